Context: an optimization exercise on an open-source flow, tuned for small area. The choices shown serve that exercise and are no tape-out recipe.
At most, simulation tests tie the RTL to the original design; equivalence was not proved.
Order is by start time. A run may have started before the one above it ended, and the first run may already hold edits.
Not every run is shown, and edits may drop behaviour that the tests do not exercise.
The RTL of runs 3, 4 and 14 was laid out without a check of its function.
In runs 13, 14, 17 and 18 the design's own scripts or RTL, not TritonCTS, make the clock network.
The clock port is modelled as an ideal driver, which makes a skipped or thinned clock tree look cheaper than it is; a real chip needs a root buffer or a tree.
Power and IR drop assume default switching activity.

===== run.sh =====
#!/bin/bash
# synth_recipe.tcl (not shown) runs the flow's synth.tcl, then flattens the netlist and writes it again
# the make line also repeats each setting of config.mk as NAME=value (left out here)
make -C /OpenROAD-flow-scripts/flow DESIGN_CONFIG=/design/flow/config.mk WORK_HOME=/design/flow/orfs CLKGATE_MAP_FILE= SYNTH_SCRIPT=/design/flow/synth_recipe.tcl finish

===== config.mk =====
export PLATFORM = sky130hd
export DESIGN_NAME = timer_top
export DESIGN_NICKNAME = timer_top
export VERILOG_FILES = /design/flow/design.v
export SDC_FILE = /design/flow/constraint.sdc
export NUM_CORES = 4
export LEC_CHECK = 0
export CAP_MARGIN = 20
export CORE_MARGIN = 2
export CORE_UTILIZATION = 40
export SLEW_MARGIN = 20

===== constraint.sdc =====
create_clock -name core_clock -period 36.0 [get_ports {CLOCK_50}]
set_input_delay 7.2000 -clock core_clock [delete_from_list [all_inputs] [get_ports {CLOCK_50}]]
set_output_delay 7.2000 -clock core_clock [all_outputs]
set_load 0.01 [all_outputs]

===== design.v =====
module decoder(
	input clk,
	input rst,
	input isCounting,
	input [3:0] digit,
	output reg [6:0] outsegment
);
always @(posedge clk)
begin
	if(rst)
		outsegment <= 7'b1111111;
	else
	if(isCounting)
	begin
		case(digit)
			0: outsegment <= 7'b1000000;
			1: outsegment <= 7'b1111001;	
			2: outsegment <= 7'b0100100;	
			3: outsegment <= 7'b0110000;
			4: outsegment <= 7'b0011001;
			5: outsegment <= 7'b0010010;	
			6: outsegment <= 7'b0000010;	
			7: outsegment <= 7'b1111000;	
			8: outsegment <= 7'b0000000;
			9: outsegment <= 7'b0010000;	
		endcase
	end
	else outsegment <= 7'b1000000;
end
endmodule
module digitPositionDecoder(
	input clk,
	input rst,
	input [13:0] in,
	output reg [3:0] digitAtPosition, 
	output reg [3:0] position	
);
localparam CLK_HZ = 4000; 
integer clk_counter;
integer count;
always @(posedge clk)
begin
	if(rst)
	begin
		clk_counter <= 0;
		count <= 0;
		digitAtPosition <= 0;
		position <= 0;
	end
	else
	if(clk_counter == CLK_HZ / 1000) 
	begin
		case(count)
			0: 
			begin
				digitAtPosition <= in % 10; 
				position <= 4'b0001;
			end
			1: 
			begin
				digitAtPosition <= ((in % 100) - (in % 10)) / 10;
				position <= 4'b0010;
			end
			2: 
			begin
				digitAtPosition <= ((in % 1000) - (in % 100)) / 100;
				position <= 4'b0100;
			end
			3: 
			begin
				digitAtPosition <= ((in % 10000) - (in % 1000)) / 1000;
				position <= 4'b1000;
			end
		endcase	
		count <= count == 4 ? 0 : count + 1;
		clk_counter <= 0;
	end
	else clk_counter <= clk_counter + 1;
end
endmodule
module timer_top(
	input CLOCK_50,
	input rst,
	input [1:0] KEY, 
	output [6:0] SEG,
	output [3:0] POS
);
reg [1:0] prevKey;
localparam CLK_HZ = 200; 
integer clock_counter;
reg isTimerCounting;
integer counter;
wire [3:0] digitAtPosition;
wire [6:0] outsegment;
wire [3:0] position;
digitPositionDecoder d2(CLOCK_50, rst, counter, digitAtPosition, position);
decoder d1(CLOCK_50, rst, isTimerCounting, digitAtPosition, outsegment);
assign SEG[6:0] = outsegment[6:0];
assign POS = position;
always @(posedge CLOCK_50)
begin
	if(rst)
	begin
		prevKey <= 2'b11;
		clock_counter <= 0;
		isTimerCounting <= 0;
		counter <= 0;
	end
	else
	begin
	if((clock_counter == CLK_HZ) && isTimerCounting)
	begin
		counter <= counter + 1;
		clock_counter <= 0;
	end
	else if(isTimerCounting) clock_counter <= clock_counter + 1;
	if(KEY[0] && prevKey[0] == 0) 
	begin
		isTimerCounting <= 0;
		counter <= 0;		
	end
	if(KEY[1] && ~prevKey[1]) isTimerCounting <= ~isTimerCounting;
	prevKey <= KEY;
	end
end
endmodule

==> flow_metrics.env, run 1 <==
export IMPL_status="finished clean"
export IMPL_tritoncts="built"
export IMPL_syn_area_per_cell_um2=6.69
export IMPL_finalCriticalPeriod_ns=32.65
export IMPL_pin_count=15
export IMPL_wirelength_um=93900
export IMPL_netlist_area_before_placement_mm2=0.0327
export IMPL_hpwlAfterDp_um=71500
export IMPL_syn_inst=4891
export IMPL_area_delta_synth_final_pct=4.68
export IMPL_cp_top_family="compound AO/OA/AOI/OAI gates"
export IMPL_post_synth_top_area_cell="sky130_fd_sc_hd__dfxtp_1"
export IMPL_synth_ff_latch_count=128
export IMPL_crit_reg2reg_launch="counter[10]"
export IMPL_whs_ns=0.458
export IMPL_period_utilization_post_route_pct=90.7
export IMPL_synth_enable_flop_cells=0
export IMPL_crit_start="counter[10]"
export IMPL_max_stage_delay_ns=0.98
export IMPL_finClkSkew_ns=0.0192
export IMPL_floorplan_core_area_mm2=0.0808
export IMPL_drc=0
export IMPL_grt_pass1_wl_um=157000
export IMPL_post_cts_resized_instances=0
export IMPL_total_iterations_of_the_first_detailed_routing_run=8
export IMPL_buffer_ports_inserted=14
export IMPL_arrival_ns=32.92
export IMPL_drt_vias_per_instance=6.26
export IMPL_groute_usage_overall_pct=21.0
export IMPL_setup_worst_path_class="flop to flop"
export IMPL_cts_hold_fix_buffers=0
export IMPL_num_rows=104
export IMPL_grt_remaining_overflow=0
export IMPL_synth_seq_area_share_pct=7.83
export IMPL_cts_htree_levels=4
export IMPL_crit_fanout=20
export IMPL_slowest_stage="sky130_fd_sc_hd__nor3_2"
export IMPL_setup_viol=0
export IMPL_grt_pass1_vias=32100
export IMPL_report_final_hold_viol_count=0
export IMPL_final_antenna_net_count=0
export IMPL_gp_congestion=0.906
export IMPL_numCtsBuffers=17
export IMPL_timing_critical_path_mode_cell="sky130_fd_sc_hd__nor2_1"
export IMPL_antenna_diode_count=0
export IMPL_synth_top_cells_by_area="sky130_fd_sc_hd__dfxtp_1 7.8%, sky130_fd_sc_hd__nor2_1 6.4%, sky130_fd_sc_hd__xnor2_1 6.3%"
export IMPL_synth_main_ff_cell="sky130_fd_sc_hd__dfxtp_1"
export IMPL_drv_cap=0
export IMPL_max_clock_path_buffers=2
export IMPL_hold_path_class="flop to flop"
export IMPL_crit_required_ns=36.26
export IMPL_drive_gt1_share_pct=6.85
export IMPL_die_height_um=290
export IMPL_postCtsSetupRepairBufs=0
export IMPL_path_clk_slew_ns=0.07
export IMPL_worstHoldStart="d2.position[3]"
export IMPL_post_synth_top_count_cell="sky130_fd_sc_hd__nor2_1"
export IMPL_clock_insertion_delay_worst_skew_ns=0.44
export IMPL_yosysWarningCount=4
export IMPL_clkSinkCount=128
export IMPL_critPathBufInv=6
export IMPL_starting_density_of_the_core_pct=40.5
export IMPL_maxSlewViolCount=0
export IMPL_fmax_mhz=30.6
export IMPL_synth_largest_type_area_fraction_pct=7.83
export IMPL_number_of_antenna_violations_at_the_first_check_in_global_routing=0
export IMPL_crit_path_end_kind="flop"
export IMPL_nets=4871
export IMPL_vias=36500
export IMPL_detail_route_wl_per_cell_um=16.1
export IMPL_synth_distinct_cells=142
export IMPL_largest_net_degree_at_the_start_of_global_routing=54
export IMPL_maxSlewHeadroom_pct=25.1
export IMPL_netlist_top_cells_count="561 x sky130_fd_sc_hd__nor2_1, 413 x sky130_fd_sc_hd__nand2_1, 319 x sky130_fd_sc_hd__a21oi_1"
export IMPL_die_width_um=290
export IMPL_detail_route_iter0_violations=2997
export IMPL_worst_slew_pin_transition_ns=1.12
export IMPL_timing_critical_path_from_type="flop"
export IMPL_die_area_mm2=0.0841
export IMPL_asyncSetResetFlopFracSynth_pct=0
export IMPL_finalSetupTns_ns=0
export IMPL_cts_root_buffer_cell="sky130_fd_sc_hd__clkbuf_16"
export IMPL_grt_setup_unrepaired="no"
## worst paths after layout
path / slack, ns / to / cells after the start
hold reg to reg: 0.46 / d2.position[3] / 2
setup / recovery: 3.35 / d2.digitAtPosition[1] / 119
hold / removal: 0.46 / d2.position[3] / 2
setup reg to reg: 3.35 / d2.digitAtPosition[1] / 119
## worst min-delay path, stage by stage (launching register included)
cell and delay (ns):
sky130_fd_sc_hd__dfxtp_1 0.31, sky130_fd_sc_hd__nand2_1 0.05, sky130_fd_sc_hd__a21oi_1 0.05
## registers in the layout (all words and copies together), names as in the netlist
signal	cells
isTimerCounting	1
d2.position	4
d2.clk_counter	32
d2.digitAtPosition	4
d1.outsegment	7
prevKey	2
d2.count	32
clock_counter	32
counter	14
## logic make-up (layout without fill, tap and decap cells)
kind of cell,count (synthesis),in the layout,synth area share (%)
other,2,28,0.0229
muxes,104,104,3.33
xor gates and xnor gates,395,395,10.7
buffers and inverters,387,244,4.72
and+or+nand+nor,2024,2024,30.9
AOI/OAI and AO/OA,1731,1731,38.1
DFF,128,128,7.83
adders and majority gates,120,120,4.48
## final cells by class
| type | instances | area, um^2 |
|---|---|---|
| Tap cell | 1060 | 1330 |
| Clock buffer | 18 | 439 |
| Sequential cell | 128 | 2560 |
| Fill cell | 8421 | 46500 |
| Multi-Input combinational cell | 4402 | 28800 |
| Clock inverter | 14 | 166 |
| Timing Repair Buffer | 46 | 380 |
| Inverter | 166 | 623 |
## per-layer routing
layer	GRT usage (%)	up-vias	wire length [um]
met5	0	-	0
met4	3.48	0	1170
met3	1.55	82	3910
met2	35.3	951	43200
met1	29.6	17100	45700
li1	-	18400	-
## through the flow
| step | instance area, um^2 | cells | worst slack, ns | util, % |
|---|---|---|---|---|
| 2_1_floorplan | 32800 | 4917 | 8.56 | - |
| 3_3_place_gp | 33600 | 5800 | 4.79 | 41.6 |
| 3_5_place_dp | 33600 | 5800 | 3.98 | 41.6 |
| 4_1_cts | 34200 | 5832 | 3.90 | 42.4 |
| 5_1_grt | 34300 | 5834 | 0.206 | 42.4 |
| 6_report | 34300 | 5834 | 3.35 | 42.4 |
## cell usage in the layout, fill, tap and decap left out, drive strengths merged, types with 32 or more instances in the layout
cell type	n
nor2	566
nand2	414
o21ai	345
a21oi	332
xnor2	237
nand3	231
nor3	214
inv	171
xor2	157
dfxtp	128
ha	106
a211oi	101
a21o	95
o211ai	94
or2	78
mux2i	74
and2	66
nor4	65
a31oi	64
and3	63
o21a	61
or3	60
nand4	60
nand2b	59
o22ai	47
o31ai	44
a22oi	39
a211o	35
a311oi	33
a21boi	33
nor2b	32
a221oi	32
a2111oi	32
Power of run 1 is left out: the tool's default activity adds up to more than one toggle a clock period on the data nets, which glitch-free logic cannot reach.
==> run 2, diff against run 1 <==
==> design.v (replaced) <==
module timer_top(
	input CLOCK_50,
	input rst,
	input [1:0] KEY,
	output [6:0] SEG,
	output [3:0] POS
);
reg [1:0] prevKey;
reg run;
reg [7:0] tc;
reg [3:0] d0, d1, d2, d3;    
reg hi;                       
reg [2:0] sc;
reg [2:0] slot;               
reg [3:0] dig;
reg [3:0] segCode;            
wire clr = KEY[0] & ~prevKey[0];
wire tog = KEY[1] & ~prevKey[1];
wire tick = run & (tc == 8'd200);
wire c1 = tick & (d0 == 4'd9);
wire c2 = c1 & (d1 == 4'd9);
wire c3 = c2 & (d2 == 4'd9);
wire c4 = c3 & (d3 == 4'd9);
wire wrap = tick & hi & (d3 == 4'd6) & (d2 == 4'd3) & (d1 == 4'd8) & (d0 == 4'd3);
wire zero = clr | wrap;
always @(posedge CLOCK_50)
begin
	if(rst)
	begin
		prevKey <= 2'b11;
		run <= 0;
		tc <= 0;
		d0 <= 0; d1 <= 0; d2 <= 0; d3 <= 0;
		hi <= 0;
		sc <= 0;
		slot <= 0;
		dig <= 0;
		segCode <= 4'd15;
	end
	else
	begin
		prevKey <= KEY;
		if(tog) run <= ~run;
		else if(clr) run <= 0;
		if(tick) tc <= 0;
		else if(run) tc <= tc + 1'b1;
		if(zero)
		begin
			d0 <= 0; d1 <= 0; d2 <= 0; d3 <= 0;
			hi <= 0;
		end
		else
		begin
			if(tick) d0 <= (d0 == 4'd9) ? 4'd0 : d0 + 1'b1;
			if(c1) d1 <= (d1 == 4'd9) ? 4'd0 : d1 + 1'b1;
			if(c2) d2 <= (d2 == 4'd9) ? 4'd0 : d2 + 1'b1;
			if(c3) d3 <= (d3 == 4'd9) ? 4'd0 : d3 + 1'b1;
			if(c4) hi <= 1'b1;
		end
		if(sc == 3'd4)
		begin
			sc <= 0;
			case(slot)
				3'd1: dig <= d1;
				3'd2: dig <= d2;
				3'd3: dig <= d3;
				3'd4: ;
				default: dig <= d0;
			endcase
			slot <= (slot == 3'd4) ? 3'd5 : (slot == 3'd5) ? 3'd1 : slot + 1'b1;
		end
		else sc <= sc + 1'b1;
		segCode <= run ? dig : 4'd0;
	end
end
wire [6:0] seg = (segCode == 4'd0) ? 7'b1000000 :
                 (segCode == 4'd1) ? 7'b1111001 :
                 (segCode == 4'd2) ? 7'b0100100 :
                 (segCode == 4'd3) ? 7'b0110000 :
                 (segCode == 4'd4) ? 7'b0011001 :
                 (segCode == 4'd5) ? 7'b0010010 :
                 (segCode == 4'd6) ? 7'b0000010 :
                 (segCode == 4'd7) ? 7'b1111000 :
                 (segCode == 4'd8) ? 7'b0000000 :
                 (segCode == 4'd9) ? 7'b0010000 : 7'b1111111;
assign SEG = seg;
assign POS = (slot == 3'd1) ? 4'b0001 :
             (slot == 3'd2) ? 4'b0010 :
             (slot == 3'd3) ? 4'b0100 :
             (slot == 3'd0) ? 4'b0000 : 4'b1000;
endmodule
--- a/config.mk
+++ b/config.mk
@@ -5,6 +5,7 @@
 export SDC_FILE = /design/flow/constraint.sdc
 export NUM_CORES = 4
 export LEC_CHECK = 0
+export ABC_AREA = 1
 export CAP_MARGIN = 20
 export CORE_MARGIN = 2
 export CORE_UTILIZATION = 40
==> flow_metrics.env, run 2 <==
export IMPL_max_clock_path_buffers=2
export IMPL_worst_slew_pin_transition_ns=0.565
export IMPL_power_frac_comb_pct=9.4
export IMPL_r2r_slack_ns=34.23
export IMPL_post_synth_fa_ha_maj_area_fraction_pct=2.77
export IMPL_grt_pass1_wl_um=7890
export IMPL_setup_viol=0
export IMPL_drv_cap=0
export IMPL_maxSlewHeadroom_pct=62.3
export IMPL_tritoncts="built"
export IMPL_synth_distinct_cells=28
export IMPL_timing_critical_path_from_type="flop"
export IMPL_report_final_hold_viol_count=0
export IMPL_finClkSkew_ns=0.00726
export IMPL_final_core_utilization_pct=46.3
export IMPL_starting_density_of_the_core_pct=41.3
export IMPL_layout_cells_non_filler=423
export IMPL_critical_path_cell_chain="inv_1 > nand2_1 > nor2_1 > nor3_1 > o21ai_0 > nor2_1 > clkdlybuf4s50_1"
export IMPL_post_cts_resized_instances=0
export IMPL_num_rows=27
export IMPL_groute_usage_overall_pct=15.7
export IMPL_synth_mux_area_fraction_pct=0
export IMPL_die_area_mm2=0.00627
export IMPL_critPathBufInv=2
export IMPL_drive_gt1_share_pct=7.69
export IMPL_post_dp_cell_area_mm2=0.00244
export IMPL_total_iterations_of_the_first_detailed_routing_run=4
export IMPL_status="finished clean"
export IMPL_die_height_um=79.2
export IMPL_drc=0
export IMPL_p_clk_share_pct=36.0
export IMPL_stages_on_worst_setup_path=7
export IMPL_die_width_um=79.2
export IMPL_grt_setup_unrepaired="no"
export IMPL_crit_fanout=4
export IMPL_timing_critical_path_mode_cell="sky130_fd_sc_hd__nor2_1"
export IMPL_cts_root_buffer_cell="sky130_fd_sc_hd__clkbuf_8"
export IMPL_dominant_combinational_cell_family_by_area_after_synthesis="simple AND/OR/NAND/NOR gates"
export IMPL_netlist_area_before_placement_mm2=0.00226
export IMPL_path_clk_slew_ns=0.09
export IMPL_mostFrequentLayoutCells="85 x sky130_fd_sc_hd__nand2_1, 52 x sky130_fd_sc_hd__nor2_1, 45 x sky130_fd_sc_hd__inv_1"
export IMPL_hpwlAfterDp_um=3440
export IMPL_postCtsSetupRepairBufs=0
export IMPL_crit_end="SEG[6]"
export IMPL_p_int_mw=0.0655
export IMPL_area_delta_synth_final_pct=12.2
export IMPL_max_stage_delay_ns=0.54
export IMPL_wirelength_um=4550
export IMPL_top_register_by_number_of_flip_flops="tc"
export IMPL_crit_path_end_kind="primary output"
export IMPL_power_density_cell_area_mw_per_mm2=35.2
export IMPL_asyncSetResetFlopFracSynth_pct=0
export IMPL_syn_area_per_cell_um2=6.77
export IMPL_synth_top_cells_by_area="sky130_fd_sc_hd__dfxtp_1 37%, sky130_fd_sc_hd__nand2_1 14%, sky130_fd_sc_hd__nor2_1 8.6%"
export IMPL_rr_endpoint="d3[3]"
export IMPL_setup_worst_path_class="flop to primary output"
export IMPL_antenna_diode_count=0
export IMPL_yosysWarningCount=1
export IMPL_vdd_ir_drop_max_mv=0.0149
export IMPL_largest_net_degree_at_the_start_of_global_routing=16
export IMPL_synth_largest_type_area_fraction_pct=37.2
export IMPL_finalInstanceArea_mm2=0.00254
export IMPL_cts_hold_fix_buffers=0
export IMPL_detail_route_wl_per_cell_um=10.8
export IMPL_synth_enable_flop_cells=0
export IMPL_p_sw_mw=0.0238
export IMPL_netSwitchingFraction_pct=26.7
export IMPL_detail_route_iter0_violations=106
export IMPL_final_antenna_net_count=0
export IMPL_hold_path_class="flop to flop"
export IMPL_grt_pass1_vias=1875
export IMPL_cts_htree_levels=2
export IMPL_nets=359
export IMPL_synth_xor_area_share_pct=1.94
export IMPL_buffer_ports_inserted=14
export IMPL_cp_top_family="buffers and inverters"
export IMPL_post_place_cells=415
export IMPL_synth_ff_latch_count=42
export IMPL_crit_required_ns=28.80
export IMPL_finalSetupTns_ns=0
export IMPL_clock_insertion_delay_worst_skew_ns=0.30
export IMPL_fmax_mhz=108
export IMPL_synth_compound_gate_area_share_pct=10.6
export IMPL_largest_reg_flops=8
export IMPL_grt_remaining_overflow=0
export IMPL_vias=2033
export IMPL_ff2ff_path_depth=9
export IMPL_clkSinkCount=42
export IMPL_netlist_top_cells_count="85 x sky130_fd_sc_hd__nand2_1, 52 x sky130_fd_sc_hd__nor2_1, 45 x sky130_fd_sc_hd__inv_1"
export IMPL_arrival_ns=2.05
export IMPL_synth_main_ff_cell="sky130_fd_sc_hd__dfxtp_1"
export IMPL_post_synth_top_count_cell="sky130_fd_sc_hd__nand2_1"
export IMPL_drt_vias_per_instance=4.81
export IMPL_numCtsBuffers=5
export IMPL_period_utilization_post_route_pct=25.7
export IMPL_filler_cell_count=583
export IMPL_maxSlewViolCount=0
export IMPL_slowest_stage="sky130_fd_sc_hd__clkdlybuf4s50_1"
export IMPL_layout_cells_most_common="sky130_fd_sc_hd__nand2_1"
export IMPL_finalCriticalPeriod_ns=9.25
export IMPL_post_synth_top_area_cell="sky130_fd_sc_hd__dfxtp_1"
export IMPL_cellLeakagePower_nw=0.972
export IMPL_power_share_sequential_pct=54.6
export IMPL_number_of_antenna_violations_at_the_first_check_in_global_routing=0
export IMPL_yosys_area_share_simple_pct=37.7
export IMPL_crit_reg2reg_launch="tc[0]"
export IMPL_synth_seq_area_share_pct=37.2
export IMPL_floorplan_core_area_mm2=0.00547
export IMPL_syn_inst=334
export IMPL_pin_count=15
export IMPL_crit_start="segCode[3]"
export IMPL_gp_congestion=0.808
-- run 2: worst min path at each step --
stage / startpoint / to / slack, ns / cells past startpoint
3_3_place_gp: dig[1] / segCode[1] / 0.43 / 2
6_report: dig[0] / segCode[0] / 0.45 / 2
2_1_floorplan: dig[0] / segCode[0] / 0.41 / 2
3_5_place_dp: dig[1] / segCode[1] / 0.42 / 2
5_1_grt: sc[0] / sc[0] / 0.47 / 1
4_1_cts: dig[1] / segCode[1] / 0.44 / 2
-- run 2: power by group through the flow --
| stage | registers (mW) | clock network [mW] | logic, mW |
|---|---|---|---|
| 6_report | 0.0487 | 0.0322 | 0.00841 |
| 5_1_grt | 0.0490 | 0.0350 | 0.00966 |
| 4_1_cts | 0.0487 | 0.0335 | 0.00857 |
| 3_5_place_dp | 0.0498 | 0 | 0.00852 |
| 3_3_place_gp | 0.0498 | 0 | 0.00833 |
| 2_1_floorplan | 0.0495 | 0 | 0.00561 |
-- run 2: cell families (layout without fill, tap and decap cells) --
logic type                 after synthesis  in the layout
DFF                                     42             42
AOI/OAI and AO/OA                       44             44
adders and majority gates                5              5
buffers and inverters                   51             68
xor gates and xnor gates                 5              5
and+or+nand+nor                        187            187
-- run 2: cell type report --
class,count,area [um^2],area share (%)
Clock buffer,5,68.8,2.71
Clock inverter,3,25.0,0.987
Inverter,46,173,6.81
Multi-Input combinational cell,241,1200,47.3
Sequential cell,42,841,33.2
Tap cell,72,90.1,3.55
Timing Repair Buffer,14,140,5.53
-- run 2: metrics by stage --
step / power, mW / hold WS [ns] / setup slack (ns)
after floorplan: 0.0551 / 0.410 / 27.67
after global placement: 0.0581 / 0.426 / 27.13
after detailed placement: 0.0584 / 0.425 / 27.12
after CTS: 0.0908 / 0.445 / 26.78
after global routing: 0.0936 / 0.468 / 26.60
final: 0.0893 / 0.447 / 26.75
-- run 2: worst min-delay path, delay by kind of cell (launching register included) --
kind | cells | cell delay, ns
simple gates | 2 | 0.09
flops | 1 | 0.32
-- run 2: per-layer routing --
layer	track usage, %	vias up	part of all wire [%]
met2	26.7	25	47
met1	19.5	918	49
li1	-	1085	-
met3	3.75	5	3.1
met4	5.17	0	1.1
met5	0	-	0
==> run 3, diff against run 2 <==
--- a/design.v
+++ b/design.v
@@ -16,12 +16,12 @@
 reg [3:0] segCode;            
 wire clr = KEY[0] & ~prevKey[0];
 wire tog = KEY[1] & ~prevKey[1];
-wire tick = run & (tc == 8'd200);
-wire c1 = tick & (d0 == 4'd9);
-wire c2 = c1 & (d1 == 4'd9);
-wire c3 = c2 & (d2 == 4'd9);
-wire c4 = c3 & (d3 == 4'd9);
-wire wrap = tick & hi & (d3 == 4'd6) & (d2 == 4'd3) & (d1 == 4'd8) & (d0 == 4'd3);
+wire tick = run & tc[7] & tc[6] & tc[3];
+wire c1 = tick & (d0[3] & d0[0]);
+wire c2 = c1 & (d1[3] & d1[0]);
+wire c3 = c2 & (d2[3] & d2[0]);
+wire c4 = c3 & (d3[3] & d3[0]);
+wire wrap = tick & hi & d3[2] & d3[1] & d2[1] & d2[0] & d1[3] & d0[1] & d0[0];
 wire zero = clr | wrap;
 always @(posedge CLOCK_50)
 begin
@@ -43,7 +43,8 @@
 		if(tog) run <= ~run;
 		else if(clr) run <= 0;
 		if(tick) tc <= 0;
-		else if(run) tc <= tc + 1'b1;
+		else tc <= tc ^ {&tc[6:0] & run, &tc[5:0] & run, &tc[4:0] & run, &tc[3:0] & run,
+		                 &tc[2:0] & run, &tc[1:0] & run, tc[0] & run, run};
 		if(zero)
 		begin
 			d0 <= 0; d1 <= 0; d2 <= 0; d3 <= 0;
@@ -51,10 +52,10 @@
 		end
 		else
 		begin
-			if(tick) d0 <= (d0 == 4'd9) ? 4'd0 : d0 + 1'b1;
-			if(c1) d1 <= (d1 == 4'd9) ? 4'd0 : d1 + 1'b1;
-			if(c2) d2 <= (d2 == 4'd9) ? 4'd0 : d2 + 1'b1;
-			if(c3) d3 <= (d3 == 4'd9) ? 4'd0 : d3 + 1'b1;
+			if(tick) d0 <= (d0[3] & d0[0]) ? 4'd0 : d0 ^ {&d0[2:0], &d0[1:0], d0[0], 1'b1};
+			if(c1) d1 <= (d1[3] & d1[0]) ? 4'd0 : d1 ^ {&d1[2:0], &d1[1:0], d1[0], 1'b1};
+			if(c2) d2 <= (d2[3] & d2[0]) ? 4'd0 : d2 ^ {&d2[2:0], &d2[1:0], d2[0], 1'b1};
+			if(c3) d3 <= (d3[3] & d3[0]) ? 4'd0 : d3 ^ {&d3[2:0], &d3[1:0], d3[0], 1'b1};
 			if(c4) hi <= 1'b1;
 		end
 		if(sc == 3'd4)
@@ -69,7 +70,7 @@
 			endcase
 			slot <= (slot == 3'd4) ? 3'd5 : (slot == 3'd5) ? 3'd1 : slot + 1'b1;
 		end
-		else sc <= sc + 1'b1;
+		else sc <= {sc[1] & sc[0], sc[1] ^ sc[0], ~sc[0]};
 		segCode <= run ? dig : 4'd0;
 	end
 end
==> flow/run.sh (new file) <==
#!/bin/bash
# Standard ORFS layout, with two changes:
#  - synthesis maps the logic with an area-oriented ABC script (flow/area.abc);
#    everything else in synthesis (and so every register) is as standard.sh synth makes it
#  - ports are buffered with the smallest buffer
set -euo pipefail
W=$PWD
rm -rf "$W/myscripts"
cp -r "$FLOW_HOME/scripts" "$W/myscripts"
cp "$W/flow/area.abc" "$W/myscripts/abc_area.script"
bash "$W/standard.sh" "SCRIPTS_DIR=$W/myscripts" synth > "$W/synth.log" 2>&1
bash "$W/standard.sh" "BUFFER_PORTS_ARGS=-buffer_cell sky130_fd_sc_hd__buf_1" finish > "$W/layout.log" 2>&1
==> flow/area.abc (new file) <==
strash
dc2
dch -f
amap
==> standard.sh (new file) <==
#!/bin/bash
# synth_recipe.tcl (not shown) runs the flow's synth.tcl, then flattens the netlist and writes it again
# the make line also repeats each setting of config.mk as NAME=value (left out here)
make -C /OpenROAD-flow-scripts/flow DESIGN_CONFIG=/design/flow/config.mk WORK_HOME=/design/flow/orfs CLKGATE_MAP_FILE= SYNTH_SCRIPT=/design/flow/synth_recipe.tcl "${@:-finish}"
removed: run.sh
==> flow_metrics.env, run 3 <==
export IMPL_top_register_by_number_of_flip_flops="tc"
export IMPL_syn_inst=224
export IMPL_final_antenna_net_count=0
export IMPL_period_utilization_post_route_pct=24.7
export IMPL_yosysWarningCount=1
export IMPL_synth_xor_area_share_pct=0
export IMPL_nets=261
export IMPL_path_clk_slew_ns=0.07
export IMPL_synth_main_ff_cell="sky130_fd_sc_hd__dfxtp_1"
export IMPL_largest_net_degree_at_the_start_of_global_routing=18
export IMPL_power_density_cell_area_mw_per_mm2=39.8
export IMPL_wirelength_um=3540
export IMPL_timing_critical_path_from_type="flop"
export IMPL_worst_slew_pin_transition_ns=0.728
export IMPL_netlist_top_cells_count="43 x sky130_fd_sc_hd__nor2_1, 42 x sky130_fd_sc_hd__dfxtp_1, 27 x sky130_fd_sc_hd__clkinv_1"
export IMPL_timing_critical_path_mode_cell="sky130_fd_sc_hd__clkinv_1"
export IMPL_maxSlewViolCount=0
export IMPL_synth_seq_area_share_pct=45.3
export IMPL_num_rows=24
export IMPL_yosys_area_share_simple_pct=23.3
export IMPL_cts_root_buffer_cell="sky130_fd_sc_hd__clkbuf_8"
export IMPL_crit_fanout=6
export IMPL_crit_path_end_kind="primary output"
export IMPL_crit_reg2reg_launch="run"
export IMPL_number_of_antenna_violations_at_the_first_check_in_global_routing=0
export IMPL_cp_top_family="buffers and inverters"
export IMPL_grt_pass1_wl_um=6250
export IMPL_numCtsBuffers=5
export IMPL_synth_top_cells_by_area="sky130_fd_sc_hd__dfxtp_1 45%, sky130_fd_sc_hd__nor2_1 8.7%, sky130_fd_sc_hd__ha_1 8.1%"
export IMPL_finClkSkew_ns=0.00625
export IMPL_hpwlAfterDp_um=2690
export IMPL_dp_worst_setup_slack_ns=27.34
export IMPL_postCtsSetupRepairBufs=0
export IMPL_critical_path_cell_chain="clkinv_1 > nor2_1 > ha_1 > clkinv_1 > nor3_1 > buf_1"
export IMPL_die_height_um=72.1
export IMPL_rr_endpoint="d3[3]"
export IMPL_synth_largest_type_area_fraction_pct=45.3
export IMPL_drv_cap=0
export IMPL_cellLeakagePower_nw=0.786
export IMPL_asyncSetResetFlopFracSynth_pct=0
export IMPL_post_cts_resized_instances=0
export IMPL_max_clock_path_buffers=2
export IMPL_critPathBufInv=3
export IMPL_gp_congestion=0.782
export IMPL_finalCriticalPeriod_ns=8.89
export IMPL_syn_area_per_cell_um2=8.28
export IMPL_maxSlewHeadroom_pct=51.4
export IMPL_clock_insertion_delay_worst_skew_ns=0.29
export IMPL_post_synth_top_count_cell="sky130_fd_sc_hd__nor2_1"
export IMPL_die_area_mm2=0.00520
export IMPL_tritoncts="built"
export IMPL_pin_count=15
export IMPL_report_final_hold_viol_count=0
export IMPL_hold_path_endpoint="segCode[1]"
export IMPL_worstHoldStart="dig[1]"
export IMPL_drc=0
export IMPL_cts_htree_levels=2
export IMPL_stages_on_worst_setup_path=6
export IMPL_post_synth_top_area_cell="sky130_fd_sc_hd__dfxtp_1"
export IMPL_clkSinkCount=42
export IMPL_vias=1533
export IMPL_setup_worst_path_class="flop to primary output"
export IMPL_ff2ff_path_depth=10
export IMPL_layout_cells_most_common="sky130_fd_sc_hd__nor2_1"
export IMPL_timing_hold_worst_path_depth=2
export IMPL_netlist_area_before_placement_mm2=0.00186
export IMPL_crit_required_ns=28.80
export IMPL_synth_enable_flop_cells=0
export IMPL_starting_density_of_the_core_pct=42.0
export IMPL_slowest_stage="sky130_fd_sc_hd__dfxtp_1"
export IMPL_synth_ff_latch_count=42
export IMPL_cts_hold_fix_buffers=0
export IMPL_grt_remaining_overflow=0
export IMPL_finalSetupTns_ns=0
export IMPL_hold_path_class="flop to flop"
export IMPL_r2r_slack_ns=33.18
export IMPL_grt_setup_unrepaired="no"
export IMPL_buffer_ports_inserted=14
export IMPL_detail_route_wl_per_cell_um=12.0
export IMPL_setup_viol=0
export IMPL_max_stage_delay_ns=0.35
export IMPL_post_synth_fa_ha_maj_area_fraction_pct=8.09
export IMPL_detail_route_iter0_violations=58
export IMPL_grt_pass1_vias=1418
export IMPL_synth_compound_gate_area_share_pct=17.8
export IMPL_largest_reg_flops=8
export IMPL_vdd_ir_drop_max_mv=0.0211
export IMPL_die_width_um=72.1
export IMPL_fmax_mhz=112
export IMPL_area_delta_synth_final_pct=11.7
export IMPL_antenna_diode_count=0
export IMPL_status="finished clean"
export IMPL_floorplan_core_area_mm2=0.00441
export IMPL_arrival_ns=1.69
export IMPL_groute_usage_overall_pct=15.3
export IMPL_finalWorstSetupSlack_ns=27.11
export IMPL_dominant_combinational_cell_family_by_area_after_synthesis="simple AND/OR/NAND/NOR gates"
export IMPL_drive_gt1_share_pct=2.87
export IMPL_synth_distinct_cells=26
export IMPL_synth_mux_area_fraction_pct=0
export IMPL_mostFrequentLayoutCells="43 x sky130_fd_sc_hd__nor2_1, 42 x sky130_fd_sc_hd__dfxtp_1, 27 x sky130_fd_sc_hd__clkinv_1"
export IMPL_total_iterations_of_the_first_detailed_routing_run=4
export IMPL_drt_vias_per_instance=5.18
run 3: changes by cell type after synthesis, moves of 9 or more:
cell / change
sky130_fd_sc_hd__nor2_1: -9
sky130_fd_sc_hd__inv_1: -45
sky130_fd_sc_hd__o21ai_0: -9
sky130_fd_sc_hd__a21oi_1: -14
sky130_fd_sc_hd__nand2_1: -64
sky130_fd_sc_hd__nand3_1: -13
sky130_fd_sc_hd__clkinv_1: +27
run 3: power breakdown:
group,internal [mW],switching (mW)
Sequential,0.0474,0.000769
Combinational,0.00175,0.00307
Clock,0.0148,0.0147
run 3: worst max path at each step:
stage	startpoint	to	slack, ns
after floorplan	rst	d1[3]	27.46
after global placement	rst	d3[3]	27.42
after detailed placement	rst	d3[3]	27.34
after CTS	slot[0]	POS[2]	27.10
after global routing	slot[0]	POS[2]	26.99
final	slot[0]	POS[2]	27.11
run 3: kinds of logic (layout without fill, tap and decap cells):
logic type | count (synthesis) | in the layout
buf+inv | 27 | 47
flops | 42 | 42
fa+ha+maj | 12 | 12
compound gates | 45 | 45
simple gates | 98 | 98
run 3: layer usage:
metal / vias to the layer above / share of wire [%] / track usage [%]
li1: 844 / - / -
met1: 657 / 52 / 20.6
met2: 27 / 43 / 23.4
met3: 5 / 3.9 / 3.75
met4: 0 / 1.6 / 6.29
met5: - / 0 / 0
run 3: stage by stage:
step	instance area [um^2]	hold slack (ns)	power (mW)	instances	utilization [%]
after global placement	1980	0.440	0.0539	290	44.9
after CTS	2060	0.450	0.0833	296	46.7
final	2070	0.448	0.0825	296	47.0
after global routing	2070	0.472	0.0858	296	47.0
after floorplan	1860	0.423	0.0523	224	-
after detailed placement	1980	0.439	0.0540	290	44.9
run 3: layout make-up:
| cell class | instances | area, um^2 |
|---|---|---|
| Sequential cell | 42 | 841 |
| Inverter | 27 | 101 |
| Tap cell | 52 | 65.1 |
| Timing Repair Buffer | 14 | 52.6 |
| Clock buffer | 6 | 82.6 |
| Fill cell | 435 | 2340 |
| Multi-Input combinational cell | 155 | 931 |
run 3: worst register-to-register path, stage by stage (launching register included):
cell and delay [ns]:
sky130_fd_sc_hd__dfxtp_1 0.50, sky130_fd_sc_hd__nand4_1 0.33, sky130_fd_sc_hd__clkinv_1 0.21, sky130_fd_sc_hd__nand3_1 0.19, sky130_fd_sc_hd__nor2_1 0.33, sky130_fd_sc_hd__clkinv_1 0.20
sky130_fd_sc_hd__nor2_1 0.17, sky130_fd_sc_hd__nand2_1 0.14, sky130_fd_sc_hd__clkinv_1 0.16, sky130_fd_sc_hd__nand2_1 0.09, sky130_fd_sc_hd__a2111oi_0 0.39
==> run 4, diff against run 3 <==
--- a/config.mk
+++ b/config.mk
@@ -9,4 +9,7 @@
 export CAP_MARGIN = 20
 export CORE_MARGIN = 2
 export CORE_UTILIZATION = 40
+export CTS_BUF_LIST = sky130_fd_sc_hd__clkbuf_4
+export CTS_CLUSTER_DIAMETER = 100
+export CTS_CLUSTER_SIZE = 30
 export SLEW_MARGIN = 20
==> flow_metrics.env, run 4 <==
export IMPL_largest_net_degree_at_the_start_of_global_routing=18
export IMPL_antenna_diode_count=0
export IMPL_post_cts_resized_instances=0
export IMPL_timing_hold_worst_path_depth=2
export IMPL_total_power_mw=0.0732
export IMPL_finalCriticalPeriod_ns=8.96
export IMPL_synth_enable_flop_cells=0
export IMPL_cts_root_buffer_cell="sky130_fd_sc_hd__clkbuf_4"
export IMPL_crit_reg2reg_launch="run"
export IMPL_p_sw_mw=0.0173
export IMPL_ff2ff_path_depth=10
export IMPL_finalInstanceArea_mm2=0.00203
export IMPL_cts_hold_fix_buffers=0
export IMPL_power_density_cell_area_mw_per_mm2=36.0
export IMPL_grt_pass1_vias=1418
export IMPL_final_antenna_net_count=0
export IMPL_die_width_um=72.1
export IMPL_setup_viol=0
export IMPL_clock_insertion_delay_worst_skew_ns=0.34
export IMPL_path_clk_slew_ns=0.10
export IMPL_fmax_mhz=112
export IMPL_layout_cells_most_common="sky130_fd_sc_hd__nor2_1"
export IMPL_setup_worst_path_class="flop to primary output"
export IMPL_area_delta_synth_final_pct=9.51
export IMPL_grt_remaining_overflow=0
export IMPL_report_final_hold_viol_count=0
export IMPL_final_core_utilization_pct=46.0
export IMPL_buffer_ports_inserted=14
export IMPL_rr_endpoint="d3[3]"
export IMPL_mostFrequentLayoutCells="43 x sky130_fd_sc_hd__nor2_1, 42 x sky130_fd_sc_hd__dfxtp_1, 28 x sky130_fd_sc_hd__clkinv_1"
export IMPL_grt_setup_unrepaired="no"
export IMPL_worstHoldStart="dig[1]"
export IMPL_largest_reg_flops=8
export IMPL_top_register_by_number_of_flip_flops="tc"
export IMPL_synth_top_cells_by_area="sky130_fd_sc_hd__dfxtp_1 45%, sky130_fd_sc_hd__nor2_1 8.7%, sky130_fd_sc_hd__ha_1 8.1%"
export IMPL_yosysWarningCount=1
export IMPL_nets=261
export IMPL_postCtsSetupRepairBufs=0
export IMPL_number_of_antenna_violations_at_the_first_check_in_global_routing=0
export IMPL_maxSlewViolCount=0
export IMPL_grt_pass1_wl_um=6220
export IMPL_drt_vias_per_instance=5.22
export IMPL_period_utilization_post_route_pct=24.9
export IMPL_vias=1546
export IMPL_post_synth_top_count_cell="sky130_fd_sc_hd__nor2_1"
export IMPL_power_frac_comb_pct=6.6
export IMPL_worst_slew_pin_transition_ns=0.715
export IMPL_crit_required_ns=28.80
export IMPL_asyncSetResetFlopFracSynth_pct=0
export IMPL_cellLeakagePower_nw=0.767
export IMPL_cts_htree_levels=2
export IMPL_syn_area_per_cell_um2=8.28
export IMPL_wirelength_um=3530
export IMPL_hold_path_endpoint="segCode[1]"
export IMPL_hpwlAfterDp_um=2690
export IMPL_post_dp_cell_area_mm2=0.00198
export IMPL_finalSetupTns_ns=0
export IMPL_starting_density_of_the_core_pct=42.0
export IMPL_post_synth_top_area_cell="sky130_fd_sc_hd__dfxtp_1"
export IMPL_detail_route_iter0_violations=47
export IMPL_die_height_um=72.1
export IMPL_gp_congestion=0.782
export IMPL_drv_cap=0
export IMPL_synth_largest_type_area_fraction_pct=45.3
export IMPL_synth_main_ff_cell="sky130_fd_sc_hd__dfxtp_1"
export IMPL_netlist_area_before_placement_mm2=0.00186
export IMPL_finClkSkew_ns=0.00757
export IMPL_max_clock_path_buffers=2
export IMPL_whs_ns=0.455
export IMPL_die_area_mm2=0.00520
export IMPL_total_iterations_of_the_first_detailed_routing_run=4
export IMPL_synth_seq_area_share_pct=45.3
export IMPL_crit_path_end_kind="primary output"
export IMPL_maxSlewHeadroom_pct=52.2
export IMPL_netlist_top_cells_count="43 x sky130_fd_sc_hd__nor2_1, 42 x sky130_fd_sc_hd__dfxtp_1, 27 x sky130_fd_sc_hd__clkinv_1"
export IMPL_timing_critical_path_from_type="flop"
export IMPL_p_int_mw=0.0558
export IMPL_clkSinkCount=42
export IMPL_drive_gt1_share_pct=2.46
export IMPL_power_share_sequential_pct=65.8
export IMPL_status="finished clean"
export IMPL_tritoncts="built"
export IMPL_detail_route_wl_per_cell_um=11.9
export IMPL_floorplan_core_area_mm2=0.00441
export IMPL_syn_inst=224
export IMPL_pin_count=15
export IMPL_vdd_ir_drop_max_mv=0.0197
export IMPL_synth_ff_latch_count=42
export IMPL_p_clk_share_pct=27.6
export IMPL_arrival_ns=1.76
export IMPL_num_rows=24
export IMPL_hold_path_class="flop to flop"
export IMPL_drc=0
export IMPL_r2r_slack_ns=33.17
export IMPL_groute_usage_overall_pct=15.1
export IMPL_netSwitchingFraction_pct=23.7
export IMPL_crit_fanout=6
export IMPL_synth_distinct_cells=26
export IMPL_numCtsBuffers=5
run 4: changes by cell type in the layout (fill, tap and decap cells not counted), sizes merged:
cell | previous run | this run
clkinv | 27 | 28
clkbuf | 6 | 5
run 4: kinds of logic after synthesis:
family	after synthesis	share of synthesized area, %
adder cells (fa/ha/maj)	12	8.09
flip-flops	42	45.3
AO/OA/AOI/OAI	45	17.8
buffers and inverters	27	5.46
AND/OR/NAND/NOR	98	23.3
run 4: area by class of cell:
cell class	count	area (um^2)
Timing Repair Buffer	14	52.6
Tap cell	52	65.1
Multi-Input combinational cell	155	931
Clock inverter	1	3.75
Inverter	27	101
Sequential cell	42	841
Fill cell	440	2380
Clock buffer	5	37.5
run 4: critical path: stages, from the launching register on:
cell and delay (ns):
sky130_fd_sc_hd__dfxtp_1 0.36, sky130_fd_sc_hd__clkinv_1 0.15, sky130_fd_sc_hd__nor2_1 0.18, sky130_fd_sc_hd__ha_1 0.23
sky130_fd_sc_hd__clkinv_1 0.13, sky130_fd_sc_hd__nor3_1 0.21, sky130_fd_sc_hd__buf_1 0.17
run 4: power by group through the flow:
| stage | Clock [mW] | Sequential, mW | Combinational (mW) |
|---|---|---|---|
| 2_1_floorplan | 0 | 0.0490 | 0.00328 |
| 3_3_place_gp | 0 | 0.0492 | 0.00469 |
| 3_5_place_dp | 0 | 0.0493 | 0.00478 |
| 4_1_cts | 0.0213 | 0.0482 | 0.00479 |
| 5_1_grt | 0.0229 | 0.0484 | 0.00553 |
| 6_report | 0.0202 | 0.0482 | 0.00482 |
run 4: layer usage:
layer	vias to the layer above	routed length, um	track usage, %
met2	20	1510	23.8
met5	-	0	0
met3	7	120	3.75
met1	665	1850	20.3
met4	0	56	5.03
li1	854	-	-
run 4: worst max path at each step:
stage / cells past startpoint / from / end
2_1_floorplan: 3 / rst / d1[3]
3_3_place_gp: 4 / rst / d3[3]
3_5_place_dp: 4 / rst / d3[3]
4_1_cts: 6 / slot[0] / POS[2]
5_1_grt: 6 / slot[0] / POS[2]
6_report: 6 / slot[0] / POS[2]
run 4: per-stage QoR:
stage | cells | worst slack [ns]
2_1_floorplan | 224 | 27.46
3_3_place_gp | 290 | 27.42
3_5_place_dp | 290 | 27.34
4_1_cts | 296 | 27.03
5_1_grt | 296 | 26.91
6_report | 296 | 27.04
==> run 5, diff against run 4 <==
==> design.v (replaced) <==
module timer_top(
	input CLOCK_50,
	input rst,
	input [1:0] KEY,
	output [6:0] SEG,
	output [3:0] POS
);
reg [1:0] prevKey;
reg run;
reg [7:0] tc;                 
reg [3:0] d0, d1, d2, d3;     
reg hi;                       
reg pc;                       
reg pt;                       
reg [2:0] sc;                 
reg [2:0] slot;               
reg [3:0] segCode;            
wire clr = KEY[0] & ~prevKey[0];
wire tog = KEY[1] & ~prevKey[1];
wire tick = run & tc[7] & tc[6] & tc[3];
wire [7:0] tcT = {&tc[6:0], &tc[5:0], &tc[4:0], &tc[3:0], &tc[2:0], &tc[1:0], tc[0], 1'b1} & {8{run}};
wire tcZ = rst | tick;
wire term = sc[2] & ~sc[1];
wire load = term & (slot[2] | slot[1] | ~slot[0]);
wire [3:0] pos = {~slot[2] & slot[0], ~slot[2] & ~slot[0], slot[2] & ~slot[1], slot[1] & ~slot[0]};
wire [3:0] dig = ({4{pos[0]}} & d0) | ({4{pos[1]}} & d1) | ({4{pos[2]}} & d2) | ({4{pos[3]}} & d3);
wire lc = load & pc;
wire e0 = load & pt & ~pc;
wire e1 = e0 & d0[3] & d0[0];
wire e2 = e1 & d1[3] & d1[0];
wire e3 = e2 & d2[3] & d2[0];
wire e4 = e3 & d3[3] & d3[0];
wire wrap = e0 & hi & d3[2] & d3[1] & d2[1] & d2[0] & d1[3] & d0[1] & d0[0];
wire z = rst | lc | wrap;
function [3:0] bcdNext(input [3:0] d, input en);
	bcdNext = {(en & d[0]) ? (d[1] & d[2]) : d[3],
	           d[2] ^ (en & d[0] & d[1]),
	           d[1] ^ (en & d[0] & ~d[3]),
	           d[0] ^ en};
endfunction
always @(posedge CLOCK_50)
begin
	prevKey <= rst ? 2'b11 : KEY;
	run <= ~rst & (tog ? ~run : (run & ~clr));
	tc <= tcZ ? 8'd0 : tc ^ tcT;
	d0 <= z ? {3'd0, ~rst & lc & pt} : bcdNext(d0, e0);
	d1 <= z ? 4'd0 : bcdNext(d1, e1);
	d2 <= z ? 4'd0 : bcdNext(d2, e2);
	d3 <= z ? 4'd0 : bcdNext(d3, e3);
	hi <= ~z & (hi | e4);
	pc <= ~rst & (clr | (pc & ~load));
	pt <= ~rst & ~clr & (tick | (pt & ~load));
	sc <= rst ? 3'b000 : {sc[1], sc[0], ~(sc[2] | sc[1])};
	slot <= rst ? 3'b111 : term ? {slot[1], slot[0], ~(slot[2] | slot[1])} : slot;
	segCode <= {4{rst}} | ({4{run}} & dig);
end
wire [3:0] c = segCode;
assign SEG[0] = (~c[3] & ~c[2] & ~c[1] & c[0]) | (c[3] & c[2]) | (c[2] & ~c[1] & ~c[0]);
assign SEG[1] = ~((~c[3] & c[1] & c[0]) | ~c[2] | (~c[1] & ~c[0]));
assign SEG[2] = (c[3] & c[2]) | (~c[2] & c[1] & ~c[0]);
assign SEG[3] = (~c[3] & ~c[2] & ~c[1] & c[0]) | (c[2] & ~c[1] & ~c[0]) | (c[2] & c[1] & c[0]);
assign SEG[4] = (c[2] & ~c[1]) | c[0];
assign SEG[5] = (~c[3] & ~c[2] & c[0]) | (~c[2] & c[1]) | (c[1] & c[0]);
assign SEG[6] = (~c[3] & ~c[2] & ~c[1]) | (c[2] & c[1] & c[0]);
assign POS = pos;
endmodule
==> flow/run.sh (replaced) <==
#!/bin/bash
# Standard ORFS layout, with these changes:
#  - synthesis maps the logic with an area-oriented ABC script (flow/area.abc) and
#    without the adder extraction step; everything else in synthesis (and so every
#    register) is as standard.sh synth makes it
#  - ports are buffered with the smallest buffer
set -euo pipefail
W=$PWD
rm -rf "$W/myscripts"
cp -r "$FLOW_HOME/scripts" "$W/myscripts"
cp "$W/flow/area.abc" "$W/myscripts/abc_area.script"
bash "$W/standard.sh" "SCRIPTS_DIR=$W/myscripts" "ADDER_MAP_FILE=" synth > "$W/synth.log" 2>&1
bash "$W/standard.sh" "BUFFER_PORTS_ARGS=-buffer_cell sky130_fd_sc_hd__buf_1" finish > "$W/layout.log" 2>&1
==> flow/area.abc (replaced) <==
strash
dc2
dch -f
amap
strash
dc2
dch -f
amap
==> flow_metrics.env, run 5 <==
export IMPL_floorplan_core_area_mm2=0.00369
export IMPL_cellLeakagePower_nw=0.593
export IMPL_grt_pass1_wl_um=5750
export IMPL_crit_required_ns=28.80
export IMPL_nets=212
export IMPL_post_synth_top_area_cell="sky130_fd_sc_hd__dfxtp_1"
export IMPL_num_rows=22
export IMPL_netlist_area_before_placement_mm2=0.00155
export IMPL_clkSinkCount=40
export IMPL_total_iterations_of_the_first_detailed_routing_run=4
export IMPL_detail_route_wl_per_cell_um=12.7
export IMPL_die_width_um=66.3
export IMPL_timing_critical_path_from_type="flop"
export IMPL_wirelength_um=3260
export IMPL_crit_path_end_kind="primary output"
export IMPL_die_area_mm2=0.00439
export IMPL_layout_cells_non_filler=256
export IMPL_filler_cell_count=385
export IMPL_synth_distinct_cells=30
export IMPL_worst_slew_pin_transition_ns=0.544
export IMPL_status="finished clean"
export IMPL_cts_root_buffer_cell="sky130_fd_sc_hd__clkbuf_4"
export IMPL_starting_density_of_the_core_pct=42.0
export IMPL_pin_count=15
export IMPL_synth_seq_area_share_pct=51.7
export IMPL_cts_htree_levels=2
export IMPL_drt_vias_per_instance=5.41
export IMPL_numCtsBuffers=5
export IMPL_grt_remaining_overflow=0
export IMPL_maxSlewHeadroom_pct=63.7
export IMPL_sequential_cell_area_um2=801
export IMPL_layout_cells_most_common="sky130_fd_sc_hd__dfxtp_1"
export IMPL_crit_reg2reg_launch="slot[1]"
export IMPL_hold_path_class="flop to flop"
export IMPL_drive_gt1_share_pct=3.37
export IMPL_die_height_um=66.3
export IMPL_report_final_hold_viol_count=0
export IMPL_largest_net_degree_at_the_start_of_global_routing=17
export IMPL_netlist_top_cells_count="40 x sky130_fd_sc_hd__dfxtp_1, 33 x sky130_fd_sc_hd__nor2_1, 20 x sky130_fd_sc_hd__clkinv_1"
export IMPL_post_place_cells=249
export IMPL_syn_area_per_cell_um2=8.29
export IMPL_clock_insertion_delay_worst_skew_ns=0.34
export IMPL_asyncSetResetFlopFracSynth_pct=0
export IMPL_groute_usage_overall_pct=17.3
export IMPL_buffer_ports_inserted=14
export IMPL_finalCriticalPeriod_ns=8.85
export IMPL_rr_endpoint="d3[3]"
export IMPL_drv_cap=0
export IMPL_detail_route_iter0_violations=90
export IMPL_ff2ff_path_depth=13
export IMPL_r2r_slack_ns=33.35
export IMPL_period_utilization_post_route_pct=24.6
export IMPL_finalWorstSetupSlack_ns=27.15
export IMPL_antenna_diode_count=0
export IMPL_crit_fanout=6
export IMPL_cts_hold_fix_buffers=0
export IMPL_number_of_antenna_violations_at_the_first_check_in_global_routing=0
export IMPL_arrival_ns=1.65
export IMPL_worstHoldStart="sc[2]"
export IMPL_finClkSkew_ns=0.0100
export IMPL_dp_worst_setup_slack_ns=27.36
export IMPL_setup_worst_path_class="flop to primary output"
export IMPL_drc=0
export IMPL_synth_ff_latch_count=40
export IMPL_mostFrequentLayoutCells="40 x sky130_fd_sc_hd__dfxtp_1, 33 x sky130_fd_sc_hd__nor2_1, 20 x sky130_fd_sc_hd__clkinv_1"
export IMPL_final_antenna_net_count=0
export IMPL_largest_reg_flops=8
export IMPL_synth_largest_type_area_fraction_pct=51.7
export IMPL_finalSetupTns_ns=0
export IMPL_hpwlAfterDp_um=2480
export IMPL_synth_main_ff_cell="sky130_fd_sc_hd__dfxtp_1"
export IMPL_grt_pass1_vias=1347
export IMPL_yosysWarningCount=1
export IMPL_fmax_mhz=113
export IMPL_tritoncts="built"
export IMPL_synth_top_cells_by_area="sky130_fd_sc_hd__dfxtp_1 52%, sky130_fd_sc_hd__nor2_1 8.0%, sky130_fd_sc_hd__a21oi_1 5.5%"
export IMPL_timing_hold_worst_path_depth=1
export IMPL_gp_congestion=0.843
export IMPL_area_delta_synth_final_pct=10.5
export IMPL_vias=1384
export IMPL_path_clk_slew_ns=0.11
export IMPL_synth_enable_flop_cells=0
export IMPL_vdd_ir_drop_max_mv=0.0209
export IMPL_top_register_by_number_of_flip_flops="tc"
export IMPL_multi_input_area_um2=674
export IMPL_postCtsSetupRepairBufs=0
export IMPL_post_cts_resized_instances=0
export IMPL_post_synth_top_count_cell="sky130_fd_sc_hd__dfxtp_1"
export IMPL_setup_viol=0
export IMPL_power_density_cell_area_mw_per_mm2=42.4
export IMPL_syn_inst=187
export IMPL_maxSlewViolCount=0
export IMPL_grt_setup_unrepaired="no"
export IMPL_hold_path_endpoint="sc[0]"
export IMPL_max_clock_path_buffers=2
## run 5: how the worst max path moves through the flow
stage,from,to,depth (start not counted)
final,segCode[2],SEG[0],5
after global routing,segCode[2],SEG[3],5
after CTS,segCode[2],SEG[0],5
after detailed placement,rst,d3[1],5
after global placement,rst,d2[1],5
after floorplan,segCode[2],SEG[0],4
## run 5: worst max-delay path: stages (launching register included)
cell	delay (ns)
sky130_fd_sc_hd__dfxtp_1	0.39
sky130_fd_sc_hd__clkinv_1	0.17
sky130_fd_sc_hd__o21ai_0	0.27
sky130_fd_sc_hd__o21ai_0	0.18
sky130_fd_sc_hd__o21ai_0	0.12
sky130_fd_sc_hd__buf_1	0.18
## run 5: metal layers
metal / global-route usage (%) / vias to the layer above / part of all wire, %
li1: - / 708 / -
met1: 19.3 / 640 / 45
met2: 30.0 / 31 / 50
met3: 5.28 / 5 / 3.6
met4: 7.40 / 0 / 1.4
met5: 0 / - / 0
## run 5: cell type report
type / count / share of cell area [%]
well taps: 48 / 3.51
clock buffers: 5 / 2.19
clock inverters: 2 / 0.730
flip-flops and latches: 40 / 46.7
inverters: 20 / 4.38
multi-input cells: 127 / 39.4
repair buffers: 14 / 3.07
## run 5: through the flow
step | power, mW | hold slack, ns | util, % | instance area, um^2
CTS | 0.0739 | 0.431 | 46.4 | 1710
detailed placement | 0.0527 | 0.410 | 45.1 | 1660
global route | 0.0767 | 0.449 | 46.4 | 1710
floorplan | 0.0508 | 0.391 | - | 1550
finish | 0.0727 | 0.429 | 46.4 | 1710
global placement | 0.0524 | 0.403 | 45.1 | 1660
## run 5: logic make-up (layout without fill, tap and decap cells)
kind of cell,count (synthesis),after routing,share of synthesized area (%)
AO/OA/AOI/OAI,46,46,19.2
buffers and inverters,20,41,4.84
flip-flops,40,40,51.7
AND/OR/NAND/NOR,81,81,24.3
## run 5: where the power goes
part	switching [mW]	leakage (nW)	total, mW	internal [mW]
Combinational	0.00356	0.241	0.00541	0.00185
Sequential	0.000917	0.325	0.0463	0.0454
Clock	0.0138	0.0271	0.0209	0.00713
Total	0.0183	0.593	0.0727	0.0544
==> run 6, diff against run 5 <==
--- a/config.mk
+++ b/config.mk
@@ -9,7 +9,7 @@
 export CAP_MARGIN = 20
 export CORE_MARGIN = 2
 export CORE_UTILIZATION = 40
-export CTS_BUF_LIST = sky130_fd_sc_hd__clkbuf_4
-export CTS_CLUSTER_DIAMETER = 100
-export CTS_CLUSTER_SIZE = 30
+export CTS_BUF_LIST = sky130_fd_sc_hd__clkbuf_8
+export CTS_CLUSTER_DIAMETER = 500
+export CTS_CLUSTER_SIZE = 50
 export SLEW_MARGIN = 20
==> flow_metrics.env, run 6 <==
export IMPL_detail_route_wl_per_cell_um=12.8
export IMPL_maxSlewViolCount=0
export IMPL_synth_top_cells_by_area="sky130_fd_sc_hd__dfxtp_1 52%, sky130_fd_sc_hd__nor2_1 8.0%, sky130_fd_sc_hd__a21oi_1 5.5%"
export IMPL_netSwitchingFraction_pct=24.2
export IMPL_post_dp_cell_area_mm2=0.00166
export IMPL_fmax_mhz=114
export IMPL_postCtsSetupRepairBufs=0
export IMPL_crit_path_end_kind="primary output"
export IMPL_power_density_cell_area_mw_per_mm2=45.7
export IMPL_grt_remaining_overflow=0
export IMPL_antenna_diode_count=0
export IMPL_synth_distinct_cells=30
export IMPL_finalInstanceArea_mm2=0.00174
export IMPL_cts_htree_levels=2
export IMPL_path_clk_slew_ns=0.08
export IMPL_status="finished clean"
export IMPL_timing_critical_path_from_type="flop"
export IMPL_syn_inst=187
export IMPL_arrival_ns=1.58
export IMPL_max_clock_path_buffers=2
export IMPL_post_place_cells=249
export IMPL_post_synth_top_area_cell="sky130_fd_sc_hd__dfxtp_1"
export IMPL_grt_setup_unrepaired="no"
export IMPL_grt_pass1_vias=1356
export IMPL_drt_vias_per_instance=5.38
export IMPL_post_synth_top_count_cell="sky130_fd_sc_hd__dfxtp_1"
export IMPL_worst_slew_pin_transition_ns=0.534
export IMPL_crit_required_ns=28.80
export IMPL_timing_hold_worst_path_depth=1
export IMPL_netlist_area_before_placement_mm2=0.00155
export IMPL_wirelength_um=3260
export IMPL_layout_cells_most_common="sky130_fd_sc_hd__dfxtp_1"
export IMPL_asyncSetResetFlopFracSynth_pct=0
export IMPL_mostFrequentLayoutCells="40 x sky130_fd_sc_hd__dfxtp_1, 33 x sky130_fd_sc_hd__nor2_1, 20 x sky130_fd_sc_hd__clkinv_1"
export IMPL_crit_fanout=6
export IMPL_finClkSkew_ns=0.00449
export IMPL_yosysWarningCount=1
export IMPL_synth_largest_type_area_fraction_pct=51.7
export IMPL_floorplan_core_area_mm2=0.00369
export IMPL_drc=0
export IMPL_total_iterations_of_the_first_detailed_routing_run=5
export IMPL_final_antenna_net_count=0
export IMPL_synth_ff_latch_count=40
export IMPL_number_of_antenna_violations_at_the_first_check_in_global_routing=0
export IMPL_die_area_mm2=0.00439
export IMPL_setup_viol=0
export IMPL_largest_net_degree_at_the_start_of_global_routing=17
export IMPL_report_final_hold_viol_count=0
export IMPL_maxSlewHeadroom_pct=64.4
export IMPL_drv_cap=0
export IMPL_clock_insertion_delay_worst_skew_ns=0.28
export IMPL_starting_density_of_the_core_pct=42.0
export IMPL_cts_root_buffer_cell="sky130_fd_sc_hd__clkbuf_8"
export IMPL_p_int_mw=0.0603
export IMPL_synth_enable_flop_cells=0
export IMPL_synth_main_ff_cell="sky130_fd_sc_hd__dfxtp_1"
export IMPL_hold_path_class="flop to flop"
export IMPL_area_delta_synth_final_pct=12.5
export IMPL_layout_cells_non_filler=256
export IMPL_power_share_sequential_pct=58.1
export IMPL_top_register_by_number_of_flip_flops="tc"
export IMPL_p_clk_share_pct=35.1
export IMPL_num_rows=22
export IMPL_period_utilization_post_route_pct=24.4
export IMPL_gp_congestion=0.843
export IMPL_power_frac_comb_pct=6.8
export IMPL_buffer_ports_inserted=14
export IMPL_nets=212
export IMPL_die_height_um=66.3
export IMPL_finalSetupTns_ns=0
export IMPL_groute_usage_overall_pct=17.7
export IMPL_drive_gt1_share_pct=3.37
export IMPL_vias=1377
export IMPL_detail_route_iter0_violations=74
export IMPL_hpwlAfterDp_um=2480
export IMPL_die_width_um=66.3
export IMPL_post_cts_resized_instances=0
export IMPL_p_sw_mw=0.0193
export IMPL_cellLeakagePower_nw=0.606
export IMPL_pin_count=15
export IMPL_numCtsBuffers=5
export IMPL_vdd_ir_drop_max_mv=0.0243
export IMPL_worstHoldStart="sc[2]"
export IMPL_largest_reg_flops=8
export IMPL_ff2ff_path_depth=13
export IMPL_netlist_top_cells_count="40 x sky130_fd_sc_hd__dfxtp_1, 33 x sky130_fd_sc_hd__nor2_1, 20 x sky130_fd_sc_hd__clkinv_1"
export IMPL_grt_pass1_wl_um=5800
export IMPL_cts_hold_fix_buffers=0
export IMPL_clkSinkCount=40
export IMPL_setup_worst_path_class="flop to primary output"
export IMPL_synth_seq_area_share_pct=51.7
export IMPL_crit_reg2reg_launch="slot[1]"
export IMPL_tritoncts="built"
export IMPL_finalCriticalPeriod_ns=8.78
export IMPL_crit_start="segCode[2]"
export IMPL_syn_area_per_cell_um2=8.29
[run 6: cell counts after synthesis]
Identical to the previous run, type by type.
[run 6: cells by family (layout without fill, tap and decap cells)]
kind of cell / Yosys count / in the layout / share of synthesized area (%)
buffers and inverters: 20 / 41 / 4.84
and+or+nand+nor: 81 / 81 / 24.3
AOI/OAI and AO/OA: 46 / 46 / 19.2
DFF: 40 / 40 / 51.7
[run 6: layout make-up]
type / instances / area (um^2)
fill: 381 / 1940
clock buffer: 5 / 68.8
multi-input combinational: 127 / 674
sequential: 40 / 801
tap: 48 / 60.1
timing repair buffer: 14 / 52.6
clock inverter: 2 / 12.5
inverter: 20 / 75.1
[run 6: power groups by stage]
stage	logic (mW)	clock network (mW)	registers, mW
floorplan	0.00368	0	0.0471
global placement	0.00515	0	0.0472
detailed placement	0.00542	0	0.0473
CTS	0.00544	0.0289	0.0463
global route	0.00626	0.0309	0.0465
finish	0.00540	0.0280	0.0463
[run 6: through the flow]
step | hold slack (ns) | power, mW | setup WS [ns] | util (%)
finish | 0.422 | 0.0797 | 27.22 | 47.3
global route | 0.443 | 0.0836 | 27.09 | 47.3
CTS | 0.425 | 0.0806 | 27.26 | 47.3
detailed placement | 0.410 | 0.0527 | 27.36 | 45.1
global placement | 0.403 | 0.0524 | 27.46 | 45.1
floorplan | 0.391 | 0.0508 | 27.67 | -
[run 6: metal layers]
layer | wire length (um) | vias to the layer above | GRT usage (%)
met5 | 0 | - | 0
met4 | 63 | 0 | 9.69
met3 | 117 | 5 | 5.28
met2 | 1600 | 28 | 30.5
met1 | 1490 | 635 | 19.1
li1 | - | 709 | -
[run 6: final timing paths]
check / endpoint / slack (ns)
setup / recovery: SEG[0] / 27.22
hold / removal: sc[0] / 0.42
setup reg to reg: d3[3] / 33.36
hold reg to reg: sc[0] / 0.42
[run 6: critical path, stage by stage, from the launching register on]
cell and delay, ns:
sky130_fd_sc_hd__dfxtp_1 0.38, sky130_fd_sc_hd__clkinv_1 0.16, sky130_fd_sc_hd__o21ai_0 0.27, sky130_fd_sc_hd__o21ai_0 0.17, sky130_fd_sc_hd__o21ai_0 0.12, sky130_fd_sc_hd__buf_1 0.18
==> run 7, diff against run 6 <==
--- a/flow/run.sh
+++ b/flow/run.sh
@@ -10,4 +10,4 @@
 cp -r "$FLOW_HOME/scripts" "$W/myscripts"
 cp "$W/flow/area.abc" "$W/myscripts/abc_area.script"
 bash "$W/standard.sh" "SCRIPTS_DIR=$W/myscripts" "ADDER_MAP_FILE=" synth > "$W/synth.log" 2>&1
-bash "$W/standard.sh" "BUFFER_PORTS_ARGS=-buffer_cell sky130_fd_sc_hd__buf_1" finish > "$W/layout.log" 2>&1
+bash "$W/standard.sh" "BUFFER_PORTS_ARGS=-buffer_cell sky130_fd_sc_hd__buf_1" "CTS_ARGS=-sink_clustering_enable -repair_clock_nets -root_buf sky130_fd_sc_hd__clkbuf_8 -buf_list sky130_fd_sc_hd__clkbuf_8 -sink_clustering_size 50 -sink_clustering_max_diameter 500 -dont_use_dummy_load" finish > "$W/layout.log" 2>&1
--- a/config.mk
+++ b/config.mk
@@ -9,7 +9,4 @@
 export CAP_MARGIN = 20
 export CORE_MARGIN = 2
 export CORE_UTILIZATION = 40
-export CTS_BUF_LIST = sky130_fd_sc_hd__clkbuf_8
-export CTS_CLUSTER_DIAMETER = 500
-export CTS_CLUSTER_SIZE = 50
 export SLEW_MARGIN = 20
==> flow_metrics.env, run 7 <==
export IMPL_status="finished clean"
export IMPL_final_antenna_net_count=0
export IMPL_mostFrequentLayoutCells="40 x sky130_fd_sc_hd__dfxtp_1, 33 x sky130_fd_sc_hd__nor2_1, 20 x sky130_fd_sc_hd__clkinv_1"
export IMPL_path_clk_slew_ns=0.08
export IMPL_maxSlewViolCount=0
export IMPL_report_final_hold_viol_count=0
export IMPL_tritoncts="built"
export IMPL_max_stage_delay_ns=0.38
export IMPL_asyncSetResetFlopFracSynth_pct=0
export IMPL_top_register_by_number_of_flip_flops="tc"
export IMPL_largest_net_degree_at_the_start_of_global_routing=17
export IMPL_floorplan_core_area_mm2=0.00369
export IMPL_power_share_sequential_pct=59.8
export IMPL_clkSinkCount=40
export IMPL_total_iterations_of_the_first_detailed_routing_run=4
export IMPL_timing_critical_path_from_type="flop"
export IMPL_synth_ff_latch_count=40
export IMPL_clock_insertion_delay_worst_skew_ns=0.28
export IMPL_syn_area_per_cell_um2=8.29
export IMPL_synth_enable_flop_cells=0
export IMPL_period_utilization_post_route_pct=24.4
export IMPL_drive_gt1_share_pct=2.43
export IMPL_detail_route_wl_per_cell_um=12.8
export IMPL_postCtsSetupRepairBufs=0
export IMPL_maxSlewHeadroom_pct=63.9
export IMPL_vdd_ir_drop_max_mv=0.0217
export IMPL_p_clk_share_pct=33.3
export IMPL_drc=0
export IMPL_finalSetupTns_ns=0
export IMPL_die_height_um=66.3
export IMPL_gp_congestion=0.843
export IMPL_power_density_cell_area_mw_per_mm2=44.8
export IMPL_number_of_antenna_violations_at_the_first_check_in_global_routing=0
export IMPL_finClkSkew_ns=0.0183
export IMPL_cts_hold_fix_buffers=0
export IMPL_synth_distinct_cells=30
export IMPL_slowest_stage="sky130_fd_sc_hd__dfxtp_1"
export IMPL_multi_input_area_um2=674
export IMPL_timing_critical_path_mode_cell="sky130_fd_sc_hd__o21ai_0"
export IMPL_nets=212
export IMPL_antenna_diode_count=0
export IMPL_layout_cells_most_common="sky130_fd_sc_hd__dfxtp_1"
export IMPL_setup_viol=0
export IMPL_die_area_mm2=0.00439
export IMPL_p_int_mw=0.0597
export IMPL_hpwlAfterDp_um=2480
export IMPL_yosysWarningCount=1
export IMPL_hold_path_class="flop to flop"
export IMPL_grt_pass1_wl_um=5790
export IMPL_finalCriticalPeriod_ns=8.77
export IMPL_pin_count=15
export IMPL_num_rows=22
export IMPL_buffer_ports_inserted=14
export IMPL_largest_reg_flops=8
export IMPL_detail_route_iter0_violations=77
export IMPL_syn_inst=187
export IMPL_arrival_ns=1.57
export IMPL_synth_main_ff_cell="sky130_fd_sc_hd__dfxtp_1"
export IMPL_cts_htree_levels=2
export IMPL_total_power_mw=0.0775
export IMPL_numCtsBuffers=5
export IMPL_p_sw_mw=0.0178
export IMPL_drv_cap=0
export IMPL_max_clock_path_buffers=2
export IMPL_vias=1383
export IMPL_fmax_mhz=114
export IMPL_crit_required_ns=28.80
export IMPL_synth_largest_type_area_fraction_pct=51.7
export IMPL_netlist_area_before_placement_mm2=0.00155
export IMPL_setup_worst_path_class="flop to primary output"
export IMPL_die_width_um=66.3
export IMPL_groute_usage_overall_pct=17.6
export IMPL_filler_cell_count=381
export IMPL_area_delta_synth_final_pct=11.7
export IMPL_worst_slew_pin_transition_ns=0.541
export IMPL_grt_remaining_overflow=0
export IMPL_post_cts_resized_instances=0
export IMPL_synth_seq_area_share_pct=51.7
export IMPL_sequential_cell_area_um2=801
export IMPL_cellLeakagePower_nw=0.602
export IMPL_crit_fanout=6
export IMPL_power_frac_comb_pct=7.0
export IMPL_critical_path_cell_chain="clkinv_1 > o21ai_0 > o21ai_0 > o21ai_0 > buf_1"
export IMPL_starting_density_of_the_core_pct=42.0
export IMPL_netlist_top_cells_count="40 x sky130_fd_sc_hd__dfxtp_1, 33 x sky130_fd_sc_hd__nor2_1, 20 x sky130_fd_sc_hd__clkinv_1"
export IMPL_netSwitchingFraction_pct=22.9
export IMPL_crit_path_end_kind="primary output"
export IMPL_grt_setup_unrepaired="no"
export IMPL_drt_vias_per_instance=5.44
export IMPL_post_synth_top_area_cell="sky130_fd_sc_hd__dfxtp_1"
export IMPL_grt_pass1_vias=1350
export IMPL_post_synth_top_count_cell="sky130_fd_sc_hd__dfxtp_1"
export IMPL_cts_root_buffer_cell="sky130_fd_sc_hd__clkbuf_8"
export IMPL_synth_top_cells_by_area="sky130_fd_sc_hd__dfxtp_1 52%, sky130_fd_sc_hd__nor2_1 8.0%, sky130_fd_sc_hd__a21oi_1 5.5%"
export IMPL_wirelength_um=3250
==> run 7: cell count changes in the layout (fill, tap and decap cells not counted) <==
cell	before	now
sky130_fd_sc_hd__clkinvlp_4	1	0
sky130_fd_sc_hd__clkinv_2	1	0
==> run 7: cell type report <==
cell class                 instances  share of cell area [%]
clock buffer                       5                    3.97
inverter                          20                    4.34
multi-input combinational        127                    38.9
sequential                        40                    46.2
tap                               48                    3.47
timing repair buffer              14                    3.03
==> run 7: cells by family (layout without fill, tap and decap cells) <==
kind of cell / count (synthesis) / count (layout) / share of synthesized area (%)
AND/OR/NAND/NOR: 81 / 81 / 24.3
flip-flops: 40 / 40 / 51.7
AO/OA/AOI/OAI: 46 / 46 / 19.2
buffers and inverters: 20 / 39 / 4.84
==> run 7: path summary, 6_finish.rpt <==
check	slack [ns]	depth (start not counted)	to	from
setup / recovery	27.23	5	SEG[0]	segCode[2]
hold / removal	0.42	1	sc[0]	sc[2]
setup reg to reg	33.37	13	d3[3]	slot[1]
hold reg to reg	0.42	1	sc[0]	sc[2]
==> run 7: worst max-delay path, delay by kind of cell (launching register included) <==
family	cells	cell delay [ns]
buf+inv	2	0.34
flops	1	0.38
compound gates	3	0.56
==> run 7: through the flow <==
| step | util (%) | hold WS, ns | std cells | area [um^2] | setup slack, ns |
|---|---|---|---|---|---|
| floorplan | - | 0.391 | 187 | 1550 | 27.67 |
| global placement | 45.1 | 0.403 | 249 | 1660 | 27.46 |
| detailed placement | 45.1 | 0.410 | 249 | 1660 | 27.36 |
| CTS | 46.9 | 0.425 | 254 | 1730 | 27.26 |
| global route | 46.9 | 0.443 | 254 | 1730 | 27.09 |
| finish | 46.9 | 0.422 | 254 | 1730 | 27.23 |
==> run 7: routing by layer <==
layer / part of all wire (%) / GRT usage (%)
met1: 45 / 19.1
met2: 49 / 30.4
met4: 1.9 / 9.69
met3: 4.2 / 5.28
met5: 0 / 0
==> run 7: power groups by stage <==
stage               logic [mW]  registers [mW]  clock network, mW
floorplan              0.00368          0.0471                  0
global placement       0.00515          0.0472                  0
detailed placement     0.00542          0.0473                  0
CTS                    0.00544          0.0463             0.0269
global route           0.00626          0.0465             0.0288
finish                 0.00541          0.0463             0.0258
==> run 8, diff against run 7 <==
==> flow/run.sh (replaced) <==
#!/bin/bash
# Standard ORFS layout, with these changes:
#  - synthesis maps the logic with an area-oriented ABC script (flow/area.abc) and
#    without the adder extraction step; everything else in synthesis (and so every
#    register) is as standard.sh synth makes it
#  - ports are buffered with the smallest buffer
set -euo pipefail
W=$PWD
rm -rf "$W/myscripts"
cp -r "$FLOW_HOME/scripts" "$W/myscripts"
cp "$W/flow/area.abc" "$W/myscripts/abc_area.script"
bash "$W/standard.sh" "SCRIPTS_DIR=$W/myscripts" "ADDER_MAP_FILE=" synth > "$W/synth.log" 2>&1
bash "$W/standard.sh" "BUFFER_PORTS_ARGS=-buffer_cell sky130_fd_sc_hd__buf_1" "CTS_ARGS=-repair_clock_nets -root_buf sky130_fd_sc_hd__clkbuf_4 -buf_list sky130_fd_sc_hd__clkbuf_8 -dont_use_dummy_load" finish > "$W/layout.log" 2>&1
==> flow_metrics.env, run 8 <==
export IMPL_setup_worst_path_class="flop to primary output"
export IMPL_finalWorstSetupSlack_ns=27.16
export IMPL_synth_distinct_cells=30
export IMPL_nets=212
export IMPL_post_synth_top_area_cell="sky130_fd_sc_hd__dfxtp_1"
export IMPL_arrival_ns=1.64
export IMPL_netSwitchingFraction_pct=24.0
export IMPL_synth_top_cells_by_area="sky130_fd_sc_hd__dfxtp_1 52%, sky130_fd_sc_hd__nor2_1 8.0%, sky130_fd_sc_hd__a21oi_1 5.5%"
export IMPL_clkSinkCount=40
export IMPL_wirelength_um=3260
export IMPL_drt_vias_per_instance=5.39
export IMPL_cts_root_buffer_cell="sky130_fd_sc_hd__clkbuf_4"
export IMPL_number_of_antenna_violations_at_the_first_check_in_global_routing=0
export IMPL_timing_critical_path_from_type="flop"
export IMPL_power_frac_comb_pct=7.6
export IMPL_fmax_mhz=113
export IMPL_hpwlAfterDp_um=2480
export IMPL_buffer_ports_inserted=14
export IMPL_post_cts_resized_instances=0
export IMPL_largest_net_degree_at_the_start_of_global_routing=17
export IMPL_report_final_hold_viol_count=0
export IMPL_cts_hold_fix_buffers=0
export IMPL_status="finished clean"
export IMPL_syn_inst=187
export IMPL_final_antenna_net_count=0
export IMPL_grt_pass1_wl_um=5750
export IMPL_synth_largest_type_area_fraction_pct=51.7
export IMPL_vdd_ir_drop_max_mv=0.0208
export IMPL_crit_start="segCode[2]"
export IMPL_total_iterations_of_the_first_detailed_routing_run=4
export IMPL_num_rows=22
export IMPL_yosysWarningCount=1
export IMPL_crit_path_end_kind="primary output"
export IMPL_drive_gt1_share_pct=2.43
export IMPL_maxSlewViolCount=0
export IMPL_drc=0
export IMPL_grt_remaining_overflow=0
export IMPL_gp_congestion=0.843
export IMPL_die_width_um=66.3
export IMPL_finalSetupTns_ns=0
export IMPL_antenna_diode_count=0
export IMPL_starting_density_of_the_core_pct=42.0
export IMPL_detail_route_wl_per_cell_um=12.8
export IMPL_synth_main_ff_cell="sky130_fd_sc_hd__dfxtp_1"
export IMPL_crit_reg2reg_launch="slot[1]"
export IMPL_path_clk_slew_ns=0.12
export IMPL_grt_pass1_vias=1347
export IMPL_crit_required_ns=28.80
export IMPL_power_density_cell_area_mw_per_mm2=41.6
export IMPL_maxSlewHeadroom_pct=63.6
export IMPL_pin_count=15
export IMPL_p_int_mw=0.0538
export IMPL_largest_reg_flops=8
export IMPL_synth_enable_flop_cells=0
export IMPL_worstHoldStart="sc[2]"
export IMPL_grt_setup_unrepaired="no"
export IMPL_dp_worst_setup_slack_ns=27.36
export IMPL_vias=1369
export IMPL_drv_cap=0
export IMPL_asyncSetResetFlopFracSynth_pct=0
export IMPL_floorplan_core_area_mm2=0.00369
export IMPL_tritoncts="built"
export IMPL_postCtsSetupRepairBufs=0
export IMPL_finalInstanceArea_mm2=0.00170
export IMPL_finalCriticalPeriod_ns=8.84
export IMPL_layout_cells_most_common="sky130_fd_sc_hd__dfxtp_1"
export IMPL_p_sw_mw=0.0170
export IMPL_netlist_area_before_placement_mm2=0.00155
export IMPL_netlist_top_cells_count="40 x sky130_fd_sc_hd__dfxtp_1, 33 x sky130_fd_sc_hd__nor2_1, 20 x sky130_fd_sc_hd__clkinv_1"
export IMPL_top_register_by_number_of_flip_flops="tc"
export IMPL_period_utilization_post_route_pct=24.6
export IMPL_numCtsBuffers=5
export IMPL_finClkSkew_ns=0.0291
export IMPL_cts_htree_levels=2
export IMPL_area_delta_synth_final_pct=9.69
export IMPL_clock_insertion_delay_worst_skew_ns=0.34
export IMPL_groute_usage_overall_pct=17.3
export IMPL_max_clock_path_buffers=2
export IMPL_mostFrequentLayoutCells="40 x sky130_fd_sc_hd__dfxtp_1, 33 x sky130_fd_sc_hd__nor2_1, 20 x sky130_fd_sc_hd__clkinv_1"
export IMPL_worst_slew_pin_transition_ns=0.546
export IMPL_power_share_sequential_pct=65.5
export IMPL_hold_path_class="flop to flop"
export IMPL_die_area_mm2=0.00439
export IMPL_setup_viol=0
export IMPL_p_clk_share_pct=26.9
export IMPL_post_synth_top_count_cell="sky130_fd_sc_hd__dfxtp_1"
export IMPL_crit_fanout=6
export IMPL_syn_area_per_cell_um2=8.29
export IMPL_cellLeakagePower_nw=0.589
export IMPL_synth_seq_area_share_pct=51.7
export IMPL_post_dp_cell_area_mm2=0.00166
export IMPL_detail_route_iter0_violations=95
export IMPL_synth_ff_latch_count=40
export IMPL_die_height_um=66.3
export IMPL_r2r_slack_ns=33.33
==> run 8: cell counts after synthesis <==
Identical to the previous run, type by type.
==> run 8: through the flow <==
step	hold slack (ns)	cells	utilization [%]	total power, mW
3_5_place_dp	0.410	249	45.1	0.0527
5_1_grt	0.449	254	46.1	0.0747
4_1_cts	0.431	254	46.1	0.0720
6_report	0.429	254	46.1	0.0707
2_1_floorplan	0.391	187	-	0.0508
3_3_place_gp	0.403	249	45.1	0.0524
==> run 8: logic make-up (layout without fill, tap and decap cells) <==
group / Yosys count / after routing / synth area share (%)
simple gates: 81 / 81 / 24.3
compound gates: 46 / 46 / 19.2
buf+inv: 20 / 39 / 4.84
flops: 40 / 40 / 51.7
==> run 8: cell type report <==
class,count,area (um^2)
fill,386,1990
sequential,40,801
clock buffer,5,37.5
inverter,20,75.1
timing repair buffer,14,52.6
multi-input combinational,127,674
tap,48,60.1
==> run 8: per-layer routing <==
layer	up-vias	GRT usage (%)	part of all wire, %
li1	706	-	-
met1	634	19.3	44
met2	27	30.0	51
met3	2	5.28	4.1
met4	0	7.40	0.52
met5	-	0	0
==> run 8: worst paths after layout <==
kind / cells past startpoint / to
worst max register to register: 13 / d3[3]
worst max-delay path: 5 / SEG[0]
worst min-delay path: 1 / sc[0]
worst min register to register: 1 / sc[0]
==> run 8: power groups by stage <==
stage               Sequential (mW)  Clock (mW)  Combinational (mW)
detailed placement           0.0473           0             0.00542
CTS                          0.0463      0.0202             0.00544
global route                 0.0466      0.0219             0.00626
floorplan                    0.0471           0             0.00368
finish                       0.0463      0.0190             0.00541
global placement             0.0472           0             0.00515
==> run 8: worst max-delay path, cell delays in order, from the launching register on <==
cell,delay [ns]
sky130_fd_sc_hd__dfxtp_1,0.39
sky130_fd_sc_hd__clkinv_1,0.17
sky130_fd_sc_hd__o21ai_0,0.27
sky130_fd_sc_hd__o21ai_0,0.17
sky130_fd_sc_hd__o21ai_0,0.12
sky130_fd_sc_hd__buf_1,0.18
==> run 9, diff against run 8 <==
--- a/flow/run.sh
+++ b/flow/run.sh
@@ -10,4 +10,4 @@
 cp -r "$FLOW_HOME/scripts" "$W/myscripts"
 cp "$W/flow/area.abc" "$W/myscripts/abc_area.script"
 bash "$W/standard.sh" "SCRIPTS_DIR=$W/myscripts" "ADDER_MAP_FILE=" synth > "$W/synth.log" 2>&1
-bash "$W/standard.sh" "BUFFER_PORTS_ARGS=-buffer_cell sky130_fd_sc_hd__buf_1" "CTS_ARGS=-repair_clock_nets -root_buf sky130_fd_sc_hd__clkbuf_4 -buf_list sky130_fd_sc_hd__clkbuf_8 -dont_use_dummy_load" finish > "$W/layout.log" 2>&1
+bash "$W/standard.sh" "BUFFER_PORTS_ARGS=-buffer_cell sky130_fd_sc_hd__buf_1" "CTS_ARGS=-repair_clock_nets -root_buf sky130_fd_sc_hd__clkbuf_8 -tree_buf sky130_fd_sc_hd__clkbuf_8 -buf_list sky130_fd_sc_hd__clkbuf_8 -distance_between_buffers 500 -dont_use_dummy_load" finish > "$W/layout.log" 2>&1
==> flow_metrics.env, run 9 <==
export IMPL_status="finished clean"
export IMPL_post_synth_top_area_cell="sky130_fd_sc_hd__dfxtp_1"
export IMPL_busiest_layer="met2"
export IMPL_power_frac_comb_pct=7.0
export IMPL_report_final_hold_viol_count=0
export IMPL_grt_pass1_wl_um=5790
export IMPL_groute_layer_met2_usage_pct=30.4
export IMPL_nets=212
export IMPL_syn_inst=187
export IMPL_detail_route_wl_per_cell_um=12.8
export IMPL_die_width_um=66.3
export IMPL_mostFrequentLayoutCells="40 x sky130_fd_sc_hd__dfxtp_1, 33 x sky130_fd_sc_hd__nor2_1, 20 x sky130_fd_sc_hd__clkinv_1"
export IMPL_setup_viol=0
export IMPL_slowest_stage="sky130_fd_sc_hd__dfxtp_1"
export IMPL_clock_insertion_delay_worst_skew_ns=0.28
export IMPL_multi_input_area_um2=674
export IMPL_filler_cell_count=381
export IMPL_period_utilization_post_route_pct=24.4
export IMPL_crit_required_ns=28.80
export IMPL_synth_ff_latch_count=40
export IMPL_total_iterations_of_the_first_detailed_routing_run=4
export IMPL_power_share_sequential_pct=59.8
export IMPL_crit_fanout=6
export IMPL_netlist_area_before_placement_mm2=0.00155
export IMPL_vdd_ir_drop_max_mv=0.0217
export IMPL_max_clock_path_buffers=2
export IMPL_buffer_ports_inserted=14
export IMPL_floorplan_core_area_mm2=0.00369
export IMPL_cts_hold_fix_buffers=0
export IMPL_finClkSkew_ns=0.0183
export IMPL_finalWorstSetupSlack_ns=27.23
export IMPL_synth_seq_area_share_pct=51.7
export IMPL_drive_gt1_share_pct=2.43
export IMPL_pin_count=15
export IMPL_dp_worst_setup_slack_ns=27.36
export IMPL_post_place_cells=249
export IMPL_layout_cells_non_filler=254
export IMPL_yosysWarningCount=1
export IMPL_top_register_by_number_of_flip_flops="tc"
export IMPL_die_height_um=66.3
export IMPL_synth_distinct_cells=30
export IMPL_finalCriticalPeriod_ns=8.77
export IMPL_drc=0
export IMPL_post_dp_cell_area_mm2=0.00166
export IMPL_synth_enable_flop_cells=0
export IMPL_fmax_mhz=114
export IMPL_whs_ns=0.422
export IMPL_area_delta_synth_final_pct=11.7
export IMPL_grt_setup_unrepaired="no"
export IMPL_cts_root_buffer_cell="sky130_fd_sc_hd__clkbuf_8"
export IMPL_detail_route_iter0_violations=77
export IMPL_arrival_ns=1.57
export IMPL_grt_pass1_vias=1350
export IMPL_wirelength_um=3250
export IMPL_post_cts_resized_instances=0
export IMPL_groute_layer_met1_usage_pct=19.1
export IMPL_maxSlewViolCount=0
export IMPL_numCtsBuffers=5
export IMPL_timing_critical_path_from_type="flop"
export IMPL_crit_path_end_kind="primary output"
export IMPL_asyncSetResetFlopFracSynth_pct=0
export IMPL_drv_cap=0
export IMPL_synth_top_cells_by_area="sky130_fd_sc_hd__dfxtp_1 52%, sky130_fd_sc_hd__nor2_1 8.0%, sky130_fd_sc_hd__a21oi_1 5.5%"
export IMPL_grtUsageMet3_pct=5.28
export IMPL_post_synth_top_count_cell="sky130_fd_sc_hd__dfxtp_1"
export IMPL_setup_worst_path_class="flop to primary output"
export IMPL_max_stage_delay_ns=0.38
export IMPL_p_sw_mw=0.0178
export IMPL_worst_slew_pin_transition_ns=0.541
export IMPL_starting_density_of_the_core_pct=42.0
export IMPL_netSwitchingFraction_pct=22.9
export IMPL_critical_path_cell_chain="clkinv_1 > o21ai_0 > o21ai_0 > o21ai_0 > buf_1"
export IMPL_cts_htree_levels=2
export IMPL_final_core_utilization_pct=46.9
export IMPL_num_rows=22
export IMPL_maxSlewHeadroom_pct=63.9
export IMPL_timing_critical_path_mode_cell="sky130_fd_sc_hd__o21ai_0"
export IMPL_largest_reg_flops=8
export IMPL_finalSetupTns_ns=0
export IMPL_clkSinkCount=40
export IMPL_total_power_mw=0.0775
export IMPL_hold_path_class="flop to flop"
export IMPL_syn_area_per_cell_um2=8.29
export IMPL_sequential_cell_area_um2=801
export IMPL_finalInstanceArea_mm2=0.00173
export IMPL_netlist_top_cells_count="40 x sky130_fd_sc_hd__dfxtp_1, 33 x sky130_fd_sc_hd__nor2_1, 20 x sky130_fd_sc_hd__clkinv_1"
export IMPL_number_of_antenna_violations_at_the_first_check_in_global_routing=0
export IMPL_drt_vias_per_instance=5.44
export IMPL_tritoncts="built"
export IMPL_power_density_cell_area_mw_per_mm2=44.8
export IMPL_p_clk_share_pct=33.3
export IMPL_synth_main_ff_cell="sky130_fd_sc_hd__dfxtp_1"
export IMPL_synth_largest_type_area_fraction_pct=51.7
export IMPL_p_int_mw=0.0597
export IMPL_antenna_diode_count=0
export IMPL_die_area_mm2=0.00439
export IMPL_grt_remaining_overflow=0
export IMPL_largest_net_degree_at_the_start_of_global_routing=17
export IMPL_postCtsSetupRepairBufs=0
export IMPL_cellLeakagePower_nw=0.602
export IMPL_path_clk_slew_ns=0.08
export IMPL_hpwlAfterDp_um=2480
export IMPL_vias=1383
export IMPL_final_antenna_net_count=0
export IMPL_groute_usage_overall_pct=17.6
export IMPL_layout_cells_most_common="sky130_fd_sc_hd__dfxtp_1"
export IMPL_gp_congestion=0.843
==> run 9: cells by family after synthesis <==
family	share of synthesized area, %
AND/OR/NAND/NOR	24.3
flip-flops	51.7
AO/OA/AOI/OAI	19.2
buffers and inverters	4.84
==> run 9: layout make-up <==
cell class                      instances  share of cell area [%]
Multi-Input combinational cell        127                    38.9
Tap cell                               48                    3.47
Timing Repair Buffer                   14                    3.03
Inverter                               20                    4.34
Sequential cell                        40                    46.2
Clock buffer                            5                    3.97
==> run 9: power by group through the flow <==
stage	clock [mW]	combinational, mW	sequential, mW
global placement	0	0.00515	0.0472
CTS	0.0269	0.00544	0.0463
detailed placement	0	0.00542	0.0473
finish	0.0258	0.00541	0.0463
floorplan	0	0.00368	0.0471
global route	0.0288	0.00626	0.0465
==> run 9: final timing paths <==
kind	from	cells past startpoint	endpoint	slack [ns]
setup / recovery	segCode[2]	5	SEG[0]	27.23
setup reg to reg	slot[1]	13	d3[3]	33.37
hold reg to reg	sc[2]	1	sc[0]	0.42
hold / removal	sc[2]	1	sc[0]	0.42
==> run 9: routing by layer <==
layer	routed length [um]	up-vias
li1	-	706
met1	1450	638
met2	1600	34
met3	137	5
met4	63	0
met5	0	-
==> run 9: critical path, delay by kind of cell, from the launching register on <==
kind            cells  cell delay (ns)
flops               1             0.38
compound gates      3             0.56
buf+inv             2             0.34
==> run 10, diff against run 9 <==
--- a/flow/run.sh
+++ b/flow/run.sh
@@ -10,4 +10,4 @@
 cp -r "$FLOW_HOME/scripts" "$W/myscripts"
 cp "$W/flow/area.abc" "$W/myscripts/abc_area.script"
 bash "$W/standard.sh" "SCRIPTS_DIR=$W/myscripts" "ADDER_MAP_FILE=" synth > "$W/synth.log" 2>&1
-bash "$W/standard.sh" "BUFFER_PORTS_ARGS=-buffer_cell sky130_fd_sc_hd__buf_1" "CTS_ARGS=-repair_clock_nets -root_buf sky130_fd_sc_hd__clkbuf_8 -tree_buf sky130_fd_sc_hd__clkbuf_8 -buf_list sky130_fd_sc_hd__clkbuf_8 -distance_between_buffers 500 -dont_use_dummy_load" finish > "$W/layout.log" 2>&1
+bash "$W/standard.sh" "BUFFER_PORTS_ARGS=-buffer_cell sky130_fd_sc_hd__buf_1" "CTS_ARGS=-repair_clock_nets -sink_clustering_enable -sink_clustering_size 40 -sink_clustering_max_diameter 1000 -sink_clustering_levels 1 -root_buf sky130_fd_sc_hd__clkbuf_8 -buf_list sky130_fd_sc_hd__clkbuf_8 -dont_use_dummy_load" finish > "$W/layout.log" 2>&1
==> flow_metrics.env, run 10 <==
export IMPL_fmax_mhz=114
export IMPL_post_synth_top_count_cell="sky130_fd_sc_hd__dfxtp_1"
export IMPL_maxSlewViolCount=0
export IMPL_grt_remaining_overflow=0
export IMPL_vdd_ir_drop_max_mv=0.0217
export IMPL_hpwlAfterDp_um=2480
export IMPL_cp_top_family="compound AO/OA/AOI/OAI gates"
export IMPL_largest_net_degree_at_the_start_of_global_routing=17
export IMPL_crit_fanout=6
export IMPL_grt_pass1_wl_um=5790
export IMPL_largest_reg_flops=8
export IMPL_finalCriticalPeriod_ns=8.77
export IMPL_die_height_um=66.3
export IMPL_synth_largest_type_area_fraction_pct=51.7
export IMPL_stages_on_worst_setup_path=5
export IMPL_setup_viol=0
export IMPL_pin_count=15
export IMPL_vias=1383
export IMPL_netlist_top_cells_count="40 x sky130_fd_sc_hd__dfxtp_1, 33 x sky130_fd_sc_hd__nor2_1, 20 x sky130_fd_sc_hd__clkinv_1"
export IMPL_die_width_um=66.3
export IMPL_grt_pass1_vias=1350
export IMPL_clock_insertion_delay_worst_skew_ns=0.28
export IMPL_starting_density_of_the_core_pct=42.0
export IMPL_synth_distinct_cells=30
export IMPL_max_stage_delay_ns=0.38
export IMPL_finalSetupTns_ns=0
export IMPL_top_register_by_number_of_flip_flops="tc"
export IMPL_critical_path_cell_chain="clkinv_1 > o21ai_0 > o21ai_0 > o21ai_0 > buf_1"
export IMPL_mostFrequentLayoutCells="40 x sky130_fd_sc_hd__dfxtp_1, 33 x sky130_fd_sc_hd__nor2_1, 20 x sky130_fd_sc_hd__clkinv_1"
export IMPL_syn_inst=187
export IMPL_drv_cap=0
export IMPL_filler_cell_count=381
export IMPL_grt_setup_unrepaired="no"
export IMPL_cts_root_buffer_cell="sky130_fd_sc_hd__clkbuf_8"
export IMPL_synth_enable_flop_cells=0
export IMPL_clkSinkCount=40
export IMPL_layout_cells_most_common="sky130_fd_sc_hd__dfxtp_1"
export IMPL_groute_usage_overall_pct=17.6
export IMPL_setup_worst_path_class="flop to primary output"
export IMPL_finClkSkew_ns=0.0183
export IMPL_hold_path_class="flop to flop"
export IMPL_netlist_area_before_placement_mm2=0.00155
export IMPL_floorplan_core_area_mm2=0.00369
export IMPL_arrival_ns=1.57
export IMPL_synth_seq_area_share_pct=51.7
export IMPL_cellLeakagePower_nw=0.602
export IMPL_detail_route_wl_per_cell_um=12.8
export IMPL_period_utilization_post_route_pct=24.4
export IMPL_timing_critical_path_from_type="flop"
export IMPL_detail_route_iter0_violations=77
export IMPL_numCtsBuffers=5
export IMPL_buffer_ports_inserted=14
export IMPL_crit_required_ns=28.80
export IMPL_asyncSetResetFlopFracSynth_pct=0
export IMPL_worst_slew_pin_transition_ns=0.541
export IMPL_syn_area_per_cell_um2=8.29
export IMPL_report_final_hold_viol_count=0
export IMPL_timing_critical_path_mode_cell="sky130_fd_sc_hd__o21ai_0"
export IMPL_wirelength_um=3250
export IMPL_slowest_stage="sky130_fd_sc_hd__dfxtp_1"
export IMPL_post_synth_top_area_cell="sky130_fd_sc_hd__dfxtp_1"
export IMPL_total_power_mw=0.0775
export IMPL_power_density_cell_area_mw_per_mm2=44.8
export IMPL_drive_gt1_share_pct=2.43
export IMPL_total_iterations_of_the_first_detailed_routing_run=4
export IMPL_final_antenna_net_count=0
export IMPL_synth_top_cells_by_area="sky130_fd_sc_hd__dfxtp_1 52%, sky130_fd_sc_hd__nor2_1 8.0%, sky130_fd_sc_hd__a21oi_1 5.5%"
export IMPL_nets=212
export IMPL_status="finished clean"
export IMPL_layout_cells_non_filler=254
export IMPL_path_clk_slew_ns=0.08
export IMPL_area_delta_synth_final_pct=11.7
export IMPL_cts_htree_levels=2
export IMPL_number_of_antenna_violations_at_the_first_check_in_global_routing=0
export IMPL_synth_ff_latch_count=40
export IMPL_num_rows=22
export IMPL_crit_path_end_kind="primary output"
export IMPL_critPathBufInv=2
export IMPL_synth_main_ff_cell="sky130_fd_sc_hd__dfxtp_1"
export IMPL_post_place_cells=249
export IMPL_gp_congestion=0.843
export IMPL_die_area_mm2=0.00439
export IMPL_drt_vias_per_instance=5.44
export IMPL_postCtsSetupRepairBufs=0
export IMPL_antenna_diode_count=0
export IMPL_max_clock_path_buffers=2
export IMPL_ff2ff_path_depth=13
export IMPL_maxSlewHeadroom_pct=63.9
export IMPL_cts_hold_fix_buffers=0
export IMPL_drc=0
export IMPL_yosysWarningCount=1
export IMPL_tritoncts="built"
export IMPL_timing_hold_worst_path_depth=1
export IMPL_post_cts_resized_instances=0
==> run 10: cell counts after synthesis <==
Identical to the previous run, type by type.
==> run 10: worst paths after layout <==
kind                                 start     end  slack (ns)
worst max-delay path            segCode[2]  SEG[0]       27.23
worst max register to register     slot[1]   d3[3]       33.37
worst min-delay path                 sc[2]   sc[0]        0.42
worst min register to register       sc[2]   sc[0]        0.42
==> run 10: logic make-up after synthesis <==
family	synth area share, %
AND/OR/NAND/NOR	24.3
AO/OA/AOI/OAI	19.2
flip-flops	51.7
buffers and inverters	4.84
==> run 10: metal layers <==
layer,up-vias,share of wire [%],GRT usage [%]
li1,706,-,-
met1,638,45,19.1
met2,34,49,30.4
met3,5,4.2,5.28
met4,0,1.9,9.69
met5,-,0,0
==> run 10: per-stage QoR <==
step | setup slack, ns | utilization [%] | hold WS, ns | instance area (um^2)
floorplan | 27.67 | - | 0.391 | 1550
global placement | 27.46 | 45.1 | 0.403 | 1660
detailed placement | 27.36 | 45.1 | 0.410 | 1660
CTS | 27.26 | 46.9 | 0.425 | 1730
global route | 27.09 | 46.9 | 0.443 | 1730
finish | 27.23 | 46.9 | 0.422 | 1730
==> run 10: where the power goes <==
group | internal, mW | total (mW) | switching (mW)
sequential | 0.0454 | 0.0463 | 0.000912
combinational | 0.00185 | 0.00541 | 0.00356
clock | 0.0125 | 0.0258 | 0.0133
total | 0.0597 | 0.0775 | 0.0178
==> run 10: cell type report <==
cell class | count | area, um^2 | area share (%)
sequential | 40 | 801 | 46.2
clock buffer | 5 | 68.8 | 3.97
inverter | 20 | 75.1 | 4.34
tap | 48 | 60.1 | 3.47
timing repair buffer | 14 | 52.6 | 3.03
multi-input combinational | 127 | 674 | 38.9
==> run 10: worst register-to-register path, stage by stage (launching register included) <==
cell,delay [ns]
sky130_fd_sc_hd__dfxtp_1,0.36
sky130_fd_sc_hd__clkinv_1,0.11
sky130_fd_sc_hd__a21oi_1,0.25
sky130_fd_sc_hd__nor2_1,0.11
sky130_fd_sc_hd__nor3_1,0.36
sky130_fd_sc_hd__and3_1,0.24
sky130_fd_sc_hd__nand2_1,0.08
sky130_fd_sc_hd__clkinv_1,0.12
sky130_fd_sc_hd__nand3_1,0.16
sky130_fd_sc_hd__clkinv_1,0.15
sky130_fd_sc_hd__nand3_1,0.17
sky130_fd_sc_hd__nor3_1,0.29
sky130_fd_sc_hd__a21oi_1,0.07
sky130_fd_sc_hd__nor2_1,0.08
==> run 11, diff against run 10 <==
==> flow/run.sh (replaced) <==
#!/bin/bash
# Standard ORFS layout, with these changes:
#  - synthesis maps the logic with an area-oriented ABC script (flow/area.abc) and
#    without the adder extraction step; everything else in synthesis (and so every
#    register) is as standard.sh synth makes it
#  - ports are buffered with the smallest buffer
#  - the clock tree is a single clock buffer that drives every register (flow/cts.tcl)
set -euo pipefail
W=$PWD
rm -rf "$W/myscripts"
cp -r "$FLOW_HOME/scripts" "$W/myscripts"
cp "$W/flow/area.abc" "$W/myscripts/abc_area.script"
cp "$W/flow/cts.tcl" "$W/myscripts/cts.tcl"
bash "$W/standard.sh" "SCRIPTS_DIR=$W/myscripts" "ADDER_MAP_FILE=" synth > "$W/synth.log" 2>&1
bash "$W/standard.sh" "SCRIPTS_DIR=$W/myscripts" "BUFFER_PORTS_ARGS=-buffer_cell sky130_fd_sc_hd__buf_1" \
  "CLOCK_BUFFER_CELL=sky130_fd_sc_hd__clkbuf_8" finish > "$W/layout.log" 2>&1
==> flow/cts.tcl (new file) <==
utl::set_metrics_stage "cts__{}"
source $::env(SCRIPTS_DIR)/load.tcl
source $::env(SCRIPTS_DIR)/lec_check.tcl
erase_non_stage_variables cts
load_design 3_place.odb 3_place.sdc
source_step_tcl PRE CTS

# Clone clock tree inverters next to register loads
# so cts does not try to buffer the inverted clocks.
repair_clock_inverters

proc save_progress { stage } {
  puts "Run 'make gui_$stage.odb' to load progress snapshot"
  orfs_write_db $::env(RESULTS_DIR)/$stage.odb
  orfs_write_sdc $::env(RESULTS_DIR)/$stage.sdc
}

# Run CTS
set cts_args [list \
  -sink_clustering_enable \
  -repair_clock_nets]

append_env_var cts_args CTS_BUF_DISTANCE -distance_between_buffers 1
append_env_var cts_args CTS_CLUSTER_SIZE -sink_clustering_size 1
append_env_var cts_args CTS_CLUSTER_DIAMETER -sink_clustering_max_diameter 1
append_env_var cts_args CTS_BUF_LIST -buf_list 1
append_env_var cts_args CTS_LIB_NAME -library 1


if { [env_var_exists_and_non_empty CTS_ARGS] } {
  set cts_args $::env(CTS_ARGS)
}

set_dont_use $::env(DONT_USE_CELLS)

# The clock tree: one clock buffer, placed at the centre of the registers,
# drives every register's clock pin (in place of clock_tree_synthesis).
set block [ord::get_db_block]
set dbu [$block getDbUnitsPerMicron]
set clk_port [lindex [get_ports -of_objects [get_clocks]] 0]
set clk_net_name [get_full_name [get_nets -of_objects $clk_port]]
set sx 0.0
set sy 0.0
set n 0
foreach inst [$block getInsts] {
  if {[[$inst getMaster] isSequential]} {
    set bb [$inst getBBox]
    set sx [expr {$sx + ([$bb xMin] + [$bb xMax]) / 2.0}]
    set sy [expr {$sy + ([$bb yMin] + [$bb yMax]) / 2.0}]
    incr n
  }
}
set cx [expr {$sx / $n / $dbu}]
set cy [expr {$sy / $n / $dbu}]
log_cmd insert_buffer -buffer_cell $::env(CLOCK_BUFFER_CELL) -net $clk_net_name \
  -location [list $cx $cy] -buffer_name clkbuf_root -net_name clknet_root
set_propagated_clock [all_clocks]

utl::push_metrics_stage "cts__{}__pre_repair_timing"
log_cmd estimate_parasitics -placement
if { $::env(DETAILED_METRICS) } {
  report_metrics 4 "cts pre-repair-timing"
}
utl::pop_metrics_stage

set_placement_padding -global \
  -left $::env(CELL_PAD_IN_SITES_DETAIL_PLACEMENT) \
  -right $::env(CELL_PAD_IN_SITES_DETAIL_PLACEMENT)

set result [catch { detailed_placement } msg]
if { $result != 0 } {
  save_progress 4_1_error
  error "Detailed placement failed in CTS: $msg"
}

log_cmd estimate_parasitics -placement

if { $::env(CTS_SNAPSHOTS) } {
  save_progress 4_1_pre_repair_hold_setup
}

if { !$::env(SKIP_CTS_REPAIR_TIMING) } {
  if { $::env(EQUIVALENCE_CHECK) } {
    write_eqy_verilog 4_before_rsz.v
  }
  if { $::env(LEC_CHECK) } {
    write_lec_verilog 4_before_rsz_lec.v
  }

  repair_timing_helper

  if { $::env(EQUIVALENCE_CHECK) } {
    run_equivalence_test
  }
  if { $::env(LEC_CHECK) } {
    write_lec_verilog 4_after_rsz_lec.v
    run_lec_test 4_rsz 4_before_rsz_lec.v 4_after_rsz_lec.v
  }

  set result [catch { detailed_placement } msg]
  if { $result != 0 } {
    save_progress 4_1_error
    error "Detailed placement failed in CTS: $msg"
  }

  check_placement -verbose
}

report_metrics 4 "cts final"

source_step_tcl POST CTS

orfs_write_db $::env(RESULTS_DIR)/4_1_cts.odb
orfs_write_sdc $::env(RESULTS_DIR)/4_cts.sdc
==> flow_metrics.env, run 11 <==
export IMPL_post_synth_top_count_cell="sky130_fd_sc_hd__dfxtp_1"
export IMPL_dp_worst_setup_slack_ns=27.36
export IMPL_starting_density_of_the_core_pct=42.0
export IMPL_status="did not finish"
export IMPL_netlist_area_before_placement_mm2=0.00155
export IMPL_synth_largest_type_area_fraction_pct=51.7
export IMPL_pin_count=15
export IMPL_tool_error="[ERROR STA-2204] get_property  is not an object."
export IMPL_buffer_ports_inserted=14
export IMPL_hpwlAfterDp_um=2480
export IMPL_syn_inst=187
export IMPL_synth_seq_area_share_pct=51.7
export IMPL_synth_main_ff_cell="sky130_fd_sc_hd__dfxtp_1"
export IMPL_asyncSetResetFlopFracSynth_pct=0
export IMPL_failed_stage="4_1_cts"
export IMPL_num_rows=22
export IMPL_synth_distinct_cells=30
export IMPL_post_synth_top_area_cell="sky130_fd_sc_hd__dfxtp_1"
export IMPL_synth_ff_latch_count=40
export IMPL_synth_top_cells_by_area="sky130_fd_sc_hd__dfxtp_1 52%, sky130_fd_sc_hd__nor2_1 8.0%, sky130_fd_sc_hd__a21oi_1 5.5%"
export IMPL_syn_area_per_cell_um2=8.29
export IMPL_post_place_cells=249
export IMPL_die_width_um=66.3
export IMPL_synth_enable_flop_cells=0
export IMPL_netlist_top_cells_count="40 x sky130_fd_sc_hd__dfxtp_1, 33 x sky130_fd_sc_hd__nor2_1, 20 x sky130_fd_sc_hd__clkinv_1"
export IMPL_yosysWarningCount=1
export IMPL_gp_congestion=0.843
export IMPL_die_height_um=66.3
==> run 11: cell counts after synthesis <==
Identical to the previous run, type by type.
==> run 11: cell families after synthesis <==
logic type	synth area share, %
simple gates	24.3
compound gates	19.2
flops	51.7
buf+inv	4.84
==> run 11: how the worst max path moves through the flow <==
| stage | from | end |
|---|---|---|
| 2_1_floorplan | segCode[2] | SEG[0] |
| 3_3_place_gp | rst | d2[1] |
| 3_5_place_dp | rst | d3[1] |
==> run 11: stage by stage <==
stage	instance area [um^2]	hold WS (ns)
after floorplan	1550	0.391
after global placement	1660	0.403
after detailed placement	1660	0.410
==> run 12, diff against run 11 <==
--- a/flow/run.sh
+++ b/flow/run.sh
@@ -13,4 +13,4 @@
 cp "$W/flow/cts.tcl" "$W/myscripts/cts.tcl"
 bash "$W/standard.sh" "SCRIPTS_DIR=$W/myscripts" "ADDER_MAP_FILE=" synth > "$W/synth.log" 2>&1
 bash "$W/standard.sh" "SCRIPTS_DIR=$W/myscripts" "BUFFER_PORTS_ARGS=-buffer_cell sky130_fd_sc_hd__buf_1" \
-  "CLOCK_BUFFER_CELL=sky130_fd_sc_hd__clkbuf_8" finish > "$W/layout.log" 2>&1
+  "CLOCK_BUFFER_CELL=sky130_fd_sc_hd__clkbuf_16" finish > "$W/layout.log" 2>&1
==> flow_metrics.env, run 12 <==
export IMPL_synth_main_ff_cell="sky130_fd_sc_hd__dfxtp_1"
export IMPL_yosysWarningCount=1
export IMPL_synth_ff_latch_count=40
export IMPL_die_height_um=66.3
export IMPL_tool_error="[ERROR STA-2204] get_property  is not an object."
export IMPL_post_synth_top_count_cell="sky130_fd_sc_hd__dfxtp_1"
export IMPL_netlist_top_cells_count="40 x sky130_fd_sc_hd__dfxtp_1, 33 x sky130_fd_sc_hd__nor2_1, 20 x sky130_fd_sc_hd__clkinv_1"
export IMPL_die_width_um=66.3
export IMPL_failed_stage="4_1_cts"
export IMPL_synth_distinct_cells=30
export IMPL_num_rows=22
export IMPL_post_synth_top_area_cell="sky130_fd_sc_hd__dfxtp_1"
export IMPL_syn_area_per_cell_um2=8.29
export IMPL_netlist_area_before_placement_mm2=0.00155
export IMPL_buffer_ports_inserted=14
export IMPL_pin_count=15
export IMPL_gp_congestion=0.843
export IMPL_synth_top_cells_by_area="sky130_fd_sc_hd__dfxtp_1 52%, sky130_fd_sc_hd__nor2_1 8.0%, sky130_fd_sc_hd__a21oi_1 5.5%"
export IMPL_synth_enable_flop_cells=0
export IMPL_syn_inst=187
export IMPL_asyncSetResetFlopFracSynth_pct=0
export IMPL_starting_density_of_the_core_pct=42.0
export IMPL_hpwlAfterDp_um=2480
export IMPL_synth_largest_type_area_fraction_pct=51.7
export IMPL_dp_worst_setup_slack_ns=27.36
export IMPL_synth_seq_area_share_pct=51.7
export IMPL_status="did not finish"
run 12: cell counts after synthesis:
Identical to the previous run, type by type.
run 12: through the flow:
stage               std cells  utilization [%]  cell area, um^2
detailed placement        249             45.1             1660
floorplan                 187                -             1550
global placement          249             45.1             1660
run 12: worst max path at each step:
stage,from,to
3_5_place_dp,rst,d3[1]
3_3_place_gp,rst,d2[1]
2_1_floorplan,segCode[2],SEG[0]
run 12: logic make-up after synthesis:
logic type,Yosys count,share of synthesized area (%)
buffers and inverters,20,4.84
flip-flops,40,51.7
AND/OR/NAND/NOR,81,24.3
AO/OA/AOI/OAI,46,19.2
==> run 13, diff against run 12 <==
--- a/flow/run.sh
+++ b/flow/run.sh
@@ -13,4 +13,4 @@
 cp "$W/flow/cts.tcl" "$W/myscripts/cts.tcl"
 bash "$W/standard.sh" "SCRIPTS_DIR=$W/myscripts" "ADDER_MAP_FILE=" synth > "$W/synth.log" 2>&1
 bash "$W/standard.sh" "SCRIPTS_DIR=$W/myscripts" "BUFFER_PORTS_ARGS=-buffer_cell sky130_fd_sc_hd__buf_1" \
-  "CLOCK_BUFFER_CELL=sky130_fd_sc_hd__clkbuf_16" finish > "$W/layout.log" 2>&1
+  "CLOCK_BUFFER_CELL=sky130_fd_sc_hd__clkbuf_8" "CLOCK_BUFFER_COUNT=2" finish > "$W/layout.log" 2>&1
--- a/flow/cts.tcl
+++ b/flow/cts.tcl
@@ -33,27 +33,41 @@
 
 set_dont_use $::env(DONT_USE_CELLS)
 
-# The clock tree: one clock buffer, placed at the centre of the registers,
-# drives every register's clock pin (in place of clock_tree_synthesis).
+# The clock tree: CLOCK_BUFFER_COUNT clock buffers, each placed at the centre
+# of its share of the registers (split by position), drive every register's
+# clock pin (in place of clock_tree_synthesis).
 set block [ord::get_db_block]
 set dbu [$block getDbUnitsPerMicron]
-set clk_port [lindex [get_ports -of_objects [get_clocks]] 0]
-set clk_net_name [get_full_name [get_nets -of_objects $clk_port]]
-set sx 0.0
-set sy 0.0
-set n 0
+set clk_src [get_full_name [lindex [get_property [lindex [all_clocks] 0] sources] 0]]
+set clk_net_name [[[$block findBTerm $clk_src] getNet] getName]
+set sinks {}
 foreach inst [$block getInsts] {
   if {[[$inst getMaster] isSequential]} {
     set bb [$inst getBBox]
-    set sx [expr {$sx + ([$bb xMin] + [$bb xMax]) / 2.0}]
-    set sy [expr {$sy + ([$bb yMin] + [$bb yMax]) / 2.0}]
-    incr n
+    lappend sinks [list [expr {([$bb xMin] + [$bb xMax]) / 2.0}] [expr {([$bb yMin] + [$bb yMax]) / 2.0}] [$inst getName]]
   }
 }
-set cx [expr {$sx / $n / $dbu}]
-set cy [expr {$sy / $n / $dbu}]
-log_cmd insert_buffer -buffer_cell $::env(CLOCK_BUFFER_CELL) -net $clk_net_name \
-  -location [list $cx $cy] -buffer_name clkbuf_root -net_name clknet_root
+set nbuf $::env(CLOCK_BUFFER_COUNT)
+set sinks [lsort -real -index 0 $sinks]
+set per [expr {int(ceil(double([llength $sinks]) / $nbuf))}]
+for {set g 0} {$g < $nbuf} {incr g} {
+  set group [lrange $sinks [expr {$g * $per}] [expr {($g + 1) * $per - 1}]]
+  if {[llength $group] == 0} continue
+  set sx 0.0
+  set sy 0.0
+  set pins {}
+  foreach s $group {
+    set sx [expr {$sx + [lindex $s 0]}]
+    set sy [expr {$sy + [lindex $s 1]}]
+    foreach p [get_pins -of_objects [get_cells [lindex $s 2]]] {
+      if {[get_property $p is_clock]} { lappend pins $p }
+    }
+  }
+  set cx [expr {$sx / [llength $group] / $dbu}]
+  set cy [expr {$sy / [llength $group] / $dbu}]
+  log_cmd insert_buffer -buffer_cell $::env(CLOCK_BUFFER_CELL) -net $clk_net_name \
+    -load_pins $pins -location [list $cx $cy] -buffer_name clkbuf_$g -net_name clknet_$g
+}
 set_propagated_clock [all_clocks]
 
 utl::push_metrics_stage "cts__{}__pre_repair_timing"
==> flow_metrics.env, run 13 <==
export IMPL_hpwlAfterDp_um=2480
export IMPL_netlist_top_cells_count="40 x sky130_fd_sc_hd__dfxtp_1, 33 x sky130_fd_sc_hd__nor2_1, 20 x sky130_fd_sc_hd__clkinv_1"
export IMPL_fmax_mhz=115
export IMPL_largest_reg_flops=8
export IMPL_crit_required_ns=28.80
export IMPL_synth_largest_type_area_fraction_pct=51.7
export IMPL_report_final_hold_viol_count=0
export IMPL_vias=1346
export IMPL_max_stage_delay_ns=0.39
export IMPL_buffer_ports_inserted=14
export IMPL_crit_path_end_kind="primary output"
export IMPL_period_utilization_post_route_pct=24.1
export IMPL_dominant_combinational_cell_family_by_area_after_synthesis="simple AND/OR/NAND/NOR gates"
export IMPL_post_synth_top_area_cell="sky130_fd_sc_hd__dfxtp_1"
export IMPL_synth_distinct_cells=30
export IMPL_cts_hold_fix_buffers=0
export IMPL_number_of_antenna_violations_at_the_first_check_in_global_routing=0
export IMPL_num_rows=22
export IMPL_area_delta_synth_final_pct=9.04
export IMPL_power_density_cell_area_mw_per_mm2=40.0
export IMPL_post_dp_cell_area_mm2=0.00166
export IMPL_synth_seq_area_share_pct=51.7
export IMPL_nets=209
export IMPL_synth_xor_area_share_pct=0
export IMPL_wirelength_um=3200
export IMPL_largest_net_degree_at_the_start_of_global_routing=21
export IMPL_finalSetupTns_ns=0
export IMPL_cp_top_family="compound AO/OA/AOI/OAI gates"
export IMPL_critical_path_cell_chain="clkinv_1 > o21ai_0 > o21ai_0 > o21ai_0 > buf_1"
export IMPL_worst_slew_pin_transition_ns=0.526
export IMPL_synth_ff_latch_count=40
export IMPL_finalInstanceArea_mm2=0.00169
export IMPL_maxSlewHeadroom_pct=64.9
export IMPL_maxSlewViolCount=0
export IMPL_critPathBufInv=2
export IMPL_synth_top_cells_by_area="sky130_fd_sc_hd__dfxtp_1 52%, sky130_fd_sc_hd__nor2_1 8.0%, sky130_fd_sc_hd__a21oi_1 5.5%"
export IMPL_vdd_ir_drop_max_mv=0.0219
export IMPL_post_synth_fa_ha_maj_area_fraction_pct=0
export IMPL_path_clk_slew_ns=0.12
export IMPL_final_antenna_net_count=0
export IMPL_grt_remaining_overflow=0
export IMPL_clock_insertion_delay_worst_skew_ns=0.17
export IMPL_yosysWarningCount=1
export IMPL_yosys_area_share_simple_pct=24.3
export IMPL_final_core_utilization_pct=45.8
export IMPL_met1Wirelength_um=1470
export IMPL_detailroute_wirelength_met3_um=102
export IMPL_synth_main_ff_cell="sky130_fd_sc_hd__dfxtp_1"
export IMPL_synth_enable_flop_cells=0
export IMPL_crit_reg2reg_launch="slot[1]"
export IMPL_layout_cells_most_common="sky130_fd_sc_hd__dfxtp_1"
export IMPL_whs_ns=0.430
export IMPL_starting_density_of_the_core_pct=42.0
export IMPL_post_synth_top_count_cell="sky130_fd_sc_hd__dfxtp_1"
export IMPL_synth_mux_area_fraction_pct=0
export IMPL_drt_vias_per_instance=5.36
export IMPL_status="finished clean"
export IMPL_synth_compound_gate_area_share_pct=19.2
export IMPL_setup_viol=0
export IMPL_die_area_mm2=0.00439
export IMPL_drc=0
export IMPL_sequential_cell_area_um2=801
export IMPL_r2r_slack_ns=33.35
export IMPL_hold_path_class="flop to flop"
export IMPL_post_cts_resized_instances=0
export IMPL_topRoutingLayerUsed="met4"
export IMPL_detail_route_wl_per_cell_um=12.7
export IMPL_postCtsSetupRepairBufs=0
export IMPL_die_height_um=66.3
export IMPL_netlist_area_before_placement_mm2=0.00155
export IMPL_total_power_mw=0.0676
export IMPL_grt_pass1_wl_um=5660
export IMPL_die_width_um=66.3
export IMPL_slowest_stage="sky130_fd_sc_hd__dfxtp_1"
export IMPL_crit_fanout=6
export IMPL_asyncSetResetFlopFracSynth_pct=0
export IMPL_total_iterations_of_the_first_detailed_routing_run=4
export IMPL_floorplan_core_area_mm2=0.00369
export IMPL_crit_start="segCode[2]"
export IMPL_timing_critical_path_mode_cell="sky130_fd_sc_hd__o21ai_0"
export IMPL_pin_count=15
export IMPL_syn_inst=187
export IMPL_groute_usage_overall_pct=15.8
export IMPL_antenna_diode_count=0
export IMPL_filler_cell_count=384
export IMPL_detail_route_iter0_violations=86
export IMPL_multi_input_area_um2=674
export IMPL_finClkSkew_ns=0.00656
export IMPL_drive_gt1_share_pct=0.985
export IMPL_top_register_by_number_of_flip_flops="tc"
export IMPL_grt_setup_unrepaired="no"
export IMPL_arrival_ns=1.47
export IMPL_setup_worst_path_class="flop to primary output"
export IMPL_grt_pass1_vias=1338
export IMPL_detailroute_wirelength_met2_um=1600
export IMPL_drv_cap=0
export IMPL_gp_congestion=0.843
export IMPL_worstHoldStart="sc[2]"
export IMPL_cellLeakagePower_nw=0.581
export IMPL_timing_critical_path_from_type="flop"
export IMPL_mostFrequentLayoutCells="40 x sky130_fd_sc_hd__dfxtp_1, 33 x sky130_fd_sc_hd__nor2_1, 20 x sky130_fd_sc_hd__clkinv_1"
export IMPL_syn_area_per_cell_um2=8.29
export IMPL_finalCriticalPeriod_ns=8.67
==> run 13: cell type report, clock buffers not listed <==
class / count / share of cell area (%)
well taps: 48 / 3.55
flip-flops and latches: 40 / 47.4
repair buffers: 14 / 3.11
multi-input cells: 127 / 39.9
inverters: 20 / 4.44
==> run 13: worst paths after layout <==
| check | to | depth (start not counted) |
|---|---|---|
| max reg2reg | d3[3] | 13 |
| min reg2reg | sc[0] | 1 |
| max | SEG[0] | 5 |
| min | sc[0] | 1 |
==> run 13: layer usage <==
metal,vias up,global-route usage (%)
met5,-,0
met4,0,2.30
met3,2,1.19
met2,23,30.8
met1,622,18.9
li1,699,-
==> run 13: logic make-up (layout without fill, tap and decap cells) <==
group | after synthesis | after routing
buf+inv | 20 | 36
simple gates | 81 | 81
compound gates | 46 | 46
flops | 40 | 40
==> run 13: report_power, final <==
| group | internal (mW) | switching (mW) |
|---|---|---|
| clock network | 0.00521 | 0.0107 |
| registers | 0.0454 | 0.000914 |
| logic | 0.00185 | 0.00356 |
| total | 0.0525 | 0.0152 |
==> run 13: per-stage QoR <==
| step | setup slack, ns | instances |
|---|---|---|
| after floorplan | 27.67 | 187 |
| after global placement | 27.46 | 249 |
| after detailed placement | 27.36 | 249 |
| after CTS | 27.37 | 251 |
| after global routing | 27.20 | 251 |
| final | 27.33 | 251 |
==> run 13: worst reg2reg max path, delay by kind of cell (launching register included) <==
family / cells / cell delay (ns)
DFF: 1 / 0.38
AOI/OAI and AO/OA: 2 / 0.32
buffers and inverters: 3 / 0.38
and+or+nand+nor: 8 / 1.51
==> run 14, diff against run 13 <==
--- a/design.v
+++ b/design.v
@@ -5,16 +5,33 @@
 	output [6:0] SEG,
 	output [3:0] POS
 );
-reg [1:0] prevKey;
-reg run;
-reg [7:0] tc;                 
-reg [3:0] d0, d1, d2, d3;     
-reg hi;                       
-reg pc;                       
-reg pt;                       
-reg [2:0] sc;                 
-reg [2:0] slot;               
-reg [3:0] segCode;            
+localparam [1:0] PK_INV = 2'd3;
+localparam       RUN_INV = 1'd1;
+localparam [7:0] TC_INV = 8'd10;
+localparam [3:0] D0_INV = 4'd0, D1_INV = 4'd0, D2_INV = 4'd0, D3_INV = 4'd0;
+localparam       HI_INV = 1'd0, PC_INV = 1'd0, PT_INV = 1'd0;
+localparam [2:0] SC_INV = 3'd0, SLOT_INV = 3'd0;
+localparam [3:0] SEG_INV = 4'd1;
+reg [1:0] prevKeyQ;
+reg runQ;
+reg [7:0] tcQ;
+reg [3:0] d0Q, d1Q, d2Q, d3Q;
+reg hiQ, pcQ, ptQ;
+reg [2:0] scQ, slotQ;
+reg [3:0] segCodeQ;
+wire [1:0] prevKey = prevKeyQ ^ PK_INV;
+wire run = runQ ^ RUN_INV;
+wire [7:0] tc = tcQ ^ TC_INV;         
+wire [3:0] d0 = d0Q ^ D0_INV;         
+wire [3:0] d1 = d1Q ^ D1_INV;
+wire [3:0] d2 = d2Q ^ D2_INV;
+wire [3:0] d3 = d3Q ^ D3_INV;
+wire hi = hiQ ^ HI_INV;               
+wire pc = pcQ ^ PC_INV;               
+wire pt = ptQ ^ PT_INV;               
+wire [2:0] sc = scQ ^ SC_INV;         
+wire [2:0] slot = slotQ ^ SLOT_INV;   
+wire [3:0] segCode = segCodeQ ^ SEG_INV;  
 wire clr = KEY[0] & ~prevKey[0];
 wire tog = KEY[1] & ~prevKey[1];
 wire tick = run & tc[7] & tc[6] & tc[3];
@@ -40,19 +57,19 @@
 endfunction
 always @(posedge CLOCK_50)
 begin
-	prevKey <= rst ? 2'b11 : KEY;
-	run <= ~rst & (tog ? ~run : (run & ~clr));
-	tc <= tcZ ? 8'd0 : tc ^ tcT;
-	d0 <= z ? {3'd0, ~rst & lc & pt} : bcdNext(d0, e0);
-	d1 <= z ? 4'd0 : bcdNext(d1, e1);
-	d2 <= z ? 4'd0 : bcdNext(d2, e2);
-	d3 <= z ? 4'd0 : bcdNext(d3, e3);
-	hi <= ~z & (hi | e4);
-	pc <= ~rst & (clr | (pc & ~load));
-	pt <= ~rst & ~clr & (tick | (pt & ~load));
-	sc <= rst ? 3'b000 : {sc[1], sc[0], ~(sc[2] | sc[1])};
-	slot <= rst ? 3'b111 : term ? {slot[1], slot[0], ~(slot[2] | slot[1])} : slot;
-	segCode <= {4{rst}} | ({4{run}} & dig);
+	prevKeyQ <= (rst ? 2'b11 : KEY) ^ PK_INV;
+	runQ <= (~rst & (tog ? ~run : (run & ~clr))) ^ RUN_INV;
+	tcQ <= (tcZ ? 8'd0 : tc ^ tcT) ^ TC_INV;
+	d0Q <= (z ? {3'd0, ~rst & lc & pt} : bcdNext(d0, e0)) ^ D0_INV;
+	d1Q <= (z ? 4'd0 : bcdNext(d1, e1)) ^ D1_INV;
+	d2Q <= (z ? 4'd0 : bcdNext(d2, e2)) ^ D2_INV;
+	d3Q <= (z ? 4'd0 : bcdNext(d3, e3)) ^ D3_INV;
+	hiQ <= (~z & (hi | e4)) ^ HI_INV;
+	pcQ <= (~rst & (clr | (pc & ~load))) ^ PC_INV;
+	ptQ <= (~rst & ~clr & (tick | (pt & ~load))) ^ PT_INV;
+	scQ <= (rst ? 3'b000 : {sc[1], sc[0], ~(sc[2] | sc[1])}) ^ SC_INV;
+	slotQ <= (rst ? 3'b111 : term ? {slot[1], slot[0], ~(slot[2] | slot[1])} : slot) ^ SLOT_INV;
+	segCodeQ <= ({4{rst}} | ({4{run}} & dig)) ^ SEG_INV;
 end
 wire [3:0] c = segCode;
 assign SEG[0] = (~c[3] & ~c[2] & ~c[1] & c[0]) | (c[3] & c[2]) | (c[2] & ~c[1] & ~c[0]);
==> flow_metrics.env, run 14 <==
export IMPL_yosysWarningCount=1
export IMPL_area_delta_synth_final_pct=9.39
export IMPL_largest_net_degree_at_the_start_of_global_routing=21
export IMPL_synth_ff_latch_count=40
export IMPL_slowest_stage="sky130_fd_sc_hd__dfxtp_1"
export IMPL_syn_area_per_cell_um2=8.02
export IMPL_cp_top_family="compound AO/OA/AOI/OAI gates"
export IMPL_syn_inst=196
export IMPL_rr_endpoint="d3Q[2]"
export IMPL_p_int_mw=0.0517
export IMPL_maxSlewHeadroom_pct=58.6
export IMPL_synth_enable_flop_cells=0
export IMPL_crit_required_ns=28.80
export IMPL_antenna_diode_count=0
export IMPL_worst_slew_pin_transition_ns=0.617
export IMPL_final_antenna_net_count=0
export IMPL_hold_path_endpoint="scQ[0]"
export IMPL_setup_viol=0
export IMPL_crit_reg2reg_launch="slotQ[1]"
export IMPL_detail_route_iter0_violations=79
export IMPL_post_cts_resized_instances=0
export IMPL_total_iterations_of_the_first_detailed_routing_run=4
export IMPL_ff2ff_path_depth=13
export IMPL_power_density_cell_area_mw_per_mm2=38.2
export IMPL_timing_hold_worst_path_depth=1
export IMPL_drive_gt1_share_pct=1.41
export IMPL_netSwitchingFraction_pct=21.3
export IMPL_buffer_ports_inserted=14
export IMPL_power_frac_comb_pct=6.3
export IMPL_detail_route_wl_per_cell_um=11.1
export IMPL_grt_setup_unrepaired="no"
export IMPL_path_clk_slew_ns=0.11
export IMPL_hpwlAfterDp_um=2270
export IMPL_gp_congestion=0.781
export IMPL_hold_path_class="flop to flop"
export IMPL_drc=0
export IMPL_die_height_um=66.7
export IMPL_vias=1334
export IMPL_postCtsSetupRepairBufs=0
export IMPL_status="finished clean"
export IMPL_timing_critical_path_mode_cell="sky130_fd_sc_hd__o21ai_0"
export IMPL_fmax_mhz=117
export IMPL_netlist_top_cells_count="40 x sky130_fd_sc_hd__dfxtp_1, 31 x sky130_fd_sc_hd__nor2_1, 29 x sky130_fd_sc_hd__clkinv_1"
export IMPL_starting_density_of_the_core_pct=42.3
export IMPL_groute_usage_overall_pct=13.7
export IMPL_post_synth_top_area_cell="sky130_fd_sc_hd__dfxtp_1"
export IMPL_finalCriticalPeriod_ns=8.55
export IMPL_mostFrequentLayoutCells="40 x sky130_fd_sc_hd__dfxtp_1, 31 x sky130_fd_sc_hd__nor2_1, 29 x sky130_fd_sc_hd__clkinv_1"
export IMPL_maxSlewViolCount=0
export IMPL_die_area_mm2=0.00445
export IMPL_r2r_slack_ns=32.67
export IMPL_pin_count=15
export IMPL_timing_critical_path_from_type="flop"
export IMPL_crit_start="segCodeQ[2]"
export IMPL_vdd_ir_drop_max_mv=0.0280
export IMPL_clock_insertion_delay_worst_skew_ns=0.17
export IMPL_die_width_um=66.7
export IMPL_largest_reg_flops=8
export IMPL_num_rows=22
export IMPL_synth_distinct_cells=27
export IMPL_synth_seq_area_share_pct=50.9
export IMPL_finalSetupTns_ns=0
export IMPL_number_of_antenna_violations_at_the_first_check_in_global_routing=0
export IMPL_grt_pass1_vias=1116
export IMPL_top_register_by_number_of_flip_flops="tcQ"
export IMPL_drv_cap=0
export IMPL_setup_worst_path_class="flop to primary output"
export IMPL_synth_largest_type_area_fraction_pct=50.9
export IMPL_finClkSkew_ns=0.00512
export IMPL_critical_path_cell_chain="clkinv_1 > o21ai_0 > o21ai_0 > o21ai_0 > buf_1"
export IMPL_power_share_sequential_pct=69.6
export IMPL_report_final_hold_viol_count=0
export IMPL_finalWorstSetupSlack_ns=27.45
export IMPL_netlist_area_before_placement_mm2=0.00157
export IMPL_floorplan_core_area_mm2=0.00372
export IMPL_asyncSetResetFlopFracSynth_pct=0
export IMPL_worstHoldStart="scQ[2]"
export IMPL_max_stage_delay_ns=0.41
export IMPL_synth_main_ff_cell="sky130_fd_sc_hd__dfxtp_1"
export IMPL_cellLeakagePower_nw=0.554
export IMPL_post_synth_top_count_cell="sky130_fd_sc_hd__dfxtp_1"
export IMPL_nets=219
export IMPL_dp_worst_setup_slack_ns=27.27
export IMPL_p_clk_share_pct=24.1
export IMPL_critPathBufInv=2
export IMPL_grt_pass1_wl_um=4990
export IMPL_crit_path_end_kind="primary output"
export IMPL_cts_hold_fix_buffers=0
export IMPL_grt_remaining_overflow=0
export IMPL_arrival_ns=1.35
export IMPL_p_sw_mw=0.0140
export IMPL_drt_vias_per_instance=5.11
export IMPL_layout_cells_most_common="sky130_fd_sc_hd__dfxtp_1"
export IMPL_synth_top_cells_by_area="sky130_fd_sc_hd__dfxtp_1 51%, sky130_fd_sc_hd__nor2_1 7.4%, sky130_fd_sc_hd__clkinv_1 6.9%"
export IMPL_period_utilization_post_route_pct=23.7
export IMPL_crit_fanout=6
export IMPL_wirelength_um=2890
## run 14: cell types whose count changed in the layout (fill, tap and decap cells not counted), moves of 3 or more
cell,previous run,this run
sky130_fd_sc_hd__a221oi_1,1,4
sky130_fd_sc_hd__and3_1,7,3
sky130_fd_sc_hd__a21oi_1,17,11
sky130_fd_sc_hd__nand2_1,10,16
sky130_fd_sc_hd__o21ai_0,10,17
sky130_fd_sc_hd__o22ai_1,1,4
sky130_fd_sc_hd__clkinv_1,20,29
sky130_fd_sc_hd__or2_0,3,0
## run 14: final cells by class, clock buffers not listed
class | count | area [um^2]
well taps | 48 | 60.1
repair buffers | 15 | 60.1
inverters | 29 | 109
fillers | 409 | 2000
flip-flops and latches | 40 | 801
multi-input cells | 127 | 663
## run 14: power by group through the flow
stage / combinational, mW / clock [mW] / sequential [mW]
2_1_floorplan: 0.00272 / 0 / 0.0466
3_3_place_gp: 0.00416 / 0 / 0.0467
3_5_place_dp: 0.00419 / 0 / 0.0467
4_1_cts: 0.00418 / 0.0164 / 0.0457
5_1_grt: 0.00477 / 0.0184 / 0.0459
6_report: 0.00414 / 0.0158 / 0.0457
## run 14: logic make-up (layout without fill, tap and decap cells)
group	count (synthesis)	in the layout	synth area share (%)
AOI/OAI and AO/OA	54	54	21.9
and+or+nand+nor	73	73	20.3
DFF	40	40	50.9
buffers and inverters	29	46	6.92
## run 14: through the flow
step	utilization (%)	instance area [um^2]	power (mW)	std cells	hold slack (ns)
finish	46.3	1720	0.0657	261	0.428
global route	46.3	1720	0.0691	261	0.442
CTS	46.3	1720	0.0663	261	0.427
detailed placement	45.6	1690	0.0509	259	0.408
global placement	45.6	1690	0.0509	259	0.412
floorplan	-	1570	0.0493	196	0.391
## run 14: layer usage
layer	track usage [%]	share of wire, %	routed length [um]
met1	20.9	54	1560
met2	22.1	42	1210
met3	1.01	3.3	94
met4	1.02	0.73	21
met5	0	0	0
## run 14: worst max-delay path by stage
stage	to	slack (ns)	depth (start not counted)
6_report	SEG[0]	27.45	5
5_1_grt	d3Q[3]	27.27	7
4_1_cts	SEG[0]	27.45	5
3_5_place_dp	d3Q[2]	27.27	7
3_3_place_gp	d3Q[3]	27.35	7
2_1_floorplan	d3Q[3]	27.43	5
==> run 15, diff against run 14 <==
==> design.v: back to that of run 5 <==
--- a/flow/run.sh
+++ b/flow/run.sh
@@ -13,4 +13,4 @@
 cp "$W/flow/cts.tcl" "$W/myscripts/cts.tcl"
 bash "$W/standard.sh" "SCRIPTS_DIR=$W/myscripts" "ADDER_MAP_FILE=" synth > "$W/synth.log" 2>&1
 bash "$W/standard.sh" "SCRIPTS_DIR=$W/myscripts" "BUFFER_PORTS_ARGS=-buffer_cell sky130_fd_sc_hd__buf_1" \
-  "CLOCK_BUFFER_CELL=sky130_fd_sc_hd__clkbuf_8" "CLOCK_BUFFER_COUNT=2" finish > "$W/layout.log" 2>&1
+  "CLOCK_BUFFER_CELL=sky130_fd_sc_hd__buf_4" "CLOCK_BUFFER_COUNT=3" finish > "$W/layout.log" 2>&1
--- a/flow/cts.tcl
+++ b/flow/cts.tcl
@@ -48,24 +48,54 @@
   }
 }
 set nbuf $::env(CLOCK_BUFFER_COUNT)
+# start from strips of equal size across x, then refine by k-means
 set sinks [lsort -real -index 0 $sinks]
 set per [expr {int(ceil(double([llength $sinks]) / $nbuf))}]
+set assign {}
+set i 0
+foreach s $sinks { lappend assign [expr {min($nbuf - 1, $i / $per)}]; incr i }
+for {set it 0} {$it < 20} {incr it} {
+  set cxs {}
+  set cys {}
+  for {set g 0} {$g < $nbuf} {incr g} {
+    set sx 0.0
+    set sy 0.0
+    set n 0
+    foreach s $sinks a $assign {
+      if {$a == $g} {
+        set sx [expr {$sx + [lindex $s 0]}]
+        set sy [expr {$sy + [lindex $s 1]}]
+        incr n
+      }
+    }
+    if {$n == 0} { set n 1 }
+    lappend cxs [expr {$sx / $n}]
+    lappend cys [expr {$sy / $n}]
+  }
+  set assign {}
+  foreach s $sinks {
+    set best 0
+    set bd 1e30
+    for {set g 0} {$g < $nbuf} {incr g} {
+      set d [expr {abs([lindex $s 0] - [lindex $cxs $g]) + abs([lindex $s 1] - [lindex $cys $g])}]
+      if {$d < $bd} { set bd $d; set best $g }
+    }
+    lappend assign $best
+  }
+}
 for {set g 0} {$g < $nbuf} {incr g} {
-  set group [lrange $sinks [expr {$g * $per}] [expr {($g + 1) * $per - 1}]]
-  if {[llength $group] == 0} continue
-  set sx 0.0
-  set sy 0.0
   set pins {}
-  foreach s $group {
-    set sx [expr {$sx + [lindex $s 0]}]
-    set sy [expr {$sy + [lindex $s 1]}]
+  foreach s $sinks a $assign {
+    if {$a != $g} continue
     foreach p [get_pins -of_objects [get_cells [lindex $s 2]]] {
       if {[get_property $p is_clock]} { lappend pins $p }
     }
   }
-  set cx [expr {$sx / [llength $group] / $dbu}]
-  set cy [expr {$sy / [llength $group] / $dbu}]
-  log_cmd insert_buffer -buffer_cell $::env(CLOCK_BUFFER_CELL) -net $clk_net_name \
+  if {[llength $pins] == 0} continue
+  puts "clock buffer $g drives [llength $pins] registers"
+  set cx [expr {[lindex $cxs $g] / $dbu}]
+  set cy [expr {[lindex $cys $g] / $dbu}]
+  log_cmd insert_buffer -buffer_cell $::env(CLOCK_BUFFER_CELL) -net $clk_net_name \\
     -load_pins $pins -location [list $cx $cy] -buffer_name clkbuf_$g -net_name clknet_$g
 }
 set_propagated_clock [all_clocks]
==> flow_metrics.env, run 15 <==
export IMPL_pin_count=15
export IMPL_asyncSetResetFlopFracSynth_pct=0
export IMPL_synth_distinct_cells=30
export IMPL_synth_top_cells_by_area="sky130_fd_sc_hd__dfxtp_1 52%, sky130_fd_sc_hd__nor2_1 8.0%, sky130_fd_sc_hd__a21oi_1 5.5%"
export IMPL_netlist_top_cells_count="40 x sky130_fd_sc_hd__dfxtp_1, 33 x sky130_fd_sc_hd__nor2_1, 20 x sky130_fd_sc_hd__clkinv_1"
export IMPL_num_rows=22
export IMPL_syn_area_per_cell_um2=8.29
export IMPL_tool_error="Error: cts.tcl, 100 invalid command name \"-load_pins\""
export IMPL_starting_density_of_the_core_pct=42.0
export IMPL_yosysWarningCount=1
export IMPL_synth_largest_type_area_fraction_pct=51.7
export IMPL_synth_enable_flop_cells=0
export IMPL_die_height_um=66.3
export IMPL_netlist_area_before_placement_mm2=0.00155
export IMPL_gp_congestion=0.843
export IMPL_synth_main_ff_cell="sky130_fd_sc_hd__dfxtp_1"
export IMPL_post_synth_top_area_cell="sky130_fd_sc_hd__dfxtp_1"
export IMPL_die_width_um=66.3
export IMPL_buffer_ports_inserted=14
export IMPL_post_dp_cell_area_mm2=0.00166
export IMPL_syn_inst=187
export IMPL_post_synth_top_count_cell="sky130_fd_sc_hd__dfxtp_1"
export IMPL_failed_stage="4_1_cts"
export IMPL_hpwlAfterDp_um=2480
export IMPL_synth_ff_latch_count=40
export IMPL_synth_seq_area_share_pct=51.7
export IMPL_status="did not finish"
[run 15: cell count changes after synthesis, moves of 3 or more]
cell	previous run	this run
sky130_fd_sc_hd__clkinv_1	29	20
sky130_fd_sc_hd__o21ai_0	17	10
sky130_fd_sc_hd__a21oi_1	11	17
sky130_fd_sc_hd__nand2_1	16	10
sky130_fd_sc_hd__and3_1	3	7
sky130_fd_sc_hd__a221oi_1	4	1
sky130_fd_sc_hd__o22ai_1	4	1
sky130_fd_sc_hd__or2_0	0	3
[run 15: how the worst max path moves through the flow]
stage	to	depth (start not counted)	startpoint
floorplan	SEG[0]	4	segCode[2]
global placement	d2[1]	5	rst
detailed placement	d3[1]	5	rst
[run 15: per-stage QoR]
stage	hold slack [ns]	setup slack [ns]	cells
detailed placement	0.410	27.36	249
global placement	0.403	27.46	249
floorplan	0.391	27.67	187
[run 15: kinds of logic after synthesis]
group / synth area share [%]
buffers and inverters: 4.84
AO/OA/AOI/OAI: 19.2
AND/OR/NAND/NOR: 24.3
flip-flops: 51.7
==> run 16, diff against run 15 <==
--- a/flow/run.sh
+++ b/flow/run.sh
@@ -13,4 +13,4 @@
 cp "$W/flow/cts.tcl" "$W/myscripts/cts.tcl"
 bash "$W/standard.sh" "SCRIPTS_DIR=$W/myscripts" "ADDER_MAP_FILE=" synth > "$W/synth.log" 2>&1
 bash "$W/standard.sh" "SCRIPTS_DIR=$W/myscripts" "BUFFER_PORTS_ARGS=-buffer_cell sky130_fd_sc_hd__buf_1" \
-  "CLOCK_BUFFER_CELL=sky130_fd_sc_hd__buf_4" "CLOCK_BUFFER_COUNT=3" finish > "$W/layout.log" 2>&1
+  "CLOCK_BUFFER_CELL=sky130_fd_sc_hd__clkbuf_8" "CLOCK_BUFFER_COUNT=2" finish > "$W/layout.log" 2>&1
==> flow_metrics.env, run 16 <==
export IMPL_status="did not finish"
export IMPL_failed_stage="4_1_cts"
export IMPL_tool_error="Error: cts.tcl, 100 invalid command name \"-load_pins\""
export IMPL_hpwlAfterDp_um=2480
export IMPL_syn_inst=187
export IMPL_synth_enable_flop_cells=0
export IMPL_yosysWarningCount=1
export IMPL_buffer_ports_inserted=14
export IMPL_asyncSetResetFlopFracSynth_pct=0
export IMPL_netlist_area_before_placement_mm2=0.00155
export IMPL_starting_density_of_the_core_pct=42.0
export IMPL_die_height_um=66.3
export IMPL_gp_congestion=0.843
export IMPL_post_synth_top_count_cell="sky130_fd_sc_hd__dfxtp_1"
export IMPL_synth_top_cells_by_area="sky130_fd_sc_hd__dfxtp_1 52%, sky130_fd_sc_hd__nor2_1 8.0%, sky130_fd_sc_hd__a21oi_1 5.5%"
export IMPL_synth_distinct_cells=30
export IMPL_die_width_um=66.3
export IMPL_synth_main_ff_cell="sky130_fd_sc_hd__dfxtp_1"
export IMPL_netlist_top_cells_count="40 x sky130_fd_sc_hd__dfxtp_1, 33 x sky130_fd_sc_hd__nor2_1, 20 x sky130_fd_sc_hd__clkinv_1"
export IMPL_synth_largest_type_area_fraction_pct=51.7
export IMPL_num_rows=22
export IMPL_synth_ff_latch_count=40
export IMPL_synth_seq_area_share_pct=51.7
export IMPL_pin_count=15
export IMPL_post_synth_top_area_cell="sky130_fd_sc_hd__dfxtp_1"
export IMPL_syn_area_per_cell_um2=8.29
==> run 16: through the flow <==
stage	setup WS (ns)	utilization [%]	hold slack, ns	area (um^2)	std cells
after floorplan	27.67	-	0.391	1550	187
after global placement	27.46	45.1	0.403	1660	249
after detailed placement	27.36	45.1	0.410	1660	249
==> run 16: kinds of logic after synthesis <==
kind of cell    Yosys count  synth area share (%)
flops                    40                  51.7
compound gates           46                  19.2
simple gates             81                  24.3
buf+inv                  20                  4.84
==> run 16: worst max-delay path by stage <==
stage,endpoint,slack (ns),depth (start not counted)
2_1_floorplan,SEG[0],27.67,4
3_3_place_gp,d2[1],27.46,5
3_5_place_dp,d3[1],27.36,5
==> run 17, diff against run 16 <==
--- a/flow/cts.tcl
+++ b/flow/cts.tcl
@@ -95,7 +95,7 @@
   puts "clock buffer $g drives [llength $pins] registers"
   set cx [expr {[lindex $cxs $g] / $dbu}]
   set cy [expr {[lindex $cys $g] / $dbu}]
-  log_cmd insert_buffer -buffer_cell $::env(CLOCK_BUFFER_CELL) -net $clk_net_name \\
+  log_cmd insert_buffer -buffer_cell $::env(CLOCK_BUFFER_CELL) -net $clk_net_name \
     -load_pins $pins -location [list $cx $cy] -buffer_name clkbuf_$g -net_name clknet_$g
 }
 set_propagated_clock [all_clocks]
==> flow_metrics.env, run 17 <==
export IMPL_arrival_ns=1.47
export IMPL_synth_enable_flop_cells=0
export IMPL_period_utilization_post_route_pct=24.1
export IMPL_total_iterations_of_the_first_detailed_routing_run=4
export IMPL_die_width_um=66.3
export IMPL_synth_top_cells_by_area="sky130_fd_sc_hd__dfxtp_1 52%, sky130_fd_sc_hd__nor2_1 8.0%, sky130_fd_sc_hd__a21oi_1 5.5%"
export IMPL_pin_count=15
export IMPL_top_register_by_number_of_flip_flops="tc"
export IMPL_grt_pass1_wl_um=5660
export IMPL_max_stage_delay_ns=0.39
export IMPL_drc=0
export IMPL_number_of_antenna_violations_at_the_first_check_in_global_routing=0
export IMPL_buffer_ports_inserted=14
export IMPL_power_density_cell_area_mw_per_mm2=40.0
export IMPL_synth_main_ff_cell="sky130_fd_sc_hd__dfxtp_1"
export IMPL_num_rows=22
export IMPL_vdd_ir_drop_max_mv=0.0219
export IMPL_crit_required_ns=28.80
export IMPL_whs_ns=0.430
export IMPL_syn_inst=187
export IMPL_detail_route_wl_per_cell_um=12.7
export IMPL_largest_reg_flops=8
export IMPL_timing_critical_path_mode_cell="sky130_fd_sc_hd__o21ai_0"
export IMPL_status="finished clean"
export IMPL_filler_cell_count=384
export IMPL_detail_route_iter0_violations=86
export IMPL_finalCriticalPeriod_ns=8.67
export IMPL_grt_remaining_overflow=0
export IMPL_maxSlewHeadroom_pct=64.9
export IMPL_area_delta_synth_final_pct=9.04
export IMPL_synth_xor_area_share_pct=0
export IMPL_yosysWarningCount=1
export IMPL_postCtsSetupRepairBufs=0
export IMPL_vias=1346
export IMPL_wirelength_um=3200
export IMPL_synth_largest_type_area_fraction_pct=51.7
export IMPL_synth_distinct_cells=30
export IMPL_setup_viol=0
export IMPL_drt_vias_per_instance=5.36
export IMPL_yosys_area_share_simple_pct=24.3
export IMPL_report_final_hold_viol_count=0
export IMPL_synth_mux_area_fraction_pct=0
export IMPL_setup_worst_path_class="flop to primary output"
export IMPL_final_antenna_net_count=0
export IMPL_synth_compound_gate_area_share_pct=19.2
export IMPL_crit_fanout=6
export IMPL_drive_gt1_share_pct=0.985
export IMPL_crit_path_end_kind="primary output"
export IMPL_grt_setup_unrepaired="no"
export IMPL_nets=209
export IMPL_synth_seq_area_share_pct=51.7
export IMPL_groute_usage_overall_pct=15.8
export IMPL_finClkSkew_ns=0.00656
export IMPL_gp_congestion=0.843
export IMPL_post_synth_top_area_cell="sky130_fd_sc_hd__dfxtp_1"
export IMPL_layout_cells_most_common="sky130_fd_sc_hd__dfxtp_1"
export IMPL_cts_hold_fix_buffers=0
export IMPL_finalSetupTns_ns=0
export IMPL_sequential_cell_area_um2=801
export IMPL_antenna_diode_count=0
export IMPL_floorplan_core_area_mm2=0.00369
export IMPL_synth_ff_latch_count=40
export IMPL_largest_net_degree_at_the_start_of_global_routing=21
export IMPL_critical_path_cell_chain="clkinv_1 > o21ai_0 > o21ai_0 > o21ai_0 > buf_1"
export IMPL_fmax_mhz=115
export IMPL_hold_path_class="flop to flop"
export IMPL_cellLeakagePower_nw=0.581
export IMPL_netlist_area_before_placement_mm2=0.00155
export IMPL_starting_density_of_the_core_pct=42.0
export IMPL_mostFrequentLayoutCells="40 x sky130_fd_sc_hd__dfxtp_1, 33 x sky130_fd_sc_hd__nor2_1, 20 x sky130_fd_sc_hd__clkinv_1"
export IMPL_netlist_top_cells_count="40 x sky130_fd_sc_hd__dfxtp_1, 33 x sky130_fd_sc_hd__nor2_1, 20 x sky130_fd_sc_hd__clkinv_1"
export IMPL_drv_cap=0
export IMPL_path_clk_slew_ns=0.12
export IMPL_asyncSetResetFlopFracSynth_pct=0
export IMPL_slowest_stage="sky130_fd_sc_hd__dfxtp_1"
export IMPL_clock_insertion_delay_worst_skew_ns=0.17
export IMPL_post_cts_resized_instances=0
export IMPL_multi_input_area_um2=674
export IMPL_die_area_mm2=0.00439
export IMPL_hpwlAfterDp_um=2480
export IMPL_post_synth_top_count_cell="sky130_fd_sc_hd__dfxtp_1"
export IMPL_worst_slew_pin_transition_ns=0.526
export IMPL_die_height_um=66.3
export IMPL_grt_pass1_vias=1338
export IMPL_dominant_combinational_cell_family_by_area_after_synthesis="simple AND/OR/NAND/NOR gates"
export IMPL_timing_critical_path_from_type="flop"
export IMPL_syn_area_per_cell_um2=8.29
export IMPL_post_synth_fa_ha_maj_area_fraction_pct=0
export IMPL_maxSlewViolCount=0
run 17: cell counts after synthesis:
No cell type changed its count.
run 17: cell type report, clock buffers not listed:
class / instances / share of cell area, %
inverter: 20 / 4.44
multi-input combinational: 127 / 39.9
sequential: 40 / 47.4
tap: 48 / 3.55
timing repair buffer: 14 / 3.11
run 17: metal layers:
layer  GRT usage (%)  part of all wire [%]  vias to the layer above
li1                -                     -                      699
met1            18.9                    46                      622
met2            30.8                    50                       23
met3            1.19                   3.2                        2
met4            2.30                  0.50                        0
met5               0                     0                        -
run 17: logic make-up after synthesis:
family	after synthesis
AND/OR/NAND/NOR	81
buffers and inverters	20
flip-flops	40
AO/OA/AOI/OAI	46
run 17: path summary, 6_finish.rpt:
check | start | endpoint | slack (ns) | depth (start not counted)
min reg2reg | sc[2] | sc[0] | 0.43 | 1
max | segCode[2] | SEG[0] | 27.33 | 5
max reg2reg | slot[1] | d3[3] | 33.35 | 13
min | sc[2] | sc[0] | 0.43 | 1
run 17: through the flow:
step	util [%]	cell area, um^2	total power [mW]	cells	setup slack [ns]
after global routing	45.8	1690	0.0712	251	27.20
after detailed placement	45.1	1660	0.0527	249	27.36
final	45.8	1690	0.0676	251	27.33
after CTS	45.8	1690	0.0685	251	27.37
after floorplan	-	1550	0.0508	187	27.67
after global placement	45.1	1660	0.0524	249	27.46
run 17: worst max-delay path, delay by kind of cell, from the launching register on:
kind	cells	cell delay [ns]
buffers and inverters	2	0.34
flip-flops	1	0.39
AO/OA/AOI/OAI	3	0.56
run 17: report_power, final:
| part | switching [mW] | leakage, nW | internal, mW |
|---|---|---|---|
| Clock | 0.0107 | 0.0144 | 0.00521 |
| Combinational | 0.00356 | 0.241 | 0.00185 |
| Sequential | 0.000914 | 0.325 | 0.0454 |
==> run 18, diff against run 17 <==
--- a/flow/cts.tcl
+++ b/flow/cts.tcl
@@ -48,53 +48,23 @@
   }
 }
 set nbuf $::env(CLOCK_BUFFER_COUNT)
-# start from strips of equal size across x, then refine by k-means
 set sinks [lsort -real -index 0 $sinks]
 set per [expr {int(ceil(double([llength $sinks]) / $nbuf))}]
-set assign {}
-set i 0
-foreach s $sinks { lappend assign [expr {min($nbuf - 1, $i / $per)}]; incr i }
-for {set it 0} {$it < 20} {incr it} {
-  set cxs {}
-  set cys {}
-  for {set g 0} {$g < $nbuf} {incr g} {
-    set sx 0.0
-    set sy 0.0
-    set n 0
-    foreach s $sinks a $assign {
-      if {$a == $g} {
-        set sx [expr {$sx + [lindex $s 0]}]
-        set sy [expr {$sy + [lindex $s 1]}]
-        incr n
-      }
-    }
-    if {$n == 0} { set n 1 }
-    lappend cxs [expr {$sx / $n}]
-    lappend cys [expr {$sy / $n}]
-  }
-  set assign {}
-  foreach s $sinks {
-    set best 0
-    set bd 1e30
-    for {set g 0} {$g < $nbuf} {incr g} {
-      set d [expr {abs([lindex $s 0] - [lindex $cxs $g]) + abs([lindex $s 1] - [lindex $cys $g])}]
-      if {$d < $bd} { set bd $d; set best $g }
-    }
-    lappend assign $best
-  }
-}
 for {set g 0} {$g < $nbuf} {incr g} {
+  set group [lrange $sinks [expr {$g * $per}] [expr {($g + 1) * $per - 1}]]
+  if {[llength $group] == 0} continue
+  set sx 0.0
+  set sy 0.0
   set pins {}
-  foreach s $sinks a $assign {
-    if {$a != $g} continue
+  foreach s $group {
+    set sx [expr {$sx + [lindex $s 0]}]
+    set sy [expr {$sy + [lindex $s 1]}]
     foreach p [get_pins -of_objects [get_cells [lindex $s 2]]] {
       if {[get_property $p is_clock]} { lappend pins $p }
     }
   }
-  if {[llength $pins] == 0} continue
-  puts "clock buffer $g drives [llength $pins] registers"
-  set cx [expr {[lindex $cxs $g] / $dbu}]
-  set cy [expr {[lindex $cys $g] / $dbu}]
+  set cx [expr {$sx / [llength $group] / $dbu}]
+  set cy [expr {$sy / [llength $group] / $dbu}]
   log_cmd insert_buffer -buffer_cell $::env(CLOCK_BUFFER_CELL) -net $clk_net_name \
     -load_pins $pins -location [list $cx $cy] -buffer_name clkbuf_$g -net_name clknet_$g
 }
--- a/config.mk
+++ b/config.mk
@@ -7,6 +7,6 @@
 export LEC_CHECK = 0
 export ABC_AREA = 1
 export CAP_MARGIN = 20
-export CORE_MARGIN = 2
-export CORE_UTILIZATION = 40
+export CORE_AREA = 2.3 2.72 59.34 59.84
+export DIE_AREA = 0 0 61.64 62.56
 export SLEW_MARGIN = 20
==> flow_metrics.env, run 18 <==
export IMPL_maxSlewViolCount=0
export IMPL_post_place_cells=247
export IMPL_mostFrequentLayoutCells="40 x sky130_fd_sc_hd__dfxtp_1, 33 x sky130_fd_sc_hd__nor2_1, 20 x sky130_fd_sc_hd__clkinv_1"
export IMPL_cts_hold_fix_buffers=0
export IMPL_arrival_ns=1.35
export IMPL_total_power_mw=0.0675
export IMPL_report_final_hold_viol_count=0
export IMPL_drv_cap=0
export IMPL_setup_viol=0
export IMPL_layout_cells_most_common="sky130_fd_sc_hd__dfxtp_1"
export IMPL_synth_distinct_cells=30
export IMPL_synth_seq_area_share_pct=51.7
export IMPL_status="finished clean"
export IMPL_groute_layer_met2_usage_pct=27.5
export IMPL_synth_ff_latch_count=40
export IMPL_maxSlewHeadroom_pct=62.8
export IMPL_crit_reg2reg_launch="slot[1]"
export IMPL_p_int_mw=0.0525
export IMPL_cellLeakagePower_nw=0.581
export IMPL_r2r_slack_ns=33.38
export IMPL_power_frac_comb_pct=8.0
export IMPL_max_stage_delay_ns=0.40
export IMPL_floorplan_core_area_mm2=0.00326
export IMPL_netlist_top_cells_count="40 x sky130_fd_sc_hd__dfxtp_1, 33 x sky130_fd_sc_hd__nor2_1, 20 x sky130_fd_sc_hd__clkinv_1"
export IMPL_rr_endpoint="d3[3]"
export IMPL_layout_cells_non_filler=249
export IMPL_drc=0
export IMPL_num_rows=21
export IMPL_detail_route_iter0_violations=131
export IMPL_power_share_sequential_pct=68.6
export IMPL_largest_net_degree_at_the_start_of_global_routing=21
export IMPL_setup_worst_path_class="flop to primary output"
export IMPL_critical_path_cell_chain="clkinv_1 > o21ai_0 > o21ai_0 > o21ai_0 > buf_1"
export IMPL_yosysWarningCount=1
export IMPL_die_height_um=62.6
export IMPL_buffer_ports_inserted=14
export IMPL_worstHoldStart="sc[2]"
export IMPL_hpwlAfterDp_um=2390
export IMPL_nets=209
export IMPL_post_synth_top_count_cell="sky130_fd_sc_hd__dfxtp_1"
export IMPL_period_utilization_post_route_pct=23.8
export IMPL_asyncSetResetFlopFracSynth_pct=0
export IMPL_number_of_antenna_violations_at_the_first_check_in_global_routing=0
export IMPL_area_delta_synth_final_pct=8.88
export IMPL_timing_critical_path_mode_cell="sky130_fd_sc_hd__o21ai_0"
export IMPL_drive_gt1_share_pct=0.985
export IMPL_groute_layer_met1_usage_pct=26.6
export IMPL_path_clk_slew_ns=0.11
export IMPL_grtUsageMet3_pct=1.24
export IMPL_fmax_mhz=117
export IMPL_worst_slew_pin_transition_ns=0.557
export IMPL_finClkSkew_ns=0.00717
export IMPL_multi_input_area_um2=674
export IMPL_postCtsSetupRepairBufs=0
export IMPL_ff2ff_path_depth=13
export IMPL_grt_remaining_overflow=0
export IMPL_sequential_cell_area_um2=801
export IMPL_wirelength_um=3070
export IMPL_die_area_mm2=0.00386
export IMPL_slowest_stage="sky130_fd_sc_hd__dfxtp_1"
export IMPL_drt_vias_per_instance=5.44
export IMPL_detail_route_wl_per_cell_um=12.3
export IMPL_largest_reg_flops=8
export IMPL_grt_pass1_wl_um=5510
export IMPL_vdd_ir_drop_max_mv=0.0297
export IMPL_top_register_by_number_of_flip_flops="tc"
export IMPL_grt_setup_unrepaired="no"
export IMPL_p_clk_share_pct=23.5
export IMPL_finalWorstSetupSlack_ns=27.45
export IMPL_timing_critical_path_from_type="flop"
export IMPL_post_synth_top_area_cell="sky130_fd_sc_hd__dfxtp_1"
export IMPL_gp_congestion=0.823
export IMPL_starting_density_of_the_core_pct=47.6
export IMPL_dp_worst_setup_slack_ns=27.34
export IMPL_synth_enable_flop_cells=0
export IMPL_die_width_um=61.6
export IMPL_finalCriticalPeriod_ns=8.55
export IMPL_synth_largest_type_area_fraction_pct=51.7
export IMPL_crit_fanout=6
export IMPL_p_sw_mw=0.0150
export IMPL_power_density_cell_area_mw_per_mm2=40.0
export IMPL_total_iterations_of_the_first_detailed_routing_run=4
export IMPL_netSwitchingFraction_pct=22.3
export IMPL_finalSetupTns_ns=0
export IMPL_crit_start="segCode[2]"
export IMPL_filler_cell_count=359
export IMPL_antenna_diode_count=0
export IMPL_synth_top_cells_by_area="sky130_fd_sc_hd__dfxtp_1 52%, sky130_fd_sc_hd__nor2_1 8.0%, sky130_fd_sc_hd__a21oi_1 5.5%"
export IMPL_clock_insertion_delay_worst_skew_ns=0.17
export IMPL_busiest_layer="met2"
export IMPL_syn_inst=187
export IMPL_crit_end="SEG[0]"
export IMPL_vias=1354
export IMPL_crit_required_ns=28.80
export IMPL_netlist_area_before_placement_mm2=0.00155
export IMPL_final_antenna_net_count=0
export IMPL_crit_path_end_kind="primary output"
export IMPL_synth_main_ff_cell="sky130_fd_sc_hd__dfxtp_1"
export IMPL_pin_count=15
export IMPL_post_cts_resized_instances=0
export IMPL_hold_path_class="flop to flop"
export IMPL_syn_area_per_cell_um2=8.29
export IMPL_groute_usage_overall_pct=17.3
export IMPL_grt_pass1_vias=1236
## run 18: stage by stage
stage | instance area [um^2] | util (%) | hold WS (ns)
2_1_floorplan | 1550 | - | 0.391
3_3_place_gp | 1660 | 51.0 | 0.401
3_5_place_dp | 1660 | 51.0 | 0.408
4_1_cts | 1690 | 51.8 | 0.425
5_1_grt | 1690 | 51.8 | 0.440
6_report | 1690 | 51.8 | 0.422
## run 18: area by class of cell, clock buffers not listed
type,instances,share of cell area [%]
inverters,20,4.45
multi-input cells,127,40.0
flip-flops and latches,40,47.4
well taps,46,3.41
repair buffers,14,3.11
## run 18: worst max-delay path: cells and delay by family, from the launching register on
| kind | cells | cell delay [ns] |
|---|---|---|
| AO/OA/AOI/OAI | 3 | 0.46 |
| buffers and inverters | 2 | 0.33 |
| flip-flops | 1 | 0.40 |
## run 18: metal layers
| layer | share of wire [%] | wire (um) | vias up |
|---|---|---|---|
| met3 | 5.4 | 166 | 3 |
| met1 | 47 | 1440 | 619 |
| li1 | - | - | 698 |
| met2 | 47 | 1450 | 34 |
| met5 | 0 | 0 | - |
| met4 | 0.55 | 17 | 0 |
## run 18: power by group through the flow
stage	Combinational [mW]	Sequential [mW]	Clock, mW
finish	0.00537	0.0463	0.0158
global route	0.00623	0.0466	0.0184
CTS	0.00542	0.0463	0.0165
detailed placement	0.00541	0.0473	0
global placement	0.00522	0.0473	0
floorplan	0.00368	0.0471	0
## run 18: worst min-delay path by stage
| stage | to | slack, ns | cells after the start |
|---|---|---|---|
| after floorplan | sc[0] | 0.39 | 1 |
| after global placement | sc[0] | 0.40 | 1 |
| after detailed placement | sc[0] | 0.41 | 1 |
| after CTS | sc[0] | 0.43 | 1 |
| after global routing | sc[0] | 0.44 | 1 |
| final | sc[0] | 0.42 | 1 |
## run 18: cells by family after synthesis
group                  Yosys count  share of synthesized area, %
AOI/OAI and AO/OA               46                          19.2
buffers and inverters           20                          4.84
DFF                             40                          51.7
and+or+nand+nor                 81                          24.3

## what the ideal ports hide
The flow's constraints put no driver on any port. The routed layouts listed below were extracted and timed again, unchanged, in two steps.
Step 1 sets driving cells, clkbuf_16 on the clock port and buf_2 on the other inputs (assumed; they add their load-dependent delay and slew).
Step 2 times the ports against the registers' clock, not the clock port: input delays grow and output delays shrink by t, the midpoint of the rising clock arrivals with the driver on.
Slacks: ideal / step 1 / step 2; pairs: ideal / step 1.
run | shift t [ns] | setup WS [ns] | worst slew at a driven data input, ns
run 1 | 0.475 | 3.349 / 3.349 / 3.349 | 0.03
run 2 | 0.327 | 26.748 / 26.719 / 27.046 | 0.03
run 3 | 0.311 | 27.107 / 27.080 / 27.391 | 0.03
run 4 | 0.360 | 27.039 / 27.012 / 27.372 | 0.03
run 5 | 0.354 | 27.154 / 27.132 / 27.395 | 0.03
run 6 | 0.310 | 27.224 / 27.196 / 27.395 | 0.03
run 7 | 0.303 | 27.228 / 27.200 / 27.383 | 0.03
run 8 | 0.345 | 27.155 / 27.133 / 27.386 | 0.03
run 9 | 0.303 | 27.228 / 27.200 / 27.383 | 0.03
run 10 | 0.303 | 27.228 / 27.200 / 27.383 | 0.03
run 13 | 0.201 | 27.325 / 27.290 / 27.411 | 0.03
run 14 | 0.199 | 27.453 / 27.419 / 27.275 | 0.03
run 17 | 0.201 | 27.325 / 27.290 / 27.411 | 0.03
run 18 | 0.199 | 27.447 / 27.413 / 27.345 | 0.03
After both steps setup and hold are still met in every run listed. The setup slack of run 14, which loses most, moves by -0.034 ns with the drivers and by -0.178 ns with both steps.
